Context: an optimization exercise on an open-source flow, tuned for small area and a short achievable clock period. The choices shown serve that exercise and are no tape-out recipe. RTL that was checked went through simulation tests only; none was proved equivalent to the original. Order is by start time. A run may have started before the one above it ended, and the first run may already hold edits. The series may have gaps, and a smaller design here may also do less where the tests do not look. No functional check of the RTL was part of runs 1, 9, 10, 14 and 24.

$ cat design/flow/run.sh
#!/bin/bash
# synth_recipe.tcl (not shown) runs the flow's synth.tcl, then flattens the netlist and writes it again
# the make line also repeats each setting of config.mk as NAME=value (left out here)
make -C /OpenROAD-flow-scripts/flow DESIGN_CONFIG=/design/flow/config.mk WORK_HOME=/design/flow/orfs CLKGATE_MAP_FILE= SYNTH_SCRIPT=/design/flow/synth_recipe.tcl finish
$ cat design/flow/design.v
module float_larger (
  a, b, isLarger
);
  input [15:0] a, b;
  output isLarger;
  wire isEqualSign, isSign, isEx, isEqualEx, isMan;
  assign isEqualSign = a[15] ~^ b[15];
  assign isSign = ~a[15] & b[15];
  assign isEx   = a[14:10] > b[14:10];
  assign isEqualEx   = a[14:10] == b[14:10];
  assign isMan = a[9:0] > b[9:0];
  assign isLarger = isSign | (isEqualSign & (isEx | (isEqualEx & isMan)));
endmodule
module add_float (
  a, b, c
);
  input wire [15:0] a;
  input wire [15:0] b;
  output wire [15:0] c;
  wire [11:0] temp_mantisa_a1, temp_mantisa_b1, temp_mantisa_a2, temp_mantisa_b2, sum;
  wire [4:0] exponent;
  wire aIsLarger;
  float_larger fl (.a(a), .b(b), .isLarger(aIsLarger));
  assign temp_mantisa_a1 = a[9:0] | 11'h400;
  assign temp_mantisa_b1 = b[9:0] | 11'h400;
  assign temp_mantisa_a2 = aIsLarger ? temp_mantisa_a1 : temp_mantisa_a1 >> (b[14:10] - a[14:10]);
  assign temp_mantisa_b2 = ~aIsLarger ? temp_mantisa_b1 : temp_mantisa_b1 >> (a[14:10] - b[14:10]);
  assign sum = (a[15] ? (~temp_mantisa_a2 + 1) : temp_mantisa_a2) + (b[15] ? (~temp_mantisa_b2 + 1) : temp_mantisa_b2);
  assign exponent = sum[11] ? -1 :
                    sum[10] ? 4'd0 :
                    sum[9] ? 4'd1 :
                    sum[8] ? 4'd2 :
                    sum[7] ? 4'd3 :
                    sum[6] ? 4'd4 :
                    sum[5] ? 4'd5 :
                    sum[4] ? 4'd6 :
                    sum[3] ? 4'd7 :
                    sum[2] ? 4'd8 :
                    sum[1] ? 4'd9 : 
                    sum[0] ? 4'd10 : 4'd11;
  assign c[15] = aIsLarger ? a[15] : b[15];
  assign c[14:10] = exponent == 4'd11 ? 0 : ((aIsLarger ? a[14:10] : b[14:10]) - exponent);
  assign c[9:0]  = sum << exponent;
endmodule
module sub_float(
  a, b, c
);
  input wire [15:0] a, b;
  output wire [15:0] c;
  wire [15:0] n_b;
  assign n_b[15] = 1;
  assign n_b[14:0] = b[14:0];
  add_float a1(.a(a), .b(n_b), .c(c));
endmodule
module float_convert(
  d, f
);
  input [15:0] d;
  output [15:0] f;
  wire [15:0] pos_d;
  wire [5:0] temp;
  assign pos_d = d[15] ? ~(d - 16'd1) : d;
  assign temp = (pos_d[15] ? 8'd15:
                 pos_d[14] ? 8'd14:
                 pos_d[13] ? 8'd13:
                 pos_d[12] ? 8'd12:
                 pos_d[11] ? 8'd11:
                 pos_d[10] ? 8'd10:
                 pos_d[9] ? 8'd9:
                 pos_d[8] ? 8'd8:
                 pos_d[7] ? 8'd7:
                 pos_d[6] ? 8'd6:
                 pos_d[5] ? 8'd5:
                 pos_d[4] ? 8'd4:
                 pos_d[3] ? 8'd3:
                 pos_d[2] ? 8'd2:
                 pos_d[1] ? 8'd1: 8'd0);
  assign f[15] = d[15];
  assign f[14:10] = d == 0 ? 0 : 5'd15 + temp;
  assign f[9:0] = pos_d << (10 - temp);
endmodule
module Multiply (a, b, result);
  input [15:0] a, b;
  output [15:0] result;
  wire [10:0] c1, c2;
  wire [21:0] temp, temp1;
  wire [15:0] re, fb;
  wire [4:0] ex;
  assign re[15] = a[15] ^ b[15];
  assign c1[10] = 1;
  assign c1[9:0] = a[9:0];
  assign c2[10] = 1;
  assign c2[9:0] = b[9:0];
  assign temp = c1 * c2;
  assign ex = temp[21] ? 5'h1f:  
              temp[20] ? 5'd0:
              temp[19] ? 5'd1:
              temp[18] ? 5'd2:
              temp[17] ? 5'd3:
              temp[16] ? 5'd4:
              temp[15] ? 5'd5:
              temp[14] ? 5'd6:
              temp[13] ? 5'd7:
              temp[12] ? 5'd8:
              temp[11] ? 5'd9:
              temp[10] ? 5'd10:
              temp[9] ? 5'd11:
              temp[8] ? 5'd12:
              temp[7] ? 5'd13:
              temp[6] ? 5'd14:
              temp[5] ? 5'd15:
              temp[4] ? 5'd16:
              temp[3] ? 5'd17:
              temp[2] ? 5'd18:
              temp[1] ? 5'd19: 5'd20;
  assign temp1 = temp << (ex == 5'h1f ? 1: (ex + 2));
  assign re[9:0] = temp1[21:12];
  assign re[14:10] = a[14:10] + b[14:10] - 5'd15 - ex;
  assign result = (a == 0 || b == 0) ? 0:re;
endmodule
module decimal_extract (
    in,
    out
);
  input wire  [15:0] in;
  output wire [15:0] out;
  wire sign;
  wire [4:0] exponent;
  wire [9:0] decimal;
  assign exponent = in[14:10] - 5'd15; 
  assign decimal  = in[9:0] >> (5'd10 - exponent);
  assign sign = in[15];
  assign out = in == 0? 0 : ((1 << exponent | decimal) ^ (sign ? 16'hffff:0)) + sign;
endmodule
module resize_controller(
    clk,
    reset_n,
    enable,
    src_addr1, 
    src_addr2,
    des_addr,
    stage_flag, 
    fraction_part,
    done
);
  parameter SRC_WIDTH       = 640;
  parameter SRC_HEIGHT      = 480;
  parameter SRC_DEPTH       = 3;
  parameter DES_WIDTH       = 384;
  parameter DES_HEIGHT      = 384;
  parameter WIDTH_SCALE     = 16'h3EAC;   
  parameter HEIGHT_SCALE    = 16'h3D00;   
  input wire clk;
  input wire reset_n;
  input wire enable;
  output reg  done, stage_flag;
  output reg  [23-1:0] src_addr1, src_addr2;
  output reg  [23-1:0] des_addr; 
  output wire [15:0] fraction_part;
  reg [15:0] row, column;
  reg [15:0] channel;
  wire [15:0] w_int_val, w_index, fw_index, fw_int_val, fw_scale; 
  wire [15:0] fw_product;
  assign w_index  = stage_flag ? row : column;
  assign fw_scale = stage_flag ? HEIGHT_SCALE : WIDTH_SCALE;
  float_convert fc1 (.d(w_index), .f(fw_index));
  Multiply      m1  (.a(fw_scale), .b(fw_index), .result(fw_product)); 
  decimal_extract de  (.in(fw_product), .out(w_int_val));  
  float_convert   fc2 (.d(w_int_val), .f(fw_int_val));
  sub_float       sf  (.a(fw_product), .b(fw_int_val), .c(fraction_part));
  always @(posedge clk or negedge reset_n) begin
      if (~reset_n) begin
          row           <= 0;
          column        <= 0;
          channel       <= 0;
          src_addr1     <= 0;
          src_addr2     <= 0;
          des_addr      <= 0;
          done          <= 0;
          stage_flag    <= 0;
      end
      else begin
          if (enable & ~done) begin
              if (~stage_flag) begin 
                  column = column + 1;   
                  if (column == DES_WIDTH) begin
                      column = 0;
                      row = row + 1;
                  end
                  if (row == SRC_HEIGHT) begin 
                      row = 0;
                      channel = channel + 1;
                  end 
                  if (channel == SRC_DEPTH) begin
                      channel = 0;
                      stage_flag = 1;
                  end
                  src_addr1 = w_int_val + SRC_WIDTH*(row + SRC_HEIGHT*channel);
                  src_addr2 = src_addr1 + 1;
                  des_addr = column + DES_WIDTH*(row + SRC_HEIGHT*channel);
              end
              else begin                            
                  column = column + 1;
                  if (column > DES_WIDTH) begin
                      column = 0;
                      row = row + 1;
                  end
                  if (row == DES_HEIGHT) begin 
                      row = 0;
                      channel = channel + 1;
                  end 
                  if (channel == SRC_DEPTH) begin
                      channel = 0;
                      done = 1;
                  end
                  src_addr1 = column + DES_WIDTH*(w_int_val + SRC_HEIGHT*channel);
                  src_addr2 = src_addr1 + DES_WIDTH;
                  des_addr = column + DES_WIDTH*(row + DES_HEIGHT*channel);
              end
          end
      end
  end
endmodule
$ cat design/flow/config.mk
export PLATFORM = sky130hd
export DESIGN_NAME = resize_controller
export DESIGN_NICKNAME = resize_controller
export VERILOG_FILES = /design/flow/design.v
export SDC_FILE = /design/flow/constraint.sdc
export NUM_CORES = 4
export LEC_CHECK = 0
export CAP_MARGIN = 20
export CORE_MARGIN = 2
export CORE_UTILIZATION = 40
export PLACE_DENSITY = 0.6
export SLEW_MARGIN = 20
$ cat design/flow/constraint.sdc
create_clock -name core_clock -period 32.0 [get_ports {clk}]
set_input_delay 6.4000 -clock core_clock [delete_from_list [all_inputs] [get_ports {clk}]]
set_output_delay 6.4000 -clock core_clock [all_outputs]
set_load 0.01 [all_outputs]
==> run summary, run 1 <==
type of the worst min-delay path flop to flop; reg2reg setup slack 14710 ps; vias per cell 5.85; final worst setup slack 1490 ps; Async SR Flop Fraction 100%; crit-path leading delay family compound AO/OA/AOI/OAI gates; FF-to-FF End src_addr2[22]; most common cell in the netlist nand2_1; final hold vios 0; clk buf depth 2; r2r startpoint stage_flag; Pre-antenna DRT Iters 5; worst hold start src_addr2[4]; drt total wl 87.6 mm; pre-CTS setup slack -803 ps; Fill cells 6913; initial antenna violation count 0; core area 0.0683 mm2; Worst slew margin 30.4%; global-route wire length before repair 140 mm; DRC 0; Worst path max stage delay 560 ps; ys flop type dfrtp_1; Seq cells post-synth 112; count of pins over their slew limit 0; via count 27000; slowest library cell on the worst path dfrtp_4; top post-synthesis cells by area ha_1 13%, dfrtp_1 10%, xnor2_1 8.3%; Final Net Count 4116; area added between synthesis and finish 11.0%; r2r worst-path depth 74; cts bufs inserted 9; final core utilization 44.6%; First DRT Iteration DRCs 2281; synth warn 1; routability cong. 0.955; Post-synth EDFFs 0; WS Path Type flop to primary output; Std-Cell Rows 96; total congestion overflow 0; Slew @ Worst Pin 1040 ps; Avg Synthesized Cell Area 7.47 um2; Synth top area share 13.5%; Final period util 95.4%; Clock transition at path regs 90 ps; Post-Syn Area 0.0275 mm2; # setup viols final 0; routing usage on met2 37.3%; post-route ant nets 0; fin crit period 30510 ps; Detail Placement HPWL 69.4 mm; Worst Hold Endpoint src_addr2[4]; Worst Setup SP stage_flag; Die Height 266 um; Worst Setup End Kind primary output; layout cells sized above 1 9.97%; Yosys top cell by area ha_1; H-tree depth 3; GR Util All Layers 24.2%; vias in the first global route 24800; hold buffer count at CTS 0; layer with the highest usage met2; CP Data Arrival Time 24110 ps; pin count of the biggest net entering global routing 101; sequential area share after synthesis 10.2%; met1 Track Usage GR 36.6%; routed len/inst 18.9 um; die width 266 um; status complete, no violations; Synth top cells by count 373 x nand2_1, 296 x ha_1, 289 x nor2_1, 282 x a21oi_1, 273 x inv_1; Worst Path Required 25600 ps; CTS tree built; initial core utilization 40.2%; cell count after synthesis 3680; Worst setup SP type flop; clock skew 10.1 ps; fmax 32.8 MHz; sum of buffers and inverters on the critical path 22; distinct cell type count after synthesis 128; Top Ports 90; met3 usage 1.91%; die area 0.0708 mm2; Worst Hold Depth 2; CTS Root Cell clkbuf_16; Worst-Skew Late Latency 390 ps; Antenna diodes 0; worst-path fanout max 33; IO Port Bufs 89; CTS Sinks 112; Max Cap Viol 0
## cell type report
cell class / instances / area [um2] / share of cell area (%)
inverters: 289 / 1100 / 3.59
clock inverters: 6 / 55.1 / 0.180
well taps: 882 / 1100 / 3.62
clock buffers: 10 / 229 / 0.751
flip-flops and latches: 112 / 2810 / 9.20
multi-input cells: 3107 / 23300 / 76.4
repair buffers: 217 / 1900 / 6.22
## routing by layer
metal	wire length [um]	vias up
li1	-	13200
met1	43100	12800
met2	37900	866
met3	4800	104
met4	1760	0
met5	0	-
## worst max path at each step
| stage | endpoint | slack [ps] | depth (start not counted) |
|---|---|---|---|
| 2_1_floorplan | fraction_part[14] | 840 | 120 |
| 3_3_place_gp | fraction_part[14] | -290 | 110 |
| 3_5_place_dp | fraction_part[14] | -800 | 109 |
| 4_1_cts | fraction_part[14] | 60 | 113 |
| 5_1_grt | fraction_part[14] | -70 | 115 |
| 6_report | fraction_part[14] | 1490 | 116 |
## worst reg2reg max path: cells and delay by family (launching register included)
kind | cells | cell delay, ps
and+or+nand+nor | 20 | 4880
xor gates and xnor gates | 5 | 910
DFF | 1 | 560
buffers and inverters | 12 | 1270
muxes | 2 | 740
adders and majority gates | 13 | 4700
AOI/OAI and AO/OA | 22 | 4140
## kinds of logic after synthesis
kind of cell	Yosys count	synth area share, %
and+or+nand+nor	1192	21.5
adders and majority gates	377	19.4
xor gates and xnor gates	385	12.5
DFF	112	10.2
other	2	0.0273
muxes	95	3.88
AOI/OAI and AO/OA	1042	25.4
buffers and inverters	475	7.19
## flip-flops by register name (all words and copies together) (netlist names)
name        count
channel        16
column         16
des_addr       16
done            1
row            16
src_addr1      23
src_addr2      23
stage_flag      1
## through the flow
stage          hold WS (ps)  setup TNS (ps)  std cells  cell area, um2
3_5_place_dp            459           -2370       4578           29400
6_report                481               0       4623           30500
3_3_place_gp            461            -294       4578           29400
2_1_floorplan           501               0       3694           27500
4_1_cts                 483               0       4596           29800
5_1_grt                 502           -70.3       4623           30500
## cells in the final DEF (no fill, tap or decap), types with 76 or more instances in the layout
| master | instances |
|---|---|
| nand2_1 | 372 |
| ha_1 | 286 |
| nor2_1 | 282 |
| a21oi_1 | 273 |
| inv_1 | 270 |
| xnor2_1 | 256 |
| o21ai_0 | 212 |
| buf_4 | 125 |
| xor2_1 | 113 |
| dfrtp_1 | 110 |
| clkdlybuf4s50_1 | 88 |
| fa_1 | 81 |
| nand3_1 | 76 |
## what timing repair did
action | in CTS | in global routing
setup buffers | 2 | 26
pin swaps | 2 | 14
gates cloned | 0 | 1
endpoints found under the setup margin | 15 | 15
resized for setup | 15 | 93
Power of run 1 is not shown: default switching activity piles up to over one toggle a cycle in this logic, so the estimate is an artifact.
==> inputs of run 2 (changes only) <==
==> design/flow/design.v (replaced) <==
module resize_controller(
    clk,
    reset_n,
    enable,
    src_addr1,
    src_addr2,
    des_addr,
    stage_flag,
    fraction_part,
    done
);
  input wire clk;
  input wire reset_n;
  input wire enable;
  output reg  done, stage_flag;
  output reg  [23-1:0] src_addr1, src_addr2;
  output reg  [23-1:0] des_addr;
  output wire [15:0] fraction_part;
  reg [8:0] col, row;
  reg [1:0] ch;
  wire [7:0] g = col[7:0] * 8'd171;
  wire [7:0] gmask = (col >= 9'd307) ? 8'h80 :
                     (col >= 9'd154) ? 8'hC0 :
                     (col >= 9'd77)  ? 8'hE0 :
                     (col >= 9'd39)  ? 8'hF0 :
                     (col >= 9'd20)  ? 8'hF8 :
                     (col >= 9'd10)  ? 8'hFC :
                     (col >= 9'd5)   ? 8'hFE : 8'hFF;
  wire [7:0] gm = stage_flag ? {row[1:0], 6'b0} : (g & gmask);
  reg  [2:0] q;
  always @* begin
    casez (gm)
      8'b1???????: q = 3'd7;
      8'b01??????: q = 3'd6;
      8'b001?????: q = 3'd5;
      8'b0001????: q = 3'd4;
      8'b00001???: q = 3'd3;
      8'b000001??: q = 3'd2;
      8'b0000001?: q = 3'd1;
      default:     q = 3'd0;
    endcase
  end
  wire [7:0] gn = gm << (3'd7 - q);
  assign fraction_part = (gm == 8'd0) ? 16'd0 : {1'b0, 5'd7 + {2'b0, q}, gn[6:0], 3'b000};
  wire step = enable & ~done;
  wire col0  = (col == 9'd0);
  wire row0  = (row == 9'd0);
  wire ch0   = (ch == 2'd0);
  wire chl   = (ch == 2'd2);
  wire cwrap = stage_flag ? (col == 9'd384) : (col == 9'd383);
  wire rwrap = stage_flag ? (row == 9'd383) : (row == 9'd479);
  wire last  = cwrap & rwrap & chl;
  wire carry = (g < 8'd171);
  reg [22:0] k;
  always @* begin
    if (~stage_flag) begin
      if (col0)       k = (row0 & ch0) ? 23'd0 : -23'd638;
      else if (cwrap) k = last ? -23'd920959 : 23'd641;
      else            k = carry ? 23'd2 : 23'd1;
    end else begin
      if (col0)       k = row0 ? (ch0 ? -23'd637 : -23'd183551) :
                                 ((row[1:0] == 2'd0) ? 23'd769 : 23'd385);
      else if (cwrap) k = rwrap ? (chl ? -23'd369024 : 23'd183936) : -23'd384;
      else            k = 23'd1;
    end
  end
  wire [22:0] src1_n = src_addr1 + k;
  always @(posedge clk or negedge reset_n) begin
    if (~reset_n) begin
      row        <= 0;
      col        <= 0;
      ch         <= 0;
      src_addr1  <= 0;
      src_addr2  <= 0;
      des_addr   <= 0;
      done       <= 0;
      stage_flag <= 0;
    end else if (step) begin
      col <= cwrap ? 9'd0 : col + 9'd1;
      if (cwrap) begin
        row <= rwrap ? 9'd0 : row + 9'd1;
        if (rwrap) ch <= chl ? 2'd0 : ch + 2'd1;
      end
      if (last) begin
        if (stage_flag) done <= 1'b1;
        else            stage_flag <= 1'b1;
      end
      src_addr1 <= src1_n;
      src_addr2 <= src1_n + (stage_flag ? 23'd384 : 23'd1);
      des_addr  <= last ? 23'd0 : (stage_flag & cwrap) ? des_addr : des_addr + 23'd1;
    end
  end
endmodule
==> run summary, run 2 <==
post-cts sizing count 0; top post-synthesis cells by area dfrtp_1 32%, ha_1 11%, nand2_1 7.2%; Post-synth EDFFs 0; type of the worst min-delay path flop to flop; worst hold start src_addr2[6]; cts bufs inserted 9; Top Registers des_addr x23, src_addr1 x23, src_addr2 x23; CP Data Arrival Time 5650 ps; Clock transition at path regs 70 ps; Synth top cells by count 139 x nand2_1, 91 x dfrtp_1, 76 x o21ai_0, 66 x ha_1, 62 x nor2_1; Post-Syn Area 0.00722 mm2; routed len/inst 15.3 um; Worst Path Required 25600 ps; IO Port Bufs 84; WS Path Type flop to primary output; GR Util All Layers 18.4%; most frequent cells in the layout 139 x nand2_1, 91 x dfrtp_1, 83 x clkdlybuf4s50_1, 76 x o21ai_0, 66 x ha_1; Std-Cell Rows 49; met3 usage 2.67%; Die Height 138 um; sequential area share after synthesis 31.5%; Antenna diodes 0; Detail Placement HPWL 13.0 mm; r2r startpoint col[4]; final hold vios 0; Seq cells post-synth 91; Worst-Skew Late Latency 360 ps; CTS Root Cell clkbuf_16; RSZ-0062 raised after global routing no; Async SR Flop Fraction 100%; cell count after synthesis 838; Worst slew margin 38.7%; routing usage on met2 28.7%; clock skew 10.8 ps; Fill cells 1743; crit-path leading delay family adder cells; Final Net Count 983; Avg Synthesized Cell Area 8.61 um2; count of pins over their slew limit 0; Yosys top cell by area dfrtp_1; pin count of the biggest net entering global routing 82; Final period util 37.6%; fin crit period 12050 ps; Final Cell Area 0.00854 mm2; Finished Layout Cells 1142; H-tree depth 3; Area after DPL 0.00821 mm2; vias in the first global route 5752; vias per cell 5.26; die area 0.0191 mm2; area added between synthesis and finish 18.3%; via count 6002; Worst setup SP type flop; Worst Setup End Kind primary output; core area 0.0178 mm2; Placed Instances 1126; met1 Track Usage GR 25.8%; DRC 0; slowest library cell on the worst path dfrtp_1; drt total wl 17.4 mm; total congestion overflow 0; hold buffer count at CTS 0; clk buf depth 2; Worst Setup SP col[4]; layer with the highest usage met2; worst-path fanout max 12; postcts setup bufs 0; First DRT Iteration DRCs 375; Max Cap Viol 0; layout cells sized above 1 6.46%; global-route wire length before repair 29.2 mm; Worst path max stage delay 620 ps; CTS tree built; status complete, no violations; ys flop type dfrtp_1; Slew @ Worst Pin 915 ps; initial core utilization 40.5%; fmax 83.0 MHz; Synth top area share 31.5%; cell breakdown of the critical path inv_1 > ha_1 > ha_1 > fa_1 > fa_1 > a21o_2 > a21oi_1 > xnor3_1 > and2_4 > a2111oi_4 > and2_0 > a22oi_1 > mux2_2 > o211ai_2 > clkdlybuf4s50_1; Pre-antenna DRT Iters 4; routability cong. 0.905; commonest non-fill, non-tap cell in the layout nand2_1; post-route ant nets 0; die width 138 um; Setup TNS 0 ps; sum of buffers and inverters on the critical path 2; distinct cell type count after synthesis 86; Top Ports 90; CTS Sinks 91; initial antenna violation count 0; # setup viols final 0; most common cell in the netlist nand2_1; synth warn 1
==> run 2: final timing paths <==
kind | end | slack, ps | cells past startpoint
worst max-delay path | fraction_part[9] | 19950 | 15
worst min-delay path | src_addr2[6] | 480 | 2
worst max register to register | src_addr2[22] | 24450 | 25
worst min register to register | src_addr2[6] | 480 | 2
max in group asynchronous | des_addr[22] | 24910 | 2
min in group asynchronous | src_addr2[16] | 6010 | 1
==> run 2: layout make-up <==
| type | instances | area (um2) | area share (%) |
|---|---|---|---|
| Clock buffer | 9 | 225 | 2.64 |
| Clock inverter | 7 | 98.8 | 1.16 |
| Inverter | 42 | 158 | 1.85 |
| Multi-Input combinational cell | 675 | 4620 | 54.1 |
| Sequential cell | 91 | 2280 | 26.7 |
| Tap cell | 229 | 287 | 3.36 |
| Timing Repair Buffer | 89 | 876 | 10.3 |
==> run 2: layer usage <==
metal	vias to the layer above	share of wire [%]
met4	0	2.4
met5	-	0
li1	3059	-
met2	114	46
met1	2801	48
met3	28	3.4
==> run 2: worst min-delay path, cell delays in order, from the launching register on <==
cell and delay [ps]:
dfrtp_1 340, nand2_1 40, o21ai_0 60
==> run 2: metrics by stage <==
| step | utilization (%) | setup WS (ps) | hold WS (ps) |
|---|---|---|---|
| after floorplan | - | 21300 | 475 |
| after detailed placement | 46.0 | 20330 | 469 |
| after global placement | 46.0 | 20450 | 463 |
| after CTS | 47.9 | 19950 | 486 |
| after global routing | 47.9 | 19700 | 501 |
| final | 47.9 | 19950 | 480 |
==> run 2: logic make-up (layout without fill, tap and decap cells) <==
group           count (synthesis)  count (layout)  share of synthesized area [%]
compound gates                192             192                           18.1
xor+xnor                       69              69                           8.77
fa+ha+maj                      73              73                           13.2
buf+inv                        76             147                           4.77
flops                          91              91                           31.5
mux                             6               6                          0.884
other cells                     1               5                         0.0520
simple gates                  330             330                           22.7
Power of run 2 is not shown: the default activity estimate is doubtful for this run.
==> inputs of run 3 (changes only) <==
==> design/flow/design.v (replaced) <==
module resize_controller(
    clk,
    reset_n,
    enable,
    src_addr1,
    src_addr2,
    des_addr,
    stage_flag,
    fraction_part,
    done
);
  input wire clk;
  input wire reset_n;
  input wire enable;
  output reg  done, stage_flag;
  output wire [23-1:0] src_addr1, src_addr2;
  output wire [23-1:0] des_addr;
  output wire [15:0] fraction_part;
  reg [19:0] des;       
  reg [1:0]  colh;      
  reg [19:0] s1, s2;    
  reg [7:0]  g;         
  reg [10:0] fr;        
  assign des_addr      = {3'b000, des};
  assign src_addr1     = {3'b000, s1};
  assign src_addr2     = {3'b000, s2};
  assign fraction_part = {2'b00, fr, 3'b000};
  wire [8:0] col  = {colh, des[6:0]};
  wire step = enable & ~done;
  wire lo127  = &des[6:0];
  wire col0   = (colh == 2'd0) & ~|des[6:0];
  wire c383   = (colh == 2'd2) & lo127;              
  wire c384   = (colh == 2'd3);                      
  wire dz     = ~|des;
  wire end0   = (des == 20'd552959);                 
  wire d147   = (des == 20'd147456);
  wire d294   = (des == 20'd294912);
  wire d442   = (des == 20'd442368);
  wire cwrap = stage_flag ? c384 : c383;
  wire last  = stage_flag ? (c384 & d442) : end0;
  wire [19:0] des_inc = des + 20'd1;
  wire [19:0] des_n = last ? 20'd0 : (stage_flag & c384) ? des : des_inc;
  wire [1:0]  colh_n = cwrap ? 2'd0 : colh + {1'b0, lo127};
  wire [7:0] g_add = g + (stage_flag ? 8'd64 : 8'd171);
  wire [7:0] g_n = stage_flag ? (c384 ? g_add : g) : (c383 ? 8'd0 : g_add);
  wire [7:0] gmask = stage_flag       ? 8'hFF :
                     (col >= 9'd306)  ? 8'h80 :
                     (col >= 9'd153)  ? 8'hC0 :
                     (col >= 9'd76)   ? 8'hE0 :
                     (col >= 9'd38)   ? 8'hF0 :
                     (col >= 9'd19)   ? 8'hF8 :
                     (col >= 9'd9)    ? 8'hFC :
                     (col >= 9'd4)    ? 8'hFE : 8'hFF;
  wire [7:0] gm = g_n & gmask;
  reg  [2:0] q;
  always @* begin
    casez (gm)
      8'b1???????: q = 3'd7;
      8'b01??????: q = 3'd6;
      8'b001?????: q = 3'd5;
      8'b0001????: q = 3'd4;
      8'b00001???: q = 3'd3;
      8'b000001??: q = 3'd2;
      8'b0000001?: q = 3'd1;
      default:     q = 3'd0;
    endcase
  end
  wire [7:0]  gn = gm << (3'd7 - q);
  wire [10:0] fr_n = (gm == 8'd0) ? 11'd0 : {4'd7 + {1'b0, q}, gn[6:0]};
  wire carry = (g < 8'd171);      
  reg  [1:0]  kl;                 
  reg  signed [3:0] kh;           
  reg         ld;                 
  reg  [12:0] hv;
  always @* begin
    kl = 2'd1; kh = 4'sd0; ld = 1'b0; hv = 13'd0;
    if (~stage_flag) begin
      if (col0) begin
        if (dz) kl = 2'd0;
        else begin kl = 2'd2; kh = -4'sd5; end
      end else if (c383) begin
        if (end0) begin ld = 1'b1; hv = 13'd4; end
        else kh = 4'sd5;
      end else kl = carry ? 2'd2 : 2'd1;
    end else begin
      if (col0) begin
        if (dz) begin kl = 2'd3; kh = -4'sd5; end
        else if (d147) begin ld = 1'b1; hv = 13'd1440; end
        else if (d294) begin ld = 1'b1; hv = 13'd2880; end
        else kh = (des[8:7] == 2'd0) ? 4'sd6 : 4'sd3;
      end else if (c384) begin
        kl = 2'd0;
        if (d147)      begin ld = 1'b1; hv = 13'd2874; end
        else if (d294) begin ld = 1'b1; hv = 13'd4314; end
        else if (d442) begin ld = 1'b1; hv = 13'd1434; end
        else kh = -4'sd3;
      end
    end
  end
  wire [7:0]  l_sum = {1'b0, s1[6:0]} + {6'd0, kl};
  wire [12:0] h_sum = s1[19:7] + {{9{kh[3]}}, kh} + {12'd0, l_sum[7]};
  wire [19:0] s1_n = {ld ? hv : h_sum, l_sum[6:0]};
  wire [19:0] s2_n = s1_n + (stage_flag ? 20'd384 : 20'd1);
  always @(posedge clk or negedge reset_n) begin
    if (~reset_n) begin
      des        <= 0;
      colh       <= 0;
      s1         <= 0;
      s2         <= 0;
      g          <= 0;
      fr         <= 0;
      done       <= 0;
      stage_flag <= 0;
    end else if (step) begin
      des  <= des_n;
      colh <= colh_n;
      s1   <= s1_n;
      s2   <= s2_n;
      g    <= g_n;
      fr   <= fr_n;
      if (last) begin
        if (stage_flag) done <= 1'b1;
        else            stage_flag <= 1'b1;
      end
    end
  end
endmodule
==> run summary, run 3 <==
drt total wl 17.3 mm; Post-synth EDFFs 0; sequential area share after synthesis 33.0%; worst-path fanout max 22; Avg Synthesized Cell Area 8.39 um2; First DRT Iteration DRCs 364; count of pins over their slew limit 0; Area after DPL 0.00706 mm2; Worst slew margin 40.7%; CP Data Arrival Time 8930 ps; Worst Setup End Kind flop; Std-Cell Rows 45; top post-synthesis cells by area dfrtp_1 33%, nand2_1 6.5%, ha_1 5.6%; H-tree depth 3; Die Height 129 um; met2 WL post-DR 8.42 mm; post-cts sizing count 0; met1 WL 7.77 mm; ys flop type dfrtp_1; cell count after synthesis 749; Final Cell Area 0.00738 mm2; fin crit period 8660 ps; Final period util 27.1%; clk buf depth 2; Seq cells post-synth 83; reg2reg setup slack 25330 ps; CTS Sinks 83; FF-to-FF End s2[19]; Pre-antenna DRT Iters 5; core area 0.0153 mm2; Yosys top cell by area dfrtp_1; Async SR Flop Fraction 100%; fmax 115 MHz; most common cell in the netlist nand2_1; r2r startpoint des[1]; WS Path Type input port to flop; CP endpoint des[19]; hold buffer count at CTS 0; final hold vios 0; Top Registers des x20, s1 x20, s2 x20; # setup viols final 0; Met3 Wirelength 769 um; distinct cell type count after synthesis 84; Worst Setup SP enable; Worst setup SP type input port; status complete, no violations; vias in the first global route 5738; type of the worst min-delay path flop to flop; slowest library cell on the worst path clkdlybuf4s50_1; clock skew 8.83 ps; synth warn 1; CTS Root Cell clkbuf_16; routability cong. 0.881; crit-path leading delay family simple AND/OR/NAND/NOR gates; Post-Syn Area 0.00629 mm2; Synth top area share 33.0%; Stages on worst setup path 9; Max Used Layer met4; DRC 0; Setup TNS 0 ps; die width 129 um; via count 5750; most frequent cells in the layout 109 x nand2_1, 83 x dfrtp_1, 74 x clkdlybuf4s50_1, 58 x o21ai_0, 49 x nor2_1; initial antenna violation count 0; commonest non-fill, non-tap cell in the layout nand2_1; r2r worst-path depth 22; Worst path max stage delay 510 ps; Worst-Skew Late Latency 350 ps; pin count of the biggest net entering global routing 83; Detail Placement HPWL 12.7 mm; IO Port Bufs 75; post-route ant nets 0; postcts setup bufs 0; sum of buffers and inverters on the critical path 2; Final Net Count 826; CTS tree built; area added between synthesis and finish 17.4%; layout cells sized above 1 6.79%; Slew @ Worst Pin 882 ps; total congestion overflow 0; die area 0.0167 mm2; cts bufs inserted 9; global-route wire length before repair 29.1 mm; Max Cap Viol 0; RSZ-0062 raised after global routing no; GR Util All Layers 21.8%; routed len/inst 17.2 um; Synth top cells by count 109 x nand2_1, 83 x dfrtp_1, 58 x o21ai_0, 49 x nor2_1, 39 x a21oi_1; Worst Path Required 32260 ps; final core utilization 48.4%; initial core utilization 41.2%; vias per cell 5.72; cell breakdown of the critical path clkdlybuf4s50_1 > nor2b_2 > buf_4 > o21ai_2 > or4_4 > nor2_4 > nand2_2 > or4_1 > a21oi_1; Top Ports 90; Clock transition at path regs 60 ps; Antenna diodes 0
-- run 3: cell types whose count changed after synthesis, moves of 8 or more --
cell and change:
buf_2 +9, buf_4 +12, dfrtp_1 -8, ha_1 -38, inv_1 -25, nand2_1 -30, nand3_1 -12, nor2_1 -13
nor2b_1 +8, nor3_1 +8, o21a_1 -8, o21ai_0 -18, xor2_1 -12
-- run 3: logic make-up (layout without fill, tap and decap cells) --
logic type	count (synthesis)	in the layout	synth area share, %
XOR/XNOR	53	53	7.38
other	1	14	0.0596
AND/OR/NAND/NOR	292	292	24.4
AO/OA/AOI/OAI	203	203	21.1
flip-flops	83	83	33.0
multiplexers	5	5	0.856
adder cells (fa/ha/maj)	32	32	6.85
buffers and inverters	80	113	6.37
-- run 3: layer usage --
metal,vias up,GRT usage [%]
li1,2762,-
met1,2801,28.4
met2,155,36.4
met3,32,3.72
met4,0,8.06
met5,-,0
-- run 3: cell type report --
type                    instances  area, um2
fillers                      1466       7880
multi-input cells             599       3870
inverters                      18       67.6
flip-flops and latches         83       2080
well taps                     211        264
repair buffers                 80        786
clock inverters                 6       88.8
clock buffers                   9        225
-- run 3: tightest hold or removal path, cell delays in order (launching register included) --
cell     delay, ps
dfrtp_1        340
nand2_1         50
o21ai_0         60
-- run 3: through the flow --
step / hold slack (ps) / worst slack (ps) / instances
floorplan: 487 / 23950 / 762
global placement: 462 / 23090 / 991
detailed placement: 470 / 23050 / 991
CTS: 485 / 23360 / 1006
global route: 508 / 23190 / 1006
finish: 476 / 23340 / 1006
-- run 3: worst min path at each step --
stage	startpoint	to	slack (ps)	cells past startpoint
2_1_floorplan	g[7]	g[7]	490	2
5_1_grt	s2[12]	s2[12]	510	2
4_1_cts	s2[12]	s2[12]	480	2
3_3_place_gp	fr[5]	fr[5]	460	2
3_5_place_dp	fr[9]	fr[9]	470	2
6_report	s2[12]	s2[12]	480	2
Power of run 3 is not shown: the default activity estimate is doubtful for this run.
==> inputs of run 4 (changes only) <==
==> design/flow/design.v (replaced) <==
module rc_next(
    input  wire        done,
    input  wire        stage_flag,
    input  wire [19:0] des,
    input  wire [1:0]  colh,
    input  wire [19:0] s1,
    input  wire [7:0]  g,
    output wire [19:0] des_n,
    output wire [1:0]  colh_n,
    output wire [19:0] s1_n,
    output reg  [19:0] s2_n,
    output wire [7:0]  g_n,
    output wire [10:0] fr_n,
    output wire        stage_n,
    output wire        done_n
);
  wire live = ~done;
  wire [8:0] col = {colh, des[6:0]};
  wire lo127  = &des[6:0];
  wire col0   = (colh == 2'd0) & ~|des[6:0];
  wire c383   = (colh == 2'd2) & lo127;              
  wire c384   = (colh == 2'd3);                      
  wire dz     = ~|des;
  wire end0   = (des == 20'd552959);                 
  wire d147   = (des == 20'd147456);
  wire d294   = (des == 20'd294912);
  wire d442   = (des == 20'd442368);
  wire cwrap = stage_flag ? c384 : c383;
  wire last  = live & (stage_flag ? (c384 & d442) : end0);
  assign stage_n = stage_flag | last;
  assign done_n  = done | (last & stage_flag);
  reg  [19:0] des_inc;
  reg         dc;
  integer     i;
  always @* begin
    dc = live & ~(stage_flag & c384);
    for (i = 0; i < 20; i = i + 1) begin
      des_inc[i] = des[i] ^ dc;
      dc = dc & des[i];
    end
  end
  assign des_n  = last ? 20'd0 : des_inc;
  assign colh_n = (live & cwrap) ? 2'd0 : colh + {1'b0, live & lo127};
  reg  [7:0] g_add;
  reg        gc;
  reg  [7:0] gk;
  integer    j;
  always @* begin
    gk = stage_flag ? ((live & c384) ? 8'd64 : 8'd0) : 8'd171;
    gc = 1'b0;
    for (j = 0; j < 8; j = j + 1) begin
      g_add[j] = g[j] ^ gk[j] ^ gc;
      gc = (g[j] & gk[j]) | (gc & (g[j] ^ gk[j]));
    end
  end
  assign g_n = (~stage_flag & c383) ? 8'd0 : g_add;
  wire [7:0] gmask = stage_flag       ? 8'hFF :
                     (col >= 9'd306)  ? 8'h80 :
                     (col >= 9'd153)  ? 8'hC0 :
                     (col >= 9'd76)   ? 8'hE0 :
                     (col >= 9'd38)   ? 8'hF0 :
                     (col >= 9'd19)   ? 8'hF8 :
                     (col >= 9'd9)    ? 8'hFC :
                     (col >= 9'd4)    ? 8'hFE : 8'hFF;
  wire [7:0] gm = g_n & gmask;
  reg  [2:0] q;
  always @* begin
    casez (gm)
      8'b1???????: q = 3'd7;
      8'b01??????: q = 3'd6;
      8'b001?????: q = 3'd5;
      8'b0001????: q = 3'd4;
      8'b00001???: q = 3'd3;
      8'b000001??: q = 3'd2;
      8'b0000001?: q = 3'd1;
      default:     q = 3'd0;
    endcase
  end
  wire [7:0]  gn = gm << (3'd7 - q);
  assign fr_n = (gm == 8'd0) ? 11'd0 : {4'd7 + {1'b0, q}, gn[6:0]};
  wire carry = (g < 8'd171);      
  reg  [1:0]  kl;                 
  reg  [3:0]  kh;                 
  reg         ld;                 
  reg  [12:0] hv;
  always @* begin
    kl = 2'd1; kh = 4'd0; ld = 1'b0; hv = 13'd0;
    if (done) kl = 2'd0;
    else if (~stage_flag) begin
      if (col0) begin
        if (dz) kl = 2'd0;
        else begin kl = 2'd2; kh = -4'd5; end
      end else if (c383) begin
        if (end0) begin ld = 1'b1; hv = 13'd4; end
        else kh = 4'd5;
      end else kl = carry ? 2'd2 : 2'd1;
    end else begin
      if (col0) begin
        if (dz) begin kl = 2'd3; kh = -4'd5; end
        else if (d147) begin ld = 1'b1; hv = 13'd1440; end
        else if (d294) begin ld = 1'b1; hv = 13'd2880; end
        else kh = (des[8:7] == 2'd0) ? 4'd6 : 4'd3;
      end else if (c384) begin
        kl = 2'd0;
        if (d147)      begin ld = 1'b1; hv = 13'd2874; end
        else if (d294) begin ld = 1'b1; hv = 13'd4314; end
        else if (d442) begin ld = 1'b1; hv = 13'd1434; end
        else kh = -4'd3;
      end
    end
  end
  reg  [6:0]  l_sum;
  reg  [12:0] h_sum;
  reg         lc, hc, pinc, pdec;
  integer     k;
  always @* begin
    lc = 1'b0;
    for (k = 0; k < 7; k = k + 1) begin
      l_sum[k] = s1[k] ^ (k < 2 ? kl[k] : 1'b0) ^ lc;
      lc = (k < 2 ? (s1[k] & kl[k]) : 1'b0) | (lc & (s1[k] ^ (k < 2 ? kl[k] : 1'b0)));
    end
    hc = lc;
    for (k = 0; k < 3; k = k + 1) begin
      h_sum[k] = s1[7+k] ^ kh[k] ^ hc;
      hc = (s1[7+k] & kh[k]) | (hc & (s1[7+k] ^ kh[k]));
    end
    pinc = hc & ~kh[3];
    pdec = ~hc & kh[3];
    for (k = 3; k < 13; k = k + 1) begin
      h_sum[k] = s1[7+k] ^ (pinc | pdec);
      pinc = pinc & s1[7+k];
      pdec = pdec & ~s1[7+k];
    end
  end
  assign s1_n = {ld ? hv : h_sum, l_sum};
  reg  [1:0] a2;
  reg        c2;
  integer    m;
  always @* begin
    a2 = stage_flag ? 2'd3 : 2'd0;
    for (m = 0; m < 7; m = m + 1)
      s2_n[m] = s1_n[m] ^ (~stage_flag & (&(s1_n[6:0] | ~((7'd1 << m) - 7'd1))));
    c2 = ~stage_flag & (&s1_n[6:0]);
    for (m = 7; m < 9; m = m + 1) begin
      s2_n[m] = s1_n[m] ^ a2[m-7] ^ c2;
      c2 = (s1_n[m] & a2[m-7]) | (c2 & (s1_n[m] ^ a2[m-7]));
    end
    for (m = 9; m < 20; m = m + 1)
      s2_n[m] = s1_n[m] ^ (c2 & (&(s1_n[19:9] | ~((11'd1 << (m - 9)) - 11'd1))));
  end
endmodule
module rc_hold #(parameter W = 1) (
    input  wire         en,
    input  wire [W-1:0] nx,
    input  wire [W-1:0] q,
    output wire [W-1:0] d
);
  assign d = en ? nx : q;
endmodule
module resize_controller(
    clk,
    reset_n,
    enable,
    src_addr1,
    src_addr2,
    des_addr,
    stage_flag,
    fraction_part,
    done
);
  input wire clk;
  input wire reset_n;
  input wire enable;
  output reg  done, stage_flag;
  output wire [23-1:0] src_addr1, src_addr2;
  output wire [23-1:0] des_addr;
  output wire [15:0] fraction_part;
  reg [19:0] des;       
  reg [1:0]  colh;      
  reg [19:0] s1, s2;    
  reg [7:0]  g;         
  reg [10:0] fr;        
  assign des_addr      = {3'b000, des};
  assign src_addr1     = {3'b000, s1};
  assign src_addr2     = {3'b000, s2};
  assign fraction_part = {2'b00, fr, 3'b000};
  wire [19:0] des_n, s1_n, s2_n;
  wire [1:0]  colh_n;
  wire [7:0]  g_n;
  wire [10:0] fr_n;
  wire        stage_n, done_n;
  rc_next u_next (
    .done(done), .stage_flag(stage_flag), .des(des), .colh(colh), .s1(s1), .g(g),
    .des_n(des_n), .colh_n(colh_n), .s1_n(s1_n), .s2_n(s2_n), .g_n(g_n), .fr_n(fr_n),
    .stage_n(stage_n), .done_n(done_n)
  );
  localparam N = 20 + 2 + 20 + 20 + 8 + 11 + 2;
  wire [N-1:0] d;
  rc_hold #(.W(N)) u_hold (
    .en(enable),
    .nx({des_n, colh_n, s1_n, s2_n, g_n, fr_n, stage_n, done_n}),
    .q ({des,   colh,   s1,   s2,   g,   fr,   stage_flag, done}),
    .d (d)
  );
  always @(posedge clk or negedge reset_n) begin
    if (~reset_n) begin
      des        <= 0;
      colh       <= 0;
      s1         <= 0;
      s2         <= 0;
      g          <= 0;
      fr         <= 0;
      stage_flag <= 0;
      done       <= 0;
    end else begin
      {des, colh, s1, s2, g, fr, stage_flag, done} <= d;
    end
  end
endmodule
==> run summary, run 4 <==
die area 0.0155 mm2; most frequent cells in the layout 83 x dfrtp_1, 73 x clkdlybuf4s50_1, 61 x nand2_1, 56 x nor2_1, 34 x ha_1; sequential area share after synthesis 35.8%; hold buffer count at CTS 0; WS Path Type flop to primary output; type of the worst min-delay path flop to flop; Worst Path Required 25600 ps; die width 124 um; status complete, no violations; initial core utilization 41.4%; CP Data Arrival Time 1690 ps; Avg Synthesized Cell Area 9.17 um2; Clock transition at path regs 60 ps; Area after DPL 0.00654 mm2; routability cong. 0.900; Post-Syn Area 0.00579 mm2; global-route wire length before repair 24.7 mm; initial antenna violation count 0; vias in the first global route 4760; final hold vios 0; Std-Cell Rows 43; Synth top area share 35.8%; fmax 124 MHz; routed len/inst 17.1 um; synth warn 2; IO Port Bufs 75; RSZ-0062 raised after global routing no; total congestion overflow 0; Yosys top cell by area dfrtp_1; Final Cell Area 0.00684 mm2; ys flop type dfrtp_1; DRC 0; CTS tree built; # setup viols final 0; Setup TNS 0 ps; via count 4945; drt total wl 14.9 mm; Top Registers des x20, s1 x20, s2 x20; cell breakdown of the critical path clkdlybuf4s50_1; top post-synthesis cells by area dfrtp_1 36%, ha_1 7.3%, nand2_1 4.0%; Worst path max stage delay 700 ps; clk buf depth 2; crit-path leading delay family flip-flops; cell count after synthesis 632; layout cells sized above 1 10.2%; worst-path fanout max 17; CTS Sinks 83; distinct cell type count after synthesis 78; slowest library cell on the worst path dfrtp_1; Placed Instances 851; count of pins over their slew limit 0; Detail Placement HPWL 10.7 mm; Die Height 124 um; pin count of the biggest net entering global routing 71; Final period util 25.3%; CTS Root Cell clkbuf_16; area added between synthesis and finish 18.1%; GR Util All Layers 19.5%; vias per cell 5.70; most common cell in the netlist dfrtp_1; fin crit period 8090 ps; core area 0.0140 mm2; Final Net Count 729; commonest non-fill, non-tap cell in the layout dfrtp_1; Antenna diodes 0; Max Cap Viol 0; Worst-Skew Late Latency 350 ps; First DRT Iteration DRCs 317; Seq cells post-synth 83; Finished Layout Cells 867; post-cts sizing count 0; Min Hold Slack 491 ps; Top Ports 90; Worst Setup End Kind primary output; Synth top cells by count 83 x dfrtp_1, 61 x nand2_1, 56 x nor2_1, 34 x ha_1, 33 x a21oi_1; Post-synth EDFFs 0; Slew @ Worst Pin 918 ps; postcts setup bufs 0; cts bufs inserted 9; H-tree depth 3; post-route ant nets 0; sum of buffers and inverters on the critical path 1; Worst slew margin 37.2%; Pre-antenna DRT Iters 5; clock skew 8.59 ps; Worst setup SP type flop; Async SR Flop Fraction 100%
-- run 4: changes by cell type after synthesis, sizes merged, moves of 14 or more --
cell	before	now
nand2	110	61
o21ai	64	29
o2bb2ai	0	25
xnor2	33	14
mux2	3	19
inv	17	31
-- run 4: cell type report --
cell class / instances / area (um2)
inverters: 31 / 116
well taps: 180 / 225
repair buffers: 79 / 776
clock buffers: 10 / 239
clock inverters: 6 / 63.8
fillers: 1352 / 7150
flip-flops and latches: 83 / 2080
multi-input cells: 478 / 3340
-- run 4: through the flow --
| stage | worst slack (ps) | utilization, % |
|---|---|---|
| global placement | 24080 | 46.7 |
| floorplan | 24450 | - |
| CTS | 23880 | 48.9 |
| finish | 23910 | 48.9 |
| detailed placement | 24050 | 46.7 |
| global route | 23810 | 48.9 |
-- run 4: final timing paths --
path                       startpoint     end  slack [ps]  cells after the start
max                              done    done       23910                      1
min                             s2[7]   s2[7]         490                      2
min in group asynchronous     reset_n  des[6]        6020                      1
min reg2reg                     s2[7]   s2[7]         490                      2
max reg2reg                    des[7]  s2[19]       24710                     25
max in group asynchronous     reset_n    g[4]       25000                      2
-- run 4: kinds of logic after synthesis --
| family | count (synthesis) | synth area share, % |
|---|---|---|
| flops | 83 | 35.8 |
| buf+inv | 84 | 7.28 |
| other cells | 1 | 0.0647 |
| mux | 25 | 4.79 |
| compound gates | 159 | 18.9 |
| xor+xnor | 21 | 3.17 |
| fa+ha+maj | 44 | 10.8 |
| simple gates | 215 | 19.1 |
-- run 4: metal layers --
metal,part of all wire [%],routed length [um],GRT usage [%]
met2,47,6980,30.9
met4,2.6,380,7.67
met1,46,6890,26.5
met5,0,0,0
met3,4.1,607,3.31
Power of run 4 is not shown: the default activity estimate is doubtful for this run.
==> inputs of run 5 (changes only) <==
--- a/design/flow/design.v
+++ b/design/flow/design.v
@@ -198,8 +198,10 @@
   wire [N-1:0] d;
-  rc_hold #(.W(N)) u_hold (
-    .en(enable),
-    .nx({des_n, colh_n, s1_n, s2_n, g_n, fr_n, stage_n, done_n}),
-    .q ({des,   colh,   s1,   s2,   g,   fr,   stage_flag, done}),
-    .d (d)
-  );
+  wire [N-1:0] nx = {des_n, colh_n, s1_n, s2_n, g_n, fr_n, stage_n, done_n};
+  wire [N-1:0] qq = {des,   colh,   s1,   s2,   g,   fr,   stage_flag, done};
+  genvar b;
+  generate
+    for (b = 0; b < N; b = b + 1) begin : hold
+      rc_hold #(.W(1)) u_hold (.en(enable), .nx(nx[b]), .q(qq[b]), .d(d[b]));
+    end
+  endgenerate
   always @(posedge clk or negedge reset_n) begin
--- a/design/flow/config.mk
+++ b/design/flow/config.mk
@@ -12 +12,2 @@
 export SLEW_MARGIN = 20
+export SYNTH_HIERARCHICAL = 1
==> run summary, run 5 <==
Min Hold Slack 508 ps; crit-path leading delay family flip-flops; Yosys top cell by area dfrtp_1; cell count after synthesis 556; slowest library cell on the worst path dfrtp_1; Avg Synthesized Cell Area 11.1 um2; area of the multi-input gates 0.00387 mm2; CP endpoint done; Std-Cell Rows 45; die area 0.0164 mm2; worst-path fanout max 18; Worst Path Required 25600 ps; status complete, no violations; fin crit period 8140 ps; type of the worst min-delay path flop to flop; cell breakdown of the critical path clkdlybuf4s50_1; Worst-Skew Late Latency 350 ps; CP Data Arrival Time 1740 ps; clock skew 8.03 ps; count of pins over their slew limit 0; Synth top area share 33.7%; Placed Instances 807; Worst slew margin 42.0%; routability cong. 0.849; Pre-antenna DRT Iters 4; sum of buffers and inverters on the critical path 1; pin count of the biggest net entering global routing 84; hold buffer count at CTS 0; distinct cell type count after synthesis 78; Area after DPL 0.00704 mm2; Antenna diodes 0; sequential area share after synthesis 33.7%; die width 128 um; DRC 0; via count 4392; Async SR Flop Fraction 100%; # setup viols final 0; Worst Setup End Kind primary output; vias in the first global route 4403; Fill cells 1351; post-cts sizing count 0; WS Path Type flop to primary output; Final Cell Area 0.00734 mm2; IO Port Bufs 75; initial antenna violation count 0; area added between synthesis and finish 19.2%; GR Util All Layers 17.5%; First DRT Iteration DRCs 303; Seq cells post-synth 83; synth warn 8; reg2reg setup slack 24930 ps; clk buf depth 2; initial core utilization 40.7%; vias per cell 5.35; total congestion overflow 0; Detail Placement HPWL 9.60 mm; final hold vios 0; post-route ant nets 0; Slew @ Worst Pin 870 ps; Worst Setup SP done; r2r startpoint des[1]; H-tree depth 3; flip-flop and latch area 0.00208 mm2; top post-synthesis cells by area dfrtp_1 34%, mux2_4 20%, ha_1 6.9%; postcts setup bufs 0; routed len/inst 16.4 um; Die Height 128 um; Max Cap Viol 0; FF-to-FF End s2[19]; most common cell in the netlist mux2_4; Top Ports 90; Final period util 25.4%; CTS Root Cell clkbuf_16; Final Net Count 677; Finished Layout Cells 821; Worst setup SP type flop; layout cells sized above 1 20.5%; Clock transition at path regs 60 ps; Stages on worst setup path 1; commonest non-fill, non-tap cell in the layout mux2_4; global-route wire length before repair 22.9 mm; Top Registers des x20, s1 x20, s2 x20; most frequent cells in the layout 84 x mux2_4, 83 x dfrtp_1, 73 x clkdlybuf4s50_1, 39 x nand2_1, 37 x nor2_1; RSZ-0062 raised after global routing no; Synth top cells by count 84 x mux2_4, 83 x dfrtp_1, 39 x nand2_1, 37 x nor2_1, 34 x ha_1; CTS tree built; drt total wl 13.5 mm; cts bufs inserted 9; Worst path max stage delay 710 ps; Setup TNS 0 ps; r2r worst-path depth 27; CTS Sinks 83; Post-Syn Area 0.00616 mm2; ys flop type dfrtp_1; core area 0.0151 mm2; fmax 123 MHz; Post-synth EDFFs 0
[run 5: changes by cell type after synthesis, moves of 9 or more]
cell	previous run	this run
nand4_1	11	2
o2bb2ai_1	25	0
mux2_2	18	1
clkbuf_1	25	6
nor2b_1	0	23
nor2_1	56	37
mux2_4	1	84
a21oi_1	33	12
nand2_1	61	39
nand3_1	19	10
[run 5: stage by stage]
stage	util, %	setup slack, ps
6_report	48.5	23860
2_1_floorplan	-	25060
5_1_grt	48.5	23810
3_3_place_gp	46.5	23760
4_1_cts	48.4	23850
3_5_place_dp	46.5	23710
[run 5: routing by layer]
metal | routed length [um] | share of wire (%) | global-route usage (%) | vias up
met5 | 0 | 0 | 0 | -
met4 | 216 | 1.6 | 6.59 | 0
met3 | 396 | 2.9 | 2.80 | 15
met2 | 6060 | 45 | 25.9 | 87
met1 | 6800 | 50 | 25.6 | 2162
li1 | - | - | - | 2128
[run 5: worst min path at each step]
| stage | startpoint | to | slack, ps | depth (start not counted) |
|---|---|---|---|---|
| 6_report | s2[1] | s2[1] | 510 | 1 |
| 5_1_grt | s2[1] | s2[1] | 520 | 1 |
| 4_1_cts | fr[0] | fr[0] | 510 | 1 |
| 3_5_place_dp | g[3] | g[3] | 490 | 1 |
| 3_3_place_gp | s2[10] | s2[10] | 500 | 1 |
| 2_1_floorplan | g[3] | g[3] | 480 | 1 |
[run 5: kinds of logic (layout without fill, tap and decap cells)]
logic type | count (synthesis) | count (layout) | share of synthesized area (%)
compound gates | 83 | 83 | 10.1
xor+xnor | 28 | 28 | 3.98
fa+ha+maj | 44 | 44 | 10.2
buf+inv | 52 | 116 | 4.27
flops | 83 | 83 | 33.7
mux | 90 | 90 | 21.6
other cells | 1 | 14 | 0.0609
simple gates | 175 | 175 | 16.1
[run 5: area by class of cell]
class | count | area share (%)
clock buffers | 11 | 3.17
well taps | 188 | 3.21
repair buffers | 78 | 10.5
multi-input cells | 434 | 52.7
flip-flops and latches | 83 | 28.3
clock inverters | 3 | 0.887
inverters | 24 | 1.23
[run 5: worst reg2reg max path: stages (launching register included)]
cell,delay (ps)
dfrtp_1,500
nor3_1,580
nand3_1,410
a311oi_1,420
nor3_1,110
ha_1,210
inv_1,60
fa_1,160
inv_1,50
ha_1,170
ha_1,180
ha_1,180
ha_1,180
ha_1,200
fa_1,380
fa_1,370
inv_1,80
fa_1,190
ha_1,210
or4b_4,490
or3_4,370
clkinv_1,80
nor2_1,50
xor2_1,180
a2111oi_4,540
nand4_2,170
xnor2_1,150
mux2_4,260
[run 5: Yosys stat by module, one instance, submodules excluded, a selection]
module / area [um2] / flip-flops and latches / cells / times used
rc_next: 2730 / 0 / 375 / 1
resize_controller: 2190 / 83 / 98 / 1
Power of run 5 is not shown: the default activity estimate is doubtful for this run.
==> inputs of run 6 (changes only) <==
--- a/design/flow/design.v
+++ b/design/flow/design.v
@@ -198,10 +198,8 @@
   wire [N-1:0] d;
-  wire [N-1:0] nx = {des_n, colh_n, s1_n, s2_n, g_n, fr_n, stage_n, done_n};
-  wire [N-1:0] qq = {des,   colh,   s1,   s2,   g,   fr,   stage_flag, done};
-  genvar b;
-  generate
-    for (b = 0; b < N; b = b + 1) begin : hold
-      rc_hold #(.W(1)) u_hold (.en(enable), .nx(nx[b]), .q(qq[b]), .d(d[b]));
-    end
-  endgenerate
+  rc_hold #(.W(N)) u_hold (
+    .en(enable),
+    .nx({des_n, colh_n, s1_n, s2_n, g_n, fr_n, stage_n, done_n}),
+    .q ({des,   colh,   s1,   s2,   g,   fr,   stage_flag, done}),
+    .d (d)
+  );
   always @(posedge clk or negedge reset_n) begin
==> design/flow/flow/run.sh (new file) <==
#!/bin/bash
# Standard ORFS layout, with the port buffers made of buf_2 cells instead of
# the default delay buffers. Each tool's output goes to the ORFS logs; make's
# own output goes to flow_make.log here.
set -euo pipefail
bash standard.sh "BUFFER_PORTS_ARGS=-buffer_cell sky130_fd_sc_hd__buf_2" finish > flow_make.log 2>&1
==> design/flow/standard.sh (new file) <==
#!/bin/bash
# synth_recipe.tcl (not shown) runs the flow's synth.tcl, then flattens the netlist and writes it again
# the make line also repeats each setting of config.mk as NAME=value (left out here)
make -C /OpenROAD-flow-scripts/flow DESIGN_CONFIG=/design/flow/config.mk WORK_HOME=/design/flow/orfs CLKGATE_MAP_FILE= SYNTH_SCRIPT=/design/flow/synth_recipe.tcl "${@:-finish}"
--- a/design/flow/config.mk
+++ b/design/flow/config.mk
@@ -12,2 +12 @@
 export SLEW_MARGIN = 20
-export SYNTH_HIERARCHICAL = 1
removed: design/flow/run.sh
==> run summary, run 6 <==
ys flop type dfrtp_1; postcts setup bufs 0; most frequent cells in the layout 83 x dfrtp_1, 73 x buf_2, 61 x nand2_1, 56 x nor2_1, 34 x ha_1; CTS tree built; Die Height 124 um; Yosys top cell by area dfrtp_1; top post-synthesis cells by area dfrtp_1 36%, ha_1 7.3%, nand2_1 4.0%; Top Ports 90; r2r worst-path depth 25; Final period util 24.0%; Min Hold Slack 487 ps; Clock transition at path regs 60 ps; WS Path Type flop to primary output; fin crit period 7690 ps; fmax 130 MHz; CTS Root Cell clkbuf_16; final core utilization 46.3%; layout cells sized above 1 20.7%; vias in the first global route 4805; Synth top area share 35.8%; H-tree depth 3; Antenna diodes 0; CTS Sinks 83; pin count of the biggest net entering global routing 76; Synth top cells by count 83 x dfrtp_1, 61 x nand2_1, 56 x nor2_1, 34 x ha_1, 33 x a21oi_1; drt total wl 14.6 mm; final hold vios 0; RSZ-0062 raised after global routing no; die width 124 um; initial core utilization 41.4%; GR Util All Layers 19.5%; Pre-antenna DRT Iters 6; Async SR Flop Fraction 100%; clock skew 15.0 ps; Seq cells post-synth 83; crit-path leading delay family flip-flops; initial antenna violation count 0; synth warn 2; # setup viols final 0; post-route ant nets 0; reg2reg setup slack 24720 ps; total congestion overflow 0; hold buffer count at CTS 0; type of the worst min-delay path flop to flop; r2r startpoint des[7]; via count 4974; worst hold start s2[7]; Top Registers des x20, s1 x20, s2 x20; cell count after synthesis 632; status complete, no violations; Final Net Count 729; Worst-Skew Late Latency 360 ps; First DRT Iteration DRCs 360; Post-Syn Area 0.00579 mm2; slowest library cell on the worst path dfrtp_1; Std-Cell Rows 43; Worst Hold Endpoint s2[7]; Worst Setup End Kind primary output; worst-path fanout max 17; sequential area share after synthesis 35.8%; cts bufs inserted 9; Max Cap Viol 0; routed len/inst 16.9 um; Worst path max stage delay 700 ps; Worst Hold Depth 2; distinct cell type count after synthesis 78; Worst setup SP type flop; Setup TNS 0 ps; cell breakdown of the critical path buf_2; Slew @ Worst Pin 826 ps; Post-synth EDFFs 0; global-route wire length before repair 24.6 mm; most common cell in the netlist dfrtp_1; clk buf depth 2; CP Data Arrival Time 1290 ps; IO Port Bufs 75; count of pins over their slew limit 0; die area 0.0155 mm2; area added between synthesis and finish 11.8%; FF-to-FF End s2[19]; vias per cell 5.74; commonest non-fill, non-tap cell in the layout dfrtp_1; Worst Path Required 25600 ps; DRC 0; core area 0.0140 mm2; sum of buffers and inverters on the critical path 1; Worst slew margin 44.9%; routability cong. 0.865; Avg Synthesized Cell Area 9.17 um2; post-cts sizing count 0; Detail Placement HPWL 10.7 mm; Fill cells 1361
run 6: logic make-up after synthesis:
| logic type | count (synthesis) | share of synthesized area, % |
|---|---|---|
| buf+inv | 84 | 7.28 |
| simple gates | 215 | 19.1 |
| fa+ha+maj | 44 | 10.8 |
| other cells | 1 | 0.0647 |
| compound gates | 159 | 18.9 |
| xor+xnor | 21 | 3.17 |
| flops | 83 | 35.8 |
| mux | 25 | 4.79 |
run 6: area by class of cell:
class | instances | area (um2) | share of cell area [%]
Multi-Input combinational cell | 478 | 3340 | 51.6
Inverter | 31 | 116 | 1.80
Clock buffer | 11 | 243 | 3.75
Sequential cell | 83 | 2080 | 32.1
Clock inverter | 5 | 61.3 | 0.946
Tap cell | 180 | 225 | 3.48
Timing Repair Buffer | 79 | 410 | 6.34
run 6: layer usage:
| layer | vias to the layer above | track usage (%) | share of wire, % |
|---|---|---|---|
| li1 | 2364 | - | - |
| met1 | 2422 | 25.1 | 44 |
| met2 | 164 | 32.7 | 49 |
| met3 | 24 | 3.91 | 5.2 |
| met4 | 0 | 6.54 | 1.6 |
| met5 | - | 0 | 0 |
run 6: worst register-to-register path: stages, from the launching register on:
cell and delay, ps:
dfrtp_1 450, or4_4 590, nor4_4 550, nand3_1 230, nor2_1 210, mux2_2 360, nand2_1 90, fa_1 170
inv_1 50, ha_1 170, ha_1 180, ha_1 180, ha_1 180, ha_1 200, fa_1 410, fa_1 370
inv_1 70, fa_1 180, ha_1 210, or4b_1 540, or2_2 350, o31ai_1 250, xor2_1 170, a21oi_1 160
or4_4 600, o311ai_1 280
run 6: how the worst max path moves through the flow:
stage           start      end  slack [ps]  cells after the start
4_1_cts          done     done       24300                      1
2_1_floorplan  enable   s1[11]       24450                      4
3_3_place_gp   enable  colh[1]       24080                      5
3_5_place_dp   enable  colh[1]       24070                      5
5_1_grt          done     done       24250                      1
6_report         done     done       24310                      1
run 6: through the flow:
step	worst slack, ps	std cells	cell area, um2
6_report	24310	867	6480
3_5_place_dp	24070	851	6170
4_1_cts	24300	867	6480
2_1_floorplan	24450	645	5840
5_1_grt	24250	867	6480
3_3_place_gp	24080	851	6170
Power of run 6 is not shown: the default activity estimate is doubtful for this run.
==> inputs of run 7 (changes only) <==
==> design/flow/flow/run.sh (replaced) <==
#!/bin/bash
# Standard ORFS layout with two changes: the port buffers are buf_1 cells
# instead of the default delay buffers, and timing repair aims for a setup
# slack of 25.0 ns at the design's clock period (a shorter achieved period).
# make's output goes to flow_make.log; each tool's log is under orfs/logs.
set -euo pipefail
bash standard.sh "BUFFER_PORTS_ARGS=-buffer_cell sky130_fd_sc_hd__buf_1" "SETUP_SLACK_MARGIN=25.0" finish > flow_make.log 2>&1
==> run summary, run 7 <==
Fill cells 1306; CTS Sinks 83; Async SR Flop Fraction 100%; Worst setup SP type flop; Top Ports 90; Yosys top cell by area dfrtp_1; Detail Placement HPWL 10.4 mm; Final Net Count 811; most common cell in the netlist dfrtp_1; worst-path fanout max 2; Worst Path Required 25600 ps; routability cong. 0.935; drt total wl 17.0 mm; ys flop type dfrtp_1; Die Height 124 um; top post-synthesis cells by area dfrtp_1 36%, ha_1 7.3%, nand2_1 4.0%; die width 124 um; total congestion overflow 0; slowest library cell on the worst path dfrtp_1; fmax 137 MHz; area of the multi-input gates 0.00342 mm2; initial core utilization 41.4%; most frequent cells in the layout 76 x buf_4, 61 x nand2_1, 60 x dfrtp_1, 54 x nor2_1, 36 x clkbuf_2; WS Path Type flop to primary output; initial antenna violation count 0; CTS Root Cell clkbuf_16; Worst path max stage delay 410 ps; IO Port Bufs 75; sequential area share after synthesis 35.8%; global-route wire length before repair 27.4 mm; via count 5369; synth warn 2; RSZ-0062 raised after global routing yes; Worst-Skew Late Latency 350 ps; Clock transition at path regs 60 ps; Post-synth EDFFs 0; Worst slew margin 48.4%; H-tree depth 3; Synth top area share 35.8%; clock skew 9.05 ps; cell breakdown of the critical path buf_2; post-route ant nets 0; Slew @ Worst Pin 774 ps; CTS tree built; cell count after synthesis 632; core area 0.0140 mm2; Worst Setup End Kind primary output; routed len/inst 17.9 um; Antenna diodes 0; Post-Syn Area 0.00579 mm2; pin count of the biggest net entering global routing 84; Top Registers des x20, s1 x20, s2 x20; area added between synthesis and finish 28.5%; Max Cap Viol 0; Final period util 22.8%; final hold vios 0; count of pins over their slew limit 0; First DRT Iteration DRCs 450; status complete, no violations; cts bufs inserted 9; Pre-antenna DRT Iters 5; DRC 0; distinct cell type count after synthesis 78; type of the worst min-delay path flop to flop; clk buf depth 2; Seq cells post-synth 83; vias per cell 5.66; CP Data Arrival Time 910 ps; commonest non-fill, non-tap cell in the layout buf_4; fin crit period 7310 ps; crit-path leading delay family flip-flops; Setup TNS 0 ps; GR Util All Layers 21.8%; Std-Cell Rows 43; sum of buffers and inverters on the critical path 1; vias in the first global route 5336; die area 0.0155 mm2; Synth top cells by count 83 x dfrtp_1, 61 x nand2_1, 56 x nor2_1, 34 x ha_1, 33 x a21oi_1; flip-flop and latch area 0.00211 mm2; layout cells sized above 1 33.6%; # setup viols final 0; Avg Synthesized Cell Area 9.17 um2
-- run 7: area by class of cell --
type	count	area share [%]
Inverter	31	1.78
Clock inverter	6	0.857
Sequential cell	83	28.3
Timing Repair Buffer	159	16.7
Clock buffer	10	3.21
Tap cell	180	3.02
Multi-Input combinational cell	478	45.9
Timing Repair inverter	2	0.269
-- run 7: per-stage QoR --
stage               instance area (um2)  utilization (%)  setup slack [ps]  hold WS (ps)  cells
floorplan                          5930                -             24880           516    645
global placement                   6090             43.6             23760           473    851
detailed placement                 6090             43.6             23690           478    851
CTS                                7110             50.8             24680           493    930
global route                       7450             53.2             24670           533    949
finish                             7450             53.2             24690           496    949
-- run 7: path summary, 6_finish.rpt --
check,depth (start not counted),to,slack (ps),start
setup reg to reg,26,s2[19],25180,des[7]
hold / removal,2,s2[17],500,s2[17]
max in group asynchronous,2,done,25180,reset_n
min in group asynchronous,2,stage_flag,6220,reset_n
setup / recovery,1,src_addr2[11],24690,s2[11]
hold reg to reg,2,s2[17],500,s2[17]
-- run 7: repair_timing --
item,CTS,global route
pin swaps,1,5
setup endpoints to repair,226,97
resized for setup,66,79
hold buffers,0,0
gates cloned,5,1
setup buffers,58,18
-- run 7: logic make-up after synthesis --
family	share of synthesized area, %
xor+xnor	3.17
other cells	0.0647
mux	4.79
compound gates	18.9
simple gates	19.1
buf+inv	7.28
flops	35.8
fa+ha+maj	10.8
-- run 7: layer usage --
metal | part of all wire, % | global-route usage, % | up-vias
met4 | 3.5 | 10.5 | 0
li1 | - | - | 2535
met1 | 44 | 28.5 | 2608
met2 | 48 | 35.0 | 182
met3 | 5.3 | 3.99 | 44
met5 | 0 | 0 | -
Power of run 7 is not shown: the default activity estimate is doubtful for this run.
==> inputs of run 8 (changes only) <==
==> design/flow/flow/run.sh (replaced) <==
#!/bin/bash
# Standard ORFS layout with two changes: the port buffers are buf_1 cells
# instead of the default delay buffers, and timing repair aims for a setup
# slack of 24.5 ns at the design's clock period (a shorter achieved period).
# make's output goes to flow_make.log; each tool's log is under orfs/logs.
set -euo pipefail
bash standard.sh "BUFFER_PORTS_ARGS=-buffer_cell sky130_fd_sc_hd__buf_1" "SETUP_SLACK_MARGIN=24.5" finish > flow_make.log 2>&1
==> run summary, run 8 <==
status complete, no violations; post-route ant nets 0; total congestion overflow 0; vias in the first global route 4646; Die Height 124 um; area of the multi-input gates 0.00334 mm2; CTS Sinks 83; Post-synth EDFFs 0; cts bufs inserted 9; CP Data Arrival Time 1060 ps; routability cong. 0.947; Max Cap Viol 0; r2r worst-path depth 26; final core utilization 46.4%; die width 124 um; H-tree depth 3; sum of buffers and inverters on the critical path 1; Worst slew margin 29.7%; Worst Hold Endpoint fr[9]; Antenna diodes 0; WS Path Type flop to primary output; routed len/inst 17.0 um; global-route wire length before repair 24.3 mm; GR Util All Layers 19.3%; IO Port Bufs 75; die area 0.0155 mm2; top post-synthesis cells by area dfrtp_1 36%, ha_1 7.3%, nand2_1 4.0%; Clock transition at path regs 60 ps; cell count after synthesis 632; Async SR Flop Fraction 100%; Worst Path Required 25600 ps; Synth top cells by count 83 x dfrtp_1, 61 x nand2_1, 56 x nor2_1, 34 x ha_1, 33 x a21oi_1; Std-Cell Rows 43; Synth top area share 35.8%; distinct cell type count after synthesis 78; clock skew 8.23 ps; flip-flop and latch area 0.00209 mm2; pin count of the biggest net entering global routing 67; Seq cells post-synth 83; Yosys top cell by area dfrtp_1; Avg Synthesized Cell Area 9.17 um2; count of pins over their slew limit 0; # setup viols final 0; commonest non-fill, non-tap cell in the layout buf_1; Post-Syn Area 0.00579 mm2; vias per cell 5.68; layout cells sized above 1 12.4%; initial antenna violation count 0; type of the worst min-delay path flop to flop; sequential area share after synthesis 35.8%; cell breakdown of the critical path buf_1; fmax 134 MHz; crit-path leading delay family flip-flops; synth warn 2; Worst path max stage delay 510 ps; Detail Placement HPWL 10.6 mm; Setup TNS 0 ps; Worst Hold Depth 1; most common cell in the netlist dfrtp_1; Area after DPL 0.00608 mm2; Slew @ Worst Pin 1030 ps; CTS tree built; CTS Root Cell clkbuf_16; area added between synthesis and finish 12.0%; Top Registers des x20, s1 x20, s2 x20; Worst setup SP type flop; r2r startpoint des[7]; worst hold start fr[9]; clk buf depth 2; Worst-Skew Late Latency 360 ps; Final Net Count 735; worst-path fanout max 8; Final Cell Area 0.00649 mm2; slowest library cell on the worst path dfrtp_1; Final period util 23.3%; Fill cells 1359; core area 0.0140 mm2; First DRT Iteration DRCs 337; fin crit period 7460 ps; most frequent cells in the layout 73 x buf_1, 72 x dfrtp_1, 61 x nand2_1, 56 x nor2_1, 34 x ha_1; Worst Setup End Kind primary output; reg2reg setup slack 25080 ps; RSZ-0062 raised after global routing no; Top Ports 90; via count 4959; FF-to-FF End s2[19]; ys flop type dfrtp_1; initial core utilization 41.4%; Pre-antenna DRT Iters 6; DRC 0; final hold vios 0; drt total wl 14.8 mm
run 8: cell counts after synthesis:
No cell type changed its count.
run 8: worst max path at each step:
stage                        from           end  slack (ps)  depth (start not counted)
after floorplan            enable         s1[0]       24510                          3
after global placement     enable         fr[5]       23970                          5
after detailed placement   enable         fr[5]       23920                          5
after CTS                    done          done       24450                          1
after global routing      des[17]  des_addr[17]       24510                          1
final                     des[14]  des_addr[14]       24540                          1
run 8: final cells by class:
type	instances	share of cell area, %
repair buffers	85	5.80
clock inverters	5	1.31
multi-input cells	478	51.5
flip-flops and latches	83	32.3
well taps	180	3.47
inverters	31	1.87
clock buffers	11	3.74
run 8: worst register-to-register path, stage by stage (launching register included):
cell and delay, ps:
dfrtp_1 450, or4_4 580, nor4_4 130, buf_4 180, nand3_1 130, nor2_1 190, mux2_2 350, nand2_1 90
fa_1 170, inv_1 40, ha_1 180, ha_1 190, ha_1 180, ha_1 180, ha_1 190, fa_1 400
fa_1 370, inv_1 70, fa_1 190, ha_1 200, or4b_1 540, or2_2 360, o31ai_1 250, xor2_1 180
a21oi_1 170, or4_4 590, o311ai_1 260
run 8: logic make-up (layout without fill, tap and decap cells):
group / Yosys count / in the layout / synth area share (%)
buf+inv: 84 / 132 / 7.28
mux: 25 / 25 / 4.79
flops: 83 / 83 / 35.8
xor+xnor: 21 / 21 / 3.17
other cells: 1 / 14 / 0.0647
compound gates: 159 / 159 / 18.9
fa+ha+maj: 44 / 44 / 10.8
simple gates: 215 / 215 / 19.1
run 8: per-stage QoR:
step | hold WS (ps) | instances | setup slack, ps
2_1_floorplan | 516 | 645 | 24510
3_3_place_gp | 484 | 851 | 23970
3_5_place_dp | 480 | 851 | 23920
4_1_cts | 498 | 867 | 24450
5_1_grt | 520 | 873 | 24510
6_report | 494 | 873 | 24540
run 8: routing by layer:
metal  global-route usage, %  wire length [um]
met5                       0                 0
met4                    10.4               493
met3                    2.96               724
met2                    29.9              6840
met1                    26.1              6760
run 8: timing repair:
item | in CTS | in global routing
setup buffers | 0 | 6
pin swaps | 0 | 1
setup endpoints to repair | 28 | 17
hold buffers | 0 | 0
resized for setup | 10 | 8
Power of run 8 is not shown: the default activity estimate is doubtful for this run.
==> inputs of run 9 (changes only) <==
--- a/design/flow/design.v
+++ b/design/flow/design.v
@@ -10,3 +10,2 @@
     output wire [19:0] s1_n,
-    output reg  [19:0] s2_n,
     output wire [7:0]  g_n,
@@ -135,17 +134,2 @@
   assign s1_n = {ld ? hv : h_sum, l_sum};
-  reg  [1:0] a2;
-  reg        c2;
-  integer    m;
-  always @* begin
-    a2 = stage_flag ? 2'd3 : 2'd0;
-    for (m = 0; m < 7; m = m + 1)
-      s2_n[m] = s1_n[m] ^ (~stage_flag & (&(s1_n[6:0] | ~((7'd1 << m) - 7'd1))));
-    c2 = ~stage_flag & (&s1_n[6:0]);
-    for (m = 7; m < 9; m = m + 1) begin
-      s2_n[m] = s1_n[m] ^ a2[m-7] ^ c2;
-      c2 = (s1_n[m] & a2[m-7]) | (c2 & (s1_n[m] ^ a2[m-7]));
-    end
-    for (m = 9; m < 20; m = m + 1)
-      s2_n[m] = s1_n[m] ^ (c2 & (&(s1_n[19:9] | ~((11'd1 << (m - 9)) - 11'd1))));
-  end
 endmodule
@@ -179,3 +163,3 @@
   reg [1:0]  colh;      
-  reg [19:0] s1, s2;    
+  reg [19:0] s1;        
   reg [7:0]  g;         
@@ -184,5 +168,22 @@
   assign src_addr1     = {3'b000, s1};
-  assign src_addr2     = {3'b000, s2};
+  wire        dz    = ~|des;
+  wire        plus1 = stage_flag ? (dz & ~done) : ~dz;
+  wire        p384  = stage_flag & ~(dz & ~done);
+  reg  [19:0] s2;
+  reg         c2;
+  integer     m;
+  always @* begin
+    for (m = 0; m < 7; m = m + 1)
+      s2[m] = s1[m] ^ (plus1 & (&(s1[6:0] | ~((7'd1 << m) - 7'd1))));
+    c2 = plus1 & (&s1[6:0]);
+    s2[7] = s1[7] ^ p384 ^ c2;
+    c2 = (s1[7] & (p384 | c2)) | (p384 & c2);
+    s2[8] = s1[8] ^ p384 ^ c2;
+    c2 = (s1[8] & (p384 | c2)) | (p384 & c2);
+    for (m = 9; m < 20; m = m + 1)
+      s2[m] = s1[m] ^ (c2 & (&(s1[19:9] | ~((11'd1 << (m - 9)) - 11'd1))));
+  end
+  assign src_addr2 = {3'b000, s2};
   assign fraction_part = {2'b00, fr, 3'b000};
-  wire [19:0] des_n, s1_n, s2_n;
+  wire [19:0] des_n, s1_n;
   wire [1:0]  colh_n;
@@ -193,6 +194,6 @@
     .done(done), .stage_flag(stage_flag), .des(des), .colh(colh), .s1(s1), .g(g),
-    .des_n(des_n), .colh_n(colh_n), .s1_n(s1_n), .s2_n(s2_n), .g_n(g_n), .fr_n(fr_n),
+    .des_n(des_n), .colh_n(colh_n), .s1_n(s1_n), .g_n(g_n), .fr_n(fr_n),
     .stage_n(stage_n), .done_n(done_n)
   );
-  localparam N = 20 + 2 + 20 + 20 + 8 + 11 + 2;
+  localparam N = 20 + 2 + 20 + 8 + 11 + 2;
   wire [N-1:0] d;
@@ -200,4 +201,4 @@
     .en(enable),
-    .nx({des_n, colh_n, s1_n, s2_n, g_n, fr_n, stage_n, done_n}),
-    .q ({des,   colh,   s1,   s2,   g,   fr,   stage_flag, done}),
+    .nx({des_n, colh_n, s1_n, g_n, fr_n, stage_n, done_n}),
+    .q ({des,   colh,   s1,   g,   fr,   stage_flag, done}),
     .d (d)
@@ -209,3 +210,2 @@
       s1         <= 0;
-      s2         <= 0;
       g          <= 0;
@@ -215,3 +215,3 @@
     end else begin
-      {des, colh, s1, s2, g, fr, stage_flag, done} <= d;
+      {des, colh, s1, g, fr, stage_flag, done} <= d;
     end
==> design/flow/flow/run.sh (replaced) <==
#!/bin/bash
set -euo pipefail
bash standard.sh "BUFFER_PORTS_ARGS=-buffer_cell sky130_fd_sc_hd__buf_1" "SETUP_SLACK_MARGIN=24.4" finish > flow_make.log 2>&1
==> run summary, run 9 <==
Avg Synthesized Cell Area 8.93 um2; Std-Cell Rows 41; clock skew 4.27 ps; Worst Setup End Kind primary output; Max Cap Viol 0; core area 0.0126 mm2; mux cell area share after synthesis 2.49%; synth warn 2; Clock transition at path regs 50 ps; pin count of the biggest net entering global routing 64; fmax 97.9 MHz; die width 117 um; CTS Sinks 63; top post-synthesis cells by area dfrtp_1 31%, ha_1 8.3%, o2bb2ai_1 4.4%; total congestion overflow 0; global-route wire length before repair 23.0 mm; DRC 0; area added between synthesis and finish 24.7%; CP Data Arrival Time 3820 ps; First DRT Iteration DRCs 285; most frequent cells in the layout 57 x nand2_1, 53 x buf_1, 48 x dfrtp_1, 35 x nor2_1, 32 x ha_1; drt total wl 14.5 mm; Worst slew margin 39.4%; Top Ports 90; Worst Path Required 25600 ps; ys flop type dfrtp_1; CTS tree built; post-route ant nets 0; post-synthesis compound-gate area fraction 23.2%; sequential area share after synthesis 30.7%; status complete, no violations; Final Net Count 703; vias per cell 5.74; Die Height 117 um; Fill cells 1159; Async SR Flop Fraction 100%; WS Path Type flop to primary output; cts bufs inserted 9; Final period util 31.9%; fin crit period 10220 ps; Slew @ Worst Pin 901 ps; worst-path fanout max 6; Seq cells post-synth 63; Synth Area in Simple Gates 20.6%; routed len/inst 17.4 um; Worst setup SP type flop; Synth top area share 30.7%; Post-synth EDFFs 0; largest family of logic cells by synthesized area compound AO/OA/AOI/OAI gates; Pre-antenna DRT Iters 4; Post-Syn Area 0.00513 mm2; cell count after synthesis 575; distinct cell type count after synthesis 83; layout cells sized above 1 22.1%; Antenna diodes 0; commonest non-fill, non-tap cell in the layout nand2_1; routability cong. 0.901; via count 4782; RSZ-0062 raised after global routing yes; # setup viols final 0; xor and xnor area share after synthesis 3.17%; GR Util All Layers 21.4%; initial core utilization 40.8%; Setup TNS 0 ps; initial antenna violation count 0; most common cell in the netlist dfrtp_1; CTS Root Cell clkbuf_16; count of pins over their slew limit 0; vias in the first global route 4493; die area 0.0138 mm2; H-tree depth 3; Detail Placement HPWL 9.39 mm; Synth top cells by count 63 x dfrtp_1, 59 x nand2_1, 39 x nor2_1, 34 x ha_1; Post-Synth Adder-Cell Area 12.2%; Top Registers des x20, s1 x20, fr x11; Yosys top cell by area dfrtp_1; final hold vios 0; type of the worst min-delay path flop to flop; Worst-Skew Late Latency 340 ps; IO Port Bufs 75; clk buf depth 2
==> run 9: layout make-up <==
cell class	count	area, um2	area share, %
multi-input cells	443	3430	53.6
flip-flops and latches	63	1600	24.9
repair buffers	112	711	11.1
clock buffers	10	239	3.73
well taps	172	215	3.36
clock inverters	6	108	1.68
inverters	27	101	1.58
==> run 9: logic make-up after synthesis <==
family,count (synthesis)
adders and majority gates,44
xor gates and xnor gates,17
buffers and inverters,82
other,1
and+or+nand+nor,204
DFF,63
AOI/OAI and AO/OA,152
muxes,12
==> run 9: repair_timing <==
| action | 4_1_cts | 5_1_grt |
|---|---|---|
| hold buffers | 0 | 0 |
| endpoints found under the hold margin | 0 | 0 |
| pin swaps | 12 | 7 |
| gates cloned | 0 | 2 |
| setup buffers | 23 | 5 |
| resized for setup | 48 | 28 |
| setup endpoints to repair | 63 | 28 |
==> run 9: path summary, 6_finish.rpt <==
check	start	endpoint	slack, ps	depth (start not counted)
max	des[13]	src_addr2[14]	21780	15
min	fr[0]	fr[0]	480	1
max reg2reg	colh[0]	s1[18]	25640	27
min reg2reg	fr[0]	fr[0]	480	1
max in group asynchronous	reset_n	s1[10]	25150	2
min in group asynchronous	reset_n	des[15]	6250	2
==> run 9: metrics by stage <==
step	utilization, %	std cells	worst slack [ps]	hold WS, ps	area, um2
3_3_place_gp	44.2	787	21640	467	5560
4_1_cts	49.4	826	21800	480	6210
6_report	50.9	833	21780	477	6400
2_1_floorplan	-	588	22080	471	5300
5_1_grt	50.9	833	21550	496	6400
3_5_place_dp	44.2	787	21450	467	5560
==> run 9: worst max-delay path, cell delays in order (launching register included) <==
cell and delay (ps):
dfrtp_2 470, nor4_4 320, nand4_1 230, nor2_4 190
mux2i_4 280, nand4_1 170, nor2_2 140, nand3_1 110
fa_2 350, fa_2 380, nor2b_4 180, nand3_4 100
buf_4 160, buf_6 100, xnor2_1 140, buf_2 160
==> run 9: routing by layer <==
| layer | up-vias | routed length (um) | share of wire [%] | global-route usage (%) |
|---|---|---|---|---|
| li1 | 2280 | - | - | - |
| met1 | 2341 | 6130 | 42 | 27.4 |
| met2 | 139 | 7330 | 51 | 36.5 |
| met3 | 22 | 677 | 4.7 | 3.66 |
| met4 | 0 | 337 | 2.3 | 7.69 |
| met5 | - | 0 | 0 | 0 |
Power of run 9 is not shown: the default activity estimate is doubtful for this run.
==> inputs of run 10 (changes only) <==
==> design/flow/flow/run.sh (replaced) <==
#!/bin/bash
# Standard ORFS layout, with the port buffers made of buf_1 cells instead of
# the default delay buffers. Each tool's output goes to the ORFS logs; make's
# own output goes to flow_make.log here.
set -euo pipefail
bash standard.sh "BUFFER_PORTS_ARGS=-buffer_cell sky130_fd_sc_hd__buf_1" finish > flow_make.log 2>&1
==> run summary, run 10 <==
Std-Cell Rows 41; # setup viols final 0; Clock transition at path regs 60 ps; top post-synthesis cells by area dfrtp_1 31%, ha_1 8.3%, o2bb2ai_1 4.4%; Top Registers des x20, s1 x20, fr x11; First DRT Iteration DRCs 229; Worst Setup SP des[3]; cts bufs inserted 9; final hold vios 0; Pre-antenna DRT Iters 4; Final period util 35.4%; Async SR Flop Fraction 100%; Yosys top cell by area dfrtp_1; routed len/inst 16.6 um; CP Data Arrival Time 4940 ps; most frequent cells in the layout 73 x buf_1, 63 x dfrtp_1, 59 x nand2_1, 39 x nor2_1, 34 x ha_1; Post-Syn Area 0.00513 mm2; H-tree depth 3; Avg Synthesized Cell Area 8.93 um2; Max Cap Viol 0; die width 117 um; Worst slew margin 44.0%; Synth top cells by count 63 x dfrtp_1, 59 x nand2_1, 39 x nor2_1, 34 x ha_1; vias in the first global route 4336; global-route wire length before repair 22.0 mm; RSZ-0062 raised after global routing no; type of the worst min-delay path flop to flop; hold buffer count at CTS 0; CTS Sinks 63; CTS Root Cell clkbuf_16; sequential area share after synthesis 30.7%; DRC 0; Post-synth EDFFs 0; fin crit period 11340 ps; cell count after synthesis 575; Worst-Skew Late Latency 330 ps; post-route ant nets 0; initial antenna violation count 0; status complete, no violations; die area 0.0138 mm2; layout cells sized above 1 7.92%; GR Util All Layers 20.4%; total congestion overflow 0; drt total wl 13.4 mm; r2r startpoint des[3]; Slew @ Worst Pin 840 ps; Top Ports 90; post-cts sizing count 0; synth warn 2; Worst setup SP type flop; worst-path fanout max 14; core area 0.0126 mm2; clk buf depth 2; via count 4608; fmax 88.2 MHz; initial core utilization 40.8%; Detail Placement HPWL 9.40 mm; area added between synthesis and finish 12.9%; Worst Setup End Kind primary output; Synth top area share 30.7%; r2r worst-path depth 26; Final Net Count 673; count of pins over their slew limit 0; clock skew 6.41 ps; Worst Path Required 25600 ps; Seq cells post-synth 63; worst hold start fr[0]; Fill cells 1204; reg2reg setup slack 25550 ps; ys flop type dfrtp_1; CTS tree built; Die Height 117 um; Antenna diodes 0; postcts setup bufs 0; commonest non-fill, non-tap cell in the layout buf_1; pin count of the biggest net entering global routing 64; IO Port Bufs 75; distinct cell type count after synthesis 83; most common cell in the netlist dfrtp_1; vias per cell 5.74; Setup TNS 0 ps; WS Path Type flop to primary output; Worst Hold Depth 1; routability cong. 0.897
-- run 10: area by class of cell --
type                            instances  area, um2  area share (%)
Clock buffer                            9        225            3.89
Clock inverter                          7        121            2.09
Inverter                               27        101            1.75
Multi-Input combinational cell        443       3220            55.5
Sequential cell                        63       1580            27.2
Tap cell                              172        215            3.71
Timing Repair Buffer                   82        337            5.81
-- run 10: per-stage QoR --
step                std cells  instance area (um2)  utilization [%]  hold WS [ps]  worst slack (ps)
floorplan                 588                 5180                -           471             21710
global placement          787                 5450             43.3           467             21100
detailed placement        787                 5450             43.3           468             20970
CTS                       803                 5790             46.1           482             20590
global route              803                 5790             46.1           507             20140
finish                    803                 5790             46.1           474             20660
-- run 10: worst paths after layout --
kind                                      end
worst max-delay path            src_addr2[19]
worst min register to register          fr[0]
worst max register to register         s1[18]
max in group asynchronous               s1[2]
worst min-delay path                    fr[0]
min in group asynchronous             des[11]
-- run 10: logic make-up after synthesis --
group | synth area share [%]
AND/OR/NAND/NOR | 20.6
AO/OA/AOI/OAI | 23.2
buffers and inverters | 7.53
flip-flops | 30.7
adder cells (fa/ha/maj) | 12.2
XOR/XNOR | 3.17
multiplexers | 2.49
other | 0.0731
-- run 10: metal layers --
layer / up-vias / track usage [%] / share of wire (%)
met5: - / 0 / 0
met4: 0 / 6.51 / 2.1
met3: 22 / 3.71 / 4.3
met2: 131 / 34.2 / 49
met1: 2253 / 26.7 / 44
li1: 2202 / - / -
-- run 10: critical path: stages, from the launching register on --
cell	delay [ps]
dfrtp_1	540
nor3_2	430
nand4_1	290
nor2_1	370
mux2i_1	460
nand4_1	230
nor2_1	200
nand3_1	120
fa_1	390
fa_1	390
nor2b_1	320
nand3_1	190
nor2_1	230
nand3_1	120
xnor2_1	160
buf_1	170
Power of run 10 is not shown: the default activity estimate is doubtful for this run.
==> inputs of run 11 (changes only) <==
==> design/flow/design.v: back to that of run 4 <==
==> run summary, run 11 <==
status complete, no violations; crit-path leading delay family flip-flops; DRC 0; die area 0.0155 mm2; routability cong. 0.944; Yosys top cell by area dfrtp_1; met3 usage 2.92%; post-cts sizing count 0; cell count after synthesis 632; fmax 131 MHz; Setup TNS 0 ps; Detail Placement HPWL 10.4 mm; synth warn 2; Worst Setup End Kind primary output; Std-Cell Rows 43; vias per cell 5.76; slowest library cell on the worst path dfrtp_1; type of the worst min-delay path flop to flop; Worst setup SP type flop; via count 4995; CTS Root Cell clkbuf_16; count of pins over their slew limit 0; First DRT Iteration DRCs 356; total congestion overflow 0; CTS Sinks 83; Die Height 124 um; sequential area share after synthesis 35.8%; Worst Path Required 25600 ps; Worst path max stage delay 690 ps; area added between synthesis and finish 10.1%; global-route wire length before repair 24.4 mm; Avg Synthesized Cell Area 9.17 um2; clock skew 7.65 ps; Max Cap Viol 0; final core utilization 45.6%; vias in the first global route 4762; layer with the highest usage met2; GR Util All Layers 19.3%; Post-synth EDFFs 0; initial antenna violation count 0; postcts setup bufs 0; top post-synthesis cells by area dfrtp_1 36%, ha_1 7.3%, nand2_1 4.0%; pin count of the biggest net entering global routing 84; hold buffer count at CTS 0; Final Net Count 729; final hold vios 0; RSZ-0062 raised after global routing no; post-route ant nets 0; H-tree depth 3; cell breakdown of the critical path buf_1; core area 0.0140 mm2; Clock transition at path regs 60 ps; Fill cells 1381; Post-Syn Area 0.00579 mm2; drt total wl 14.5 mm; sum of buffers and inverters on the critical path 1; most common cell in the netlist dfrtp_1; Pre-antenna DRT Iters 5; Synth top cells by count 83 x dfrtp_1, 61 x nand2_1, 56 x nor2_1, 34 x ha_1, 33 x a21oi_1; cts bufs inserted 9; most frequent cells in the layout 83 x dfrtp_1, 73 x buf_1, 61 x nand2_1, 56 x nor2_1, 34 x ha_1; WS Path Type flop to primary output; Antenna diodes 0; worst-path fanout max 17; CP Data Arrival Time 1260 ps; distinct cell type count after synthesis 78; Seq cells post-synth 83; met1 Track Usage GR 25.9%; clk buf depth 2; IO Port Bufs 75; Worst-Skew Late Latency 350 ps; Final period util 23.9%; ys flop type dfrtp_1; Top Registers des x20, s1 x20, s2 x20; die width 124 um; Top Ports 90; # setup viols final 0; Slew @ Worst Pin 835 ps; Worst slew margin 44.2%; Async SR Flop Fraction 100%; routed len/inst 16.8 um; CTS tree built; commonest non-fill, non-tap cell in the layout dfrtp_1; fin crit period 7660 ps; routing usage on met2 30.7%; Synth top area share 35.8%; layout cells sized above 1 9.90%; initial core utilization 41.4%
## run 11: path summary, 6_finish.rpt
kind,cells after the start,end,startpoint,slack [ps]
setup reg to reg,25,s2[19],des[7],24760
setup / recovery,1,done,done,24340
max in group asynchronous,2,colh[1],reset_n,25210
hold reg to reg,1,fr[2],fr[2],490
hold / removal,1,fr[2],fr[2],490
min in group asynchronous,2,des[4],reset_n,6180
## run 11: area by class of cell
| class | instances | area (um2) | share of cell area (%) |
|---|---|---|---|
| multi-input cells | 478 | 3340 | 52.4 |
| clock buffers | 12 | 246 | 3.86 |
| inverters | 31 | 116 | 1.82 |
| clock inverters | 4 | 50.0 | 0.784 |
| well taps | 180 | 225 | 3.53 |
| repair buffers | 79 | 323 | 5.06 |
| flip-flops and latches | 83 | 2080 | 32.5 |
## run 11: cells by family after synthesis
kind of cell | count (synthesis) | synth area share (%)
AOI/OAI and AO/OA | 159 | 18.9
xor gates and xnor gates | 21 | 3.17
adders and majority gates | 44 | 10.8
buffers and inverters | 84 | 7.28
DFF | 83 | 35.8
muxes | 25 | 4.79
other | 1 | 0.0647
and+or+nand+nor | 215 | 19.1
## run 11: through the flow
| stage | instances | setup WS [ps] | hold WS [ps] | instance area (um2) |
|---|---|---|---|---|
| after floorplan | 645 | 24450 | 516 | 5840 |
| after global placement | 851 | 24020 | 479 | 6080 |
| after CTS | 867 | 24290 | 492 | 6380 |
| final | 867 | 24340 | 489 | 6380 |
| after global routing | 867 | 24200 | 513 | 6380 |
| after detailed placement | 851 | 23980 | 474 | 6080 |
## run 11: per-layer routing
layer	share of wire, %	vias to the layer above
met5	0	-
met1	45	2442
li1	-	2366
met4	2.2	0
met3	4.4	30
met2	48	157
Power of run 11 is not shown: the default activity estimate is doubtful for this run.
==> inputs of run 12 (changes only) <==
--- a/design/flow/design.v
+++ b/design/flow/design.v
@@ -10,3 +10,2 @@
     output wire [19:0] s1_n,
-    output reg  [19:0] s2_n,
     output wire [7:0]  g_n,
@@ -14,3 +13,9 @@
     output wire        stage_n,
-    output wire        done_n
+    output wire        done_n,
+    input  wire        a1,
+    input  wire        a384,
+    output wire        a1_n,
+    output wire        a384_n,
+    output wire        c7_n,
+    output wire        c9_n
 );
@@ -135,17 +140,6 @@
   assign s1_n = {ld ? hv : h_sum, l_sum};
-  reg  [1:0] a2;
-  reg        c2;
-  integer    m;
-  always @* begin
-    a2 = stage_flag ? 2'd3 : 2'd0;
-    for (m = 0; m < 7; m = m + 1)
-      s2_n[m] = s1_n[m] ^ (~stage_flag & (&(s1_n[6:0] | ~((7'd1 << m) - 7'd1))));
-    c2 = ~stage_flag & (&s1_n[6:0]);
-    for (m = 7; m < 9; m = m + 1) begin
-      s2_n[m] = s1_n[m] ^ a2[m-7] ^ c2;
-      c2 = (s1_n[m] & a2[m-7]) | (c2 & (s1_n[m] ^ a2[m-7]));
-    end
-    for (m = 9; m < 20; m = m + 1)
-      s2_n[m] = s1_n[m] ^ (c2 & (&(s1_n[19:9] | ~((11'd1 << (m - 9)) - 11'd1))));
-  end
+  assign a1_n   = live ? ~stage_flag : a1;
+  assign a384_n = live ? stage_flag : a384;
+  assign c7_n   = a1_n & (&s1_n[6:0]);
+  assign c9_n   = a384_n ? (s1_n[8] | s1_n[7]) : (a1_n & (&s1_n[8:0]));
 endmodule
@@ -179,3 +173,3 @@
   reg [1:0]  colh;      
-  reg [19:0] s1, s2;    
+  reg [19:0] s1;        
   reg [7:0]  g;         
@@ -184,5 +178,17 @@
   assign src_addr1     = {3'b000, s1};
-  assign src_addr2     = {3'b000, s2};
+  reg         a1, a384, c7, c9;
+  wire        a1_n, a384_n, c7_n, c9_n;
+  reg  [19:0] s2;
+  integer     m;
+  always @* begin
+    for (m = 0; m < 7; m = m + 1)
+      s2[m] = s1[m] ^ (a1 & (&(s1[6:0] | ~((7'd1 << m) - 7'd1))));
+    s2[7] = s1[7] ^ (a384 | c7);
+    s2[8] = s1[8] ^ (a384 ? ~s1[7] : (c7 & s1[7]));
+    for (m = 9; m < 20; m = m + 1)
+      s2[m] = s1[m] ^ (c9 & (&(s1[19:9] | ~((11'd1 << (m - 9)) - 11'd1))));
+  end
+  assign src_addr2 = {3'b000, s2};
   assign fraction_part = {2'b00, fr, 3'b000};
-  wire [19:0] des_n, s1_n, s2_n;
+  wire [19:0] des_n, s1_n;
   wire [1:0]  colh_n;
@@ -193,6 +199,7 @@
     .done(done), .stage_flag(stage_flag), .des(des), .colh(colh), .s1(s1), .g(g),
-    .des_n(des_n), .colh_n(colh_n), .s1_n(s1_n), .s2_n(s2_n), .g_n(g_n), .fr_n(fr_n),
-    .stage_n(stage_n), .done_n(done_n)
+    .des_n(des_n), .colh_n(colh_n), .s1_n(s1_n), .g_n(g_n), .fr_n(fr_n),
+    .stage_n(stage_n), .done_n(done_n),
+    .a1(a1), .a384(a384), .a1_n(a1_n), .a384_n(a384_n), .c7_n(c7_n), .c9_n(c9_n)
   );
-  localparam N = 20 + 2 + 20 + 20 + 8 + 11 + 2;
+  localparam N = 20 + 2 + 20 + 8 + 11 + 2 + 4;
   wire [N-1:0] d;
@@ -200,4 +207,4 @@
     .en(enable),
-    .nx({des_n, colh_n, s1_n, s2_n, g_n, fr_n, stage_n, done_n}),
-    .q ({des,   colh,   s1,   s2,   g,   fr,   stage_flag, done}),
+    .nx({des_n, colh_n, s1_n, g_n, fr_n, stage_n, done_n, a1_n, a384_n, c7_n, c9_n}),
+    .q ({des,   colh,   s1,   g,   fr,   stage_flag, done, a1, a384, c7, c9}),
     .d (d)
@@ -209,3 +216,2 @@
       s1         <= 0;
-      s2         <= 0;
       g          <= 0;
@@ -214,4 +220,8 @@
       done       <= 0;
+      a1         <= 0;
+      a384       <= 0;
+      c7         <= 0;
+      c9         <= 0;
     end else begin
-      {des, colh, s1, s2, g, fr, stage_flag, done} <= d;
+      {des, colh, s1, g, fr, stage_flag, done, a1, a384, c7, c9} <= d;
     end
==> run summary, run 12 <==
First DRT Iteration DRCs 263; postcts setup bufs 0; Antenna diodes 0; Synth top cells by count 69 x nand2_1, 67 x dfrtp_1, 38 x nor2_1, 34 x ha_1, 28 x o2bb2ai_1; Avg Synthesized Cell Area 8.80 um2; area added between synthesis and finish 14.0%; area of the multi-input gates 0.00307 mm2; Clock transition at path regs 60 ps; Synth top area share 33.2%; vias in the first global route 4168; crit-path leading delay family simple AND/OR/NAND/NOR gates; global-route wire length before repair 20.7 mm; Pre-antenna DRT Iters 5; WS Path Type flop to primary output; status complete, no violations; worst-path fanout max 11; Top Registers des x20, s1 x20, fr x11; Worst path max stage delay 540 ps; RSZ-0062 raised after global routing no; most frequent cells in the layout 73 x buf_1, 69 x nand2_1, 67 x dfrtp_1, 38 x nor2_1, 34 x ha_1; final hold vios 0; Worst setup SP type flop; Std-Cell Rows 41; cell count after synthesis 574; cell breakdown of the critical path nand3_1 > nor2_1 > nand4_1 > inv_1 > and3_1 > nand2_1 > xnor2_1 > buf_1; CTS Root Cell clkbuf_16; Top Ports 90; die width 116 um; cts bufs inserted 9; Slew @ Worst Pin 920 ps; clk buf depth 2; met1 WL 5.80 mm; vias per cell 5.47; initial core utilization 40.5%; Post-synth EDFFs 0; distinct cell type count after synthesis 71; synth warn 2; DRC 0; initial antenna violation count 0; via count 4408; clock skew 7.25 ps; type of the worst min-delay path flop to flop; Max Cap Viol 0; routability cong. 0.852; r2r worst-path depth 28; count of pins over their slew limit 0; flip-flop and latch area 0.00168 mm2; Worst Setup End Kind primary output; sequential area share after synthesis 33.2%; commonest non-fill, non-tap cell in the layout buf_1; slowest library cell on the worst path dfrtp_1; met2 WL post-DR 5.96 mm; fmax 116 MHz; Fill cells 1226; drt total wl 12.5 mm; Worst-Skew Late Latency 350 ps; CTS tree built; post-cts sizing count 0; Stages on worst setup path 8; Yosys top cell by area dfrtp_1; H-tree depth 3; post-route ant nets 0; core area 0.0125 mm2; Met3 Wirelength 541 um; Setup TNS 0 ps; Max Used Layer met4; Post-Syn Area 0.00505 mm2; Die Height 116 um; total congestion overflow 0; die area 0.0135 mm2; layout cells sized above 1 7.41%; Worst slew margin 38.7%; IO Port Bufs 75; # setup viols final 0; Final Net Count 674; fin crit period 8590 ps; GR Util All Layers 19.5%; Async SR Flop Fraction 100%; Worst Path Required 25600 ps; hold buffer count at CTS 0; routed len/inst 15.5 um; CTS Sinks 67; sum of buffers and inverters on the critical path 2; Worst Hold Depth 1; top post-synthesis cells by area dfrtp_1 33%, ha_1 8.4%, nand2_1 5.1%; Final period util 26.8%; Detail Placement HPWL 8.79 mm; most common cell in the netlist nand2_1; pin count of the biggest net entering global routing 81; Seq cells post-synth 67; CP Data Arrival Time 2190 ps; ys flop type dfrtp_1
## run 12: metal layers
metal  track usage (%)  vias up
li1                  -     2173
met1              25.6     2125
met2              32.2       94
met3              4.00       16
met4              6.51        0
met5                 0        -
## run 12: metrics by stage
stage                     util, %  hold slack [ps]  std cells  cell area (um2)  worst slack (ps)
final                        46.2              491        806             5760             23410
after global routing         46.2              523        806             5760             23230
after CTS                    46.2              498        806             5760             23380
after detailed placement     43.2              479        790             5380             23540
after global placement       43.2              478        790             5380             23600
after floorplan                 -              471        587             5100             23830
## run 12: worst reg2reg max path, delay by kind of cell (launching register included)
family                   cells  cell delay, ps
AO/OA/AOI/OAI                3             550
adder cells (fa/ha/maj)     10            2410
buffers and inverters        4             290
flip-flops                   1             510
multiplexers                 1              90
AND/OR/NAND/NOR             10            2500
## run 12: logic make-up after synthesis
family / synth area share, %
AOI/OAI and AO/OA: 20.4
muxes: 2.95
xor gates and xnor gates: 3.47
buffers and inverters: 7.04
DFF: 33.2
and+or+nand+nor: 21.3
other: 0.0743
adders and majority gates: 11.6
## run 12: final cells by class
class / count / area share [%]
multi-input combinational: 444 / 53.3
sequential: 67 / 29.1
timing repair buffer: 80 / 5.59
clock buffer: 10 / 4.15
tap: 172 / 3.74
clock inverter: 6 / 2.37
inverter: 27 / 1.76
## run 12: path summary, 6_finish.rpt
check / from / to / slack, ps
max in group asynchronous: reset_n / des[12] / 25120
worst min register to register: fr[8] / fr[8] / 490
min in group asynchronous: reset_n / s1[10] / 6240
worst min-delay path: fr[8] / fr[8] / 490
worst max-delay path: s1[10] / src_addr2[19] / 23410
worst max register to register: des[5] / s1[19] / 25580
Power of run 12 is not shown: the default activity estimate is doubtful for this run.
==> inputs of run 13 (changes only) <==
--- a/design/flow/flow/run.sh
+++ b/design/flow/flow/run.sh
@@ -5,2 +5,2 @@
 set -euo pipefail
-bash standard.sh "BUFFER_PORTS_ARGS=-buffer_cell sky130_fd_sc_hd__buf_1" finish > flow_make.log 2>&1
+bash standard.sh "BUFFER_PORTS_ARGS=-buffer_cell sky130_fd_sc_hd__buf_1" "SETUP_SLACK_MARGIN=24.5" finish > flow_make.log 2>&1
==> run summary, run 13 <==
r2r startpoint des[5]; via count 4627; synth warn 2; routed len/inst 16.6 um; Setup TNS 0 ps; die area 0.0135 mm2; distinct cell type count after synthesis 71; CTS Sinks 67; cell count after synthesis 574; final hold vios 0; Seq cells post-synth 67; Final Net Count 709; WS Path Type flop to primary output; total congestion overflow 0; Top Ports 90; Post-Syn Area 0.00505 mm2; Worst Hold Endpoint fr[7]; Async SR Flop Fraction 100%; Fill cells 1207; Synth top area share 33.2%; clk buf depth 2; Antenna diodes 0; Worst Hold Depth 1; commonest non-fill, non-tap cell in the layout nand2_1; ys flop type dfrtp_1; Detail Placement HPWL 9.04 mm; Worst Path Required 25600 ps; Worst setup SP type flop; FF-to-FF End s1[19]; routability cong. 0.859; layout cells sized above 1 20.6%; First DRT Iteration DRCs 346; DRC 0; reg2reg setup slack 25600 ps; Std-Cell Rows 41; RSZ-0062 raised after global routing yes; type of the worst min-delay path flop to flop; Slew @ Worst Pin 945 ps; die width 116 um; pin count of the biggest net entering global routing 68; Worst-Skew Late Latency 330 ps; most common cell in the netlist nand2_1; r2r worst-path depth 28; Worst slew margin 37.0%; Pre-antenna DRT Iters 5; vias in the first global route 4461; area added between synthesis and finish 23.2%; count of pins over their slew limit 0; Max Cap Viol 0; CTS Root Cell clkbuf_16; core area 0.0125 mm2; worst-path fanout max 2; vias per cell 5.50; drt total wl 14.0 mm; CTS tree built; Final period util 25.3%; initial core utilization 40.5%; Die Height 116 um; # setup viols final 0; initial antenna violation count 0; Worst Setup End Kind primary output; most frequent cells in the layout 66 x nand2_1, 54 x dfrtp_1, 52 x buf_1, 35 x nor2_1, 32 x ha_1; CP Data Arrival Time 1710 ps; worst hold start fr[7]; Synth top cells by count 69 x nand2_1, 67 x dfrtp_1, 38 x nor2_1, 34 x ha_1, 28 x o2bb2ai_1; status complete, no violations; post-route ant nets 0; fin crit period 8110 ps; Yosys top cell by area dfrtp_1; Top Registers des x20, s1 x20, fr x11; H-tree depth 3; sequential area share after synthesis 33.2%; fmax 123 MHz; GR Util All Layers 21.1%; Post-synth EDFFs 0; top post-synthesis cells by area dfrtp_1 33%, ha_1 8.4%, nand2_1 5.1%; cts bufs inserted 9; clock skew 7.38 ps; IO Port Bufs 75; global-route wire length before repair 22.5 mm; Clock transition at path regs 60 ps; Avg Synthesized Cell Area 8.80 um2
run 13: cell types whose count changed in the layout (fill, tap and decap cells not counted), moves of 5 or more:
cell      previous run  this run
buf_4                5        27
buf_1               73        52
buf_2                1        19
dfrtp_1             67        54
dfrtp_2              0        12
buf_6                0        11
xnor2_1             15         9
xnor2_2              0         6
clkinv_2             0         5
run 13: worst max-delay path by stage:
| stage | end | depth (start not counted) | start |
|---|---|---|---|
| 6_report | src_addr2[19] | 8 | c9 |
| 5_1_grt | src_addr2[19] | 8 | c9 |
| 4_1_cts | src_addr2[19] | 8 | c9 |
| 3_5_place_dp | c9 | 8 | enable |
| 3_3_place_gp | c9 | 8 | enable |
| 2_1_floorplan | src_addr2[19] | 8 | s1[11] |
run 13: metrics by stage:
stage	cell area (um2)	setup slack, ps	hold slack, ps	cells	utilization [%]
2_1_floorplan	5190	24150	471	587	-
3_3_place_gp	5440	23600	479	790	43.7
3_5_place_dp	5440	23540	478	790	43.7
4_1_cts	6030	23840	493	827	48.3
5_1_grt	6220	23810	518	841	49.9
6_report	6220	23890	492	841	49.9
run 13: timing repair:
item / in CTS / in global routing
resized for setup: 48 / 22
buffers inserted: 19 / 13
endpoints found under the setup margin: 60 / 25
hold buffers: 0 / 0
pin swaps: 12 / 6
gates cloned: 2 / 1
run 13: cell type report:
type | instances | area [um2] | share of cell area (%)
sequential | 67 | 1700 | 27.3
clock inverter | 6 | 32.5 | 0.523
timing repair buffer | 115 | 749 | 12.0
tap | 172 | 215 | 3.46
multi-input combinational | 444 | 3190 | 51.3
clock buffer | 10 | 229 | 3.68
inverter | 27 | 105 | 1.69
run 13: kinds of logic after synthesis:
kind of cell             Yosys count  synth area share (%)
XOR/XNOR                          20                  3.47
AO/OA/AOI/OAI                    144                  20.4
multiplexers                      14                  2.95
flip-flops                        67                  33.2
AND/OR/NAND/NOR                  210                  21.3
buffers and inverters             76                  7.04
adder cells (fa/ha/maj)           42                  11.6
other                              1                0.0743
run 13: metal layers:
| metal | GRT usage (%) | vias up | share of wire [%] |
|---|---|---|---|
| li1 | - | 2242 | - |
| met1 | 27.2 | 2233 | 44 |
| met2 | 36.3 | 136 | 50 |
| met3 | 3.89 | 16 | 4.7 |
| met4 | 6.11 | 0 | 1.5 |
| met5 | 0 | - | 0 |
run 13: critical path, cell delays in order (launching register included):
cell	delay (ps)
dfrtp_2	410
nand3_4	90
nor2_4	90
nand4_1	160
inv_2	100
and3_4	210
nand2_4	60
xnor2_2	130
buf_2	140
Power of run 13 is not shown: the default activity estimate is doubtful for this run.
==> inputs of run 14 (changes only) <==
--- a/design/flow/design.v
+++ b/design/flow/design.v
@@ -205,8 +205,10 @@
   wire [N-1:0] d;
-  rc_hold #(.W(N)) u_hold (
-    .en(enable),
-    .nx({des_n, colh_n, s1_n, g_n, fr_n, stage_n, done_n, a1_n, a384_n, c7_n, c9_n}),
-    .q ({des,   colh,   s1,   g,   fr,   stage_flag, done, a1, a384, c7, c9}),
-    .d (d)
-  );
+  wire [N-1:0] nx = {des_n, colh_n, s1_n, g_n, fr_n, stage_n, done_n, a1_n, a384_n, c7_n, c9_n};
+  wire [N-1:0] qq = {des,   colh,   s1,   g,   fr,   stage_flag, done, a1, a384, c7, c9};
+  genvar b;
+  generate
+    for (b = 0; b < N; b = b + 1) begin : hold
+      rc_hold #(.W(1)) u_hold (.en(enable), .nx(nx[b]), .q(qq[b]), .d(d[b]));
+    end
+  endgenerate
   always @(posedge clk or negedge reset_n) begin
--- a/design/flow/flow/run.sh
+++ b/design/flow/flow/run.sh
@@ -5,2 +5,2 @@
 set -euo pipefail
-bash standard.sh "BUFFER_PORTS_ARGS=-buffer_cell sky130_fd_sc_hd__buf_1" "SETUP_SLACK_MARGIN=24.5" finish > flow_make.log 2>&1
+bash standard.sh "BUFFER_PORTS_ARGS=-buffer_cell sky130_fd_sc_hd__buf_1" finish > flow_make.log 2>&1
--- a/design/flow/config.mk
+++ b/design/flow/config.mk
@@ -12 +12,2 @@
 export SLEW_MARGIN = 20
+export SYNTH_HIERARCHICAL = 1
==> run summary, run 14 <==
status complete, no violations; Setup TNS 0 ps; Clock transition at path regs 60 ps; Synth top cells by count 67 x dfrtp_1, 67 x mux2_4, 35 x nor2_1, 34 x ha_1, 26 x nand2_1; Worst setup SP type flop; hold buffer count at CTS 0; Detail Placement HPWL 8.51 mm; layout cells sized above 1 19.2%; # setup viols final 0; Top Ports 90; Post-Syn Area 0.00551 mm2; routability cong. 0.867; WS Path Type flop to primary output; fmax 122 MHz; vias per cell 5.25; Antenna diodes 0; fin crit period 8200 ps; synth warn 8; Async SR Flop Fraction 100%; Worst Path Required 25600 ps; postcts setup bufs 0; CP Data Arrival Time 1800 ps; First DRT Iteration DRCs 178; core area 0.0133 mm2; Slew @ Worst Pin 908 ps; distinct cell type count after synthesis 74; initial core utilization 41.3%; H-tree depth 3; r2r worst-path depth 25; Synth top area share 30.4%; Top Registers des x20, s1 x20, fr x11; Yosys top cell by area dfrtp_1; Final period util 25.6%; Max Cap Viol 0; Worst-Skew Late Latency 330 ps; clock skew 5.45 ps; Worst Hold Depth 1; pin count of the biggest net entering global routing 68; Post-synth EDFFs 0; IO Port Bufs 75; Seq cells post-synth 67; RSZ-0062 raised after global routing no; top post-synthesis cells by area dfrtp_1 30%, mux2_4 18%, ha_1 7.7%; vias in the first global route 3878; GR Util All Layers 16.8%; sum of buffers and inverters on the critical path 1; type of the worst min-delay path flop to flop; post-cts sizing count 0; CTS Sinks 67; initial antenna violation count 0; routed len/inst 15.2 um; slowest library cell on the worst path dfrtp_1; Avg Synthesized Cell Area 10.5 um2; Stages on worst setup path 4; Final Net Count 640; Std-Cell Rows 42; Worst Setup End Kind primary output; Worst slew margin 39.5%; crit-path leading delay family flip-flops; cell breakdown of the critical path nand4_4 > nor4_2 > xor2_1 > buf_1; die width 121 um; Die Height 121 um; total congestion overflow 0; Worst path max stage delay 580 ps; worst-path fanout max 11; cts bufs inserted 9; commonest non-fill, non-tap cell in the layout buf_1; final hold vios 0; CTS tree built; global-route wire length before repair 19.9 mm; ys flop type dfrtp_1; Pre-antenna DRT Iters 4; post-route ant nets 0; die area 0.0147 mm2; CTS Root Cell clkbuf_16; DRC 0; sequential area share after synthesis 30.4%; clk buf depth 2; count of pins over their slew limit 0; most frequent cells in the layout 73 x buf_1, 67 x mux2_4, 67 x dfrtp_1, 35 x nor2_1, 34 x ha_1; via count 4067; area added between synthesis and finish 12.1%; cell count after synthesis 524; drt total wl 11.8 mm
==> run 14: cell count changes after synthesis, sizes merged, moves of 6 or more <==
cell     previous run  this run
clkbuf             24         6
nand3              27        16
mux2                7        68
nor2b               3        23
o22ai               1         7
nand4              14         7
o31ai               6         0
or3                11         2
o2bb2ai            28         0
nand2              70        28
xor2                5        14
o21ai              30        21
==> run 14: worst paths after layout <==
| kind | startpoint | endpoint | slack [ps] |
|---|---|---|---|
| max | s1[10] | src_addr2[19] | 23800 |
| min | fr[9] | fr[9] | 510 |
| max reg2reg | des[3] | s1[19] | 25510 |
| min reg2reg | fr[9] | fr[9] | 510 |
| max in group asynchronous | reset_n | des[5] | 25170 |
| min in group asynchronous | reset_n | s1[11] | 6280 |
==> run 14: routing by layer <==
metal  share of wire, %  routed length [um]  track usage (%)
met2                 46                5430             25.4
met1                 49                5740             24.5
met3                4.2                 498             3.10
met4                1.0                 119             4.53
met5                  0                   0                0
==> run 14: worst reg2reg max path, stage by stage, from the launching register on <==
cell	delay (ps)
dfrtp_1	530
nor4_2	520
nand3_1	290
a311o_1	400
and2_1	150
ha_1	180
fa_1	370
ha_1	190
ha_1	180
ha_1	170
ha_1	180
ha_1	200
fa_1	360
inv_1	70
fa_1	160
inv_1	50
fa_1	380
inv_1	80
ha_1	190
nor4b_1	330
nand2b_1	140
or3_1	380
o41ai_1	350
xnor2_1	170
o22ai_1	90
mux2_4	270
==> run 14: layout make-up <==
| type | count | area (um2) |
|---|---|---|
| inverters | 21 | 83.8 |
| repair buffers | 78 | 309 |
| multi-input cells | 418 | 3590 |
| flip-flops and latches | 67 | 1680 |
| clock inverters | 2 | 35.0 |
| fillers | 1323 | 7170 |
| well taps | 176 | 220 |
| clock buffers | 13 | 260 |
==> run 14: logic make-up after synthesis <==
kind of cell    count (synthesis)  share of synthesized area [%]
buf+inv                        52                           5.34
simple gates                  174                           18.9
compound gates                 82                           9.97
mux                            72                           19.2
xor+xnor                       34                           5.41
flops                          67                           30.4
fa+ha+maj                      42                           10.6
other cells                     1                         0.0681
==> run 14: modules after synthesis (local to each module, per instance), excerpt <==
module             cells  times used  flip-flops and latches  area, um2
rc_next              332           1                       0       2380
resize_controller    125           1                      67       2120
==> run 14: metrics by stage <==
step | hold slack (ps) | utilization (%) | setup slack [ps] | instances | instance area (um2)
floorplan | 482 | - | 24280 | 537 | 5560
global placement | 499 | 44.0 | 23920 | 760 | 5880
detailed placement | 495 | 44.0 | 23880 | 760 | 5880
CTS | 515 | 46.3 | 23760 | 775 | 6170
global route | 528 | 46.3 | 23670 | 775 | 6170
finish | 507 | 46.3 | 23800 | 775 | 6170
Power of run 14 is not shown: the default activity estimate is doubtful for this run.
==> inputs of run 15 (changes only) <==
--- a/design/flow/design.v
+++ b/design/flow/design.v
@@ -205,10 +205,8 @@
   wire [N-1:0] d;
-  wire [N-1:0] nx = {des_n, colh_n, s1_n, g_n, fr_n, stage_n, done_n, a1_n, a384_n, c7_n, c9_n};
-  wire [N-1:0] qq = {des,   colh,   s1,   g,   fr,   stage_flag, done, a1, a384, c7, c9};
-  genvar b;
-  generate
-    for (b = 0; b < N; b = b + 1) begin : hold
-      rc_hold #(.W(1)) u_hold (.en(enable), .nx(nx[b]), .q(qq[b]), .d(d[b]));
-    end
-  endgenerate
+  rc_hold #(.W(N)) u_hold (
+    .en(enable),
+    .nx({des_n, colh_n, s1_n, g_n, fr_n, stage_n, done_n, a1_n, a384_n, c7_n, c9_n}),
+    .q ({des,   colh,   s1,   g,   fr,   stage_flag, done, a1, a384, c7, c9}),
+    .d (d)
+  );
   always @(posedge clk or negedge reset_n) begin
==> design/flow/flow/run.sh (replaced) <==
#!/bin/bash
# Standard ORFS layout with two changes: the port buffers are buf_1 cells
# instead of the default delay buffers, and clock tree synthesis uses small
# clock buffers and no dummy loads (the design has few flip-flops).
# make's output goes to flow_make.log; each tool's log is under orfs/logs.
set -euo pipefail
bash standard.sh "BUFFER_PORTS_ARGS=-buffer_cell sky130_fd_sc_hd__buf_1" \
  "CTS_ARGS=-sink_clustering_enable -repair_clock_nets -dont_use_dummy_load -buf_list sky130_fd_sc_hd__clkbuf_4 -root_buf sky130_fd_sc_hd__clkbuf_4" \
  finish > flow_make.log 2>&1
--- a/design/flow/config.mk
+++ b/design/flow/config.mk
@@ -12,2 +12 @@
 export SLEW_MARGIN = 20
-export SYNTH_HIERARCHICAL = 1
==> run summary, run 15 <==
layout cells sized above 1 6.38%; Worst Setup SP s1[10]; initial core utilization 40.5%; RSZ-0062 raised after global routing no; drt total wl 12.4 mm; Final Net Count 674; Avg Synthesized Cell Area 8.80 um2; Detail Placement HPWL 8.79 mm; Slew @ Worst Pin 924 ps; CTS Root Cell clkbuf_4; vias per cell 5.52; hold buffer count at CTS 0; Std-Cell Rows 41; DRC 0; worst-path fanout max 11; crit-path leading delay family simple AND/OR/NAND/NOR gates; Final period util 27.1%; count of pins over their slew limit 0; Max Cap Viol 0; slowest library cell on the worst path dfrtp_1; Async SR Flop Fraction 100%; Top Ports 90; # setup viols final 0; die width 116 um; Worst Path Required 25600 ps; CTS Sinks 67; initial antenna violation count 0; Worst Hold Depth 1; Pre-antenna DRT Iters 4; sum of buffers and inverters on the critical path 2; post-cts sizing count 0; Clock transition at path regs 130 ps; clk buf depth 2; via count 4414; Synth top area share 33.2%; First DRT Iteration DRCs 260; H-tree depth 3; Top Registers des x20, s1 x20, fr x11; core area 0.0125 mm2; worst hold start fr[8]; routed len/inst 15.5 um; WS Path Type flop to primary output; Area after DPL 0.00538 mm2; FF-to-FF End s1[19]; area added between synthesis and finish 7.90%; Die Height 116 um; Antenna diodes 0; total congestion overflow 0; most common cell in the netlist nand2_1; cell count after synthesis 574; CP Data Arrival Time 2290 ps; GR Util All Layers 19.4%; post-route ant nets 0; IO Port Bufs 75; Seq cells post-synth 67; Post-Syn Area 0.00505 mm2; most frequent cells in the layout 73 x buf_1, 69 x nand2_1, 67 x dfrtp_1, 38 x nor2_1, 34 x ha_1; final hold vios 0; Worst slew margin 38.4%; type of the worst min-delay path flop to flop; Worst Hold Endpoint fr[8]; cell breakdown of the critical path nand3_1 > nor2_1 > nand4_1 > inv_1 > and3_1 > nand2_1 > xnor2_1 > buf_1; sequential area share after synthesis 33.2%; status complete, no violations; synth warn 2; CTS tree built; commonest non-fill, non-tap cell in the layout buf_1; die area 0.0135 mm2; Yosys top cell by area dfrtp_1; Worst path max stage delay 550 ps; Worst Setup End Kind primary output; vias in the first global route 4145; pin count of the biggest net entering global routing 81; routability cong. 0.852; Final Cell Area 0.00545 mm2; Synth top cells by count 69 x nand2_1, 67 x dfrtp_1, 38 x nor2_1, 34 x ha_1, 28 x o2bb2ai_1; top post-synthesis cells by area dfrtp_1 33%, ha_1 8.4%, nand2_1 5.1%; cts bufs inserted 9; Worst-Skew Late Latency 460 ps; global-route wire length before repair 20.6 mm; ys flop type dfrtp_1; clock skew 34.9 ps; distinct cell type count after synthesis 71; fmax 115 MHz; r2r startpoint des[5]; r2r worst-path depth 28; Worst setup SP type flop; Post-synth EDFFs 0; fin crit period 8690 ps; Setup TNS 0 ps; postcts setup bufs 0; reg2reg setup slack 25600 ps
## run 15: cell count changes in the layout (fill, tap and decap cells not counted), moves of 7 or more
cell       before  now
o21ai_0        15   26
nor2b_1        22    3
nand3_1        13   26
o2bb2ai_1       0   28
clkbuf_16       9    0
clkbuf_4        1    9
nand2_1        26   69
mux2_2          0    7
xor2_1         14    5
mux2_4         67    0
nand4_1         5   13
## run 15: cells by family after synthesis
group                      share of synthesized area, %
and+or+nand+nor                                    21.3
buffers and inverters                              7.04
DFF                                                33.2
AOI/OAI and AO/OA                                  20.4
adders and majority gates                          11.6
xor gates and xnor gates                           3.47
other                                            0.0743
muxes                                              2.95
## run 15: layout make-up
type | instances | area [um2]
Timing Repair Buffer | 80 | 322
Inverter | 27 | 101
Multi-Input combinational cell | 444 | 3070
Sequential cell | 67 | 1680
Clock buffer | 9 | 67.6
Fill cell | 1268 | 7020
Tap cell | 172 | 215
## run 15: metrics by stage
| step | instances | hold slack (ps) | utilization (%) | setup WS [ps] |
|---|---|---|---|---|
| after floorplan | 587 | 471 | - | 23830 |
| after global placement | 790 | 478 | 43.2 | 23600 |
| after detailed placement | 790 | 479 | 43.2 | 23540 |
| after CTS | 799 | 514 | 43.7 | 23280 |
| after global routing | 799 | 540 | 43.7 | 23120 |
| final | 799 | 507 | 43.7 | 23310 |
## run 15: how the worst max path moves through the flow
stage | endpoint | cells after the start
floorplan | src_addr2[19] | 8
global placement | c9 | 8
detailed placement | c9 | 8
CTS | src_addr2[19] | 8
global route | src_addr2[19] | 8
finish | src_addr2[19] | 8
## run 15: layer usage
layer	wire length (um)	GRT usage, %	up-vias
li1	-	-	2175
met1	5810	25.6	2114
met2	5830	31.9	104
met3	529	3.37	21
met4	210	7.22	0
met5	0	0	-
Power of run 15 is not shown: the default activity estimate is doubtful for this run.
==> inputs of run 16 (changes only) <==
==> design/flow/design.v: back to that of run 4 <==
--- a/design/flow/flow/run.sh
+++ b/design/flow/flow/run.sh
@@ -7,3 +7,3 @@
 bash standard.sh "BUFFER_PORTS_ARGS=-buffer_cell sky130_fd_sc_hd__buf_1" \
-  "CTS_ARGS=-sink_clustering_enable -repair_clock_nets -dont_use_dummy_load -buf_list sky130_fd_sc_hd__clkbuf_4 -root_buf sky130_fd_sc_hd__clkbuf_4" \
+  "CTS_ARGS=-sink_clustering_enable -repair_clock_nets -dont_use_dummy_load -buf_list sky130_fd_sc_hd__clkbuf_4 -root_buf sky130_fd_sc_hd__clkbuf_8" \
   finish > flow_make.log 2>&1
==> run summary, run 16 <==
crit-path leading delay family flip-flops; Avg Synthesized Cell Area 9.17 um2; Synth top cells by count 83 x dfrtp_1, 61 x nand2_1, 56 x nor2_1, 34 x ha_1, 33 x a21oi_1; routing usage on met2 30.2%; Post-synth EDFFs 0; cts bufs inserted 9; layer with the highest usage met2; drt total wl 14.3 mm; Yosys top cell by area dfrtp_1; slowest library cell on the worst path dfrtp_1; Clock transition at path regs 70 ps; Die Height 124 um; global-route wire length before repair 24.2 mm; Top Ports 90; commonest non-fill, non-tap cell in the layout dfrtp_1; initial core utilization 41.4%; Detail Placement HPWL 10.4 mm; RSZ-0062 raised after global routing no; Synth top area share 35.8%; CTS Root Cell clkbuf_8; hold buffer count at CTS 0; clock skew 18.6 ps; area added between synthesis and finish 7.17%; Post-Syn Area 0.00579 mm2; vias in the first global route 4709; Top Registers des x20, s1 x20, s2 x20; Final period util 24.0%; routability cong. 0.944; fin crit period 7680 ps; initial antenna violation count 0; GR Util All Layers 19.1%; WS Path Type flop to primary output; Worst-Skew Late Latency 370 ps; count of pins over their slew limit 0; core area 0.0140 mm2; fmax 130 MHz; Pre-antenna DRT Iters 5; Worst Setup End Kind primary output; sequential area share after synthesis 35.8%; ys flop type dfrtp_1; final hold vios 0; distinct cell type count after synthesis 78; Seq cells post-synth 83; status complete, no violations; area of the multi-input gates 0.00334 mm2; routed len/inst 16.7 um; IO Port Bufs 75; cell breakdown of the critical path buf_1; CTS tree built; layout cells sized above 1 9.26%; Slew @ Worst Pin 837 ps; Setup TNS 0 ps; most common cell in the netlist dfrtp_1; clk buf depth 2; total congestion overflow 0; worst-path fanout max 17; post-route ant nets 0; CP Data Arrival Time 1280 ps; cell count after synthesis 632; flip-flop and latch area 0.00208 mm2; met1 Track Usage GR 25.9%; Async SR Flop Fraction 100%; most frequent cells in the layout 83 x dfrtp_1, 73 x buf_1, 61 x nand2_1, 56 x nor2_1, 34 x ha_1; top post-synthesis cells by area dfrtp_1 36%, ha_1 7.3%, nand2_1 4.0%; post-cts sizing count 0; Worst Path Required 25600 ps; sum of buffers and inverters on the critical path 1; postcts setup bufs 0; Antenna diodes 0; Std-Cell Rows 43; # setup viols final 0; First DRT Iteration DRCs 318; Worst setup SP type flop; Worst path max stage delay 700 ps; CTS Sinks 83; Final Net Count 729; Max Cap Viol 0; synth warn 2; H-tree depth 3; Fill cells 1394; vias per cell 5.76; type of the worst min-delay path flop to flop; Worst slew margin 42.8%; DRC 0; via count 4950; die width 124 um; met3 usage 2.92%; pin count of the biggest net entering global routing 84; die area 0.0155 mm2
[run 16: changes by cell type after synthesis, moves of 6 or more]
| cell | delta |
|---|---|
| nor2_1 | +18 |
| nand3_1 | -7 |
| mux2_2 | +11 |
| nand2_1 | -8 |
| or3_1 | -6 |
| a21oi_1 | +10 |
| dfrtp_1 | +16 |
[run 16: logic make-up (layout without fill, tap and decap cells)]
logic type	after synthesis	count (layout)	synth area share [%]
other cells	1	14	0.0647
fa+ha+maj	44	44	10.8
simple gates	215	215	19.1
compound gates	159	159	18.9
flops	83	83	35.8
mux	25	25	4.79
buf+inv	84	119	7.28
xor+xnor	21	21	3.17
[run 16: final cells by class]
type / instances / area share [%]
Multi-Input combinational cell: 478 / 53.9
Clock buffer: 9 / 1.99
Inverter: 31 / 1.87
Sequential cell: 83 / 33.4
Timing Repair Buffer: 79 / 5.20
Tap cell: 180 / 3.63
[run 16: path summary, 6_finish.rpt]
path / to / from / cells past startpoint / slack, ps
worst max-delay path: done / done / 1 / 24320
worst min-delay path: s2[18] / s2[18] / 1 / 500
worst max register to register: s2[19] / des[7] / 25 / 24780
worst min register to register: s2[18] / s2[18] / 1 / 500
max in group asynchronous: colh[1] / reset_n / 2 / 25230
min in group asynchronous: des[6] / reset_n / 2 / 6170
[run 16: routing by layer]
metal  wire length [um]  up-vias
met5                  0        -
met4                324        0
met3                654       25
met2               6810      161
met1               6550     2404
li1                   -     2360
[run 16: through the flow]
step	instances	area (um2)	setup slack [ps]	hold WS [ps]	util (%)
3_3_place_gp	851	6080	24020	479	43.5
4_1_cts	860	6210	24260	498	44.4
2_1_floorplan	645	5840	24450	516	-
6_report	860	6210	24320	495	44.4
5_1_grt	860	6210	24210	520	44.4
3_5_place_dp	851	6080	23980	474	43.5
Power of run 16 is not shown: the default activity estimate is doubtful for this run.
==> inputs of run 17 (changes only) <==
==> design/flow/design.v: back to that of run 12 <==
==> run summary, run 17 <==
count of pins over their slew limit 0; Synth top area share 33.2%; Worst Path Required 25600 ps; Final Net Count 674; global-route wire length before repair 20.6 mm; fmax 116 MHz; FF-to-FF End s1[19]; reg2reg setup slack 25620 ps; routability cong. 0.852; Worst path max stage delay 540 ps; most frequent cells in the layout 73 x buf_1, 69 x nand2_1, 67 x dfrtp_1, 38 x nor2_1, 34 x ha_1; fin crit period 8600 ps; Worst Setup End Kind primary output; Slew @ Worst Pin 922 ps; Avg Synthesized Cell Area 8.80 um2; DRC 0; CP endpoint src_addr2[19]; distinct cell type count after synthesis 71; hold buffer count at CTS 0; CTS Root Cell clkbuf_8; core area 0.0125 mm2; CP Data Arrival Time 2200 ps; vias per cell 5.49; Worst Hold Depth 1; Synth top cells by count 69 x nand2_1, 67 x dfrtp_1, 38 x nor2_1, 34 x ha_1, 28 x o2bb2ai_1; postcts setup bufs 0; H-tree depth 3; type of the worst min-delay path flop to flop; GR Util All Layers 19.3%; Post-Syn Area 0.00505 mm2; final worst setup slack 23400 ps; Final period util 26.9%; synth warn 2; Setup TNS 0 ps; Worst slew margin 38.5%; Clock transition at path regs 80 ps; Pre-antenna DRT Iters 5; sequential area share after synthesis 33.2%; die width 116 um; post-route ant nets 0; Yosys top cell by area dfrtp_1; post-cts sizing count 0; r2r startpoint des[5]; status complete, no violations; Async SR Flop Fraction 100%; vias in the first global route 4143; Worst-Skew Late Latency 370 ps; slowest library cell on the worst path dfrtp_1; clock skew 19.9 ps; die area 0.0135 mm2; most common cell in the netlist nand2_1; Area after DPL 0.00538 mm2; total congestion overflow 0; drt total wl 12.4 mm; r2r worst-path depth 28; initial antenna violation count 0; routed len/inst 15.5 um; commonest non-fill, non-tap cell in the layout buf_1; final core utilization 44.2%; Antenna diodes 0; Max Cap Viol 0; final hold vios 0; via count 4385; cts bufs inserted 9; Seq cells post-synth 67; RSZ-0062 raised after global routing no; clk buf depth 2; pin count of the biggest net entering global routing 81; layout cells sized above 1 6.38%; WS Path Type flop to primary output; Worst Setup SP s1[10]; top post-synthesis cells by area dfrtp_1 33%, ha_1 8.4%, nand2_1 5.1%; Std-Cell Rows 41; Post-synth EDFFs 0; cell count after synthesis 574; initial core utilization 40.5%; IO Port Bufs 75; Final Cell Area 0.00551 mm2; Detail Placement HPWL 8.79 mm; Top Ports 90; ys flop type dfrtp_1; cell breakdown of the critical path nand3_1 > nor2_1 > nand4_1 > inv_1 > and3_1 > nand2_1 > xnor2_1 > buf_1; area added between synthesis and finish 9.02%; Top Registers des x20, s1 x20, fr x11; CTS tree built; CTS Sinks 67; First DRT Iteration DRCs 252; # setup viols final 0; Worst setup SP type flop; worst-path fanout max 11; Die Height 116 um; pre-CTS setup slack 23540 ps
==> run 17: cell count changes after synthesis, sizes merged, moves of 5 or more <==
cell	previous run	this run
dfrtp	83	67
inv	31	26
or3	3	11
nor2	57	38
nor4	11	3
mux2	19	7
nand3	19	27
o22ai	6	1
nand2	61	70
a21oi	34	23
nor3	17	11
or4	8	3
==> run 17: kinds of logic after synthesis <==
group / synth area share [%]
XOR/XNOR: 3.47
AO/OA/AOI/OAI: 20.4
adder cells (fa/ha/maj): 11.6
buffers and inverters: 7.04
multiplexers: 2.95
other: 0.0743
AND/OR/NAND/NOR: 21.3
flip-flops: 33.2
==> run 17: through the flow <==
| step | std cells | hold WS (ps) |
|---|---|---|
| 2_1_floorplan | 587 | 471 |
| 3_3_place_gp | 790 | 478 |
| 3_5_place_dp | 790 | 479 |
| 4_1_cts | 799 | 503 |
| 5_1_grt | 799 | 529 |
| 6_report | 799 | 496 |
==> run 17: final cells by class <==
| cell class | instances | area (um2) |
|---|---|---|
| Sequential cell | 67 | 1680 |
| Tap cell | 172 | 215 |
| Fill cell | 1254 | 6960 |
| Clock buffer | 9 | 124 |
| Multi-Input combinational cell | 444 | 3070 |
| Inverter | 27 | 101 |
| Timing Repair Buffer | 80 | 322 |
==> run 17: worst max-delay path, delay by kind of cell, from the launching register on <==
family | cells | cell delay [ps]
and+or+nand+nor | 5 | 900
xor gates and xnor gates | 1 | 140
buffers and inverters | 2 | 270
DFF | 1 | 540
==> run 17: worst min path at each step <==
stage / end / from
floorplan: g[1] / g[1]
global placement: fr[7] / fr[7]
detailed placement: fr[1] / fr[1]
CTS: fr[8] / fr[8]
global route: fr[8] / fr[8]
finish: fr[8] / fr[8]
==> run 17: metal layers <==
metal	share of wire (%)	vias to the layer above	GRT usage [%]
met4	1.4	0	7.14
met1	47	2092	25.5
met2	48	116	31.9
li1	-	2161	-
met5	0	-	0
met3	4.3	16	3.22
Power of run 17 is not shown: the default activity estimate is doubtful for this run.
==> inputs of run 18 (changes only) <==
--- a/design/flow/design.v
+++ b/design/flow/design.v
@@ -19,3 +19,6 @@
     output wire        c7_n,
-    output wire        c9_n
+    output wire        c9_n,
+    output wire        c4_n,
+    output wire        c13_n,
+    output wire        c17_n
 );
@@ -144,2 +147,5 @@
   assign c9_n   = a384_n ? (s1_n[8] | s1_n[7]) : (a1_n & (&s1_n[8:0]));
+  assign c4_n   = a1_n & (&s1_n[3:0]);
+  assign c13_n  = c9_n & (&s1_n[12:9]);
+  assign c17_n  = c13_n & (&s1_n[16:13]);
 endmodule
@@ -178,4 +184,4 @@
   assign src_addr1     = {3'b000, s1};
-  reg         a1, a384, c7, c9;
-  wire        a1_n, a384_n, c7_n, c9_n;
+  reg         a1, a384, c7, c9, c4, c13, c17;
+  wire        a1_n, a384_n, c7_n, c9_n, c4_n, c13_n, c17_n;
   reg  [19:0] s2;
@@ -183,8 +189,14 @@
   always @* begin
-    for (m = 0; m < 7; m = m + 1)
-      s2[m] = s1[m] ^ (a1 & (&(s1[6:0] | ~((7'd1 << m) - 7'd1))));
+    for (m = 0; m < 4; m = m + 1)
+      s2[m] = s1[m] ^ (a1 & (&(s1[3:0] | ~((4'd1 << m) - 4'd1))));
+    for (m = 4; m < 7; m = m + 1)
+      s2[m] = s1[m] ^ (c4 & (&(s1[6:4] | ~((3'd1 << (m - 4)) - 3'd1))));
     s2[7] = s1[7] ^ (a384 | c7);
     s2[8] = s1[8] ^ (a384 ? ~s1[7] : (c7 & s1[7]));
-    for (m = 9; m < 20; m = m + 1)
-      s2[m] = s1[m] ^ (c9 & (&(s1[19:9] | ~((11'd1 << (m - 9)) - 11'd1))));
+    for (m = 9; m < 13; m = m + 1)
+      s2[m] = s1[m] ^ (c9 & (&(s1[12:9] | ~((4'd1 << (m - 9)) - 4'd1))));
+    for (m = 13; m < 17; m = m + 1)
+      s2[m] = s1[m] ^ (c13 & (&(s1[16:13] | ~((4'd1 << (m - 13)) - 4'd1))));
+    for (m = 17; m < 20; m = m + 1)
+      s2[m] = s1[m] ^ (c17 & (&(s1[19:17] | ~((3'd1 << (m - 17)) - 3'd1))));
   end
@@ -201,5 +213,6 @@
     .stage_n(stage_n), .done_n(done_n),
-    .a1(a1), .a384(a384), .a1_n(a1_n), .a384_n(a384_n), .c7_n(c7_n), .c9_n(c9_n)
+    .a1(a1), .a384(a384), .a1_n(a1_n), .a384_n(a384_n), .c7_n(c7_n), .c9_n(c9_n),
+    .c4_n(c4_n), .c13_n(c13_n), .c17_n(c17_n)
   );
-  localparam N = 20 + 2 + 20 + 8 + 11 + 2 + 4;
+  localparam N = 20 + 2 + 20 + 8 + 11 + 2 + 7;
   wire [N-1:0] d;
@@ -207,4 +220,4 @@
     .en(enable),
-    .nx({des_n, colh_n, s1_n, g_n, fr_n, stage_n, done_n, a1_n, a384_n, c7_n, c9_n}),
-    .q ({des,   colh,   s1,   g,   fr,   stage_flag, done, a1, a384, c7, c9}),
+    .nx({des_n, colh_n, s1_n, g_n, fr_n, stage_n, done_n, a1_n, a384_n, c7_n, c9_n, c4_n, c13_n, c17_n}),
+    .q ({des,   colh,   s1,   g,   fr,   stage_flag, done, a1, a384, c7, c9, c4, c13, c17}),
     .d (d)
@@ -224,4 +237,7 @@
       c9         <= 0;
+      c4         <= 0;
+      c13        <= 0;
+      c17        <= 0;
     end else begin
-      {des, colh, s1, g, fr, stage_flag, done, a1, a384, c7, c9} <= d;
+      {des, colh, s1, g, fr, stage_flag, done, a1, a384, c7, c9, c4, c13, c17} <= d;
     end
==> run summary, run 18 <==
global-route wire length before repair 23.1 mm; CTS tree built; cts bufs inserted 9; clk buf depth 2; commonest non-fill, non-tap cell in the layout buf_1; CTS Sinks 70; vias in the first global route 4557; Worst Hold Depth 1; Final Net Count 708; Worst-Skew Late Latency 360 ps; met2 WL post-DR 6.87 mm; routability cong. 0.851; CP Data Arrival Time 8640 ps; layout cells sized above 1 6.23%; Max Cap Viol 0; status complete, no violations; Async SR Flop Fraction 100%; Final period util 26.3%; die width 120 um; Area after DPL 0.00566 mm2; Post-Syn Area 0.00534 mm2; Final Cell Area 0.00578 mm2; Slew @ Worst Pin 1030 ps; worst-path fanout max 84; drt total wl 14.0 mm; Synth top cells by count 70 x dfrtp_1, 68 x nand2_1, 38 x nor2_1, 37 x ha_1; initial antenna violation count 0; Die Height 120 um; postcts setup bufs 0; Top Ports 90; sequential area share after synthesis 32.8%; Post-synth EDFFs 0; RSZ-0062 raised after global routing no; CTS Root Cell clkbuf_8; fmax 119 MHz; GR Util All Layers 20.0%; Fill cells 1325; vias per cell 5.78; Met3 Wirelength 523 um; via count 4818; Pre-antenna DRT Iters 5; count of pins over their slew limit 0; Setup TNS 0 ps; WS Path Type input port to flop; type of the worst min-delay path flop to flop; Synth top area share 32.8%; Std-Cell Rows 42; area added between synthesis and finish 8.27%; hold buffer count at CTS 0; IO Port Bufs 75; Detail Placement HPWL 9.78 mm; die area 0.0143 mm2; Clock transition at path regs 60 ps; Worst slew margin 31.1%; Min Hold Slack 491 ps; met1 WL 6.37 mm; Worst Setup End Kind flop; post-cts sizing count 0; r2r worst-path depth 22; Worst setup SP type input port; pin count of the biggest net entering global routing 85; initial core utilization 40.7%; most frequent cells in the layout 73 x buf_1, 70 x dfrtp_1, 68 x nand2_1, 38 x nor2_1, 37 x ha_1; total congestion overflow 0; ys flop type dfrtp_1; Worst Path Required 32240 ps; cell count after synthesis 612; Max Used Layer met4; distinct cell type count after synthesis 75; DRC 0; Seq cells post-synth 70; synth warn 2; First DRT Iteration DRCs 237; routed len/inst 16.8 um; post-route ant nets 0; # setup viols final 0; clock skew 20.0 ps; top post-synthesis cells by area dfrtp_1 33%, ha_1 8.7%, nand2_1 4.8%; Yosys top cell by area dfrtp_1; Top Registers des x20, s1 x20, fr x11; Avg Synthesized Cell Area 8.73 um2; fin crit period 8400 ps; final hold vios 0; final core utilization 44.0%; core area 0.0131 mm2; H-tree depth 3; most common cell in the netlist dfrtp_1; Antenna diodes 0
-- run 18: cell types whose count changed after synthesis, sizes merged, moves of 5 or more --
cell,change
o22ai,+7
xor2,+6
nor4,+5
or3,-7
a21oi,+6
clkbuf,+5
-- run 18: final timing paths --
kind	from	end	slack, ps
setup / recovery	enable	c17	23600
hold / removal	fr[2]	fr[2]	490
setup reg to reg	des[4]	s1[19]	25630
hold reg to reg	fr[2]	fr[2]	490
max in group asynchronous	reset_n	s1[19]	25090
min in group asynchronous	reset_n	s1[18]	6240
-- run 18: layout make-up --
| class | count | area, um2 | share of cell area (%) |
|---|---|---|---|
| Inverter | 30 | 113 | 1.95 |
| Clock buffer | 9 | 124 | 2.14 |
| Tap cell | 176 | 220 | 3.81 |
| Sequential cell | 70 | 1750 | 30.3 |
| Multi-Input combinational cell | 469 | 3250 | 56.3 |
| Timing Repair Buffer | 80 | 322 | 5.56 |
-- run 18: critical path, stage by stage --
cell	delay, ps
clkbuf_2	80
buf_4	650
inv_2	600
a21oi_1	350
o211ai_1	160
o41ai_1	370
-- run 18: routing by layer --
| metal | vias up | GRT usage (%) |
|---|---|---|
| met2 | 122 | 33.5 |
| met1 | 2361 | 26.3 |
| li1 | 2313 | - |
| met4 | 0 | 6.47 |
| met5 | - | 0 |
| met3 | 22 | 3.52 |
-- run 18: logic make-up (layout without fill, tap and decap cells) --
family,count (synthesis),after routing,share of synthesized area [%]
and+or+nand+nor,203,203,18.9
AOI/OAI and AO/OA,171,171,22.7
buffers and inverters,86,119,7.54
DFF,70,70,32.8
adders and majority gates,45,45,11.7
xor gates and xnor gates,24,24,3.93
muxes,12,12,2.44
other,1,14,0.0702
-- run 18: per-stage QoR --
step	std cells	setup WS, ps
after floorplan	625	24500
after global placement	825	23360
after detailed placement	825	23240
after CTS	834	23600
after global routing	834	23360
final	834	23600
Power of run 18 is not shown: the default activity estimate is doubtful for this run.
==> inputs of run 19 (changes only) <==
==> design/flow/design.v: back to that of run 12 <==
--- a/design/flow/flow/run.sh
+++ b/design/flow/flow/run.sh
@@ -8,2 +8,2 @@
   "CTS_ARGS=-sink_clustering_enable -repair_clock_nets -dont_use_dummy_load -buf_list sky130_fd_sc_hd__clkbuf_4 -root_buf sky130_fd_sc_hd__clkbuf_8" \
-  finish > flow_make.log 2>&1
+  "SETUP_SLACK_MARGIN=24.0" finish > flow_make.log 2>&1
==> run summary, run 19 <==
status complete, no violations; Die Height 116 um; layout cells sized above 1 10.7%; Post-synth EDFFs 0; Synth top cells by count 69 x nand2_1, 67 x dfrtp_1, 38 x nor2_1, 34 x ha_1, 28 x o2bb2ai_1; initial core utilization 40.5%; vias in the first global route 4191; Min Hold Slack 494 ps; synth warn 2; RSZ-0062 raised after global routing yes; fin crit period 8070 ps; routability cong. 0.829; core area 0.0125 mm2; worst-path fanout max 2; cell count after synthesis 574; Final Net Count 684; cts bufs inserted 9; IO Port Bufs 75; Pre-antenna DRT Iters 4; final hold vios 0; count of pins over their slew limit 0; Top Registers des x20, s1 x20, fr x11; Max Cap Viol 0; FF-to-FF End s1[19]; clock skew 26.6 ps; r2r startpoint des[5]; type of the worst min-delay path flop to flop; Yosys top cell by area dfrtp_1; First DRT Iteration DRCs 232; Worst Setup End Kind primary output; Worst slew margin 36.6%; Final period util 25.2%; most common cell in the netlist nand2_1; Worst Hold Endpoint fr[7]; WS Path Type flop to primary output; most frequent cells in the layout 68 x nand2_1, 67 x buf_1, 61 x dfrtp_1, 36 x nor2_1, 34 x ha_1; CTS tree built; Worst setup SP type flop; sequential area share after synthesis 33.2%; Seq cells post-synth 67; Slew @ Worst Pin 951 ps; die area 0.0135 mm2; Top Ports 90; fmax 124 MHz; via count 4477; Clock transition at path regs 70 ps; Synth top area share 33.2%; Worst Path Required 25600 ps; routed len/inst 15.6 um; Avg Synthesized Cell Area 8.80 um2; Async SR Flop Fraction 100%; top post-synthesis cells by area dfrtp_1 33%, ha_1 8.4%, nand2_1 5.1%; Placed Instances 790; r2r worst-path depth 28; post-route ant nets 0; area added between synthesis and finish 11.4%; die width 116 um; drt total wl 12.6 mm; Setup TNS 0 ps; CP Data Arrival Time 1670 ps; DRC 0; commonest non-fill, non-tap cell in the layout nand2_1; H-tree depth 3; Post-Syn Area 0.00505 mm2; distinct cell type count after synthesis 71; Worst Setup SP c9; # setup viols final 0; GR Util All Layers 19.1%; Worst Hold Depth 1; ys flop type dfrtp_1; clk buf depth 2; total congestion overflow 0; Detail Placement HPWL 8.83 mm; vias per cell 5.53; initial antenna violation count 0; Finished Layout Cells 809; Worst-Skew Late Latency 360 ps; Std-Cell Rows 41; hold buffer count at CTS 0; pin count of the biggest net entering global routing 81; worst hold start fr[7]; Antenna diodes 0; CTS Root Cell clkbuf_8; final core utilization 45.1%; global-route wire length before repair 20.6 mm; reg2reg setup slack 25620 ps; CTS Sinks 67
## run 19: changes by cell type in the layout (fill, tap and decap cells not counted), sizes merged, moves of 5 or more
cell and change:
a21oi -6, xor2 -6, o22ai -7, buf +8, nor4 -5, or3 +7
## run 19: cell type report
type / count / area, um2
Inverter: 27 / 101
Tap cell: 172 / 215
Fill cell: 1274 / 6840
Sequential cell: 67 / 1680
Clock buffer: 9 / 124
Multi-Input combinational cell: 444 / 3090
Timing Repair Buffer: 90 / 410
## run 19: through the flow
stage	instance area, um2	setup WS (ps)
finish	5630	23930
detailed placement	5390	23530
CTS	5600	23880
floorplan	5110	24030
global route	5630	23800
global placement	5390	23600
## run 19: worst max path at each step
stage                    end  slack [ps]
3_3_place_gp              c9       23600
2_1_floorplan  src_addr2[19]       24030
6_report       src_addr2[19]       23930
4_1_cts        src_addr2[19]       23880
3_5_place_dp              c9       23530
5_1_grt        src_addr2[19]       23800
## run 19: worst max-delay path: stages (launching register included)
cell and delay (ps):
dfrtp_2 390, nand3_2 80, nor2_2 110, nand4_1 130, inv_1 100, and3_4 200, nand2_2 60, xnor2_2 130
buf_2 140
## run 19: cell families (layout without fill, tap and decap cells)
| group | after synthesis | in the layout | synth area share (%) |
|---|---|---|---|
| compound gates | 144 | 144 | 20.4 |
| simple gates | 210 | 210 | 21.3 |
| xor+xnor | 20 | 20 | 3.47 |
| other cells | 1 | 14 | 0.0743 |
| mux | 14 | 14 | 2.95 |
| buf+inv | 76 | 126 | 7.04 |
| fa+ha+maj | 42 | 42 | 11.6 |
| flops | 67 | 67 | 33.2 |
## run 19: per-layer routing
layer / up-vias / GRT usage [%] / wire length (um)
met4: 0 / 5.95 / 193
met5: - / 0 / 0
met2: 112 / 31.4 / 6010
met3: 19 / 3.48 / 526
met1: 2168 / 25.8 / 5880
li1: 2178 / - / -
## run 19: timing repair
| item | 4_1_cts | 5_1_grt |
|---|---|---|
| endpoints found under the setup margin | 10 | 7 |
| gates resized for setup | 13 | 8 |
| buffers inserted | 8 | 2 |
| pin swaps | 2 | 3 |
Power of run 19 is not shown: the default activity estimate is doubtful for this run.
==> inputs of run 20 (changes only) <==
==> design/flow/design.v: back to that of run 18 <==
==> run summary, run 20 <==
Final Net Count 708; die area 0.0143 mm2; Area after DPL 0.00566 mm2; Finished Layout Cells 834; synth warn 2; Async SR Flop Fraction 100%; vias per cell 5.76; worst-path fanout max 6; Post-Syn Area 0.00534 mm2; RSZ-0062 raised after global routing no; top post-synthesis cells by area dfrtp_1 33%, ha_1 8.7%, nand2_1 4.8%; post-route ant nets 0; cell breakdown of the critical path o21ai_0 > xnor2_1 > buf_1; post-cts sizing count 2; ys flop type dfrtp_1; distinct cell type count after synthesis 75; CTS Sinks 70; fin crit period 7840 ps; routed len/inst 16.8 um; sum of buffers and inverters on the critical path 1; CTS tree built; layout cells sized above 1 6.23%; final hold vios 0; post-synthesis compound-gate area fraction 22.7%; vias in the first global route 4563; r2r startpoint des[4]; initial core utilization 40.7%; Setup TNS 0 ps; drt total wl 14.0 mm; reg2reg setup slack 25630 ps; core area 0.0131 mm2; type of the worst min-delay path flop to flop; clk buf depth 2; FF-to-FF End s1[19]; largest family of logic cells by synthesized area compound AO/OA/AOI/OAI gates; Placed Instances 825; postcts setup bufs 0; WS Path Type flop to primary output; Worst-Skew Late Latency 360 ps; count of pins over their slew limit 0; die width 120 um; CP endpoint src_addr2[8]; global-route wire length before repair 23.1 mm; CTS Root Cell clkbuf_8; via count 4803; Worst Setup SP s1[7]; DRC 0; Pre-antenna DRT Iters 5; slowest library cell on the worst path dfrtp_1; fmax 128 MHz; routability cong. 0.851; Worst Setup End Kind primary output; crit-path leading delay family flip-flops; clock skew 19.9 ps; cts bufs inserted 9; area added between synthesis and finish 8.45%; H-tree depth 3; Post-synth EDFFs 0; sequential area share after synthesis 32.8%; Top Registers des x20, s1 x20, fr x11; Max Cap Viol 0; First DRT Iteration DRCs 233; Clock transition at path regs 70 ps; Synth Area in Simple Gates 18.9%; Fill cells 1324; Synth top cells by count 70 x dfrtp_1, 68 x nand2_1, 38 x nor2_1, 37 x ha_1; # setup viols final 0; xor and xnor area share after synthesis 3.93%; Post-Synth Adder-Cell Area 11.7%; Min Hold Slack 491 ps; Yosys top cell by area dfrtp_1; status complete, no violations; total congestion overflow 0; commonest non-fill, non-tap cell in the layout buf_1; most common cell in the netlist dfrtp_1; Antenna diodes 0; Worst setup SP type flop; Seq cells post-synth 70; Synth top area share 32.8%; Slew @ Worst Pin 1030 ps; GR Util All Layers 20.0%; Worst slew margin 31.0%; pin count of the biggest net entering global routing 85; initial antenna violation count 0; CP Data Arrival Time 1440 ps; Final Cell Area 0.00579 mm2; Top Ports 90; Avg Synthesized Cell Area 8.73 um2; Detail Placement HPWL 9.78 mm; cell count after synthesis 612; most frequent cells in the layout 73 x buf_1, 70 x dfrtp_1, 68 x nand2_1, 38 x nor2_1, 37 x ha_1; mux cell area share after synthesis 2.44%; hold buffer count at CTS 0; IO Port Bufs 75; Stages on worst setup path 3; Die Height 120 um; Std-Cell Rows 42; Final period util 24.5%; Worst Path Required 25600 ps; r2r worst-path depth 22; Worst path max stage delay 470 ps
==> run 20: area by class of cell <==
type                       count  area (um2)  area share [%]
clock buffer                   9         124            2.14
multi-input combinational    469        3250            56.2
sequential                    70        1750            30.2
inverter                      30         115            1.99
tap                          176         220            3.80
timing repair buffer          80         329            5.68
==> run 20: cells by family after synthesis <==
| family | after synthesis |
|---|---|
| other | 1 |
| xor gates and xnor gates | 24 |
| and+or+nand+nor | 203 |
| buffers and inverters | 86 |
| muxes | 12 |
| AOI/OAI and AO/OA | 171 |
| adders and majority gates | 45 |
| DFF | 70 |
==> run 20: through the flow <==
stage / utilization [%] / worst slack (ps)
finish: 44.1 / 24160
global route: 44.1 / 24020
CTS: 44.0 / 24070
detailed placement: 43.0 / 23240
global placement: 43.0 / 23360
floorplan: - / 24500
==> run 20: worst min-delay path by stage <==
stage,startpoint,end,cells after the start
after global routing,fr[2],fr[2],1
after CTS,fr[2],fr[2],1
after detailed placement,fr[2],fr[2],1
after global placement,fr[8],fr[8],1
final,fr[2],fr[2],1
after floorplan,c17,c17,2
==> run 20: layer usage <==
metal  part of all wire (%)  vias to the layer above  global-route usage [%]
li1                       -                     2314                       -
met1                     45                     2338                    26.3
met2                     49                      131                    33.5
met3                    4.0                       20                    3.52
met4                    1.7                        0                    6.47
met5                      0                        -                       0
Power of run 20 is not shown: the default activity estimate is doubtful for this run.
==> inputs of run 21 (changes only) <==
--- a/design/flow/flow/run.sh
+++ b/design/flow/flow/run.sh
@@ -8,2 +8,2 @@
   "CTS_ARGS=-sink_clustering_enable -repair_clock_nets -dont_use_dummy_load -buf_list sky130_fd_sc_hd__clkbuf_4 -root_buf sky130_fd_sc_hd__clkbuf_8" \
-  "SETUP_SLACK_MARGIN=24.0" finish > flow_make.log 2>&1
+  "SETUP_SLACK_MARGIN=24.3" finish > flow_make.log 2>&1
==> run summary, run 21 <==
Slew @ Worst Pin 992 ps; Post-Syn Area 0.00534 mm2; Worst Setup SP a1; Worst Hold Depth 1; distinct cell type count after synthesis 75; CTS Sinks 70; H-tree depth 3; Yosys top cell by area dfrtp_1; crit-path leading delay family flip-flops; FF-to-FF End s1[19]; Worst-Skew Late Latency 360 ps; top post-synthesis cells by area dfrtp_1 33%, ha_1 8.7%, nand2_1 4.8%; Synth top area share 32.8%; Antenna diodes 0; Worst path max stage delay 450 ps; r2r worst-path depth 22; # setup viols final 0; Async SR Flop Fraction 100%; routability cong. 0.851; GR Util All Layers 20.3%; layout cells sized above 1 14.6%; CTS tree built; fin crit period 7700 ps; Std-Cell Rows 42; initial antenna violation count 0; DRC 0; vias in the first global route 4686; final hold vios 0; core area 0.0131 mm2; hold buffer count at CTS 0; commonest non-fill, non-tap cell in the layout nand2_1; global-route wire length before repair 23.5 mm; Final period util 24.1%; post-route ant nets 0; Fill cells 1301; clk buf depth 2; WS Path Type flop to primary output; drt total wl 14.4 mm; Top Registers des x20, s1 x20, fr x11; count of pins over their slew limit 0; synth warn 2; Worst slew margin 33.3%; sequential area share after synthesis 32.8%; status complete, no violations; Max Cap Viol 0; via count 4887; cts bufs inserted 9; Worst Setup End Kind primary output; Post-synth EDFFs 0; reg2reg setup slack 25600 ps; IO Port Bufs 75; clock skew 20.3 ps; Pre-antenna DRT Iters 6; CP Data Arrival Time 1300 ps; pin count of the biggest net entering global routing 85; RSZ-0062 raised after global routing yes; Final Net Count 729; most common cell in the netlist dfrtp_1; cell count after synthesis 612; die area 0.0143 mm2; sum of buffers and inverters on the critical path 1; fmax 130 MHz; vias per cell 5.72; Die Height 120 um; ys flop type dfrtp_1; Worst Path Required 25600 ps; Worst setup SP type flop; area added between synthesis and finish 13.5%; Avg Synthesized Cell Area 8.73 um2; slowest library cell on the worst path dfrtp_2; routed len/inst 16.8 um; cell breakdown of the critical path ha_4 > xor2_1 > buf_2; Clock transition at path regs 80 ps; Seq cells post-synth 70; Setup TNS 0 ps; CTS Root Cell clkbuf_8; die width 120 um; worst-path fanout max 4; type of the worst min-delay path flop to flop; most frequent cells in the layout 68 x nand2_1, 63 x buf_1, 55 x dfrtp_1, 37 x nor2_1, 32 x ha_1; Synth top cells by count 70 x dfrtp_1, 68 x nand2_1, 38 x nor2_1, 37 x ha_1; Top Ports 90; CP endpoint src_addr2[1]; Stages on worst setup path 3; r2r startpoint des[4]; Detail Placement HPWL 9.78 mm; initial core utilization 40.7%; First DRT Iteration DRCs 259; total congestion overflow 0
-- run 21: cell counts after synthesis --
No cell type changed its count.
-- run 21: worst register-to-register path, cell delays in order (launching register included) --
cell and delay (ps):
dfrtp_1 510, nor4_1 430, nand3_1 360, a311oi_1 430
nor2b_1 100, ha_1 200, fa_1 380, ha_1 190
ha_1 180, ha_1 190, ha_1 180, ha_1 190
fa_1 380, inv_1 80, fa_1 190, fa_1 210
ha_1 220, or4b_2 690, or3_1 430, o31a_1 310
nor3_1 190, a22oi_1 90, o2bb2ai_1 170
-- run 21: cell families after synthesis --
logic type,synth area share [%]
simple gates,18.9
buf+inv,7.54
fa+ha+maj,11.7
xor+xnor,3.93
other cells,0.0702
flops,32.8
mux,2.44
compound gates,22.7
-- run 21: routing by layer --
metal	track usage, %	vias to the layer above	share of wire (%)
met5	0	-	0
met4	6.62	0	1.8
met3	3.52	19	4.3
met2	34.2	132	50
met1	26.6	2377	44
li1	-	2359	-
-- run 21: layout make-up --
| class | count | area [um2] | area share, % |
|---|---|---|---|
| Multi-Input combinational cell | 469 | 3330 | 54.8 |
| Inverter | 30 | 118 | 1.94 |
| Clock buffer | 9 | 124 | 2.04 |
| Sequential cell | 70 | 1770 | 29.2 |
| Tap cell | 176 | 220 | 3.63 |
| Timing Repair Buffer | 101 | 508 | 8.37 |
-- run 21: how the worst min path moves through the flow --
stage | to | start
floorplan | c17 | c17
global placement | fr[8] | fr[8]
detailed placement | fr[2] | fr[2]
CTS | fr[2] | fr[2]
global route | fr[2] | fr[2]
finish | fr[2] | fr[2]
-- run 21: stage by stage --
stage          setup slack [ps]  util, %  area, um2  std cells  hold WS [ps]
3_3_place_gp              23360     43.0       5660        825           470
3_5_place_dp              23240     43.0       5660        825           472
6_report                  24300     46.2       6070        855           491
2_1_floorplan             24500        -       5390        625           470
4_1_cts                   24270     45.1       5920        847           496
5_1_grt                   24220     46.2       6070        855           510
-- run 21: what timing repair did --
| item | CTS | global route |
|---|---|---|
| pin swaps | 1 | 6 |
| buffers inserted | 13 | 8 |
| endpoints found under the setup margin | 57 | 17 |
| resized for setup | 25 | 24 |
| cloned | 0 | 0 |
Power of run 21 is not shown: the default activity estimate is doubtful for this run.
==> inputs of run 22 (changes only) <==
--- a/design/flow/flow/run.sh
+++ b/design/flow/flow/run.sh
@@ -8,2 +8,2 @@
   "CTS_ARGS=-sink_clustering_enable -repair_clock_nets -dont_use_dummy_load -buf_list sky130_fd_sc_hd__clkbuf_4 -root_buf sky130_fd_sc_hd__clkbuf_8" \
-  "SETUP_SLACK_MARGIN=24.3" finish > flow_make.log 2>&1
+  "SETUP_SLACK_MARGIN=24.6" finish > flow_make.log 2>&1
==> run summary, run 22 <==
post-route ant nets 0; Pre-antenna DRT Iters 6; worst hold start fr[8]; CP Data Arrival Time 1280 ps; most frequent cells in the layout 68 x nand2_1, 47 x buf_4, 43 x buf_1, 38 x dfrtp_2, 37 x nor2_1; vias in the first global route 4713; Slew @ Worst Pin 1040 ps; die area 0.0143 mm2; Worst-Skew Late Latency 370 ps; Final Net Count 766; synth warn 2; GR Util All Layers 21.1%; clock skew 19.6 ps; RSZ-0062 raised after global routing yes; routed len/inst 17.3 um; ys flop type dfrtp_1; Detail Placement HPWL 9.90 mm; most common cell in the netlist dfrtp_1; Final period util 24.0%; Max Cap Viol 0; Async SR Flop Fraction 100%; Worst path max stage delay 450 ps; sum of buffers and inverters on the critical path 1; Die Height 120 um; H-tree depth 3; fin crit period 7680 ps; Worst slew margin 30.4%; area added between synthesis and finish 23.3%; clk buf depth 2; top post-synthesis cells by area dfrtp_1 33%, ha_1 8.7%, nand2_1 4.8%; status complete, no violations; WS Path Type flop to primary output; pin count of the biggest net entering global routing 85; cts bufs inserted 9; Worst Path Required 25600 ps; via count 5080; Max Used Layer met4; sequential area share after synthesis 32.8%; routability cong. 0.861; CTS Root Cell clkbuf_8; Post-Syn Area 0.00534 mm2; Antenna diodes 0; CTS Sinks 70; Avg Synthesized Cell Area 8.73 um2; layout cells sized above 1 25.1%; Synth top cells by count 70 x dfrtp_1, 68 x nand2_1, 38 x nor2_1, 37 x ha_1; r2r startpoint des[4]; Met3 Wirelength 622 um; met2 WL post-DR 7.78 mm; Worst setup SP type flop; Post-synth EDFFs 0; Setup TNS 0 ps; core area 0.0131 mm2; total congestion overflow 0; cell count after synthesis 612; fmax 130 MHz; met1 WL 6.77 mm; count of pins over their slew limit 0; Fill cells 1281; Std-Cell Rows 42; CTS tree built; DRC 0; Yosys top cell by area dfrtp_1; slowest library cell on the worst path dfrtp_2; initial core utilization 40.7%; Synth top area share 32.8%; initial antenna violation count 0; worst-path fanout max 4; Top Registers des x20, s1 x20, fr x11; die width 120 um; Worst Setup End Kind primary output; Worst Setup SP a1; distinct cell type count after synthesis 75; Top Ports 90; crit-path leading delay family flip-flops; # setup viols final 0; IO Port Bufs 75; Min Hold Slack 489 ps; vias per cell 5.70; cell breakdown of the critical path ha_4 > xor2_1 > buf_2; drt total wl 15.4 mm; Clock transition at path regs 70 ps; type of the worst min-delay path flop to flop; hold buffer count at CTS 0; First DRT Iteration DRCs 282; final hold vios 0; Seq cells post-synth 70; commonest non-fill, non-tap cell in the layout nand2_1; global-route wire length before repair 24.3 mm
## run 22: changes by cell type in the layout (fill, tap and decap cells not counted), sizes merged
cell	previous run	this run
buf	98	135
## run 22: metrics by stage
step	instance area, um2	utilization [%]	setup slack [ps]	std cells
final	6590	50.1	24320	892
after global routing	6590	50.1	24270	892
after CTS	6410	48.8	24300	882
after detailed placement	5660	43.0	23240	825
after global placement	5660	43.0	23360	825
after floorplan	5400	-	24600	625
## run 22: path summary, 6_finish.rpt
check                                to  cells past startpoint  slack (ps)
setup / recovery           src_addr2[1]                      3       24320
hold / removal                    fr[8]                      1         490
setup reg to reg                 s1[19]                     23       25540
hold reg to reg                   fr[8]                      1         490
max in group asynchronous         s1[0]                      2       25060
min in group asynchronous       des[12]                      2        6260
## run 22: final cells by class
class                           count  area (um2)  share of cell area [%]
Tap cell                          176         220                    3.34
Clock buffer                        9         124                    1.88
Sequential cell                    70        1800                    27.3
Inverter                           30         118                    1.79
Multi-Input combinational cell    469        3350                    50.9
Timing Repair Buffer              138         972                    14.8
## run 22: kinds of logic (layout without fill, tap and decap cells)
| group | Yosys count | after routing | synth area share (%) |
|---|---|---|---|
| AND/OR/NAND/NOR | 203 | 203 | 18.9 |
| AO/OA/AOI/OAI | 171 | 171 | 22.7 |
| buffers and inverters | 86 | 177 | 7.54 |
| flip-flops | 70 | 70 | 32.8 |
| adder cells (fa/ha/maj) | 45 | 45 | 11.7 |
| XOR/XNOR | 24 | 24 | 3.93 |
| multiplexers | 12 | 12 | 2.44 |
| other | 1 | 14 | 0.0702 |
## run 22: what timing repair did
item | in CTS | in global routing
resized for setup | 99 | 27
cloned | 0 | 1
pin swaps | 7 | 8
endpoints found under the setup margin | 93 | 39
setup buffers | 48 | 9
## run 22: routing by layer
metal  track usage, %  vias up
li1                 -     2428
met1             27.9     2497
met2             36.1      140
met3             2.57       15
met4             6.69        0
met5                0        -
Power of run 22 is not shown: the default activity estimate is doubtful for this run.
==> inputs of run 23 (changes only) <==
==> design/flow/flow/run.sh (replaced) <==
#!/bin/bash
set -euo pipefail
bash standard.sh "BUFFER_PORTS_ARGS=-buffer_cell sky130_fd_sc_hd__buf_1" \
  "CTS_ARGS=-sink_clustering_enable -repair_clock_nets -dont_use_dummy_load -buf_list sky130_fd_sc_hd__clkbuf_4 -root_buf sky130_fd_sc_hd__clkbuf_8" \
  "SETUP_SLACK_MARGIN=24.0" finish > flow_make.log 2>&1
==> run summary, run 23 <==
layout cells sized above 1 6.23%; DRC 0; most common cell in the netlist dfrtp_1; type of the worst min-delay path flop to flop; Post-Syn Area 0.00534 mm2; # setup viols final 0; Die Height 120 um; First DRT Iteration DRCs 233; Worst slew margin 31.0%; Yosys top cell by area dfrtp_1; Std-Cell Rows 42; pin count of the biggest net entering global routing 85; Post-synth EDFFs 0; area added between synthesis and finish 8.45%; Worst setup SP type flop; Pre-antenna DRT Iters 5; Worst Setup End Kind primary output; Top Ports 90; die width 120 um; Avg Synthesized Cell Area 8.73 um2; Max Cap Viol 0; Finished Layout Cells 834; Antenna diodes 0; count of pins over their slew limit 0; worst-path fanout max 6; cts bufs inserted 9; sequential area share after synthesis 32.8%; distinct cell type count after synthesis 75; clk buf depth 2; IO Port Bufs 75; Slew @ Worst Pin 1030 ps; most frequent cells in the layout 73 x buf_1, 70 x dfrtp_1, 68 x nand2_1, 38 x nor2_1, 37 x ha_1; hold buffer count at CTS 0; slowest library cell on the worst path dfrtp_1; initial antenna violation count 0; global-route wire length before repair 23.1 mm; fmax 128 MHz; Setup TNS 0 ps; die area 0.0143 mm2; Synth top cells by count 70 x dfrtp_1, 68 x nand2_1, 38 x nor2_1, 37 x ha_1; Worst Hold Depth 1; Final Net Count 708; drt total wl 14.0 mm; top post-synthesis cells by area dfrtp_1 33%, ha_1 8.7%, nand2_1 4.8%; total congestion overflow 0; Placed Instances 825; crit-path leading delay family flip-flops; CTS Sinks 70; commonest non-fill, non-tap cell in the layout buf_1; GR Util All Layers 20.0%; Final period util 24.5%; Clock transition at path regs 70 ps; vias in the first global route 4563; cell breakdown of the critical path o21ai_0 > xnor2_1 > buf_1; clock skew 19.9 ps; sum of buffers and inverters on the critical path 1; ys flop type dfrtp_1; Worst Path Required 25600 ps; cell count after synthesis 612; CP Data Arrival Time 1440 ps; Top Registers des x20, s1 x20, fr x11; CTS tree built; H-tree depth 3; Area after DPL 0.00566 mm2; routability cong. 0.851; WS Path Type flop to primary output; Synth top area share 32.8%; via count 4803; Stages on worst setup path 3; CTS Root Cell clkbuf_8; Worst path max stage delay 470 ps; initial core utilization 40.7%; RSZ-0062 raised after global routing no; final hold vios 0; routed len/inst 16.8 um; fin crit period 7840 ps; status complete, no violations; Seq cells post-synth 70; r2r worst-path depth 22; core area 0.0131 mm2; post-route ant nets 0; Detail Placement HPWL 9.78 mm; Async SR Flop Fraction 100%; vias per cell 5.76; synth warn 2; Worst-Skew Late Latency 360 ps; Final Cell Area 0.00579 mm2
-- run 23: through the flow --
stage | worst slack, ps | hold WS (ps) | utilization [%]
6_report | 24160 | 491 | 44.1
5_1_grt | 24020 | 510 | 44.1
4_1_cts | 24070 | 496 | 44.0
3_5_place_dp | 23240 | 472 | 43.0
3_3_place_gp | 23360 | 470 | 43.0
2_1_floorplan | 24500 | 470 | -
-- run 23: timing repair --
item | 4_1_cts | 5_1_grt
gates resized for setup | 2 | 2
setup buffers | 0 | 0
endpoints found under the setup margin | 4 | 1
-- run 23: cells by family (layout without fill, tap and decap cells) --
| family | Yosys count | after routing | synth area share, % |
|---|---|---|---|
| buf+inv | 86 | 119 | 7.54 |
| other cells | 1 | 14 | 0.0702 |
| mux | 12 | 12 | 2.44 |
| fa+ha+maj | 45 | 45 | 11.7 |
| simple gates | 203 | 203 | 18.9 |
| flops | 70 | 70 | 32.8 |
| xor+xnor | 24 | 24 | 3.93 |
| compound gates | 171 | 171 | 22.7 |
-- run 23: final timing paths --
path / from / to / slack, ps
max in group asynchronous: reset_n / s1[19] / 25090
hold reg to reg: fr[2] / fr[2] / 490
min in group asynchronous: reset_n / s1[18] / 6240
setup / recovery: s1[7] / src_addr2[8] / 24160
hold / removal: fr[2] / fr[2] / 490
setup reg to reg: des[4] / s1[19] / 25630
-- run 23: cell type report --
type / instances / area, um2
Fill cell: 1324 / 7340
Tap cell: 176 / 220
Sequential cell: 70 / 1750
Timing Repair Buffer: 80 / 329
Multi-Input combinational cell: 469 / 3250
Inverter: 30 / 115
Clock buffer: 9 / 124
-- run 23: metal layers --
| metal | vias up | wire length (um) | track usage, % |
|---|---|---|---|
| met5 | - | 0 | 0 |
| met4 | 0 | 244 | 6.47 |
| met3 | 20 | 557 | 3.52 |
| met2 | 131 | 6870 | 33.5 |
| met1 | 2338 | 6340 | 26.3 |
| li1 | 2314 | - | - |
-- run 23: worst register-to-register path, cell delays in order, from the launching register on --
cell and delay (ps):
dfrtp_1 510, nor4_1 430, nand3_1 360, a311oi_1 430
nor2b_1 100, ha_1 200, fa_1 380, ha_1 190
ha_1 190, ha_1 190, ha_1 180, ha_1 190
fa_1 360, inv_1 80, fa_1 190, fa_1 210
ha_1 220, or4b_2 680, or3_1 420, o31a_1 300
nor3_1 190, a22oi_1 100, o2bb2ai_1 170
Power of run 23 is not shown: the default activity estimate is doubtful for this run.
==> inputs of run 24 (changes only) <==
--- a/design/flow/design.v
+++ b/design/flow/design.v
@@ -90,7 +90,5 @@
   reg  [1:0]  kl;                 
-  reg  [3:0]  kh;                 
-  reg         ld;                 
-  reg  [12:0] hv;
-  always @* begin
-    kl = 2'd1; kh = 4'd0; ld = 1'b0; hv = 13'd0;
+  reg  [12:0] kh;                 
+  always @* begin
+    kl = 2'd1; kh = 13'd0;
     if (done) kl = 2'd0;
@@ -99,19 +97,15 @@
         if (dz) kl = 2'd0;
-        else begin kl = 2'd2; kh = -4'd5; end
-      end else if (c383) begin
-        if (end0) begin ld = 1'b1; hv = 13'd4; end
-        else kh = 4'd5;
-      end else kl = carry ? 2'd2 : 2'd1;
+        else begin kl = 2'd2; kh = -13'd5; end
+      end else if (c383) kh = end0 ? -13'd7195 : 13'd5;
+      else kl = carry ? 2'd2 : 2'd1;
     end else begin
       if (col0) begin
-        if (dz) begin kl = 2'd3; kh = -4'd5; end
-        else if (d147) begin ld = 1'b1; hv = 13'd1440; end
-        else if (d294) begin ld = 1'b1; hv = 13'd2880; end
-        else kh = (des[8:7] == 2'd0) ? 4'd6 : 4'd3;
+        if (dz) begin kl = 2'd3; kh = -13'd5; end
+        else if (d147 | d294) kh = -13'd1434;
+        else kh = (des[8:7] == 2'd0) ? 13'd6 : 13'd3;
       end else if (c384) begin
         kl = 2'd0;
-        if (d147)      begin ld = 1'b1; hv = 13'd2874; end
-        else if (d294) begin ld = 1'b1; hv = 13'd4314; end
-        else if (d442) begin ld = 1'b1; hv = 13'd1434; end
-        else kh = -4'd3;
+        if (d147 | d294) kh = 13'd1437;
+        else if (d442)   kh = -13'd2883;
+        else             kh = -13'd3;
       end
@@ -121,3 +115,3 @@
   reg  [12:0] h_sum;
-  reg         lc, hc, pinc, pdec;
+  reg         lc, hc;
   integer     k;
@@ -130,3 +124,3 @@
     hc = lc;
-    for (k = 0; k < 3; k = k + 1) begin
+    for (k = 0; k < 13; k = k + 1) begin
       h_sum[k] = s1[7+k] ^ kh[k] ^ hc;
@@ -134,11 +128,4 @@
     end
-    pinc = hc & ~kh[3];
-    pdec = ~hc & kh[3];
-    for (k = 3; k < 13; k = k + 1) begin
-      h_sum[k] = s1[7+k] ^ (pinc | pdec);
-      pinc = pinc & s1[7+k];
-      pdec = pdec & ~s1[7+k];
-    end
-  end
-  assign s1_n = {ld ? hv : h_sum, l_sum};
+  end
+  assign s1_n = {h_sum, l_sum};
   assign a1_n   = live ? ~stage_flag : a1;
==> run summary, run 24 <==
type of the worst min-delay path flop to flop; Yosys top cell by area dfrtp_1; hold buffer count at CTS 0; status complete, no violations; count of pins over their slew limit 0; Synth top area share 35.5%; IO Port Bufs 75; clk buf depth 2; via count 3960; layout cells sized above 1 15.2%; Post-synth EDFFs 0; cts bufs inserted 9; cell count after synthesis 497; Avg Synthesized Cell Area 9.94 um2; vias per cell 5.52; worst-path fanout max 74; final core utilization 46.4%; Final Net Count 628; drt total wl 11.4 mm; CTS tree built; commonest non-fill, non-tap cell in the layout buf_1; Worst path max stage delay 630 ps; top post-synthesis cells by area dfrtp_1 35%, ha_1 8.9%, fa_1 6.9%; Clock transition at path regs 70 ps; die area 0.0133 mm2; die width 115 um; routability cong. 0.839; core area 0.0120 mm2; RSZ-0062 raised after global routing no; Worst Setup End Kind flop; initial antenna violation count 0; crit-path leading delay family buffers and inverters; WS Path Type input port to flop; Worst Path Required 32250 ps; routed len/inst 15.9 um; sum of buffers and inverters on the critical path 4; CP dominant cell by count buf_4; Final period util 24.5%; initial core utilization 41.1%; CTS Root Cell clkbuf_8; Seq cells post-synth 70; CTS Sinks 70; Final Cell Area 0.00557 mm2; Area after DPL 0.00525 mm2; Worst setup SP type input port; Worst slew margin 39.1%; Post-Syn Area 0.00494 mm2; Top Ports 90; First DRT Iteration DRCs 209; Max Cap Viol 0; Std-Cell Rows 40; most frequent cells in the layout 73 x buf_1, 65 x dfrtp_1, 48 x nand2_1, 35 x ha_1, 34 x nor2_1; Synth top cells by count 70 x dfrtp_1, 48 x nand2_1, 36 x nor2_1, 35 x ha_1, 32 x inv_1; fin crit period 7850 ps; vias in the first global route 3807; Fill cells 1175; Pre-antenna DRT Iters 4; global-route wire length before repair 18.8 mm; Async SR Flop Fraction 100%; Setup TNS 0 ps; distinct cell type count after synthesis 73; area of the multi-input gates 0.00295 mm2; H-tree depth 3; slowest library cell on the worst path buf_4; Top Registers des x20, s1 x20, fr x11; most common cell in the netlist dfrtp_1; # setup viols final 0; cell breakdown of the critical path clkbuf_2 > buf_4 > inv_1 > buf_4 > a221o_1; post-route ant nets 0; Slew @ Worst Pin 914 ps; Antenna diodes 0; pin count of the biggest net entering global routing 75; Die Height 115 um; flip-flop and latch area 0.00176 mm2; clock skew 9.41 ps; area added between synthesis and finish 12.8%; final hold vios 0; Detail Placement HPWL 7.85 mm; ys flop type dfrtp_1; sequential area share after synthesis 35.5%; synth warn 2; CP Data Arrival Time 8090 ps; fmax 127 MHz; total congestion overflow 0; GR Util All Layers 17.9%; Worst-Skew Late Latency 360 ps; DRC 0
## run 24: cell count changes after synthesis, moves of 7 or more
| cell | delta |
|---|---|
| o21ai_0 | -22 |
| a21oi_1 | -16 |
| mux2_2 | +10 |
| o211ai_1 | -7 |
| fa_1 | +9 |
| clkbuf_1 | -14 |
| nand2_1 | -20 |
| nand3_1 | -14 |
| a22oi_1 | -7 |
## run 24: layout make-up
| class | count | area share (%) |
|---|---|---|
| clock buffer | 9 | 2.22 |
| tap | 147 | 3.30 |
| sequential | 70 | 31.5 |
| inverter | 33 | 2.22 |
| timing repair buffer | 93 | 7.74 |
| multi-input combinational | 366 | 53.0 |
## run 24: final timing paths
path | depth (start not counted) | slack, ps | from | endpoint
hold reg to reg | 1 | 490 | fr[8] | fr[8]
min in group asynchronous | 2 | 6260 | reset_n | c13
max in group asynchronous | 2 | 25080 | reset_n | des[4]
hold / removal | 1 | 490 | fr[8] | fr[8]
setup reg to reg | 35 | 24430 | des[6] | s1[19]
setup / recovery | 5 | 24150 | enable | fr[6]
## run 24: repair_timing
item | in CTS | in global routing
buffers inserted | 0 | 13
gates resized for setup | 3 | 20
endpoints found under the setup margin | 1 | 3
pin swaps | 0 | 7
## run 24: per-layer routing
metal	wire [um]	vias to the layer above	GRT usage, %
li1	-	1906	-
met1	5510	1947	24.7
met2	5290	88	28.2
met3	364	19	2.64
met4	250	0	7.47
met5	0	-	0
## run 24: logic make-up (layout without fill, tap and decap cells)
kind of cell / Yosys count / in the layout / share of synthesized area (%)
AND/OR/NAND/NOR: 151 / 151 / 15.3
AO/OA/AOI/OAI: 108 / 108 / 17.7
buffers and inverters: 74 / 135 / 7.42
flip-flops: 70 / 70 / 35.5
adder cells (fa/ha/maj): 52 / 52 / 15.8
multiplexers: 22 / 22 / 4.91
XOR/XNOR: 19 / 19 / 3.37
other: 1 / 14 / 0.0759
## run 24: stage by stage
step / hold slack, ps / worst slack, ps / cells
after floorplan: 471 / 24440 / 510
after global placement: 474 / 23810 / 696
after detailed placement: 474 / 23800 / 696
after CTS: 498 / 24000 / 705
after global routing: 513 / 24050 / 718
final: 489 / 24150 / 718
Power of run 24 is not shown: the default activity estimate is doubtful for this run.
==> inputs of run 25 (changes only) <==
--- a/design/flow/design.v
+++ b/design/flow/design.v
@@ -30,3 +30,2 @@
   wire c384   = (colh == 2'd3);                      
-  wire dz     = ~|des;
   wire end0   = (des == 20'd552959);                 
@@ -96,3 +95,3 @@
       if (col0) begin
-        if (dz) kl = 2'd0;
+        if (~a1) kl = 2'd0;               
         else begin kl = 2'd2; kh = -13'd5; end
@@ -102,3 +101,3 @@
       if (col0) begin
-        if (dz) begin kl = 2'd3; kh = -13'd5; end
+        if (~a384) begin kl = 2'd3; kh = -13'd5; end    
         else if (d147 | d294) kh = -13'd1434;
@@ -118,7 +117,9 @@
   always @* begin
-    lc = 1'b0;
-    for (k = 0; k < 7; k = k + 1) begin
-      l_sum[k] = s1[k] ^ (k < 2 ? kl[k] : 1'b0) ^ lc;
-      lc = (k < 2 ? (s1[k] & kl[k]) : 1'b0) | (lc & (s1[k] ^ (k < 2 ? kl[k] : 1'b0)));
-    end
+    l_sum[0] = s1[0] ^ kl[0];
+    lc = s1[0] & kl[0];
+    l_sum[1] = s1[1] ^ kl[1] ^ lc;
+    lc = (s1[1] & kl[1]) | (lc & (s1[1] ^ kl[1]));
+    for (k = 2; k < 7; k = k + 1)
+      l_sum[k] = s1[k] ^ (lc & (&(s1[6:2] | ~((5'd1 << (k - 2)) - 5'd1))));
+    lc = (&s1[6:2]) & (s1[1] ? (s1[0] ? |kl : kl[1]) : (s1[0] & (&kl)));
     hc = lc;
==> run summary, run 25 <==
initial antenna violation count 0; most frequent cells in the layout 73 x buf_1, 70 x dfrtp_1, 60 x nand2_1, 39 x inv_1, 30 x ha_1; most common cell in the netlist dfrtp_1; Final period util 24.5%; synth warn 2; core area 0.0121 mm2; r2r worst-path depth 27; mux cell area share after synthesis 2.79%; Synth top area share 35.2%; hold buffer count at CTS 0; count of pins over their slew limit 0; Die Height 115 um; Pre-antenna DRT Iters 4; Synth top cells by count 70 x dfrtp_1, 60 x nand2_1, 40 x inv_1, 30 x ha_1, 28 x nor2_1; CTS Root Cell clkbuf_8; commonest non-fill, non-tap cell in the layout buf_1; clk buf depth 2; area of the multi-input gates 0.00288 mm2; Post-Syn Area 0.00497 mm2; Worst setup SP type flop; CTS Sinks 70; distinct cell type count after synthesis 78; Max Cap Viol 0; Synth Area in Simple Gates 17.4%; Worst Hold Depth 2; FF-to-FF End s1[18]; Antenna diodes 0; via count 4045; area added between synthesis and finish 9.49%; crit-path leading delay family flip-flops; Final Cell Area 0.00544 mm2; cell breakdown of the critical path ha_1 > xor2_1 > buf_1; # setup viols final 0; Top Registers des x20, s1 x20, fr x11; Detail Placement HPWL 8.16 mm; worst-path fanout max 9; vias per cell 5.39; GR Util All Layers 18.3%; RSZ-0062 raised after global routing no; Post-Synth Adder-Cell Area 14.6%; reg2reg setup slack 24760 ps; Area after DPL 0.00531 mm2; WS Path Type flop to primary output; DRC 0; Worst-Skew Late Latency 350 ps; First DRT Iteration DRCs 224; Worst slew margin 37.8%; Final Net Count 634; drt total wl 11.6 mm; Finished Layout Cells 750; largest family of logic cells by synthesized area compound AO/OA/AOI/OAI gates; routed len/inst 15.5 um; CP Data Arrival Time 1430 ps; H-tree depth 3; die width 115 um; flip-flop and latch area 0.00175 mm2; Avg Synthesized Cell Area 9.54 um2; Clock transition at path regs 70 ps; total congestion overflow 0; IO Port Bufs 75; Seq cells post-synth 70; postcts setup bufs 0; Std-Cell Rows 40; pin count of the biggest net entering global routing 76; Top Ports 90; Yosys top cell by area dfrtp_1; Worst Path Required 25600 ps; Post-synth EDFFs 0; cell count after synthesis 521; worst hold start g[3]; Slew @ Worst Pin 933 ps; Async SR Flop Fraction 100%; cts bufs inserted 9; r2r startpoint des[5]; clock skew 17.3 ps; Worst Hold Endpoint g[3]; type of the worst min-delay path flop to flop; initial core utilization 41.2%; xor and xnor area share after synthesis 4.41%; slowest library cell on the worst path dfrtp_1; ys flop type dfrtp_1; final core utilization 45.1%; CTS tree built; Worst path max stage delay 540 ps; global-route wire length before repair 19.4 mm; fin crit period 7830 ps; sequential area share after synthesis 35.2%; post-synthesis compound-gate area fraction 17.7%; Setup TNS 0 ps; layout cells sized above 1 8.08%; die area 0.0133 mm2; fmax 128 MHz; Fill cells 1195; vias in the first global route 3842; final hold vios 0; Placed Instances 741; top post-synthesis cells by area dfrtp_1 35%, ha_1 7.6%, fa_1 6.8%; sum of buffers and inverters on the critical path 1; status complete, no violations; post-route ant nets 0; Worst Setup End Kind primary output; routability cong. 0.854
## run 25: cell type report
| type | count | share of cell area [%] |
|---|---|---|
| Clock buffer | 9 | 2.28 |
| Timing Repair Buffer | 80 | 5.98 |
| Sequential cell | 70 | 32.2 |
| Inverter | 40 | 2.76 |
| Tap cell | 168 | 3.86 |
| Multi-Input combinational cell | 383 | 52.9 |
## run 25: metrics by stage
stage          hold WS, ps  worst slack [ps]
2_1_floorplan          449             24400
3_3_place_gp           463             23680
3_5_place_dp           475             23630
4_1_cts                488             24000
5_1_grt                511             24040
6_report               486             24170
## run 25: worst max path at each step
stage / startpoint / to / slack [ps] / cells past startpoint
floorplan: enable / c7 / 24400 / 4
global placement: enable / c9 / 23680 / 5
finish: a1 / src_addr2[1] / 24170 / 3
CTS: enable / c9 / 24000 / 5
detailed placement: enable / c9 / 23630 / 5
global route: a384 / src_addr2[8] / 24040 / 5
## run 25: timing repair
action | in CTS | in global routing
endpoints found under the hold margin | 0 | 0
gates resized for setup | 0 | 4
endpoints found under the setup margin | 0 | 19
## run 25: metal layers
metal	vias up	GRT usage, %	wire length [um]
met1	1976	26.2	5440
met2	105	28.0	5500
met5	-	0	0
met3	20	3.40	463
li1	1944	-	-
met4	0	6.35	189
## run 25: worst reg2reg max path: cells and delay by family, from the launching register on
family | cells | cell delay, ps
buffers and inverters | 7 | 450
AOI/OAI and AO/OA | 3 | 470
and+or+nand+nor | 3 | 1570
muxes | 1 | 270
DFF | 1 | 520
adders and majority gates | 13 | 3860
## run 25: cells by family after synthesis
kind of cell	count (synthesis)
AND/OR/NAND/NOR	164
AO/OA/AOI/OAI	119
buffers and inverters	81
flip-flops	70
adder cells (fa/ha/maj)	48
XOR/XNOR	25
multiplexers	13
other	1
Power of run 25 is not shown: the default activity estimate is doubtful for this run.
==> inputs of run 26 (changes only) <==
==> design/flow/flow/run.sh (replaced) <==
#!/bin/bash
set -euo pipefail
bash standard.sh "BUFFER_PORTS_ARGS=-buffer_cell sky130_fd_sc_hd__buf_1" \
  "CTS_ARGS=-sink_clustering_enable -repair_clock_nets -dont_use_dummy_load -buf_list sky130_fd_sc_hd__clkbuf_4 -root_buf sky130_fd_sc_hd__clkbuf_8" \
  "SETUP_SLACK_MARGIN=24.2" finish > flow_make.log 2>&1
==> run summary, run 26 <==
status complete, no violations; Slew @ Worst Pin 934 ps; CTS Root Cell clkbuf_8; RSZ-0062 raised after global routing yes; cell count after synthesis 521; drt total wl 11.6 mm; Worst Setup End Kind primary output; Antenna diodes 0; # setup viols final 0; DRC 0; Final Net Count 638; First DRT Iteration DRCs 221; Async SR Flop Fraction 100%; Worst-Skew Late Latency 350 ps; Min Hold Slack 486 ps; H-tree depth 3; Post-Syn Area 0.00497 mm2; Max Cap Viol 0; CTS Sinks 70; ys flop type dfrtp_1; total congestion overflow 0; clk buf depth 2; pin count of the biggest net entering global routing 76; top post-synthesis cells by area dfrtp_1 35%, ha_1 7.6%, fa_1 6.8%; Synth top area share 35.2%; clock skew 17.4 ps; Detail Placement HPWL 8.16 mm; die area 0.0133 mm2; Die Height 115 um; final hold vios 0; WS Path Type flop to primary output; Post-synth EDFFs 0; Yosys top cell by area dfrtp_1; Worst setup SP type flop; post-route ant nets 0; Seq cells post-synth 70; synth warn 2; Std-Cell Rows 40; final core utilization 45.6%; met2 WL post-DR 5.62 mm; Setup TNS 0 ps; Fill cells 1195; Top Ports 90; Worst slew margin 37.7%; Clock transition at path regs 70 ps; Pre-antenna DRT Iters 6; via count 4052; GR Util All Layers 18.3%; vias per cell 5.37; CTS tree built; IO Port Bufs 75; Top Registers des x20, s1 x20, fr x11; type of the worst min-delay path flop to flop; die width 115 um; Met3 Wirelength 471 um; most frequent cells in the layout 68 x buf_1, 61 x dfrtp_1, 60 x nand2_1, 39 x inv_1, 29 x ha_1; Synth top cells by count 70 x dfrtp_1, 60 x nand2_1, 40 x inv_1, 30 x ha_1, 28 x nor2_1; fmax 130 MHz; initial core utilization 41.2%; core area 0.0121 mm2; Avg Synthesized Cell Area 9.54 um2; routability cong. 0.854; Final period util 24.1%; fin crit period 7720 ps; routed len/inst 15.4 um; layout cells sized above 1 11.4%; commonest non-fill, non-tap cell in the layout buf_1; sequential area share after synthesis 35.2%; initial antenna violation count 0; most common cell in the netlist dfrtp_1; Max Used Layer met4; count of pins over their slew limit 0; CP Data Arrival Time 1320 ps; cts bufs inserted 9; Worst Path Required 25600 ps; met1 WL 5.38 mm; worst-path fanout max 8; distinct cell type count after synthesis 78; global-route wire length before repair 19.4 mm; vias in the first global route 3842; area added between synthesis and finish 10.7%
run 26: what timing repair did:
action                                  CTS  global route
endpoints found under the setup margin   28            15
endpoints found under the hold margin     0             0
hold buffers                              0             0
setup buffers                             0             4
pin swaps                                 0             0
resized for setup                         6            18
run 26: metal layers:
metal / track usage, % / vias to the layer above
li1: - / 1956
met5: 0 / -
met1: 26.2 / 1974
met3: 3.40 / 14
met4: 6.35 / 0
met2: 28.0 / 108
run 26: metrics by stage:
step	area (um2)	setup WS, ps	cells
floorplan	5020	24400	534
global placement	5310	23680	741
detailed placement	5310	23630	741
CTS	5440	24210	750
global route	5500	24180	754
finish	5500	24280	754
run 26: worst max-delay path, cell delays in order (launching register included):
cell and delay, ps:
dfrtp_2 470, ha_1 230, xor2_1 130, clkbuf_2 150
run 26: area by class of cell:
type / count / area (um2) / share of cell area (%)
clock buffer: 9 / 124 / 2.25
inverter: 40 / 153 / 2.77
multi-input combinational: 383 / 2890 / 52.5
sequential: 70 / 1760 / 32.0
tap: 168 / 210 / 3.82
timing repair buffer: 84 / 365 / 6.64
run 26: final timing paths:
path | end | slack, ps | cells past startpoint | from
min in group asynchronous | des[0] | 6270 | 2 | reset_n
hold reg to reg | g[3] | 490 | 2 | g[3]
hold / removal | g[3] | 490 | 2 | g[3]
setup reg to reg | s1[18] | 24770 | 27 | des[5]
max in group asynchronous | s1[14] | 25060 | 2 | reset_n
setup / recovery | src_addr2[1] | 24280 | 3 | s1[0]
run 26: cells by family (layout without fill, tap and decap cells):
group                    count (synthesis)  after routing  share of synthesized area (%)
XOR/XNOR                                25             25                           4.41
AND/OR/NAND/NOR                        164            164                           17.4
other                                    1             14                         0.0755
flip-flops                              70             70                           35.2
multiplexers                            13             13                           2.79
AO/OA/AOI/OAI                          119            119                           17.7
buffers and inverters                   81            133                           7.80
adder cells (fa/ha/maj)                 48             48                           14.6
Power of run 26 is not shown: the default activity estimate is doubtful for this run.
==> inputs of run 27 (changes only) <==
--- a/design/flow/config.mk
+++ b/design/flow/config.mk
@@ -9,4 +9,4 @@
 export CORE_MARGIN = 2
-export CORE_UTILIZATION = 40
-export PLACE_DENSITY = 0.6
+export CORE_UTILIZATION = 60
+export PLACE_DENSITY = 0.75
 export SLEW_MARGIN = 20
==> run summary, run 27 <==
status complete, no violations; Yosys top cell by area dfrtp_1; area added between synthesis and finish 9.26%; commonest non-fill, non-tap cell in the layout buf_1; Fill cells 685; global-route wire length before repair 18.8 mm; Avg Synthesized Cell Area 9.54 um2; Antenna diodes 0; pin count of the biggest net entering global routing 76; distinct cell type count after synthesis 78; CTS Root Cell clkbuf_8; initial core utilization 61.1%; Clock transition at path regs 70 ps; final hold vios 0; Stages on worst setup path 3; vias in the first global route 3882; # setup viols final 0; clock skew 18.4 ps; CTS Sinks 70; core area 0.00813 mm2; First DRT Iteration DRCs 188; CTS tree built; Synth top area share 35.2%; H-tree depth 3; Worst Setup End Kind primary output; Post-synth EDFFs 0; Worst path max stage delay 440 ps; Std-Cell Rows 33; total congestion overflow 0; Worst Path Required 25600 ps; Slew @ Worst Pin 903 ps; ys flop type dfrtp_1; r2r startpoint des[5]; top post-synthesis cells by area dfrtp_1 35%, ha_1 7.6%, fa_1 6.8%; Detail Placement HPWL 7.89 mm; sequential area share after synthesis 35.2%; Seq cells post-synth 70; GR Util All Layers 26.5%; cts bufs inserted 9; Worst-Skew Late Latency 350 ps; Synth top cells by count 70 x dfrtp_1, 60 x nand2_1, 40 x inv_1, 30 x ha_1, 28 x nor2_1; RSZ-0062 raised after global routing no; Pre-antenna DRT Iters 5; fin crit period 7750 ps; pre-CTS setup slack 23700 ps; worst hold start fr[9]; die width 95.0 um; Worst Hold Depth 1; layout cells sized above 1 11.2%; most frequent cells in the layout 67 x buf_1, 64 x dfrtp_1, 60 x nand2_1, 39 x inv_1, 30 x ha_1; worst-path fanout max 5; count of pins over their slew limit 0; Worst Setup SP s1[17]; most common cell in the netlist dfrtp_1; Top Ports 90; WS Path Type flop to primary output; routability cong. 0.864; clk buf depth 2; area of the multi-input gates 0.00288 mm2; Final period util 24.2%; CP Data Arrival Time 1350 ps; Final Net Count 640; Max Cap Viol 0; Worst setup SP type flop; cell count after synthesis 521; Post-Syn Area 0.00497 mm2; synth warn 2; fmax 129 MHz; sum of buffers and inverters on the critical path 1; type of the worst min-delay path flop to flop; Die Height 95.0 um; Top Registers des x20, s1 x20, fr x11; r2r worst-path depth 25; Async SR Flop Fraction 100%; Setup TNS 0 ps; IO Port Bufs 75; Worst slew margin 39.8%; post-route ant nets 0; final worst setup slack 24250 ps; vias per cell 5.95; flip-flop and latch area 0.00176 mm2; routed len/inst 16.3 um; cell breakdown of the critical path ha_1 > xor2_1 > clkbuf_2; hold buffer count at CTS 0; die area 0.00903 mm2; initial antenna violation count 0; via count 4126; DRC 0; slowest library cell on the worst path dfrtp_1; drt total wl 11.3 mm; crit-path leading delay family flip-flops
==> run 27: cell counts after synthesis <==
Identical to the previous run, type by type.
==> run 27: worst reg2reg max path, delay by kind of cell, from the launching register on <==
family                   cells  cell delay [ps]
AND/OR/NAND/NOR              4             2270
adder cells (fa/ha/maj)     11             3380
buffers and inverters        6              400
flip-flops                   1              520
AO/OA/AOI/OAI                4              640
==> run 27: repair_timing <==
| item | 4_1_cts | 5_1_grt |
|---|---|---|
| pin swaps | 0 | 1 |
| gates resized for setup | 1 | 20 |
| buffers inserted | 1 | 5 |
| endpoints found under the setup margin | 6 | 16 |
==> run 27: per-layer routing <==
metal | wire length (um) | up-vias | global-route usage, %
li1 | - | 1961 | -
met1 | 4980 | 2023 | 36.0
met3 | 488 | 20 | 3.56
met2 | 5650 | 122 | 44.6
met5 | 0 | - | 0
met4 | 206 | 0 | 8.09
==> run 27: cells by family after synthesis <==
group / synth area share, %
AOI/OAI and AO/OA: 17.7
xor gates and xnor gates: 4.41
adders and majority gates: 14.6
buffers and inverters: 7.80
DFF: 35.2
muxes: 2.79
other: 0.0755
and+or+nand+nor: 17.4
==> run 27: stage by stage <==
step                      util, %  instance area, um2  hold WS, ps  std cells
after floorplan                 -                5020          449        534
after global placement       64.3                5230          471        678
after detailed placement     64.3                5230          473        678
after CTS                    66.0                5370          491        688
after global routing         66.8                5430          502        693
final                        66.8                5430          485        693
==> run 27: path summary, 6_finish.rpt <==
check | to | slack [ps]
min in group asynchronous | des[4] | 6250
min | fr[9] | 480
min reg2reg | fr[9] | 480
max reg2reg | c17 | 24710
max | src_addr2[18] | 24250
max in group asynchronous | a1 | 25090
==> run 27: cell type report <==
type	instances	share of cell area, %
Tap cell	105	2.42
Inverter	40	2.76
Clock buffer	9	2.28
Multi-Input combinational cell	383	53.1
Sequential cell	70	32.4
Timing Repair Buffer	86	7.03
Power of run 27 is not shown: the default activity estimate is doubtful for this run.
==> inputs of run 28 (changes only) <==
--- a/design/flow/design.v
+++ b/design/flow/design.v
@@ -72,17 +72,9 @@
   wire [7:0] gm = g_n & gmask;
-  reg  [2:0] q;
-  always @* begin
-    casez (gm)
-      8'b1???????: q = 3'd7;
-      8'b01??????: q = 3'd6;
-      8'b001?????: q = 3'd5;
-      8'b0001????: q = 3'd4;
-      8'b00001???: q = 3'd3;
-      8'b000001??: q = 3'd2;
-      8'b0000001?: q = 3'd1;
-      default:     q = 3'd0;
-    endcase
-  end
-  wire [7:0]  gn = gm << (3'd7 - q);
-  assign fr_n = (gm == 8'd0) ? 11'd0 : {4'd7 + {1'b0, q}, gn[6:0]};
+  wire       z4 = ~|gm[7:4];
+  wire [7:0] n4 = z4 ? {gm[3:0], 4'd0} : gm;
+  wire       z2 = ~|n4[7:6];
+  wire [7:0] n2 = z2 ? {n4[5:0], 2'd0} : n4;
+  wire       z1 = ~n2[7];
+  wire [6:0] n1 = z1 ? n2[5:0] << 1 : n2[6:0];
+  assign fr_n = (gm == 8'd0) ? 11'd0 : {4'd14 - {1'b0, z4, z2, z1}, n1};
   wire carry = (g < 8'd171);      
--- a/design/flow/config.mk
+++ b/design/flow/config.mk
@@ -9,4 +9,4 @@
 export CORE_MARGIN = 2
-export CORE_UTILIZATION = 60
-export PLACE_DENSITY = 0.75
+export CORE_UTILIZATION = 40
+export PLACE_DENSITY = 0.6
 export SLEW_MARGIN = 20
==> run summary, run 28 <==
Synth top area share 36.2%; Die Height 114 um; r2r worst-path depth 25; CTS Sinks 70; CP Data Arrival Time 1340 ps; Detail Placement HPWL 7.98 mm; clk buf depth 2; vias per cell 5.46; via count 3950; worst hold start g[5]; Slew @ Worst Pin 1030 ps; cell count after synthesis 510; xor and xnor area share after synthesis 4.81%; sequential area share after synthesis 36.2%; Avg Synthesized Cell Area 9.49 um2; core area 0.0119 mm2; largest family of logic cells by synthesized area compound AO/OA/AOI/OAI gates; Seq cells post-synth 70; reg2reg setup slack 25180 ps; area added between synthesis and finish 11.2%; Clock transition at path regs 60 ps; Worst Hold Endpoint g[5]; hold buffer count at CTS 0; IO Port Bufs 75; Worst Setup End Kind primary output; routability cong. 0.831; initial core utilization 40.6%; Worst setup SP type flop; Synth Area in Simple Gates 16.5%; fmax 129 MHz; sum of buffers and inverters on the critical path 2; CTS Root Cell clkbuf_8; Std-Cell Rows 40; GR Util All Layers 18.1%; r2r startpoint des[1]; vias in the first global route 3836; count of pins over their slew limit 0; post-route ant nets 0; CTS tree built; pin count of the biggest net entering global routing 71; layout cells sized above 1 8.84%; clock skew 16.9 ps; post-synthesis compound-gate area fraction 17.1%; global-route wire length before repair 18.8 mm; most frequent cells in the layout 69 x buf_1, 64 x dfrtp_1, 56 x nand2_1, 36 x inv_1, 29 x ha_1; top post-synthesis cells by area dfrtp_1 36%, ha_1 7.5%, fa_1 7.0%; total congestion overflow 0; initial antenna violation count 0; die width 114 um; Yosys top cell by area dfrtp_1; Top Ports 90; First DRT Iteration DRCs 317; Fill cells 1191; Worst slew margin 30.7%; type of the worst min-delay path flop to flop; Async SR Flop Fraction 100%; die area 0.0130 mm2; Worst path max stage delay 460 ps; crit-path leading delay family flip-flops; Max Cap Viol 0; Post-synth EDFFs 0; Final period util 24.2%; FF-to-FF End c17; Worst Hold Depth 2; Post-Syn Area 0.00484 mm2; commonest non-fill, non-tap cell in the layout buf_1; RSZ-0062 raised after global routing yes; Final Net Count 628; status complete, no violations; mux cell area share after synthesis 3.31%; synth warn 2; # setup viols final 0; cts bufs inserted 9; fin crit period 7740 ps; cell breakdown of the critical path inv_4 > nand3_2 > o21ai_2 > xnor2_1 > buf_2; routed len/inst 15.6 um; worst-path fanout max 5; drt total wl 11.3 mm; Setup TNS 0 ps; Synth top cells by count 70 x dfrtp_1, 56 x nand2_1, 37 x inv_1, 29 x ha_1, 27 x o2bb2ai_1; ys flop type dfrtp_1; Worst-Skew Late Latency 350 ps; most common cell in the netlist dfrtp_1; distinct cell type count after synthesis 62; Top Registers des x20, s1 x20, fr x11; final hold vios 0; Antenna diodes 0; Pre-antenna DRT Iters 5; DRC 0; WS Path Type flop to primary output; slowest library cell on the worst path dfrtp_2; Worst Path Required 25600 ps; Post-Synth Adder-Cell Area 14.7%; H-tree depth 3
run 28: cell types whose count changed after synthesis, moves of 4 or more:
cell	delta
a31oi_1	+4
and3_1	+6
or3_1	+4
nor2_1	-5
o31ai_1	+4
nand2_1	-4
run 28: layout make-up:
| cell class | count | area, um2 | area share, % |
|---|---|---|---|
| Multi-Input combinational cell | 376 | 2790 | 51.9 |
| Sequential cell | 70 | 1760 | 32.7 |
| Timing Repair Buffer | 85 | 380 | 7.07 |
| Tap cell | 147 | 184 | 3.42 |
| Inverter | 37 | 141 | 2.63 |
| Clock buffer | 9 | 124 | 2.30 |
run 28: how the worst max path moves through the flow:
stage | start | endpoint | slack [ps] | depth (start not counted)
after floorplan | enable | colh[0] | 24490 | 5
after global placement | enable | fr[4] | 23600 | 8
after detailed placement | enable | fr[4] | 23560 | 8
after CTS | enable | fr[4] | 24200 | 8
after global routing | a384 | src_addr2[8] | 24170 | 5
final | a384 | src_addr2[8] | 24260 | 5
run 28: cells by family after synthesis:
family	count (synthesis)
AO/OA/AOI/OAI	118
buffers and inverters	77
flip-flops	70
multiplexers	15
AND/OR/NAND/NOR	157
other	1
XOR/XNOR	25
adder cells (fa/ha/maj)	47
run 28: worst reg2reg max path, stage by stage (launching register included):
cell,delay [ps]
dfrtp_1,510
or4_4,590
nor2_1,100
nand2_1,140
a211oi_1,220
o21ai_0,210
maj3_1,390
or3_1,350
fa_1,390
fa_1,360
inv_1,70
fa_1,180
fa_1,160
inv_1,50
fa_1,340
inv_1,70
fa_1,160
inv_1,60
fa_1,370
inv_1,80
fa_1,160
inv_1,50
fa_1,370
fa_1,460
or4b_2,670
o32ai_1,230
run 28: timing repair:
item,CTS,global route
resized for setup,9,10
pin swaps,0,1
endpoints found under the setup margin,10,12
setup buffers,0,6
run 28: routing by layer:
layer / track usage (%) / part of all wire [%] / vias up / routed length [um]
li1: - / - / 1921 / -
met1: 25.7 / 48 / 1934 / 5370
met2: 27.8 / 47 / 89 / 5350
met3: 2.76 / 4.5 / 6 / 507
met4: 7.32 / 0.57 / 0 / 64
met5: 0 / 0 / - / 0
run 28: through the flow:
stage	worst slack (ps)	std cells	hold WS (ps)	instance area (um2)	util, %
global placement	23600	709	465	5170	43.4
CTS	24200	718	479	5310	44.6
finish	24260	724	474	5380	45.2
global route	24170	724	508	5380	45.2
detailed placement	23560	709	466	5170	43.4
floorplan	24490	523	449	4890	-
Power of run 28 is not shown: the default activity estimate is doubtful for this run.

what the ideal ports hide:
The flow's constraints put no driver on any port. The routed layouts listed below were extracted and timed again, unchanged, in two steps.
Step 1 assumes that a clkbuf_16 drives the clock port and a buf_2 every other input.
Step 2 adds t to the input delays and takes it off the output delays; t is the mean of the earliest and latest rising clock arrival at the registers after step 1. Input paths then give back, and output paths get back, about the clock's delay inside the block.
Slacks: no drivers / after step 1 / after step 2; pairs: no drivers / after step 1.
run	shift t [ns]	setup slack, ns	worst setup path at the end
run 1	0.436	1.487 / 1.438 / 1.874	register to output
run 2	0.393	19.953 / 19.913 / 20.305	register to output
run 3	0.388	23.339 / 23.354 / 22.966	input to register
run 4	0.380	23.911 / 23.873 / 24.035	input to register
run 5	0.390	23.857 / 23.815 / 23.754	input to register
run 6	0.392	24.309 / 24.267 / 24.031	input to register
run 7	0.381	24.694 / 24.654 / 24.513	input to register
run 8	0.392	24.542 / 24.502 / 24.266	input to register
run 9	0.374	21.784 / 21.746 / 22.120	register to output
run 10	0.370	20.657 / 20.618 / 20.988	register to output
run 11	0.384	24.338 / 24.299 / 23.987	input to register
run 12	0.380	23.408 / 23.371 / 23.554	input to register
run 13	0.369	23.890 / 23.852 / 24.214	input to register
run 14	0.368	23.798 / 23.758 / 23.892	input to register
run 15	0.473	23.313 / 23.282 / 23.524	input to register
run 16	0.395	24.319 / 24.284 / 23.995	input to register
run 17	0.392	23.403 / 23.370 / 23.532	input to register
run 18	0.381	23.598 / 23.609 / 23.228	input to register
run 19	0.377	23.925 / 23.892 / 23.767	input to register
run 20	0.380	24.160 / 24.126 / 23.814	input to register
run 21	0.381	24.301 / 24.268 / 24.054	input to register
run 22	0.393	24.322 / 24.290 / 24.032	input to register
run 23	0.380	24.160 / 24.126 / 23.814	input to register
run 24	0.390	24.153 / 24.162 / 23.772	input to register
run 25	0.376	24.173 / 24.140 / 23.811	input to register
run 26	0.371	24.284 / 24.252 / 23.957	input to register
run 27	0.371	24.251 / 24.218 / 24.001	input to register
run 28	0.378	24.265 / 24.232 / 23.940	input to register
After both steps every run listed still meets setup and hold. For run 24, which loses most, drivers alone change the setup slack by +0.009 ns; drivers and shift together by -0.381 ns.
